Source: an optimization exercise on an open RTL-to-GDS flow (aim: small area). Production flows keep margins and buffers that such runs may drop. Function was checked by simulation only, so behaviour that the tests miss may differ from the original. The runs stand in the order in which they began. Some may have run side by side, so a run need not build on the results above it, and the first need not be the original design. The series may have gaps, and a smaller design here may also do less where the tests do not look.

==> flow/design.v <==
package risc_v_core_pkg;
typedef enum logic [6:0] { 
    R_type        =   7'b0110011,
    load_type     =   7'b0000011,
    I_type        =   7'b0010011,
    jalr_type     =   7'b1100111,
    S_type        =   7'b0100011,
    B_type        =   7'b1100011,
    lui_type      =   7'b0110111,
    auipc_type    =   7'b0010111,
    J_type        =   7'b1101111,
    E_type        =   7'b1110011,
    Noop          =   7'b0000000,
    Atomic_type   =   7'b0101111
 }opcode_t ;    
typedef enum logic [1:0] {
    STATE0,
    STATE1,
    STATE2,
    STATE3
} fsm_state;
typedef enum logic [15:0] { 
    NOP,
    ADD,  SUB,  SLL,    SLT,  SLTU,
    XOR,  SRL,  SRA,    OR,   AND,
    ADDI, SLTI, SLTIU,  XORI, ORI,
    ANDI, SLLI, SRAI,   SRLI, 
    LB,   LH,   LW,     LBU,  LHU,
    JALR, 
    SB,   SH,   SW,     
    BEQ,  BNE,  BLT,    BGE,  BLTU,
    BGEU,
    LUI,  AUIPC,
    JAL,
    ECALL, EBREAK,
    MUL, MULH, MULHSU, MULHU, DIV, DIVU, REM, REMU,
    LR_W,   SC_W, AMOSWAP, AMOADD, AMOOR, AMOXOR, AMOAND, AMOMAX, AMOMINI,
    AMOMINU, AMOMAXU,
    INVALID
  } instr_name_t;
typedef logic [4:0] rs1_addr_t;
typedef logic [4:0] rs2_addr_t;
typedef logic [4:0] rd_addr_t;
typedef logic [2:0] funct3_t;
typedef logic [4:0] funct5_t;
typedef logic [6:0] funct7_t;
typedef logic [11:0]  imm_I_t;
typedef logic [11:0]  imm_S_t;
typedef logic [12:0]  imm_B_t;
typedef logic [31:0]  imm_U_t;
typedef logic [20:0]  imm_J_t;
typedef struct packed {
  instr_name_t  instr_name;
  opcode_t      opcode    ;
  funct3_t      funct3    ;
  funct5_t      funct5    ;
  rs1_addr_t    rs1_addr  ;
  rs2_addr_t    rs2_addr  ;
  rd_addr_t     rd_addr   ;
  funct7_t      funct7    ;
  imm_I_t       imm_I     ;
  imm_S_t       imm_S     ;
  imm_B_t       imm_B     ;
  imm_U_t       imm_U     ;
  imm_J_t       imm_J     ;
} instruction_t;
typedef logic         one_bit_t;
typedef logic [1:0]   two_bit_t;
typedef struct packed {
    one_bit_t amo_stall ;
    two_bit_t ALUSrcA   ;
    two_bit_t ALUSrcB   ;
    two_bit_t ALUOp     ;
    one_bit_t MemRead   ;
    one_bit_t MemWrite  ;
    one_bit_t regfile_rd_addr_sel   ;
    one_bit_t RegWrite  ;
    one_bit_t MemtoReg  ;
    one_bit_t dmem_wr_data_sel      ;
    two_bit_t is_sc_reg_wr         ;
}amo_controls_t;
endpackage
module adder (
  input   [31:0]  a,b,
  output  [31:0]  c
);
  assign  c = a + b;
endmodule
module m_PC_selector(
input	csr_new_pc_req,
input	exe_new_pc_req,
input	wfi_req,
input[31:0]	csr_new_pc,
input[31:0]	pc_plus_4,
input[31:0]	pc_ff,       
input[31:0]	exe_new_pc,
output reg[31:0] pc_next
);
always_comb begin
    pc_next = (pc_plus_4);
    case (1'b1)
        csr_new_pc_req : begin
            pc_next = csr_new_pc;
        end
        wfi_req        : begin
            pc_next = csr_new_pc;  
        end
        exe_new_pc_req : begin
            pc_next = exe_new_pc;  
        end
        default        : begin       end
    endcase
end	
endmodule
module register_en
#(
  parameter width       = 32,  
  parameter Default_val = 0
)(
  input       clk, 
  input       reset, 
  input       en,
  input       flush,
  input       [width-1:0] d,
  output reg  [width-1:0] q
);
  always@(posedge clk or posedge reset )
  begin
  	if(reset)
  		q <= Default_val;
  	else if(flush)
  	 	q <= Default_val;
  	else if(en)
  		q <= d;
  end
endmodule
module register
#(
  parameter width       = 32,  
  parameter Default_val = 0
)(
  input       clk, 
  input       reset, 
  input       flush,
  input       [width-1:0] d,
  output reg  [width-1:0] q
);
  always@(posedge clk or posedge reset )
  begin
  	if(reset)
  		q <= Default_val;
  	else if(flush)
  	 	q <= Default_val;
  	else
  		q <= d;
  end
endmodule
import risc_v_core_pkg::*;
module c_controller
(
  input             clk,
  input             reset, 
  input      [31:0] instruction_in,
  input      [31:0] PC_jump_addr, 
  input             PCSrc, 
  input             PCWrite,
  input  logic      atomic_,
  input  logic      amo_stall,
  output reg [31:0] instruction_out,
  output reg        pc_disable,
  output reg        compressed,
  output risc_v_core_pkg::fsm_state  comp_state
);
  reg  [15:0] inst_comp;
  wire [1 :0]  op, op1;
  wire [2 :0] funct3;
  reg  [31:0] instruction_reg;
  wire [2 :0] r_d;
  wire [4 :0] rd;
  wire [9 :0] nzuimm;
  wire [4 :0] x1;
  wire [4 :0] x2;
  wire [2 :0] r_s1;
  wire [4 :0] rs1;
  wire [6 :0] load_imm;
  wire [6 :0] store_imm;
  wire [5 :0] addi_imm;
  wire [4 :0] rs1_ci;
  wire [4 :0] rd_ci;
  wire [11:0] jal_imm;
  wire [9 :0] addi16sp_imm;
  wire [2 :0] r_s2;
  wire [4 :0] rs2;
  wire [8 :0] branch_imm;
  wire [7 :0] lwsp_imm;
  wire [4 :0] rs2_cr;
  wire [7 :0] swsp_imm;
  risc_v_core_pkg::fsm_state   p_state;
  risc_v_core_pkg::fsm_state   n_state;
  reg  [1 :0] register; 
  wire [31:0] nop;
  reg  [31:0] PC_jump_addr_reg;
  wire [31:0] jump_addr;
  reg         PCSrc_reg;
  logic       ato_stall;
  logic       ato_stall_reg;
  assign op1           = instruction_in[1:0];
  assign op            = inst_comp[1:0];
  assign funct3        = inst_comp[15:13];
  assign r_d           = inst_comp[4:2];
  assign rd            = r_d + 8;
  assign nzuimm        = {inst_comp[10:7],inst_comp[12:11],inst_comp[5],inst_comp[6],2'b0};
  assign x2            = 5'd2;
  assign x1            = 5'd1;
  assign r_s1          = inst_comp[9:7];
  assign rs1           = r_s1 + 8;
  assign r_s2          = inst_comp[4:2];
  assign rs2           = r_s2 + 8;
  assign load_imm      = {inst_comp[5],inst_comp[12:10],inst_comp[6],2'b0};
  assign store_imm     = {inst_comp[5],inst_comp[12:10],inst_comp[6],2'b0};
  assign addi_imm      = {inst_comp[12],inst_comp[6:2]};
  assign rs1_ci        = inst_comp[11:7];
  assign rd_ci         = inst_comp[11:7];
  assign jal_imm       = {inst_comp[12],inst_comp[8],inst_comp[10:9],inst_comp[6],inst_comp[7],inst_comp[2],inst_comp[11],inst_comp[5:3],1'b0};
  assign addi16sp_imm  = {inst_comp[12],inst_comp[4:3],inst_comp[5],inst_comp[2],inst_comp[6],4'b0};
  assign branch_imm    = {inst_comp[12],inst_comp[6:5],inst_comp[2],inst_comp[11:10],inst_comp[4:3],1'b0};
  assign lwsp_imm      = {inst_comp[3:2],inst_comp[12],inst_comp[6:4],2'b0};
  assign rs2_cr        = inst_comp[6:2];
  assign swsp_imm      = {inst_comp[8:7],inst_comp[12:9],2'b0};
  assign comp_state    = p_state; 
  assign nop           = {instruction_in[15:0],instruction_reg[31:16]};
  assign jump_addr     = {PC_jump_addr_reg[31:1],1'b0};
  always@(posedge clk or posedge reset)
  begin
      if(reset)
          instruction_reg <= 32'b0;
      else if(!pc_disable & PCWrite & !amo_stall)
          instruction_reg <= instruction_in;
  end
  always@(posedge clk or posedge reset)
  begin
      if(reset)begin
          PCSrc_reg         <= 1'b0;
          PC_jump_addr_reg  <= 32'd0;
      end
      else begin 
          PCSrc_reg         <=  PCSrc; 
          PC_jump_addr_reg  <= PC_jump_addr;
      end
  end
  always@(*)
  begin
    instruction_out = 32'b0;
    if(!compressed) begin
        if(register==2'd0)
              instruction_out = instruction_in;
        else if(register==2'd1)
              instruction_out = {instruction_in[15:0],instruction_reg[31:16]};
        else if(register==2'd2)
              instruction_out = instruction_reg;
        else if(register==2'd3)
              instruction_out = 32'd0;
    end
    else if (compressed)
        begin
        case(op)
        2'b00  : case(funct3)
                  3'b000     : instruction_out = {2'b0, nzuimm, x2, 3'b0, rd, 7'b0010011};
                  3'b010     : instruction_out = {5'b0, load_imm, rs1, 3'b010, rd, 7'b0000011};
                  3'b110     : instruction_out = {5'b0, store_imm[6:5], rs2, rs1, 3'b010, store_imm[4:0], 7'b0100011}; 
                  default    : instruction_out = 32'b0;
        endcase
        2'b01  : case(funct3)
                  3'b000     :  if(inst_comp[11:7]==5'b0)
                                      instruction_out = 32'b0;   
                                else  instruction_out = {{6{addi_imm[5]}}, addi_imm, rd_ci, 3'b000, rd_ci, 7'b0010011};   
                  3'b001     :  instruction_out = { jal_imm[11], jal_imm[10:1], jal_imm[11], {8{jal_imm[11]}}, x1, 7'b1101111}; 
                  3'b010     :  instruction_out = {{6{addi_imm[5]}}, addi_imm, 5'b0, 3'b000, rd_ci, 7'b0010011};  
                  3'b011     :  if(inst_comp[11:7]==5'd2)
                                      instruction_out = {{2{addi16sp_imm[9]}}, addi16sp_imm, x2, 3'b000, x2, 7'b0010011};   
                                else  instruction_out = {{14{addi_imm[5]}}, addi_imm, rd_ci, 7'b0110111};  					        
                  3'b100     :  if(inst_comp[11:10]==2'b00)
                                      instruction_out = {7'b0, addi_imm[4:0], rs1, 3'b101, rs1, 7'b0010011};  			  
                                else if(inst_comp[11:10]==2'b01)
                                       instruction_out = {7'b0100000, addi_imm[4:0], rs1, 3'b101, rs1, 7'b0010011};   
                                else if(inst_comp[11:10]==2'b10)
                                       instruction_out = {{6{addi_imm[5]}}, addi_imm, rs1, 3'b111, rs1, 7'b0010011};  
                                else if(inst_comp[11:10]==2'b11) begin
                                          if(inst_comp[12]==1'b0 && inst_comp[6:5]==2'b00)
                                              instruction_out = {7'b0100000, rs2, rs1, 3'b000, rs1, 7'b0110011}; 		  
                                          else if(inst_comp[12]==1'b0 && inst_comp[6:5]==2'b01)
                                              instruction_out = {7'b0000000, rs2, rs1, 3'b100, rs1, 7'b0110011};      
                                          else if(inst_comp[12]==1'b0 && inst_comp[6:5]==2'b10)
                                              instruction_out = {7'b0000000, rs2, rs1, 3'b110, rs1, 7'b0110011};      
                                          else if(inst_comp[12]==1'b0 && inst_comp[6:5]==2'b11)
                                              instruction_out = {7'b0000000, rs2, rs1, 3'b111, rs1, 7'b0110011};      
                                end
                  3'b101     :   instruction_out = { jal_imm[11], jal_imm[10:1], jal_imm[11], {8{jal_imm[11]}}, 5'b0, 7'b1101111}; 
                  3'b110     :   instruction_out = {{3{branch_imm[8]}}, branch_imm[8:5], 5'b0, rs1, 3'b000, branch_imm[4:1], branch_imm[8], 7'b1100011}; 
                  3'b111     :   instruction_out = {{3{branch_imm[8]}}, branch_imm[8:5], 5'b0, rs1, 3'b001, branch_imm[4:1], branch_imm[8], 7'b1100011}; 
                  default    :   instruction_out = 32'b0;
        endcase
        2'b10  : case(funct3)
                  3'b000     :  instruction_out = {7'b0, addi_imm[4:0], rd_ci, 3'b001, rd_ci, 7'b0010011};
                  3'b010     :  instruction_out = {4'b0, lwsp_imm, x2, 3'b010, rd_ci, 7'b0000011};				
                  3'b100     :  if(inst_comp[12]==1'b0) begin
                                        if(rs1_ci != 5'b0 && rs2_cr == 5'b0)
                                              instruction_out = {12'b0, rs1_ci, 3'b000, 5'b0, 7'b1100111};  			     
                                        else if(rs1_ci != 5'b0 && rs2_cr != 5'b0)
                                              instruction_out = {7'b0, rs2_cr, 5'b0, 3'b000, rs1_ci, 7'b0110011};      
                                        end
                                else  begin
                                        if(rs1_ci == 5'b0 && rs2_cr == 5'b0)
                                              instruction_out = {11'b0, 1'b1, 5'b0, 3'b0, 5'b0, 7'b1110011};          
                                        else if(rs1_ci != 5'b0 && rs2_cr == 5'b0)
                                              instruction_out = {12'b0, rs1_ci, 3'b000, x1, 7'b1100111};              
                                        else if(rs1_ci != 5'b0 && rs2_cr != 5'b0)
                                              instruction_out = {7'b0, rs2_cr, rs1_ci, 3'b000, rs1_ci, 7'b0110011};   
                                      end
                  3'b110     :  instruction_out = {4'b0, swsp_imm[7:5], rs2_cr, x2, 3'b010, swsp_imm[4:0], 7'b0100011}; 
                  default    :  instruction_out = 32'b0;
        endcase
        default:   instruction_out = 32'b0;
        endcase
        end
  end
  always @(*)
    begin
    n_state = p_state;
    case (p_state)
        STATE0  :   if (op1 == 2'b11 | instruction_in == 32'b0)begin
                        if(PCSrc_reg) begin
                            if(jump_addr % 4 ==0)
                                n_state = STATE0;
                            else 
                                n_state = STATE3;
                        end
                        else n_state    = STATE0;
                    end
                    else if (op1 == 2'b10| op1 == 2'b01| op1 == 2'b00 ) begin
                        if(PCSrc_reg) begin
                            if(jump_addr % 4 ==0)
                                n_state = STATE0;
                            else
                                n_state = STATE3;
                        end
                        else n_state    = STATE1;
                    end
        STATE1  :   if (instruction_reg[17:16] == 2'b11 | nop == 32'b0)begin
                        if(PCSrc_reg) begin
                            if(jump_addr % 4 ==0)
                                n_state = STATE0;
                            else 
                                n_state = STATE3;
                        end
                        else n_state    = STATE1;
                    end
                    else begin
                        if(PCSrc_reg) begin
                            if(jump_addr % 4 ==0)
                                n_state = STATE0;
                            else 
                                n_state = STATE3;
                        end
                        else n_state    = STATE2;
                    end
        STATE2  :   if (instruction_reg[1:0] == 2'b11 | instruction_reg == 32'b0)begin
                        if(PCSrc_reg) begin
                            if(jump_addr % 4 ==0)
                                n_state = STATE0;
                            else
                                n_state = STATE3;
                        end
                        else n_state    = STATE2;
                    end
                    else begin
                        if(PCSrc_reg) begin
                            if(jump_addr % 4 ==0)
                                n_state = STATE0;
                            else
                                n_state = STATE3;
                        end
                        else n_state    = STATE1;
                    end
        STATE3  :   if (instruction_in[17:16] == 2'b11 || instruction_in[31:16] == 16'b0) begin
                    n_state    = STATE1;
                    end
                    else begin
                    n_state    = STATE0;
                    end
        default :   begin n_state = STATE0; end
	  endcase
	end
  always @(*)
    begin
    pc_disable = 1'b0;
    compressed = 1'b0;
    register   = 2'd0;
    inst_comp  = 16'b0;
    case (p_state)
        STATE0  :   if (op1 == 2'b11 | instruction_in == 32'b0)begin
                    compressed = 1'b0;
                    register   = 2'd0;
                    end
                    else if (op1 == 2'b10| op1 == 2'b01| op1 == 2'b00 ) begin
                    compressed  = 1'b1;
                    register    = 2'd0;
                    inst_comp   = instruction_in[15:0];
                    end
        STATE1  :   if (instruction_reg[17:16] == 2'b11 | nop == 32'b0)begin
                    compressed = 1'b0;
                    register   = 2'd1;
                    end
                    else begin
                    compressed = 1'b1;
                    register   = 2'd0;
                    inst_comp  = instruction_reg[31:16];
                    end
        STATE2  :   if (instruction_reg[1:0] == 2'b11 | instruction_reg == 32'b0)begin
                    compressed  = 1'b0;
                    register    = 2'd2;
                    end
                    else begin
                    compressed = 1'b1;
                    register   = 2'd0;
                    inst_comp  = instruction_reg[15:0];
                    if (PCSrc | PCSrc_reg ) 
                      pc_disable = 1'b0;
                    else
                      pc_disable = 1'b1;
                    end
        STATE3  :   if (instruction_in[17:16] == 2'b11 || instruction_in[31:16] == 16'b0) begin
                    compressed = 1'b0;
                    register   = 2'd3;
                    end
                    else begin
                    compressed = 1'b1;
                    register   = 2'd0;
                    inst_comp  = instruction_in[31:16];
                    end
        default :   begin compressed = 1'b0; register = 2'd0; inst_comp = 16'b0; pc_disable = 1'b0; end
	  endcase
	end
  assign ato_stall = (PCSrc_reg)?1'b0:atomic_;
  always@(posedge clk or posedge reset)
  begin
      if(reset)
          p_state <= STATE0;
      else if(ato_stall)
          p_state <= p_state; 
      else if (PCWrite)
          p_state <= n_state;
  end
  always_ff @(posedge clk or posedge reset) begin
    if(reset) begin 
      ato_stall_reg <= 0;
    end
    else  
      begin 
        ato_stall_reg <= ato_stall;
      end
  end
endmodule
import risc_v_core_pkg::*;
module dummy_PC
(
  input             clk,
  input             reset,
  input             enable,
  input      [31:0] instruction,
  input             PCSrc,
  input             PCWrite,
  input      [31:0] PC_jump_addr,
  input   risc_v_core_pkg::fsm_state p_state,
  output reg [31:0] dummy_pc
);
  wire [31:0] nop;
  reg  [31:0] pc_next;
  reg  [31:0] instruction_dec;
  reg  [31:0] PC_jump_addr_reg;
  reg  PC_disable;
  reg  PCSrc_reg;
  always_ff @(posedge clk or posedge reset)
  begin
      if(reset)begin
          PCSrc_reg         <= 1'b0;
          PC_jump_addr_reg  <= 32'd0;
      end
      else begin
        if(enable) begin
          PCSrc_reg         <= PCSrc; 
          PC_jump_addr_reg  <= PC_jump_addr;
        end
        else begin 
          PCSrc_reg         <= PCSrc_reg;
          PC_jump_addr_reg  <= PC_jump_addr_reg;
        end
      end
  end
  always_ff @( posedge clk or posedge reset) 
  begin 
      if(reset)
          instruction_dec 	<= 32'd0; 
      else if(enable) begin 
        if(!PC_disable & PCWrite)
          instruction_dec   <= instruction;
        else 
          instruction_dec   <= instruction_dec;
      end
      else 
        instruction_dec   <= instruction_dec;
  end
  assign nop = {instruction[15:0],instruction_dec[31:16]};
  always@(*) begin
    pc_next = dummy_pc;
    PC_disable = 0;
    case (p_state)
        STATE0  :   if (PCSrc_reg) begin
                        pc_next = {PC_jump_addr_reg[31:1],1'b0};
                    end
                    else if (PCWrite == 1'b0) 
                        pc_next = pc_next;
                    else if (instruction[1:0] == 2'b11 | instruction == 32'b0)begin 
                        pc_next = dummy_pc + 4;
                    end
                    else if (instruction[1:0] == 2'b10| instruction[1:0] == 2'b01| instruction[1:0] == 2'b00 ) begin
                        pc_next = dummy_pc + 2;
                    end
        STATE1  :   if (PCSrc_reg) begin
                        pc_next = {PC_jump_addr_reg[31:1],1'b0};
                    end
                    else if (PCWrite == 1'b0) 
                        pc_next = pc_next;
                    else if (instruction_dec[17:16] == 2'b11  | nop == 32'b0) begin
                        pc_next = dummy_pc + 4; 
                    end
                    else begin
                        pc_next = dummy_pc + 2;
                    end
        STATE2  :   if (PCSrc_reg) begin
                        pc_next = {PC_jump_addr_reg[31:1],1'b0};
                    end
                    else if (PCWrite == 1'b0) 
                        pc_next = pc_next;
                    else if (instruction_dec[1:0] == 2'b11  | instruction_dec == 32'b0)begin
                        pc_next = dummy_pc + 4;
                    end
                    else begin
                        pc_next = dummy_pc + 2;
                        PC_disable = 1;
                    end
        STATE3  :   if (PCSrc_reg) begin
                        pc_next = {PC_jump_addr_reg[31:1],1'b0};
                    end
                    else if (PCWrite == 1'b0) 
                        pc_next = pc_next;
                    else if (instruction[17:16] == 2'b11 | instruction[31:16] == 16'b0)begin 
                        pc_next = pc_next;
                    end
                    else begin
                        pc_next = dummy_pc + 2;
                    end
        default :   begin pc_next = dummy_pc; PC_disable = 0; end
	  endcase
  end
  always_ff @( posedge clk or posedge reset)
  begin
      if(reset)
          dummy_pc <= 32'h80000000;
      else if(enable)
          dummy_pc <= pc_next;
      else 
        dummy_pc   <= dummy_pc;
  end
endmodule
module	m_exc_gen(
input 		clk,
input       rst, 
input			[31:0]instruction,   
input 		[31:0]pc,
input			csr_new_pc_req,  
input 		exe_new_pc_req,  
input 		wfi_req,         
input 		if_stall,		 
input 		i_page_fault,    
output 		   exc_req_o,
output  [3:0]  exc_code_o
);
logic		pc_misaligned;
logic		exc_req_ff , exc_req_next;
logic		[3:0]exc_code_ff , exc_code_next;
parameter EXC_CODE_NO_EXCEPTION    = 4'd14;
parameter EXC_CODE_INSTR_MISALIGN  = 4'd0 ;
parameter EXC_CODE_INST_PAGE_FAULT = 4'd12;
assign pc_misaligned = pc[1] | pc[0];  
always_ff @(posedge clk) begin	 
    if (rst) begin
        exc_req_ff  <= '0; 
        exc_code_ff <= EXC_CODE_NO_EXCEPTION;
    end else begin
        exc_req_ff  <= exc_req_next;
        exc_code_ff <= exc_code_next;
    end
end
always_comb begin
exc_req_next   = exc_req_ff;
exc_code_next  = exc_code_ff;
    if (csr_new_pc_req | exe_new_pc_req | wfi_req | (~if_stall & exc_req_ff)) begin    
        exc_req_next  = 1'b0;
        exc_code_next = EXC_CODE_NO_EXCEPTION;
    end else if (pc_misaligned) begin
        exc_req_next  = 1'b1;
        exc_code_next = EXC_CODE_INSTR_MISALIGN; 
    end else if (i_page_fault & ~exc_req_ff) begin
        exc_req_next   = 1'b1;
        exc_code_next  = EXC_CODE_INST_PAGE_FAULT; 
    end 
end
assign exc_req_o  = exc_req_next;
assign exc_code_o = exc_code_next;
endmodule
module m_hazard_detection_unit_v3(
	input logic clk,
	input logic rst,
	input [4:0] ID_EX_rd, 
	input [4:0] IF_ID_rs1, 
	input [4:0] IF_ID_rs2,
	input       ID_EX_memread,
	input [6:0] opcode,
	input		exe_pc_req_i,	 
	input		csr_pc_req_i,
	input 	wfi_req_i,
   input    irq_flush_i,
	input logic csr_rd_req_i,
	input logic lsu_req,
	input logic lsu_ack,
	output		exe_pc_req_o,
	output		csr_pc_req_o,
	output		wfi_req_o,
	output reg  	PCWrite, 	  
	output reg  	IF_Dwrite,   	 
	output logic 	ID_EXEwrite,	 
	output logic 	EXE_MEMwrite,	 
	output reg  	hazard_out,	  
	output logic  flush_IF_ID,
	output logic  flush_ID_EXE,
	output logic  flush_EXE_MEM,
	output logic  flush_MEM_WB,
	output logic  PC_changed,
	output logic  lsu_flush_o
);
  parameter Load = 7'b0000011;
  logic 	ld_use_hazard;
  logic  lsu_stall_ff, lsu_stall_next;
  logic	lsu_flush;
  logic  serve_exe_pc_req;
	assign lsu_flush = csr_pc_req_i | wfi_req_i;  
	assign ld_use_hazard = ( ID_EX_memread && ( ID_EX_rd==IF_ID_rs1 || (ID_EX_rd==IF_ID_rs2 && opcode!=Load)) ) & ~(lsu_req  );  
	assign serve_exe_pc_req = exe_pc_req_i & ~(ld_use_hazard | lsu_stall_next);  
	assign exe_pc_req_o = serve_exe_pc_req;
	assign csr_pc_req_o = csr_pc_req_i;
	assign wfi_req_o 	= wfi_req_i;
	assign PC_changed = serve_exe_pc_req | csr_pc_req_i;	 
		assign PCWrite      = ~(ld_use_hazard | lsu_stall_next);
		assign IF_Dwrite    = ~(ld_use_hazard | lsu_stall_next);
		assign ID_EXEwrite  = ~lsu_stall_next;
		assign EXE_MEMwrite = ~lsu_stall_next;  			    
		assign hazard_out   = ld_use_hazard;   
		assign flush_IF_ID   = serve_exe_pc_req | csr_pc_req_i | wfi_req_i;
		assign flush_ID_EXE  = serve_exe_pc_req | csr_pc_req_i | wfi_req_i;
		assign flush_EXE_MEM = lsu_flush;   
		assign flush_MEM_WB  =  irq_flush_i;   
	always_ff @(posedge clk)
	begin
		    if (rst | lsu_flush) begin
				  lsu_stall_ff <= '0;
			 end else begin
				  lsu_stall_ff <= lsu_stall_next;
			 end
	end
	always_comb 
	begin
			 lsu_stall_next = lsu_stall_ff; 
			 if (lsu_ack) begin
				  lsu_stall_next = 1'b0;
			 end else if (lsu_req) begin                         
				  lsu_stall_next = 1'b1; 
			 end   
	end
	assign lsu_flush_o= lsu_flush;
endmodule
module mux
#(
	parameter width = 32
)(
	input  [width-1:0] a,
	input  [width-1:0] b,
	input              s, 
	output [width-1:0] c
);
	assign c = (s) ? b : a ;
endmodule
module register_file
#(
	parameter DATA_WIDTH=32, 
	parameter ADDR_WIDTH=5
)(
	input                     we, 
	input                     clk,
	input                     rst,
	input [(DATA_WIDTH-1):0]  write_data,
	input [(ADDR_WIDTH-1):0]  rs1,
	input [(ADDR_WIDTH-1):0]  rs2,
	input [(ADDR_WIDTH-1):0]  rd,
	output [(DATA_WIDTH-1):0] read_data1, 
	output [(DATA_WIDTH-1):0] read_data2,
	output  [32:0]		  reg_x10,
	output  [32:0]		  reg_x11
);
	reg      [DATA_WIDTH-1:0] ram[2**ADDR_WIDTH-1:0];  
	integer  i;                                        
  assign read_data1 = (we && rd==rs1 && rd!=0) ? write_data: ram[rs1];
  assign read_data2 = (we && rd==rs2 && rd!=0) ? write_data: ram[rs2];
  always @ (posedge clk, posedge rst)
	begin
		if(rst) begin
		  for (i=0; i< 2**ADDR_WIDTH; i=i+1)
		    ram[i] <= 32'd0;
		end
		else if (we & rd!=0)
		  ram[rd] <= write_data;
	end
	assign reg_x10 = ram[10];
	assign reg_x11 = ram[11];
endmodule
module Imm_Gen 
(
  input      [31:0] Inst_In,
  output reg [31:0] Imm_Out
);
  wire [6:0]opcode;
  assign opcode = Inst_In[6:0];
  always@(*)
  begin
    case(opcode)
      7'b0100011 : Imm_Out = {{20{Inst_In[31]}},Inst_In[31:25],Inst_In[11:7]};
      7'b1100011 : Imm_Out = {{20{Inst_In[31]}}, Inst_In[7], Inst_In[30:25], Inst_In[11:8], 1'b0};
      7'b1101111 : Imm_Out = {{12{Inst_In[31]}}, Inst_In[19:12], Inst_In[20], Inst_In[30:21], 1'b0};
      7'b0010111 : Imm_Out = {Inst_In[31:12], 12'b0};
      7'b0110111 : Imm_Out = {Inst_In[31:12], 12'b0};
		7'b1110011 : Imm_Out = {27'b0,Inst_In[19:15]};
      default    : Imm_Out = {{20{Inst_In[31]}},Inst_In[31:20]};
    endcase
  end
endmodule
module m_control_unit_ZICSR(
  input       [6:0] Op,
  input       [2:0] funct3,
  input       [6:0] funct7,
  input 	  [4:0] funct5,
  input 	  [1:0] priv_mode,
  output reg  [1:0] ALUOp, 
  output reg  [1:0] ALUSrcA, 
  output reg  [1:0] ALUSrcB,
  output reg  [5:0] Branch,
  output reg        RegWrite, 
  output reg  [1:0] MemtoReg, 
  output reg        MemRead, 
  output reg        MemWrite, 
  output reg        jal,
  output reg        jalr, 
  output reg        valid,
  output logic      dmem_addr_sel,                
  input 	   			exc_req_if2id,				 
  input					exc_code_if_id,
  output reg [1:0]	csr_ops,
  output reg [2:0] 	sys_ops,
  output reg		 	exc_req,
  output reg [3:0]	exc_code
);
    parameter R_type  = 7'b0110011, I_type = 7'b0010011, Load_type = 7'b0000011;
    parameter St_type = 7'b0100011, B_type = 7'b1100011, J_type    = 7'b1101111;
    parameter lui_type = 7'b0110111, auipc = 7'b0010111, JALR_Type = 7'b1100111;
    parameter Noop = 7'b0000000;
	parameter system = 7'b1110011; 
	parameter csr_ops_none  = 2'b00;
	parameter csr_ops_write = 2'b01;
	parameter csr_ops_set	= 2'b10;
	parameter csr_ops_clear = 2'b11;
	parameter SYS_OPS_NONE = 3'b000;
	parameter SYS_OPS_SRET = 3'b001;
	parameter SYS_OPS_WFI =  3'b010;
	parameter SYS_OPS_MRET = 3'b011;
	parameter SYS_OPS_SFENCE_VMA = 3'b100;
	parameter  EXC_CODE_ECALL_UMODE = 4'd8;      
   parameter  EXC_CODE_ECALL_SMODE = 4'd9;      
   parameter  EXC_CODE_ECALL_MMODE = 4'd11;     
	parameter  EXC_CODE_BREAKPOINT  = 4'd3;      
	parameter  EXC_CODE_ILLEGAL_INSTR = 4'd2;      
	parameter PRIV_MODE_M = 2'b11;
   parameter PRIV_MODE_S = 2'b01;
   parameter PRIV_MODE_U = 2'b00;
	logic illegal_instr;	 
  always@(*)
  begin
    valid   = 1'b1;
    ALUSrcA = 2'b00;
    ALUSrcB = 2'b00;
    MemtoReg= 2'b00;
    RegWrite= 1'b0;
    MemRead = 1'b0;
    MemWrite= 1'b0;
    Branch  = 6'b000000;
    ALUOp   = 2'b00;
    jal     = 1'b0;
    jalr    = 1'b0;
    dmem_addr_sel = 1'b1;            
	csr_ops = 2'b00;
	sys_ops = '0;
	exc_req =  0;
	exc_code ='0;
	illegal_instr=0; 
    case(Op)
      R_type : begin
        ALUSrcA  = 2'b00;
        ALUSrcB  = 2'b00;
        MemtoReg = 2'b00;
        RegWrite = 1'b1;
        MemRead  = 1'b0;
        MemWrite = 1'b0;
        Branch   = 6'b000000;
        ALUOp    = 2'b10;
        jal      = 1'b0;
        jalr     = 1'b0;
      end
      I_type : begin
        ALUSrcA  = 2'b00;
        ALUSrcB  = 2'b01;
        MemtoReg = 2'b00;
        RegWrite = 1'b1;
        MemRead  = 1'b0;
        MemWrite = 1'b0;
        Branch   = 6'b000000;
        ALUOp    = 2'b10;
        jal      = 1'b0;
        jalr     = 1'b0;
      end
      Load_type : begin
        ALUSrcA  = 2'b00;
        ALUSrcB  = 2'b01;
        MemtoReg = 2'b01;
        RegWrite = 1'b1;
        MemRead  = 1'b1;
        MemWrite = 1'b0;
        Branch   = 6'b000000;
        ALUOp    = 2'b00;
        jal      = 1'b0;
        jalr     = 1'b0;
      end
      St_type : begin
        ALUSrcA  = 2'b00;
        ALUSrcB  = 2'b01; 
        MemtoReg = 2'b00;
        RegWrite = 1'b0;
        MemRead  = 1'b0;
        MemWrite = 1'b1;
        Branch   = 6'b000000;
        ALUOp    = 2'b00;
        jal      = 1'b0;
        jalr     = 1'b0;
      end         
      J_type : begin
        ALUSrcA   = 2'b01;
        ALUSrcB   = 2'b10;
        MemtoReg  = 2'b00;
        RegWrite  = 1'b1;
        MemRead   = 1'b0;
        MemWrite  = 1'b0;
        Branch    = 6'b000000;
        ALUOp     = 2'b00;
        jal       = 1'b1;
        jalr      = 1'b0;
      end
      JALR_Type : begin
        ALUSrcA   = 2'b01;
        ALUSrcB   = 2'b10;
        MemtoReg  = 2'b00;
        RegWrite  = 1'b1;
        MemRead   = 1'b0;
        MemWrite  = 1'b0;
        Branch    = 6'b000000;
        ALUOp     = 2'b00;
        jal       = 1'b0;
        jalr      = 1'b1;
      end
      lui_type : begin
        ALUSrcA   = 2'b10;
        ALUSrcB   = 2'b01;
        MemtoReg  = 2'b00;
        RegWrite  = 1'b1;
        MemRead   = 1'b0;
        MemWrite  = 1'b0;
        Branch    = 6'b000000;
        ALUOp     = 2'b00;
        jal       = 1'b0;
        jalr      = 1'b0;
      end
      auipc : begin
        ALUSrcA   = 2'b01;
        ALUSrcB   = 2'b01;
        MemtoReg  = 2'b00;
        RegWrite  = 1'b1;
        MemRead   = 1'b0;
        MemWrite  = 1'b0;
        Branch    = 6'b000000;
        ALUOp     = 2'b00;
        jal       = 1'b0;
        jalr      = 1'b0;
      end
      B_type : begin
              dmem_addr_sel = 1'b1;
        case(funct3)
          3'd0 : begin
            ALUSrcA   = 2'b00;
            ALUSrcB   = 2'b00;
            MemtoReg  = 2'b00;
            RegWrite  = 1'b0;
            MemRead   = 1'b0;
            MemWrite  = 1'b0;
            Branch    = 6'b000001;
            ALUOp     = 2'b01;
            jal       = 1'b0;
            jalr      = 1'b0;
          end
          3'd1 : begin
            ALUSrcA   = 2'b00;
            ALUSrcB   = 2'b00;
            MemtoReg  = 2'b00;
            RegWrite  = 1'b0;
            MemRead   = 1'b0;
            MemWrite  = 1'b0;
            Branch    = 6'b000010;
            ALUOp     = 2'b01;
            jal       = 1'b0;
            jalr      = 1'b0;
          end
          3'd4 : begin
            ALUSrcA   = 2'b00;
            ALUSrcB   = 2'b00;
            MemtoReg  = 2'b00;
            RegWrite  = 1'b0;
            MemRead   = 1'b0;
            MemWrite  = 1'b0;
            Branch    = 6'b000100;
            ALUOp     = 2'b01;
            jal       = 1'b0;
            jalr      = 1'b0;
          end
          3'd5 : begin
            ALUSrcA   = 2'b00;
            ALUSrcB   = 2'b00;
            MemtoReg  = 2'b00;
            RegWrite  = 1'b0;
            MemRead   = 1'b0;
            MemWrite  = 1'b0;
            Branch    = 6'b001000;
            ALUOp     = 2'b01;
            jal       = 1'b0;
            jalr      = 1'b0;
          end
          3'd6 : begin
            ALUSrcA   = 2'b00;
            ALUSrcB   = 2'b00;
            MemtoReg  = 2'b00;
            RegWrite  = 1'b0;
            MemRead   = 1'b0;
            MemWrite  = 1'b0;
            Branch    = 6'b010000;
            ALUOp     = 2'b01;
            jal       = 1'b0;
            jalr      = 1'b0;
          end
          3'd7 : begin
            ALUSrcA   = 2'b00;
            ALUSrcB   = 2'b00;
            MemtoReg  = 2'b00;
            RegWrite  = 1'b0;
            MemRead   = 1'b0;
            MemWrite  = 1'b0;
            Branch    = 6'b100000;
            ALUOp     = 2'b01;
            jal       = 1'b0;
            jalr      = 1'b0;
          end
			 default:begin 
			 end
        endcase
      end
      Noop : begin
        ALUSrcA   = 2'b00;
        ALUSrcB   = 2'b00;
        MemtoReg  = 2'b00;
        RegWrite  = 1'b0;
        MemRead   = 1'b0;
        MemWrite  = 1'b0;
        Branch    = 6'b000000;
        ALUOp     = 2'b00;
        jal       = 1'b0;
        jalr      = 1'b0;
      end
	  system: begin     
		case(funct3)
			3'b001 : begin               
				ALUSrcA   = 2'b00;  
				ALUSrcB   = 2'b11;  
				RegWrite  = 1'b1;
				ALUOp     = 2'b00;
				csr_ops	  = csr_ops_write;   
				MemtoReg  = 2'b10;  
            end
			3'b010 : begin               
				ALUSrcA   = 2'b00;  
				ALUSrcB   = 2'b11;  
				RegWrite  = 1'b1;
				ALUOp     = 2'b00;
				csr_ops	  = csr_ops_set;   
				MemtoReg  = 2'b10;  
			end
			3'b011 : begin              
				ALUSrcA   = 2'b00;  
				ALUSrcB   = 2'b11;  
				RegWrite  = 1'b1;
				ALUOp     = 2'b00;
				csr_ops	  = csr_ops_clear;   
				MemtoReg  = 2'b10;  
			end
			3'b101 : begin              
				ALUSrcA   = 2'b10;  
				ALUSrcB   = 2'b01;  
				RegWrite  = 1'b1;
				ALUOp     = 2'b00;
				csr_ops	  = csr_ops_write;   
				MemtoReg  = 2'b10;  
			end
			3'b110 : begin              
				ALUSrcA   = 2'b10;  
				ALUSrcB   = 2'b01;  
				RegWrite  = 1'b1;
				ALUOp     = 2'b00;
				csr_ops	  = csr_ops_set;   
				MemtoReg  = 2'b10;  
			end
			3'b111 : begin              
				ALUSrcA   = 2'b10;  
				ALUSrcB   = 2'b01;  
				RegWrite  = 1'b1;
				ALUOp     = 2'b00;
				csr_ops	  = csr_ops_clear;   
				MemtoReg  = 2'b10;  
			end	
			3'b000 : begin
				case(funct7)
					7'b0000000: begin
						case(funct5)
							5'b00000 : begin   
								exc_req  = 1'b1;
                                exc_code = EXC_CODE_ECALL_MMODE;
								 case (priv_mode)
												PRIV_MODE_M: exc_code = EXC_CODE_ECALL_MMODE;
                                    PRIV_MODE_S: exc_code = EXC_CODE_ECALL_SMODE;
                                    PRIV_MODE_U: exc_code = EXC_CODE_ECALL_UMODE;
												default: 	; 
                                  endcase
							end
							5'b00001 : begin   
                                exc_req  = 1'b1;
                                exc_code = EXC_CODE_BREAKPOINT;
                            end
                            default : illegal_instr  =  1'b1;
						endcase
					end
					7'b0001000: begin
						case (funct5)
                            5'b00010 : begin   
                                sys_ops    = SYS_OPS_SRET;
                            end
                            5'b00101 : begin   
                                sys_ops    = SYS_OPS_WFI;  
                            end
                            default : illegal_instr  =  1'b1; 
                        endcase  
					end
					7'b0011000: begin
						sys_ops    = SYS_OPS_MRET;   
					end
					7'b0001001: begin
						sys_ops    = SYS_OPS_SFENCE_VMA;  
					end
					default: illegal_instr = 1'b1;
				endcase  
			end
			default: illegal_instr = 1'b1;
		endcase  
	  end  
      default : begin
        ALUSrcA = 2'b00; MemtoReg = 1'b0; MemRead = 1'b0; Branch = 6'b000000;
        ALUSrcB = 2'b00; RegWrite = 1'b0; MemWrite= 1'b0; ALUOp  = 2'b00;
        jal = 1'b0;      jalr = 1'b0;     valid = 1'b1; dmem_addr_sel = 1'b1;
      end
      endcase
	   if(illegal_instr | exc_req_if2id)  begin
		ALUSrcA   = 2'b00;
        ALUSrcB   = 2'b00;
        MemtoReg  = 1'b0;
        RegWrite  = 1'b0;
        MemRead   = 1'b0;
        MemWrite  = 1'b0;
        Branch    = 6'b000000;
        ALUOp     = 2'b00;
        jal       = 1'b0;
        jalr      = 1'b0;
		exc_req     = 1'b1;
		 if (exc_req_if2id) begin 	 
			 exc_code = exc_code_if_id; 
		 end else begin
			 exc_code    = EXC_CODE_ILLEGAL_INSTR;
		 end
	   end
  end
endmodule
import risc_v_core_pkg::*;
module amo_control_unit(
		input	  clk,
		input	  reset,
    input   [31:0]  instruction,
    output logic lr_sc_w_inst,
    output logic is_atomic,
    output logic atomic_,
    output logic lr_w_inst_reg,
    output logic sc_w_inst_reg,
    output logic amo_stall,
    output logic [1:0] ALUSrcA,
    output logic [1:0] ALUSrcB,
    output logic [1:0] ALUOp,
    output logic MemRead,
    output logic MemWrite,
    output logic regfile_rd_addr_sel,
    output logic RegWrite,
    output logic MemtoReg,
    output logic dmem_wr_data_sel,
    output logic dmem_addr_sel,
    output logic [1:0] is_sc_reg_wr
		);
	logic   [1:0]	    state;
	logic   [1:0]	    next_state;
  logic             is_atomic_reg;
  logic             is_atomic_reg2;
  logic   [4:0]     amo_inst_for_state_3;
  logic             lr_w_inst;
  logic             sc_w_inst;
  logic   [31:0]    Instruction_reg; 
	parameter	idle_state	    =	2'b00;           
	parameter	lr_sc_state	    =	2'b01;           
	parameter	amo_ins_state	  =	2'b10;           
  parameter amo_ins_state_2 = 2'b11;           
  assign lr_w_inst  =   (instruction[6:0] == 7'b0101111 & instruction[14:12] == 3'd2 & instruction[31:27] == 5'd2) ? 1:0;
  assign sc_w_inst  =   (instruction[6:0] == 7'b0101111 & instruction[14:12] == 3'd2 & instruction[31:27] == 5'd3) ? 1:0;
  assign is_atomic  =   ((instruction[6:0] == 7'b0101111) & (instruction[14:12] == 3'd2) & (instruction[31:27] != 5'd2) & (instruction[31:27] != 5'd3)) ? 1:0;
  assign amo_inst   =   instruction[31:27];      
  assign amo_inst_for_state_3 = Instruction_reg[31:27];    
  assign atomic_ = ((Instruction_reg[6:0] == 7'b0101111) & (Instruction_reg[14:12] == 3'd2) & (Instruction_reg[31:27] != 5'd2) & (Instruction_reg[31:27] != 5'd3)) ? 1:0;
  assign lr_sc_w_inst = lr_w_inst | sc_w_inst;
  parameter amoswap =  5'd1;
  parameter amoor   =  5'd8;
  parameter amoxor  =  5'd4;
  parameter amoand  =  5'd12; 
  parameter amomax  =  5'd20;
  parameter amomini =  5'd16;
  parameter amoadd  =  5'd0;
  parameter amominu =  5'd24;
  parameter amomaxu =  5'd28;
    always_ff @(posedge clk or posedge reset) begin
      if(reset) begin 
        lr_w_inst_reg   <= 0;
        sc_w_inst_reg   <= 0;
        Instruction_reg <= 0;
      end
      else begin  
        lr_w_inst_reg   <=  lr_w_inst;
        sc_w_inst_reg   <=  sc_w_inst;
        Instruction_reg <=  instruction;
      end
    end
	always @ (*) begin 
    case (state)
    idle_state:         begin 
                        if(is_atomic)
                          next_state = amo_ins_state;           
                        else if(lr_w_inst | sc_w_inst)
                          next_state = lr_sc_state;             
                        else
                          next_state = idle_state;              
                        end
    amo_ins_state:      begin 
                        next_state = amo_ins_state_2;
                        end 
    amo_ins_state_2:    begin 
                        if(is_atomic)
                          next_state = amo_ins_state;         
                        else if(lr_w_inst | sc_w_inst)
                          next_state = lr_sc_state;           
                        else
                          next_state = idle_state;            
                        end 
    lr_sc_state:        begin 
                        if(is_atomic)
                          next_state = amo_ins_state;           
                        else if(lr_w_inst | sc_w_inst)
                          next_state = lr_sc_state;             
                        else
                          next_state = idle_state;              
                        end
    default:            begin 
                        next_state = idle_state;             
                        end     
    endcase
  end
		always @ (posedge clk or posedge reset) begin 
			if(reset) begin 
				state           <= idle_state;
        is_atomic_reg   <= 0;
        is_atomic_reg2  <= 0;
      end
			else begin  
				state           <= next_state;
        is_atomic_reg   <= is_atomic;
        is_atomic_reg2  <= is_atomic_reg;
      end
		end
    always @ (*)  begin 
      ALUSrcA  = 2'b00;            
      ALUSrcB = 2'd0;              
      ALUOp    = 2'b10;            
      MemRead  = 1'b0;             
      RegWrite = 1'b0;             
      MemtoReg = 1'b0;             
      is_sc_reg_wr = 2'd0;        
      regfile_rd_addr_sel = 1'b0;  
      dmem_wr_data_sel = 1'b0;     
      amo_stall = 1'b0;            
      MemWrite = 1'b0;             
      dmem_addr_sel = 0;           
    if(is_atomic  | atomic_ | lr_w_inst_reg | sc_w_inst_reg) begin 
      case (state)
        idle_state:       begin 
                          if(!lr_sc_w_inst)
                            amo_stall = 1;
                          else 
                            amo_stall = 0;
        end
        lr_sc_state:      begin 
                          dmem_addr_sel = 1;           
                          if(next_state == amo_ins_state)
                              amo_stall = 1;
                            else  
                              amo_stall = 0;
                          if(lr_w_inst_reg) begin
                            ALUSrcA = 2'b00;               
                            ALUSrcB = 2'd3;                
                            ALUOp = 2'b11;                 
                            MemRead = 1'b1;                
                            MemWrite  = 1'b0;              
                            regfile_rd_addr_sel = 1'b0;    
                            MemtoReg = 1'b1;               
                            RegWrite = 1'b1;               
                          end
                          else begin
                            ALUSrcA = 2'b00;               
                            ALUSrcB = 2'd3;                
                            ALUOp = 2'b11;                 
                            MemRead = 1'b0;                
                            regfile_rd_addr_sel = 1'b0;    
                            RegWrite = 1'b1;               
                            is_sc_reg_wr = 2'd1;       
                          end
        end
        amo_ins_state:    begin 
                          dmem_addr_sel = 1;           
                          case(amo_inst)
                            amoswap:      begin         
                                          ALUSrcA  = 2'b00;            
                                          ALUSrcB  = 2'd3;              
                                          ALUOp    = 2'b0;            
                                          MemRead  = 1'b1;             
                                          RegWrite = 1'b1;             
                                          MemtoReg = 1'b1;             
                                          is_sc_reg_wr = 2'd0;        
                                          end
                            amoadd:       begin
                                          ALUSrcA  = 2'b00;            
                                          ALUSrcB = 2'd3;              
                                          ALUOp    = 2'b0;            
                                          MemRead  = 1'b1;             
                                          MemtoReg = 1'b1;             
                                          is_sc_reg_wr = 2'd0;        
                                          RegWrite = 1'b1;             
                                          end
                            amoor:       begin
                                          ALUSrcA  = 2'b00;            
                                          ALUSrcB = 2'd3;              
                                          ALUOp    = 2'b0;            
                                          MemRead  = 1'b1;             
                                          MemtoReg = 1'b1;             
                                          is_sc_reg_wr = 2'd0;        
                                          RegWrite = 1'b1;             
                                          end
                            amoxor:       begin
                                          ALUSrcA  = 2'b00;            
                                          ALUSrcB = 2'd3;              
                                          ALUOp    = 2'b0;            
                                          MemRead  = 1'b1;             
                                          MemtoReg = 1'b1;             
                                          is_sc_reg_wr = 2'd0;        
                                          RegWrite = 1'b1;             
                                          end
                            amoand:       begin
                                          ALUSrcA  = 2'b00;            
                                          ALUSrcB = 2'd3;              
                                          ALUOp    = 2'b0;            
                                          MemRead  = 1'b1;             
                                          MemtoReg = 1'b1;             
                                          is_sc_reg_wr = 2'd0;        
                                          RegWrite = 1'b1;             
                                          end
                            amomax:       begin
                                          ALUSrcA  = 2'b00;            
                                          ALUSrcB = 2'd3;              
                                          ALUOp    = 2'b0;            
                                          MemRead  = 1'b1;             
                                          MemtoReg = 1'b1;             
                                          is_sc_reg_wr = 2'd0;        
                                          RegWrite = 1'b1;             
                                          end
                            amomini:       begin
                                          ALUSrcA  = 2'b00;            
                                          ALUSrcB = 2'd3;              
                                          ALUOp    = 2'b0;            
                                          MemRead  = 1'b1;             
                                          MemtoReg = 1'b1;             
                                          is_sc_reg_wr = 2'd0;        
                                          RegWrite = 1'b1;             
                                          end
                            amominu:      begin 
                                          ALUSrcA  = 2'b00;            
                                          ALUSrcB = 2'd3;              
                                          ALUOp    = 2'b0;            
                                          MemRead  = 1'b1;             
                                          MemtoReg = 1'b1;             
                                          is_sc_reg_wr = 2'd0;        
                                          RegWrite = 1'b1;             
                            end
                            amomaxu:      begin 
                                          ALUSrcA  = 2'b00;            
                                          ALUSrcB = 2'd3;              
                                          ALUOp    = 2'b0;            
                                          MemRead  = 1'b1;             
                                          MemtoReg = 1'b1;             
                                          is_sc_reg_wr = 2'd0;        
                                          RegWrite = 1'b1;             
                            end
                            default:      begin 
                                          ALUSrcA  = 2'b00;            
                                          ALUSrcB = 2'd0;              
                                          ALUOp    = 2'b0;            
                                          MemRead  = 1'b0;             
                                          RegWrite = 1'b0;             
                                          MemtoReg = 1'b0;             
                                          is_sc_reg_wr = 2'd0;        
                                          regfile_rd_addr_sel = 1'b0;  
                                          dmem_wr_data_sel = 1'b0;     
                                          dmem_addr_sel = 0;           
                            end
                          endcase
                          end
        amo_ins_state_2:    begin 
                            dmem_addr_sel = 0;           
                            if(next_state == amo_ins_state)
                              amo_stall = 1;
                            else  
                              amo_stall = 0;
                            case(amo_inst_for_state_3) 
                              amoswap:      begin
                                            ALUSrcA  = 2'd3;             
                                            ALUSrcB = 2'd3;              
                                            ALUOp    = 2'b11;            
                                            MemWrite = 1'b1;             
                                            dmem_wr_data_sel = 1'b0;     
                                            end
                              amoadd:       begin
                                            ALUSrcA  = 2'd3;             
                                            ALUSrcB  = 2'b00;            
                                            ALUOp    = 2'b11;            
                                            MemWrite = 1'b1;             
                                            dmem_wr_data_sel = 1'b1;     
                                            end
                              amoand:       begin
                                            ALUSrcA  = 2'd3;             
                                            ALUSrcB  = 2'b00;            
                                            ALUOp    = 2'b11;            
                                            MemWrite = 1'b1;             
                                            dmem_wr_data_sel = 1'b1;     
                                            end
                              amoor:       begin
                                            ALUSrcA  = 2'd3;             
                                            ALUSrcB  = 2'b00;            
                                            ALUOp    = 2'b11;            
                                            MemWrite = 1'b1;             
                                            dmem_wr_data_sel = 1'b1;     
                                            end
                              amoxor:       begin
                                            ALUSrcA  = 2'd3;             
                                            ALUSrcB  = 2'b00;            
                                            ALUOp    = 2'b11;            
                                            MemWrite = 1'b1;             
                                            dmem_wr_data_sel = 1'b1;     
                                            end
                              amomax:       begin
                                            ALUSrcA  = 2'd3;             
                                            ALUSrcB  = 2'b00;            
                                            ALUOp    = 2'b11;            
                                            MemWrite = 1'b1;             
                                            dmem_wr_data_sel = 1'b1;     
                                            end
                              amomini:       begin
                                            ALUSrcA  = 2'd3;             
                                            ALUSrcB  = 2'b00;            
                                            ALUOp    = 2'b11;            
                                            MemWrite = 1'b1;             
                                            dmem_wr_data_sel = 1'b1;     
                                            end
                              amominu:      begin 
                                            ALUSrcA  = 2'd3;             
                                            ALUSrcB  = 2'b00;            
                                            ALUOp    = 2'b11;            
                                            MemWrite = 1'b1;             
                                            dmem_wr_data_sel = 1'b1;     
                              end
                              amomaxu:      begin 
                                            ALUSrcA  = 2'd3;             
                                            ALUSrcB  = 2'b00;            
                                            ALUOp    = 2'b11;            
                                            MemWrite = 1'b1;             
                                            dmem_wr_data_sel = 1'b1;     
                              end
                              default:      begin 
                                            ALUSrcA  = 2'b00;            
                                            ALUSrcB = 2'd0;              
                                            ALUOp    = 2'b10;            
                                            MemRead  = 1'b0;             
                                            RegWrite = 1'b0;             
                                            MemtoReg = 1'b0;             
                                            is_sc_reg_wr = 2'd0;        
                                            regfile_rd_addr_sel = 1'b0;  
                                            dmem_wr_data_sel = 1'b0;     
                                            amo_stall = 1'b0;            
                                            MemWrite = 1'b0;             
                              end
                            endcase
                            end 
        default:    begin 
                    ALUSrcA  = 2'b00;            
                    ALUSrcB = 2'd0;              
                    ALUOp    = 2'b10;            
                    MemRead  = 1'b0;             
                    RegWrite = 1'b0;             
                    MemtoReg = 1'b0;             
                    is_sc_reg_wr = 2'd0;        
                    regfile_rd_addr_sel = 1'b0;  
                    dmem_wr_data_sel = 1'b0;     
                    amo_stall = 1'b0;            
                    MemWrite = 1'b0;             
                    dmem_addr_sel = 0;           
        end 
      endcase
    end
    end
endmodule 
module forwarding_unit(
  input      [4:0] rs1, 
  input      [4:0] rs2, 
  input      [4:0] EX_MEM_rd, 
  input      [4:0] MEM_WB_rd,
  input            EX_MEM_regwrite, 
  input            MEM_WB_regwrite,
  input            is_atomic,
  input            sc_w_inst_EX_MEM,
  input            sc_w_inst_MEM_WB,
  input            reserved,
  input		 [6:0]instruction_in,
  output reg [2:0] forward_A, 
  output reg [2:0] forward_B
);
	always@(*)
	begin
		forward_B = 3'b000;
    if(sc_w_inst_EX_MEM && EX_MEM_rd!=5'b0 && EX_MEM_rd==rs1)
      forward_A = 3'b011;      
		else if(EX_MEM_regwrite==1'b1 && EX_MEM_rd!=5'b0 && EX_MEM_rd==rs1 && !sc_w_inst_EX_MEM) 
			begin      
				if(instruction_in == 7'b1110011)
					forward_A = 3'b100;
				else
					forward_A = 3'b010;
			end
		else if(MEM_WB_regwrite==1'b1 && MEM_WB_rd!=5'b0 && MEM_WB_rd==rs1 )  
			forward_A = 3'b001;
		else 	forward_A = 3'b000;									                           
    if(sc_w_inst_EX_MEM && EX_MEM_rd!=5'b0 && EX_MEM_rd==rs2)
      forward_A = 3'b011;
    else if(EX_MEM_regwrite==1'b1 && EX_MEM_rd!=5'b0 && EX_MEM_rd==rs2 && !is_atomic && !sc_w_inst_EX_MEM) begin      
			if(instruction_in[6:0] == 7'b1110011)
				forward_A = 3'b100;
			else
				forward_B = 3'b010;
			end
		else if(MEM_WB_regwrite==1'b1 && MEM_WB_rd!=5'b0 && MEM_WB_rd==rs2 )  
			forward_B = 3'b001;
		else  forward_B = 3'b000;								                             
	end
endmodule
module mux_5x1
#(
  parameter width = 32
)(
  input      [width-1:0] a,
  input      [width-1:0] b,
  input      [width-1:0] c,
  input      [width-1:0] d,
  input      [width-1:0] e,
  input      [      2:0] s,
  output reg [width-1:0] q 
);
  always@(*)
  begin
  	case(s)
  	3'b000: q = a;
  	3'b001: q = b;
  	3'b010: q = c;
   3'b011: q = d;
   3'b100: q = e;
  	default: q = {width{1'b0}};
  	endcase
  end
endmodule
module mux_3x1
#(
  parameter width = 32
)(
  input      [width-1:0] a,
  input      [width-1:0] b,
  input      [width-1:0] c,
  input      [      1:0] s,
  output reg [width-1:0] q 
);
  always@(*)
  begin
  	case(s)
  	2'b00: q = a;
  	2'b01: q = b;
  	2'b10: q = c;
  	default: q = {width{1'b0}};
  	endcase
  end
endmodule
module mux_4x1
#(
  parameter width = 32
)(
  input      [width-1:0] a,
  input      [width-1:0] b,
  input      [width-1:0] c,
  input      [width-1:0] d,
  input      [      1:0] s,
  output reg [width-1:0] q 
);
  always@(*)
  begin
  	case(s)
  	2'b00: q = a;
  	2'b01: q = b;
  	2'b10: q = c;
    2'b11: q = d;
  	default: q = {width{1'b0}};
  	endcase
  end
endmodule
module ALUControl(
  input       [1:0] ALUOp,
  input       [2:0] funct3,
  input       [6:0] funct7,
  input       [4:0] funct5,
  input       [6:0] OP,
  output reg  [4:0] ALUCtl
);
  always@(*)
  begin
  ALUCtl = 5'b00000; 
  case(ALUOp)
  2'b00 : ALUCtl = 5'b00010;    
  2'b01 : ALUCtl = 5'b00110;    
  2'b10 : if (OP == 7'b0010011)
          begin
          case(funct3)
          3'b000 : ALUCtl = 5'b00010;    
          3'b010 : ALUCtl = 5'b01000;    
          3'b011 : ALUCtl = 5'b00111;    
          3'b100 : ALUCtl = 5'b01001;    
          3'b110 : ALUCtl = 5'b00001;    
          3'b111 : ALUCtl = 5'b00000;    
          3'b001 : ALUCtl = 5'b00011;    
          3'b101 : case(funct7)
                   7'b0000000 : ALUCtl = 5'b00100;    
                   7'b0100000 : ALUCtl = 5'b00101;    
                   default    : ALUCtl = 5'b00000;
                   endcase
          default : ALUCtl = 5'b00000;  
          endcase
          end
          else 
          begin
          case(funct7)
          7'b0000000 : case(funct3)
                       3'b000 : ALUCtl = 5'b00010;    
                       3'b001 : ALUCtl = 5'b00011;    
                       3'b010 : ALUCtl = 5'b01000;    
                       3'b011 : ALUCtl = 5'b00111;    
                       3'b100 : ALUCtl = 5'b01001;    
                       3'b101 : ALUCtl = 5'b00100;    
                       3'b110 : ALUCtl = 5'b00001;    
                       3'b111 : ALUCtl = 5'b00000;    
                       default : ALUCtl = 5'b00000;  
                       endcase
          7'b0100000 : case(funct3)
                       3'b000 : ALUCtl = 5'b00110;    
                       3'b101 : ALUCtl = 5'b00101;    
                       default : ALUCtl = 5'b00000;
                       endcase
          7'b0000001 : case(funct3)
                       3'b000 : ALUCtl = 5'd11;       
                       3'b001 : ALUCtl = 5'd12;       
                       3'b010 : ALUCtl = 5'd13;       
                       3'b011 : ALUCtl = 5'd14;       
                       3'b100 : ALUCtl = 5'd15;       
                       3'b101 : ALUCtl = 5'd16;       
                       3'b110 : ALUCtl = 5'd17;       
                       3'b111 : ALUCtl = 5'd18;       
                       default : ALUCtl = 5'b00000;  
                       endcase
          default    : ALUCtl = 5'b00000; 
          endcase
          end
  2'b11 : begin
          case(funct5)
            5'h00, 5'h01, 5'h03, 5'h02:     ALUCtl = 5'b00010;    
            5'h0c:                          ALUCtl = 5'b00000;    
            5'h08:                          ALUCtl = 5'b00001;     
            5'h04:                          ALUCtl = 5'b01001;     
            5'h14:                          ALUCtl = 5'd19;        
            5'h10:                          ALUCtl = 5'd20;        
            5'd28:                          ALUCtl = 5'd21;        
            5'd24:                          ALUCtl = 5'd22;        
            default:                        ALUCtl = 5'b00010;
          endcase
  end
  default : ALUCtl = 5'b00000; 
  endcase				
  end 
endmodule
module ALU (
  input      [4:0] ALUctl,
  input      [31:0] A,
  input      [31:0] B,
  output reg [31:0] ALUOut,
  output            Zero,
  output            n_zero,
  output            less_than,
  output            greater_than,
  output            less_than_u,
  output            greater_than_u
);
wire [4:0]shamt; 
  assign Zero           = (ALUOut==0);  
  assign n_zero         = (ALUOut!=0)  ? 1 : 0;  
  assign less_than      = ($signed(A) < $signed(B)) ? 1 : 0;  
  assign greater_than   = ($signed(A)>$signed(B) | $signed(A)==$signed(B)) ? 1 : 0;  
  assign less_than_u    = (A < B)      ? 1 : 0;  
  assign greater_than_u = (A>B | A==B) ? 1 : 0;  
  assign shamt = B[4:0]; 
  always @(*) 
  begin
    ALUOut = 32'd0; 
    case (ALUctl)
    0: ALUOut  = A & B;
    1: ALUOut  = A | B;
    2: ALUOut  = A + B;
    6: ALUOut  = A - B;
    7: ALUOut  = (A < B) ? 1 : 0;  
    10: ALUOut = ~(A | B);  
    9: ALUOut  = A ^ B;  
    3: ALUOut  = A << shamt;  
    4: ALUOut  = A >> shamt;  
    5: ALUOut  = $signed(A) >>> shamt;  
    8: ALUOut  = $signed(A) < $signed(B) ? 1 : 0;  
    19: ALUOut = ($signed(A) < $signed(B)) ? $signed(B): $signed(A);       
    20: ALUOut = ($signed(A) < $signed(B)) ? $signed(A): $signed(B);       
    21: ALUOut = (A < B) ? B: A;                                           
    22: ALUOut = (A < B) ? A: B;                                           
    default: ALUOut = 0;  
    endcase
  end
endmodule
module m_csr_RWChecker(
input		[31:0]instruction, 	 
input		[31:0]immediate, 		 
input		[1:0]csr_ops,
input       RegWrite_id2exe,
output reg	csr_rd_req,
output reg	csr_wr_req,
output reg	RegWrite 		 
);
parameter CSR_OPS_NONE  = 2'b00;
parameter CSR_OPS_WRITE = 2'b01;
parameter CSR_OPS_SET	= 2'b10;
parameter CSR_OPS_CLEAR = 2'b11;
logic	[4:0]rd_addr ;
logic	[4:0]rs1_addr;
assign  rd_addr  = instruction[11:7] ;
assign  rs1_addr = instruction[19:15];
always_comb begin
    case (csr_ops)
        CSR_OPS_WRITE  : begin
            csr_rd_req = |rd_addr;
            csr_wr_req = 1'b1;
        end
        CSR_OPS_SET,
        CSR_OPS_CLEAR  : begin
            csr_rd_req = |rd_addr;		
            csr_wr_req = 1'b1;
        end
        default : begin
            csr_rd_req = 1'b0;
            csr_wr_req = 1'b0;
        end
    endcase
end
assign RegWrite  = (|csr_ops) ? (|rd_addr) : RegWrite_id2exe;   
endmodule
module store_unit(
  input       [2:0] func3,
  input       [1:0] dmem_address,
  output reg  [3:0] byte_en
);
  always@(*)
  begin
    case(func3)
      3'd0 : begin
        case(dmem_address)
          2'd0    : byte_en = 4'b0001;
          2'd1    : byte_en = 4'b0010;
          2'd2    : byte_en = 4'b0100;
          2'd3    : byte_en = 4'b1000;
          default : byte_en = 4'b0001;
        endcase
      end
      3'd1 : begin
        case(dmem_address)
          2'd0    : byte_en = 4'b0011;
          2'd2    : byte_en = 4'b1100;
          default : byte_en = 4'b0011;
        endcase
      end
      3'd2 : byte_en = 4'b1111;
      default : byte_en = 4'b1111;
    endcase
  end
endmodule
module reservation_file
#(
	parameter DATA_WIDTH=6, 
	parameter ADDR_WIDTH=2
)(
	input                           clk,
	input                           rst,
  input   [31:0]                  instruction,   
  output  logic                   reserved          
);
	reg      [DATA_WIDTH-1:0] ram[2**ADDR_WIDTH-1:0];  
	integer  i;                                        
  logic         we;
  logic [4:0]   comp_addr;
  logic [5:0]   compare_data;
  logic [5:0]   write_data;
  assign we         =   (instruction[6:0] == 7'b0101111 & instruction[14:12] == 3'd2 & instruction[31:27] == 5'd2) ? 1:0;                
  assign read_en1   =   (instruction[6:0] == 7'b0101111 & instruction[14:12] == 3'd2 & instruction[31:27] == 5'd3) ? 1:0;          
  assign comp_addr  =   instruction[19:15];
  assign read_en2   =   (instruction[6:0] ==  7'b0100011) ? 1:0;  
  assign read_en    =   read_en1 | read_en2;
  assign compare_data = {1'b1,comp_addr};
  assign write_data   = {1'b1,comp_addr};                   
  always @ (*) begin 
    reserved = 0;
    if(read_en) begin 
      if(ram[0] == compare_data) begin 
        reserved  = 1;
      end
      else if(ram[1] == compare_data) begin
        reserved  = 1;
      end
      else if(ram[2] == compare_data) begin
        reserved  = 1;
      end
      else if(ram[3] == compare_data) begin
        reserved  = 1;
      end
      else 
        reserved = 0;
    end
  end
  always @ (posedge clk, posedge rst)
	begin
		if(rst) begin                       
		  for (i=0; i< 2**ADDR_WIDTH; i=i+1)
		    ram[i] <= 6'd0;
		end
    else if(read_en) begin               
      if(ram[0] == compare_data)
        ram[0] <= 6'd0;
      else if(ram[1] == compare_data)
        ram[1] <= 6'd0;
      else if(ram[2] == compare_data)
        ram[2] <= 6'd0;
      else if(ram[2] == compare_data)
        ram[3] <= 6'd0;
    end
		else if (we) begin 
      if(ram[0][DATA_WIDTH-1] == 0 )           
		    ram[0] <= write_data;
      else if (ram[1][DATA_WIDTH-1] == 0) 
        ram[1] <= write_data;
      else if (ram[2][DATA_WIDTH-1] == 0) 
        ram[2] <= write_data;
      else
        ram[3] <= write_data;       
    end
	end
endmodule
module m_lsu(
input logic[31:0] alu_result,
input logic[31:0] write_data,
input logic mem_rd,
input logic mem_wr,
input logic[3:0] byte_enable_in,
input logic [21:0] satp_ppn,
input logic	 en_vaddr,
input logic	 mxr,
input logic  tlb_flush,
input logic  en_ld_st_vaddr,
input logic  dcache_flush,
input logic	 sum,
input logic[1:0]  priv_mode,  
input logic[31:0] dbus_rdata,
input logic	dbus_ack,
input logic ld_page_fault,
input logic st_page_fault,
input logic[31:0] d_paddr,
input logic d_hit,
input logic  hzd2lsu_lsu_flush,
output logic[31:0] lsu2csr_dbus_addr,
output logic lsu2csr_ld_page_fault,
output logic lsu2csr_st_page_fault,
output logic lsu2csr_dcache_flush_or_ack,
output logic lsu_req,
output logic lsu_ack,
output logic[31:0] r_data,
output logic  		lsu2mmu_satp_ppn,
output logic  		lsu2mmu_en_vaddr,
output logic  		lsu2mmu_mxr,
output logic  		lsu2mmu_tlb_flush,
output logic  		lsu2mmu_lsu_flush,
output logic  		lsu2mmu_en_ld_st_vaddr,
output logic  		lsu2mmu_dcache_flush,
output logic  		lsu2mmu_sum,
output logic[1:0] lsu2mmu_priv_mode,  
output logic[31:0] lsu2mmu_d_vaddr,
output logic      lsu2mmu_d_req,
output logic      lsu2mmu_st_req,
output logic[31:0] dbus_addr,				 
output logic 		 lsu2dbus_ld_req,
output logic[3:0]	 lsu2dbus_byte_enable,
output logic 		 lsu2dbus_st_req,
output logic[31:0] lsu2dbus_W_data		 
);
logic dcache_flush_req;
assign lsu2csr_dbus_addr = alu_result;    
assign lsu2csr_ld_page_fault = ld_page_fault;	 
assign lsu2csr_st_page_fault = st_page_fault;	 
assign lsu2csr_dcache_flush_or_ack = dbus_ack;   
assign  lsu2mmu_satp_ppn		= satp_ppn;
assign  lsu2mmu_en_vaddr		= en_vaddr;
assign  lsu2mmu_mxr				= mxr;
assign  lsu2mmu_tlb_flush		= tlb_flush; 
assign  lsu2mmu_en_ld_st_vaddr=en_ld_st_vaddr; 
assign  lsu2mmu_dcache_flush 	= dcache_flush; 
assign  lsu2mmu_sum 				= sum;	    
assign  lsu2mmu_priv_mode		= priv_mode; 
assign  lsu2mmu_lsu_flush		= hzd2lsu_lsu_flush;	 
assign  lsu2mmu_d_vaddr 		= alu_result;  
assign  lsu2mmu_d_req         = mem_rd | mem_wr; 
assign  lsu2mmu_st_req        = mem_wr;	 
assign dcache_flush_req = dcache_flush;  
assign  lsu_req = mem_wr|mem_rd|dcache_flush_req;
assign  lsu_ack = dbus_ack;
assign lsu2dbus_W_data  = write_data; 		 
assign dbus_addr 			= d_paddr;			 
assign lsu2dbus_ld_req  = mem_rd & d_hit;  
assign lsu2dbus_st_req  = mem_wr & d_hit;  
assign lsu2dbus_byte_enable = byte_enable_in;
assign r_data = dbus_rdata;
endmodule
module load_unit
(
  input      [31:0] data_in_load,
  input      [ 2:0] func3,
  input      [ 1:0] addr,
  output reg [31:0] data_out_load
);
  always@(*)
  begin
    case(func3)
      3'd0    : begin
        case(addr)
          2'd0    : data_out_load <= {{24{data_in_load[7 ]}}, data_in_load[ 7: 0]};
          2'd1    : data_out_load <= {{24{data_in_load[15]}}, data_in_load[15: 8]};
          2'd2    : data_out_load <= {{24{data_in_load[23]}}, data_in_load[23:16]};
          2'd3    : data_out_load <= {{24{data_in_load[31]}}, data_in_load[31:24]};
          default : data_out_load <= {{24{data_in_load[7 ]}}, data_in_load[ 7: 0]};
        endcase
      end
      3'd1    : begin
        case(addr)
          2'd0    : data_out_load <= {{16{data_in_load[15]}}, data_in_load[15: 0]};
          2'd2    : data_out_load <= {{16{data_in_load[31]}}, data_in_load[31:16]};
          default : data_out_load <= {{16{data_in_load[15]}}, data_in_load[15: 0]};
        endcase
      end
      3'd2    : data_out_load <= data_in_load;
      3'd4    : begin
        case(addr)
          2'd0    : data_out_load <= {24'b0, data_in_load[ 7: 0]};
          2'd1    : data_out_load <= {24'b0, data_in_load[15: 8]};
          2'd2    : data_out_load <= {24'b0, data_in_load[23:16]};
          2'd3    : data_out_load <= {24'b0, data_in_load[31:24]};
          default : data_out_load <= {24'b0, data_in_load[ 7: 0]};
        endcase
      end
      3'd5    : begin
        case(addr)
          2'd0    : data_out_load <= {16'b0, data_in_load[15: 0]};
          2'd2    : data_out_load <= {16'b0, data_in_load[31:16]};
          default : data_out_load <= {16'b0, data_in_load[15: 0]};
        endcase
      end
      default : data_out_load <= data_in_load;
    endcase
  end
endmodule
import risc_v_core_pkg::*;
module m_RISCV32I_ZICSR
(
  input                clk_in                ,
  input                rst_in                ,
  output	logic			  i_kill						,			 
  output logic[31:0]	  i_vaddr					,
  output logic			  icache_flush				,
  input 	logic			  i_page_fault				,
  input  logic[31:0]   instruction_in					,
  input logic[31:0]    dbus_rdata_in			,
  input logic			  dbus_ack_in				,
  output logic[31:0]  dbus_addr_o				,				 
  output logic 		 dbus_ld_req_o				,
  output logic 		 dbus_st_req_o				,
  output logic[31:0]  dbus_W_data_o				,				 
  output logic[3:0]	 dbus_byte_en				,
  input logic 			  ld_page_fault_in		,
  input logic 			  st_page_fault_in		,
  input logic[31:0] 	  d_paddr_in				,
  input logic 			  d_hit_in					,
  	output logic  		 satp_ppn_o					,
	output logic  		 en_vaddr_o					,
	output logic  		 mxr_o						,
	output logic  		 tlb_flush_o				,
	output logic  		 lsu_flush_o				,
	output logic  		 en_ld_st_vaddr_o			,
	output logic  		 dcache_flush_o			,
	output logic  		 sum_o						,
	output logic[1:0]  priv_mode_o				, 				 
	output logic[31:0] d_vaddr_o					,
	output logic       d_req_o						,
	output logic       st_req_o,
	output logic [31:0]	reg_x10,
	output logic [31:0]	reg_x11,
	output logic [31:0]	reg_mcause,
	output logic [31:0]	reg_mepc,
	output logic [31:0]	reg_mtval
);
      wire [31:0] PCout_plus4;		
		wire [31:0] pc_selector_out;	
		wire 			exc_req_if2id;	
		wire [3:0]	exc_code_if2id;
      wire [31:0] PC_out; 
      wire [31:0] inst_mem_out;
      reg  [31:0] PC_out_reg;
		wire 			exc_req_out;
		wire [3:0]	exc_code_out;
		wire			exe_pc_req_fb2if;		 
		wire			csr_pc_reqid_fb2if;	 
		wire			wfi_req_fb2if;			 
		wire			lsu_req_lsu2hzd;		 
		wire			lsu_ack_lsu2hzd;		 
		wire 			irq_flush_lsu;			 
		assign irq_flush_lsu = 1'b0;	 
		wire        PCWrite; 
      wire        IF_Dwrite; 
		wire			ID_EXEwrite;			 
		wire			EXE_MEMwrite;			 
      wire        hazard_out;
		wire			flush_IF_ID;			 
		wire			flush_ID_EXE;			 
		wire			flush_EXE_MEM;			 
		wire			flush_MEM_WB;			 
		wire			PC_changed;				 
		wire			lsu_flush_hzd2lsu;	 
      reg         hazard_out_reg; 
      reg         IF_Dwrite_reg;
      reg         PCSrc_reg;
      wire [31:0] PC_out_IF_ID; 
      wire [31:0] inst_out_IF_ID;
      wire [31:0] rs1_out; 
      wire [31:0] rs2_out; 
      wire [31:0] rd_regfile;
      wire [31:0] inst_out_imm; 
      wire        RegWrite; 
      wire        MemtoReg; 
      wire        MemRead; 
      wire        MemWrite; 
      wire        jal; 
      wire        jalr;
      wire [1:0]  ALUOp; 
      wire [1:0]  ALUSrcA; 
      wire [1:0]  ALUSrcB;
      wire [5:0]  Branch;
      wire        valid;
		wire [1:0]	csr_ops;					 
		wire [2:0] 	sys_ops;					 
		wire			exc_req_out_cntrl;	 
		wire [3:0]	exc_code_out_cntrl;	 
      wire [33:0] cntrl_out; 				 
		wire [3:0]	exc_code_out_IF_ID;
		wire 			exc_req_out_IF_ID;
      wire [31:0] PC_out_ID_EX; 
      wire [31:0] inst_out_ID_EX;
      wire [31:0] imm_out_ID_EX;
      wire [33:0] cntrl_out_ID_EX;
      wire [31:0] rs1_out_ID_EX;
      wire [31:0] rs2_out_ID_EX;
      wire [31:0] mux_out_jump;
      wire [31:0] jump_addr;
      wire [2 :0] forwardA; 
      wire [2 :0] forwardB;
      wire [31:0] rs1_forwarded;
      wire [31:0] rs2_forwarded;
      wire [31:0] alu_input_A;
      wire [31:0] alu_input_B;
      wire [4 :0] alu_contrl;
      wire [31:0] alu_result;
      wire zero; 
      wire nzero; 
      wire less; 
      wire greater; 
      wire lessun; 
      wire greaterun;
      wire a_n_d_1, a_n_d_2, a_n_d_3, a_n_d_4, a_n_d_5, a_n_d_6;
      wire PCSrc; 
		wire	csr_rd_req;
		wire	csr_wr_req;
		wire	reg_write_exe;
      wire [3:0] byte_en;
      wire [31:0] data_mem_out;
      wire [33:0] cntrl_out_Ex_MEM;
      wire [31:0] alu_result_EX_MEM;
      wire [31:0] inst_out_EX_MEM;
		logic [31:0] PC_out_EX_MEM;
      wire [31:0] dmem_wr_data;
		logic       dmem_addr_sel;
		wire			csr_rd_req_EX_MEM;
		wire			csr_wr_req_EX_MEM;
			wire [31:0]	pc_new_csr2if_fb;
			wire [1:0]  priv_mode_csr2id_fb;
			wire [31:0] rdata_csr2wb;	
			wire 			wfi_req_csr2hzd;
			wire			csr_pc_req_csr2hzd;
			wire			csr_read_req_csr2hzd;
			wire			irq_flush_mem2wb_csr2hzd;
		   wire [21:0]	satp_ppn_csr2lsu;   
			wire        en_vaddr_csr2lsu;
			wire			en_ld_st_vaddr_csr2lsu;
			wire			mxr_csr2lsu; 
			wire			lsu_flush_csr2lsu;  
			wire			tlb_flush_csr2lsu;
			wire	      dcache_flush_csr2lsu;
			wire 			sum_csr2lsu;
			wire [1:0]  priv_mode_csr2lsu;   
			wire[31:0] dbus_addr_lsu2csr;
			wire ld_page_fault_lsu2csr;
			wire st_page_fault_lsu2csr;
			wire dcache_flush_or_ack_lsu2csr;
      wire [33:0] cntrl_out_MEM_WB;
      wire [31:0] dataout_MEM_WB;
      wire [31:0] alu_result_MEM_WB;
      wire [31:0] inst_out_MEM_WB; 
      wire [31:0] load_store_unit_out;
      wire  [31:0]  regfile_write_data; 
      logic [31:0]  regfile_wr_data_final;
    wire [31:0] inst_out_comp;
    wire        pc_disable;
	 risc_v_core_pkg::fsm_state   comp_state;
    wire [31:0] mux_jump_out;
    wire [31:0] dummypc;
    reg  [31:0] dummy_pc_ifid; 
    reg  [31:0] dummy_pc_idex; 
    reg  [31:0] dummy_pc_exmem; 
    reg  [31:0] dummy_pc_memwb;
    reg         compressed; 
    reg         compressed1; 
    reg         compressed2; 
    wire        regfile_rd_addr_sel;
    wire        dmem_wr_data_sel;
    logic       reserved;
    wire [31:0]   rs2_out_MEM_WB; 
    logic         amo_stall ;
    logic [1:0]   amo_ALUSrcA   ;
    logic [1:0]   amo_ALUSrcB   ;
    logic [1:0]   amo_ALUOp     ;
    logic         amo_MemRead   ;
    logic         amo_MemWrite  ;
    logic         amo_regfile_rd_addr_sel;
    logic         amo_RegWrite  ;
    logic         amo_MemtoReg  ;
    logic         amo_dmem_wr_data_sel;
    logic [1:0]   amo_is_sc_reg_wr;
    logic         is_atomic;
    logic [33:0]  cntrl_out_normal;
    logic         is_atomic_reg;
    logic         is_atomic_reg2;
    logic         is_atomic_reg3;
    logic         amo_stall_reg;
    logic         atomic_;
    logic         lr_w_inst_reg;
    logic         sc_w_inst_reg;
    logic         sc_w_inst_reg2;
    logic         lr_sc_w_inst_reg;
    logic         reserved_reg;
    logic         reserved_reg2;
    logic [31:0]  rs2_forwarded_reg;
    logic         amo_dmem_addr_sel;
    logic         dmem_addr_sel_reg;
    logic         sc_w_inst_EX_MEM;
    logic         sc_w_inst_MEM_WB;
    logic         atomic_stall;
    logic         PCSrc_reg2;
    logic         atomic_stall_2;
    adder pc_adder(
      .a(PC_out     ),
      .b(32'd4      ),
      .c(PCout_plus4)
    );
	 m_PC_selector selector(
	 	.csr_new_pc_req(csr_pc_reqid_fb2if),
		.exe_new_pc_req(exe_pc_req_fb2if),
		.wfi_req(wfi_req_fb2if),
		.csr_new_pc(pc_new_csr2if_fb),
		.pc_plus_4(PCout_plus4),
		.pc_ff(PC_out),      
		.exe_new_pc(jump_addr),
		.pc_next(pc_selector_out)
	 );
    register_en   
    #(
      .Default_val(32'h00000000)  
    )  PC (  
        .clk  (clk_in                ), 
        .reset(rst_in                ),
        .en   (PCWrite & ~pc_disable & !atomic_stall ),
        .flush(1'b0                  ),
        .d    (pc_selector_out),             
        .q    (PC_out                )
    );
	assign i_vaddr = PC_out;
	assign i_kill = csr_pc_reqid_fb2if | exe_pc_req_fb2if;
    always@(posedge clk_in or posedge rst_in)
    begin
      if (rst_in)
          PC_out_reg <= 32'b0;
      else PC_out_reg <= PC_out;        
    end
    c_controller		compr(					
      .clk            (clk_in         ),
      .reset          (rst_in         ),
      .instruction_in (instruction_in   ),					 
      .PCWrite        (PCWrite        ),
      .atomic_        (is_atomic        ),
      .amo_stall      (atomic_stall),
      .instruction_out(inst_out_comp  ),
      .pc_disable     (pc_disable     ),
      .compressed     (compressed     ),
      .PCSrc          (PC_changed          ),	 
      .PC_jump_addr   (jump_addr      ),			 
      .comp_state     (comp_state     )
	  );
    dummy_PC dummy_PC_inst(
      .clk          (clk_in           ),
      .reset        (rst_in           ),
      .enable       (!atomic_stall),       
      .instruction  (instruction_in     ), 			 
      .PCWrite      (PCWrite          ),
      .PCSrc        (PC_changed            ),
      .PC_jump_addr (jump_addr        ),			 
      .p_state      (comp_state       ),        
      .dummy_pc     (dummypc          )
	);
  assign atomic_stall = (PCSrc_reg) ? 0 : amo_stall;
    always@(posedge clk_in or posedge rst_in)
    begin
      if(rst_in)begin 
        dummy_pc_ifid  <= 32'd0;
        dummy_pc_idex  <= 32'd0;
        dummy_pc_exmem <= 32'd0;
        dummy_pc_memwb <= 32'd0;
        end
      else begin
        dummy_pc_ifid  <= dummypc;
        dummy_pc_idex  <= dummy_pc_ifid;
        dummy_pc_exmem <= dummy_pc_idex;
        dummy_pc_memwb <= dummy_pc_exmem;
        end
    end
    always@(posedge clk_in or posedge rst_in) 
    begin
      if(rst_in)
           PCSrc_reg <= 1'b0;
      else PCSrc_reg <= PC_changed;
    end
	 m_exc_gen exc_gen(
	.clk(clk_in),
	.rst(rst_in), 
	.instruction(instruction_in),
	.pc(PC_out_reg),																				 
	.csr_new_pc_req(csr_pc_reqid_fb2if),  
	.exe_new_pc_req(exe_pc_req_fb2if),  
	.wfi_req(wfi_req_fb2if),         
	.if_stall(IF_Dwrite),		 
	.i_page_fault(i_page_fault),    
	.exc_req_o(exc_req_out),
	.exc_code_o(exc_code_out)
	 );
	register_en #(1)	IF_ID_exc_req(					 
		.clk   (clk_in            ), 
      .reset (rst_in            ),
      .flush (flush_IF_ID|PC_changed | PCSrc_reg ),  
      .en    (IF_Dwrite_reg     ), 
      .d     (exc_req_out        ),
      .q     (exc_req_out_IF_ID  )
	);
		register_en #(4)	IF_ID_exc_code(					 
		.clk   (clk_in            ), 
      .reset (rst_in            ),
      .flush (flush_IF_ID| PC_changed | PCSrc_reg ),  
      .en    (IF_Dwrite_reg     ), 
      .d     (exc_code_out        ),
      .q     (exc_code_out_IF_ID  )
	);
    m_hazard_detection_unit_v3 hazard_unit(	
	 .clk(clk_in),
	 .rst(rst_in),
	.ID_EX_rd	(inst_out_IF_ID[11:7]), 
	.IF_ID_rs1	(inst_out_comp[19:15]), 
	.IF_ID_rs2	(inst_out_comp[24:20]),
	.ID_EX_memread(MemRead | (amo_MemRead && lr_w_inst_reg)),
	.opcode (inst_out_comp[6:0]  ),
	.exe_pc_req_i(PCSrc),	 
	.csr_pc_req_i(csr_pc_req_csr2hzd),
	.wfi_req_i(wfi_req_csr2hzd),
	.irq_flush_i(irq_flush_lsu),
	.csr_rd_req_i(csr_read_req_csr2hzd),
	.lsu_req(lsu_req_lsu2hzd),
	.lsu_ack(lsu_ack_lsu2hzd),
	.exe_pc_req_o(exe_pc_req_fb2if),
	.csr_pc_req_o(csr_pc_reqid_fb2if),
	.wfi_req_o(wfi_req_fb2if),
	.PCWrite(PCWrite), 	  
	.IF_Dwrite(IF_Dwrite),    
	.ID_EXEwrite(ID_EXEwrite),
	.EXE_MEMwrite(EXE_MEMwrite),
	.hazard_out(hazard_out),  
	.flush_IF_ID(flush_IF_ID),
	.flush_ID_EXE(flush_ID_EXE),
	.flush_EXE_MEM(flush_EXE_MEM),
	.flush_MEM_WB(flush_MEM_WB),
	.PC_changed(PC_changed),
	.lsu_flush_o(lsu_flush_hzd2lsu)
  );
    always@(posedge clk_in or posedge rst_in)
    begin
      if (rst_in) begin
          hazard_out_reg <= 1'b0;
          IF_Dwrite_reg  <= 1'b0;
          PCSrc_reg2     <= 0;
      end
      else begin
        hazard_out_reg <= hazard_out;
        IF_Dwrite_reg  <= IF_Dwrite;
        PCSrc_reg2     <= PCSrc_reg;
      end
    end
    register_en IF_ID_pcout(
      .clk   (clk_in            ), 
      .reset (rst_in            ),
      .flush ( flush_IF_ID | PC_changed | PCSrc_reg ),  
      .en    (IF_Dwrite_reg     ), 
      .d     (PC_out_reg        ),
      .q     (PC_out_IF_ID      )
    );
    register_en IF_ID_instout(
      .clk   (clk_in            ), 
      .reset (rst_in            ), 
      .flush ( flush_IF_ID | PC_changed | PCSrc_reg ),  
      .en    (IF_Dwrite_reg  & atomic_stall_2  ),  
      .d     (inst_out_comp     ),
      .q     (inst_out_IF_ID    )
    );
    assign atomic_stall_2 = (PCSrc_reg2) ? 1:!amo_stall_reg;
    mux mux_rd_regfile(
      .a(inst_out_MEM_WB[11:7]),     
      .b(inst_out_MEM_WB[24:20]),    
      .s(cntrl_out_MEM_WB[22]),     
      .c(rd_regfile)
    );
    register_file reg_file(
      .write_data (regfile_wr_data_final ), 
      .rs1        (inst_out_IF_ID[19:15] ),  
      .rs2        (inst_out_IF_ID[24:20] ),   
      .rd         (inst_out_MEM_WB[11:7] ),     
      .we         (cntrl_out_MEM_WB[1]   ),    
      .clk        (clk_in                ), 
      .rst        (rst_in                ),
      .read_data1 (rs1_out               ), 
      .read_data2 (rs2_out               ),
		.reg_x10		(reg_x10					  ),
		.reg_x11		(reg_x11					  )
  );
    Imm_Gen imm_gen(
      .Inst_In    (inst_out_IF_ID        ),      
      .Imm_Out    (inst_out_imm          )
  );
  m_control_unit_ZICSR control_unit2(
  .Op(inst_out_IF_ID[6:0]   ),
  .funct3(inst_out_IF_ID[14:12] ),
  .funct7(inst_out_IF_ID[31:25] ),
  .funct5(inst_out_IF_ID[31:25] ),		 
  .priv_mode(priv_mode_csr2id_fb),
  .ALUOp (ALUOp                 ), 
  .ALUSrcA (ALUSrcA               ), 
  .ALUSrcB(ALUSrcB               ),
  .Branch(Branch                ),
  .RegWrite(RegWrite              ), 
  .MemtoReg(MemtoReg              ), 
  .MemRead(MemRead               ), 
  .MemWrite(MemWrite              ), 
  .jal (jal                   ),
  .jalr(jalr                  ), 
  .valid(valid                 ),
  .dmem_addr_sel(dmem_addr_sel),                
  .exc_req_if2id(exc_req_out_IF_ID),				 
  .exc_code_if_id(exc_code_out_IF_ID),
  .csr_ops(csr_ops),
  .sys_ops(sys_ops),
  .exc_req(exc_req_out_cntrl),
  .exc_code(exc_code_out_cntrl)
);
    amo_control_unit amo_control_unit_inst(
        .clk(clk_in),
        .reset(rst_in),
        .instruction(inst_out_comp),   
        .lr_sc_w_inst(lr_sc_w_inst),
        .is_atomic(is_atomic),
        .atomic_(atomic_),
        .lr_w_inst_reg(lr_w_inst_reg),
        .sc_w_inst_reg(sc_w_inst_reg),
        .amo_stall(amo_stall),
        .ALUSrcA(amo_ALUSrcA),
        .ALUSrcB(amo_ALUSrcB),  
        .ALUOp(amo_ALUOp),   
        .MemRead(amo_MemRead),
        .MemWrite(amo_MemWrite),
        .regfile_rd_addr_sel(amo_regfile_rd_addr_sel),  
        .RegWrite(amo_RegWrite),
        .MemtoReg(amo_MemtoReg),
        .dmem_wr_data_sel(amo_dmem_wr_data_sel),  
        .dmem_addr_sel(amo_dmem_addr_sel),  
        .is_sc_reg_wr(amo_is_sc_reg_wr)
    );
    mux #(34) control_signals(						 
      .a({csr_ops[1:0],sys_ops[2:0],exc_req_out_cntrl,exc_code_out_cntrl[3:0],dmem_addr_sel,amo_regfile_rd_addr_sel,amo_stall,amo_is_sc_reg_wr[1:0],amo_dmem_wr_data_sel,ALUOp[1:0], ALUSrcA[1:0], ALUSrcB[1:0], jalr, Branch[5:0], jal, MemRead, MemWrite, RegWrite, MemtoReg }), 
      .b(34'd0), 
      .s(hazard_out_reg ), 	 
      .c(cntrl_out_normal)
  );
    always_ff @(posedge clk_in or posedge rst_in) begin
      if(rst_in) begin
        is_atomic_reg <= 0;
        lr_sc_w_inst_reg  <= 0;
        amo_stall_reg <= 0;
        dmem_addr_sel_reg <= 0;
        is_atomic_reg2    <= 0;
        is_atomic_reg3    <= 0;
      end
      else begin 
        is_atomic_reg <= is_atomic;
        amo_stall_reg <= amo_stall;
        lr_sc_w_inst_reg <= lr_sc_w_inst;
        dmem_addr_sel_reg <=  dmem_addr_sel;
        is_atomic_reg2  <= is_atomic_reg;
        is_atomic_reg3    <= is_atomic_reg2;
      end 
    end
    mux #(34) final_controls(
      .a(cntrl_out_normal),
      .b({csr_ops[1:0],sys_ops[2:0],exc_req_out_cntrl,exc_code_out_cntrl[3:0],amo_dmem_addr_sel,amo_regfile_rd_addr_sel,amo_stall,amo_is_sc_reg_wr[1:0],amo_dmem_wr_data_sel,amo_ALUOp[1:0], amo_ALUSrcA[1:0],amo_ALUSrcB[1:0],jalr,Branch[5:0],jal,amo_MemRead,amo_MemWrite,amo_RegWrite,amo_MemtoReg}),
      .s(is_atomic_reg | cntrl_out_ID_EX[21] | lr_sc_w_inst_reg),
      .c(cntrl_out)
    );
    register_en ID_EX_pcout(
      .clk   (clk_in                ), 
      .reset (rst_in                ),
      .flush (flush_ID_EXE ),    
		.en    (ID_EXEwrite),
      .d     (PC_out_IF_ID          ), 
      .q     (PC_out_ID_EX          )
    );
    register_en ID_EX_instout(
      .clk   (clk_in                ), 
      .reset (rst_in                ), 
      .flush (flush_ID_EXE ),         
		.en    (ID_EXEwrite),
      .d     (inst_out_IF_ID        ),   
      .q     (inst_out_ID_EX        )
    );
    register_en ID_EX_imm(
      .clk   (clk_in                ), 
      .reset (rst_in                ), 
      .flush (flush_ID_EXE          ), 
		.en    (ID_EXEwrite),
      .d     (inst_out_imm          ), 
      .q     (imm_out_ID_EX         )
    );
    register_en #(34) ID_EX_controls(
      .clk   (clk_in                ), 
      .reset (rst_in                ), 
      .flush (flush_ID_EXE                 ), 
		.en    (ID_EXEwrite),
      .d     (cntrl_out             ),
      .q     (cntrl_out_ID_EX       )
    );
    register_en ID_EX_rs1out(
      .clk   (clk_in                ), 
      .reset (rst_in                ), 
      .flush (flush_ID_EXE                 ), 
		.en    (ID_EXEwrite),
      .d     (rs1_out               ), 
      .q     (rs1_out_ID_EX         )
    );
    register_en ID_EX_rs2out(
      .clk   (clk_in                ), 
      .reset (rst_in                ), 
      .flush (flush_ID_EXE                 ), 
		.en    (ID_EXEwrite),
      .d     (rs2_out               ), 
      .q     (rs2_out_ID_EX         )
    );
    mux jump(
      .a     (dummy_pc_idex         ), 
      .b     (rs1_forwarded         ),   
      .s     (cntrl_out_ID_EX[11]   ),  
      .c     (mux_out_jump          )
    );
    adder ADDJump_imm(
      .a     (mux_out_jump          ),
      .b     (imm_out_ID_EX         ),
      .c     (jump_addr             )
    );
    forwarding_unit forwarding_unit(
      .rs1            (inst_out_ID_EX[19:15]), 
      .rs2            (inst_out_ID_EX[24:20]), 
      .EX_MEM_rd      (inst_out_EX_MEM[11:7]), 
      .MEM_WB_rd      (inst_out_MEM_WB[11:7]),
      .EX_MEM_regwrite(cntrl_out_Ex_MEM[1]  ),   
      .MEM_WB_regwrite(cntrl_out_MEM_WB[1]  ),   
      .is_atomic      (is_atomic_reg3       ),
      .sc_w_inst_EX_MEM(sc_w_inst_EX_MEM    ),
      .sc_w_inst_MEM_WB(sc_w_inst_MEM_WB    ),
      .reserved       (reserved             ),
		.instruction_in (inst_out_EX_MEM[6:0]	  ),	 
      .forward_A      (forwardA             ), 
      .forward_B      (forwardB             )
    );
    mux_5x1 mux_rs1(
      .a     (rs1_out_ID_EX         ),  
      .b     (regfile_write_data    ),  
      .c     (alu_result_EX_MEM     ),  
      .d     ((reserved_reg) ? 0:1  ),   
		.e		 (rdata_csr2wb				),
      .s     (forwardA              ), 
      .q     (rs1_forwarded         )
    );
    mux_5x1 mux_rs2(
      .a     (rs2_out_ID_EX         ),  
      .b     (regfile_write_data    ),  
      .c     (alu_result_EX_MEM     ),  
      .d     ((reserved_reg) ? 0:1  ),
		.e		 ( rdata_csr2wb			),
      .s     (forwardB              ),  
      .q     (rs2_forwarded         )
    );
	  always@(posedge clk_in or posedge rst_in)			
	  begin
      if(rst_in)begin 
          compressed1       <= 1'b0;
          compressed2       <= 1'b0;
          sc_w_inst_reg2    <= 0;  
          sc_w_inst_EX_MEM  <= 0;    
          sc_w_inst_MEM_WB  <= 0;
      end
      else begin
          compressed1       <= compressed;
          compressed2       <= compressed1;
          sc_w_inst_reg2    <= sc_w_inst_reg;       
          sc_w_inst_EX_MEM  <= sc_w_inst_reg2;    
          sc_w_inst_MEM_WB  <= sc_w_inst_EX_MEM;  
      end
	  end
	  mux comp_jump (
      .a	(32'd4          ),
      .b	(32'd2          ), 
      .s	(compressed2    ), 
      .c	(mux_jump_out   )
	  );
    mux_4x1 mux_ALU_A(
      .a     (rs1_forwarded         ), 
      .b     (dummy_pc_idex         ), 
      .c     (32'd0                 ),
      .d     (data_mem_out          ),   
      .s     (cntrl_out_ID_EX[15:14]),   
      .q     (alu_input_A           )
    );
    mux_4x1 mux_ALU_B(
      .a     (rs2_forwarded         ), 
      .b     (imm_out_ID_EX         ), 
      .c     (mux_jump_out          ),
      .d     (32'd0                 ),     
      .s     (cntrl_out_ID_EX[13:12]),   
      .q     (alu_input_B           )
    );
    ALUControl alu_control(
      .ALUOp          (cntrl_out_ID_EX[17:16]), 
      .funct3         (inst_out_ID_EX[14:12] ), 
      .funct7         (inst_out_ID_EX[31:25] ),
      .funct5         (inst_out_ID_EX[31:27] ),   
      .OP             (inst_out_ID_EX[6:0]   ),
      .ALUCtl         (alu_contrl            )
    );
    ALU alu (
      .ALUctl         (alu_contrl            ), 
      .A              (alu_input_A           ), 
      .B              (alu_input_B           ), 
      .ALUOut         (alu_result            ), 
      .Zero           (zero                  ),
      .n_zero         (nzero                 ),
      .less_than      (less                  ),
      .greater_than   (greater               ),
      .less_than_u    (lessun                ),
      .greater_than_u (greaterun             )
    );
	 m_csr_RWChecker csr_rw_checker(
		.instruction(inst_out_ID_EX), 	
		.immediate(imm_out_ID_EX), 		
		.csr_ops(cntrl_out_ID_EX[33:32]),
		.RegWrite_id2exe(cntrl_out_ID_EX[1]),
		.csr_rd_req(csr_rd_req),
		.csr_wr_req(csr_wr_req),
		.RegWrite(reg_write_exe) 		 
);
    assign a_n_d_1 = zero       & cntrl_out_ID_EX[5];  
    assign a_n_d_2 = nzero      & cntrl_out_ID_EX[6];  
    assign a_n_d_3 = less       & cntrl_out_ID_EX[7];  
    assign a_n_d_4 = greater    & cntrl_out_ID_EX[8];  
    assign a_n_d_5 = lessun     & cntrl_out_ID_EX[9];  
    assign a_n_d_6 = greaterun  & cntrl_out_ID_EX[10]; 
    assign PCSrc = a_n_d_1 | a_n_d_2 |a_n_d_3 |a_n_d_4 |a_n_d_5 |a_n_d_6 | cntrl_out_ID_EX[11] | cntrl_out_ID_EX[4];
    store_unit store_unit(
      .func3       (inst_out_ID_EX[14:12] ),
      .dmem_address(alu_result[1:0]       ), 
      .byte_en     (byte_en               )
    );
  always_ff @(posedge clk_in or posedge rst_in) begin
    if(rst_in)
      rs2_forwarded_reg <= 0;
    else  
      rs2_forwarded_reg <= rs2_forwarded;
  end
    mux dmem_wr_mux(
      .a(rs2_forwarded),  
      .b(alu_result),
      .s(cntrl_out_ID_EX[18]),   
      .c(dmem_wr_data)
    );
    reservation_file  reserve_file(
          .clk(clk_in),
          .rst(rst_in),
          .instruction(inst_out_ID_EX),
          .reserved(reserved)
    );
    register_en #(34) EX_MEM_controls(
      .clk   (clk_in               ), 
      .reset (rst_in               ), 
		.en	(EXE_MEMwrite),
		.flush(flush_EXE_MEM),
      .d     ({cntrl_out_ID_EX[33:2],reg_write_exe ,cntrl_out_ID_EX[0]} ),
      .q     (cntrl_out_Ex_MEM     )
    );
    register_en EX_MEM_ALU(
      .clk   (clk_in               ), 
      .reset (rst_in               ), 
		.en	(EXE_MEMwrite),
		.flush(flush_EXE_MEM),
      .d     (alu_result           ), 
      .q     (alu_result_EX_MEM    )
    );
    register_en EX_MEM_instout(
      .clk   (clk_in               ), 
      .reset (rst_in               ), 
				.en(EXE_MEMwrite),
		.flush(flush_EXE_MEM),
      .d     (inst_out_ID_EX       ), 
      .q     (inst_out_EX_MEM      )
    );
	 register_en #(1) EX_MEM_csr_rd_req(
      .clk   (clk_in               ), 
      .reset (rst_in               ), 
				.en(EXE_MEMwrite),
		.flush(flush_EXE_MEM),
      .d     (csr_rd_req      ), 
      .q     (csr_rd_req_EX_MEM      )
    );
	 register_en #(1) EX_MEM_csr_wr_req(
      .clk   (clk_in               ), 
      .reset (rst_in               ), 
				.en(EXE_MEMwrite),
		.flush(flush_EXE_MEM),
      .d     (csr_wr_req      ), 
      .q     (csr_wr_req_EX_MEM      )
    );
	  register_en EX_MEM_pcout(
      .clk   (clk_in                ), 
      .reset (rst_in                ),		
		.en(EXE_MEMwrite),
		.flush(flush_EXE_MEM),		
      .d     (PC_out_ID_EX          ), 
      .q     (PC_out_EX_MEM)
    );
	 m_lsu lsu(			
		.alu_result((cntrl_out_ID_EX[23]) ? alu_result : alu_result_EX_MEM),
		.write_data(dmem_wr_data),
		.mem_rd(cntrl_out_ID_EX[3]),
		.mem_wr(reserved | cntrl_out_ID_EX[2]),
		.byte_enable_in(byte_en),
		.satp_ppn(satp_ppn_csr2lsu),
		.en_vaddr(en_vaddr_csr2lsu),
		.mxr(mxr_csr2lsu),
		.tlb_flush(tlb_flush_csr2lsu),
		.en_ld_st_vaddr(en_ld_st_vaddr_csr2lsu),
		.dcache_flush(dcache_flush_csr2lsu),
		.sum(sum_csr2lsu),
		.priv_mode(priv_mode_csr2lsu),
		.dbus_rdata(dbus_rdata_in),
		.dbus_ack(dbus_ack_in),
		.ld_page_fault(ld_page_fault_in),
		.st_page_fault(st_page_fault_in),
		.d_paddr(d_paddr_in),
		.d_hit(d_hit_in),
		.hzd2lsu_lsu_flush(lsu_flush_hzd2lsu),    
		.lsu2csr_dbus_addr(dbus_addr_lsu2csr),
		.lsu2csr_ld_page_fault(ld_page_fault_lsu2csr),
		.lsu2csr_st_page_fault(st_page_fault_lsu2csr),
		.lsu2csr_dcache_flush_or_ack(dcache_flush_or_ack_lsu2csr),
		.lsu_req(lsu_req_lsu2hzd),					 
		.lsu_ack(lsu_ack_lsu2hzd),
		.r_data(data_mem_out),				 
		.lsu2mmu_satp_ppn(satp_ppn_o),	 
		.lsu2mmu_en_vaddr(en_vaddr_o),
		.lsu2mmu_mxr(mxr_o),
		.lsu2mmu_tlb_flush(tlb_flush_o),
		.lsu2mmu_lsu_flush(lsu_flush_o),
		.lsu2mmu_en_ld_st_vaddr(en_ld_st_vaddr_o),
		.lsu2mmu_dcache_flush(dcache_flush_o),
		.lsu2mmu_sum(sum_o),
		.lsu2mmu_priv_mode(priv_mode_o),
		.lsu2mmu_d_vaddr(d_vaddr_o),
		.lsu2mmu_d_req(d_req_o),
		.lsu2mmu_st_req(st_req_o),
		.dbus_addr(dbus_addr_o),						 
		.lsu2dbus_ld_req(dbus_ld_req_o),
		.lsu2dbus_byte_enable(dbus_byte_en),
		.lsu2dbus_st_req(dbus_st_req_o),
		.lsu2dbus_W_data(dbus_W_data_o)
	 );
	 m_csr_new csr(
		.rst(rst_in),
		.clk(clk_in),
		.csr_ops_in(cntrl_out_Ex_MEM[33:32]),			 
		.sys_ops_in(cntrl_out_Ex_MEM[31:29]),			 
		.exc_req_in(cntrl_out_Ex_MEM[28]),
		.irq_req_in('0),											 
		.csr_rd_req_in(csr_rd_req_EX_MEM),
		.csr_wr_req_in(csr_wr_req_EX_MEM),
		.fence_i_req_in('0),    					 
		.csr_addr_in(inst_out_EX_MEM[31:20]),		 
		.pc_in(PC_out_EX_MEM),
		.instr_in(inst_out_EX_MEM),
		.csr_wdata_in(alu_result_EX_MEM),      
		.exc_code_in(cntrl_out_Ex_MEM[27:24]),		 
		.instr_flushed_in('0),							 
		.pipe_stall_in('0),			 
		.timer_val_low_in('0), 
		.timer_val_high_in('0),  
		.csr_mhartid_in('0),                           
		.ext_irq_in('0),  
		.timer_irq_in('0),  
		.soft_irq_in('0),
		.uart_irq_in('0),   
		.dbus_addr_in(dbus_addr_lsu2csr),
		.ld_page_fault_in(ld_page_fault_lsu2csr),
		.st_page_fault_in(st_page_fault_lsu2csr),
		.pc_next_in('0),
		.dcache_flush_ack_in(dcache_flush_or_ack_lsu2csr),
		.csr_rdata_o(rdata_csr2wb),  
		.new_pc_req_o(csr_pc_req_csr2hzd), 
		.irq_flush_lsu_o(irq_flush_mem2wb_csr2hzd),
		.wfi_req_o(wfi_req_csr2hzd ),						 
		.csr_read_req_o(csr_read_req_csr2hzd),
		.priv_mode_o(priv_mode_csr2id_fb),
		.pc_new_o(pc_new_csr2if_fb),	
		.icache_flush_o(icache_flush),
		.satp_ppn(satp_ppn_csr2lsu),   
		.en_vaddr(en_vaddr_csr2lsu),
		.mxr(mxr_csr2lsu),
		.tlb_flush(tlb_flush_csr2lsu),
		.en_ld_st_vaddr(en_ld_st_vaddr_csr2lsu),
		.dcache_flush(dcache_flush_csr2lsu),
		.sum(sum_csr2lsu),
		.priv_mode_to_lsu(priv_mode_csr2lsu),
		.lsu_flush(),									 
		.mcause_o(reg_mcause),
		.mepc_o(reg_mepc),
		.mtval_o(reg_mtval)
	 );
	wire[31:0] csr_rdata_MEM_WB;
	wire csr_rd_req_MEM_WB;
	wire[31:0] regfile_write_data2;
	 register #(1)  MEM_WB_csr_rd_req(
      .clk   (clk_in               ), 
      .reset (rst_in               ), 
		.flush (flush_MEM_WB),
      .d     (csr_rd_req_EX_MEM       ), 
      .q     (csr_rd_req_MEM_WB      )
    );
    register #(34) MEM_WB_controls(
      .clk   (clk_in               ), 
      .reset (rst_in               ), 
		.flush(flush_MEM_WB),
      .d     (cntrl_out_Ex_MEM),
      .q     (cntrl_out_MEM_WB     )		 
    );
    register #(32) csr_rdata_reg(
      .clk   (clk_in               ), 
      .reset (rst_in               ), 
		.flush(flush_MEM_WB),
      .d     (rdata_csr2wb),
      .q     (csr_rdata_MEM_WB     )
    );
    register MEM_WB_datamem(
      .clk   (clk_in               ), 
      .reset (rst_in               ), 
		.flush (flush_MEM_WB         ),
      .d     (data_mem_out         ), 	 
      .q     (dataout_MEM_WB       )
    );
    register MEM_WB_ALU(
      .clk   (clk_in               ), 
      .reset (rst_in               ), 
		.flush (flush_MEM_WB			  ),
      .d     (alu_result_EX_MEM    ), 
      .q     (alu_result_MEM_WB    )
    );
    register MEM_WB_instout(
      .clk   (clk_in               ), 
      .reset (rst_in               ), 
		.flush(flush_MEM_WB),
      .d     (inst_out_EX_MEM      ), 
      .q     (inst_out_MEM_WB      )
    );
    load_unit load_unit(
      .data_in_load (dataout_MEM_WB        ), 
      .func3        (inst_out_MEM_WB[14:12]),  
      .addr         (alu_result_MEM_WB[1:0]),  
      .data_out_load(load_store_unit_out   )
    );
    mux write_back(
      .a     (alu_result_MEM_WB    ),  
      .b     (load_store_unit_out  ),  
      .s     (cntrl_out_MEM_WB[0]  ),  
      .c     (regfile_write_data   )
    );
	   mux write_back2(
      .a     (regfile_write_data    ),  
      .b     (csr_rdata_MEM_WB      ),  
      .s     (csr_rd_req_MEM_WB ),  
      .c     (regfile_write_data2   )
    );
    always_ff @(posedge clk_in or posedge rst_in) begin
      if(rst_in) begin 
        reserved_reg <= 0;
        reserved_reg2 <= 0;
        end
      else begin 
        reserved_reg <= reserved; 
        reserved_reg2 <= reserved_reg;
        end
      end
    mux_4x1 final_write_back(
      .a(regfile_write_data2),        
      .b((reserved_reg2) ? 32'd0: 32'd1),                     
      .c(32'd1),                     
      .d(rs2_out_MEM_WB),
      .s(cntrl_out_MEM_WB[20:19]),  
      .q(regfile_wr_data_final)                           
    );
  wire [31:0] rs1_out_EX_MEM; 
  wire [31:0] rs2_out_EX_MEM;  
  wire [31:0] rs1_out_MEM_WB; 
  wire [31:0] PC_out_MEM_WB;
  reg valid_ie;
  reg valid_dmem;
  reg valid_wback;
  register EX_MEM_rs1out(
    .clk  (clk_in        ), 
    .flush(1'b0          ),
    .reset(rst_in        ), 
    .d    (rs1_out_ID_EX ), 
    .q    (rs1_out_EX_MEM)
  );
  register EX_MEM_rs2out(
    .clk  (clk_in        ), 
    .flush(1'b0          ),
    .reset(rst_in        ), 
    .d    (rs2_out_ID_EX ), 
    .q    (rs2_out_EX_MEM)
  );
  register MEM_WB_rs1out(
    .clk  (clk_in        ), 
    .flush(1'b0          ),
    .reset(rst_in        ),  
    .d    (rs1_out_EX_MEM), 
    .q    (rs1_out_MEM_WB)
  );
  register MEM_WB_rs2out(
    .clk  (clk_in        ), 
    .flush(1'b0          ),
    .reset(rst_in        ),  
    .d    (rs2_out_EX_MEM),
    .q    (rs2_out_MEM_WB)			 
  );
  register MEM_WB_pcout(
    .clk  (clk_in        ), 
    .flush(1'b0          ),
    .reset(rst_in        ), 
    .d    (PC_out_EX_MEM ), 
    .q    (PC_out_MEM_WB )
  );
  always @ (posedge clk_in , posedge rst_in)
  begin
    if(rst_in)
    begin
      valid_ie<=0;
      valid_dmem<=0;
      valid_wback<=0;
    end
    else
    begin
      valid_ie<=valid;
      valid_dmem<=valid_ie;
      valid_wback<=valid_dmem;
    end
  end
endmodule
    parameter int unsigned EXC_CODE_WIDTH = 4;
    parameter logic [EXC_CODE_WIDTH-1:0] EXC_CODE_INSTR_MISALIGN        = 4'd0;   
    parameter logic [EXC_CODE_WIDTH-1:0] EXC_CODE_INSTR_ACCESS_FAULT    = 4'd1;   
    parameter logic [EXC_CODE_WIDTH-1:0] EXC_CODE_ILLEGAL_INSTR         = 4'd2;   
    parameter logic [EXC_CODE_WIDTH-1:0] EXC_CODE_BREAKPOINT            = 4'd3;   
    parameter logic [EXC_CODE_WIDTH-1:0] EXC_CODE_LD_ADDR_MISALIGN      = 4'd4;   
    parameter logic [EXC_CODE_WIDTH-1:0] EXC_CODE_LD_ACCESS_FAULT       = 4'd5;   
    parameter logic [EXC_CODE_WIDTH-1:0] EXC_CODE_ST_ADDR_MISALIGN      = 4'd6;   
    parameter logic [EXC_CODE_WIDTH-1:0] EXC_CODE_ST_ACCESS_FAULT       = 4'd7;   
    parameter logic [EXC_CODE_WIDTH-1:0] EXC_CODE_ECALL_UMODE           = 4'd8;   
    parameter logic [EXC_CODE_WIDTH-1:0] EXC_CODE_ECALL_SMODE           = 4'd9;   
    parameter logic [EXC_CODE_WIDTH-1:0] EXC_CODE_ECALL_MMODE           = 4'd11;  
    parameter logic [EXC_CODE_WIDTH-1:0] EXC_CODE_INST_PAGE_FAULT       = 4'd12;  
    parameter logic [EXC_CODE_WIDTH-1:0] EXC_CODE_LD_PAGE_FAULT         = 4'd13;  
    parameter logic [EXC_CODE_WIDTH-1:0] EXC_CODE_NO_EXCEPTION          = 4'd14;  
    parameter logic [EXC_CODE_WIDTH-1:0] EXC_CODE_ST_PAGE_FAULT         = 4'd15;  
localparam int unsigned IRQ_CODE_WIDTH = 4;
typedef enum logic [IRQ_CODE_WIDTH-1:0] {
    IRQ_CODE_NONE       = 4'd0,
    IRQ_CODE_S_SOFTWARE = 4'd1,      
    IRQ_CODE_M_SOFTWARE = 4'd3,      
    IRQ_CODE_S_TIMER    = 4'd5,      
    IRQ_CODE_M_TIMER    = 4'd7,      
    IRQ_CODE_S_EXTERNAL = 4'd9,      
    IRQ_CODE_M_EXTERNAL = 4'd11      
} type_irq_code_e;
    parameter logic [11:0] CSR_ADDR_MVENDORID    = 12'hF11;
    parameter logic [11:0] CSR_ADDR_MARCHID      = 12'hF12;
    parameter logic [11:0] CSR_ADDR_MIMPID       = 12'hF13;
    parameter logic [11:0] CSR_ADDR_MHARTID      = 12'hF14;
    parameter logic [11:0] CSR_ADDR_MSTATUS      = 12'h300;   
    parameter logic [11:0] CSR_ADDR_MISA         = 12'h301;   
    parameter logic [11:0] CSR_ADDR_MEDELEG      = 12'h302;   
    parameter logic [11:0] CSR_ADDR_MIDELEG      = 12'h303;   
    parameter logic [11:0] CSR_ADDR_MIE          = 12'h304;   
    parameter logic [11:0] CSR_ADDR_MTVEC        = 12'h305;   
    parameter logic [11:0] CSR_ADDR_MCOUNTEREN   = 12'h306;   
    parameter logic [11:0] CSR_ADDR_MSTATUSH     = 12'h310;   
    parameter logic [11:0] CSR_ADDR_MSCRATCH     = 12'h340;   
    parameter logic [11:0] CSR_ADDR_MEPC         = 12'h341;   
    parameter logic [11:0] CSR_ADDR_MCAUSE       = 12'h342;   
    parameter logic [11:0] CSR_ADDR_MTVAL        = 12'h343;   
    parameter logic [11:0] CSR_ADDR_MIP          = 12'h344;   
    parameter logic [11:0] CSR_ADDR_SSTATUS      = 12'h100;
    parameter logic [11:0] CSR_ADDR_SIE          = 12'h104;
    parameter logic [11:0] CSR_ADDR_STVEC        = 12'h105;
    parameter logic [11:0] CSR_ADDR_SCOUNTEREN   = 12'h106;
    parameter logic [11:0] CSR_ADDR_SSCRATCH     = 12'h140;
    parameter logic [11:0] CSR_ADDR_SEPC         = 12'h141;
    parameter logic [11:0] CSR_ADDR_SCAUSE       = 12'h142;
    parameter logic [11:0] CSR_ADDR_STVAL        = 12'h143;
    parameter logic [11:0] CSR_ADDR_SIP          = 12'h144;
    parameter logic [11:0] CSR_ADDR_SATP         = 12'h180;
    parameter logic [11:0] CSR_ADDR_PMPCFG0      = 12'h3A0;
    parameter logic [11:0] CSR_ADDR_PMPADDR0     = 12'h3B0;
    parameter logic [11:0] CSR_ADDR_PMPADDR1     = 12'h3B1;
    parameter logic [11:0] CSR_ADDR_PMPADDR2     = 12'h3B2;
    parameter logic [11:0] CSR_ADDR_PMPADDR3     = 12'h3B3;
    parameter logic [11:0] CSR_ADDR_MCYCLE       = 12'hB00;
    parameter logic [11:0] CSR_ADDR_MINSTRET     = 12'hB02;
    parameter logic [11:0] CSR_ADDR_MHPMCOUNTER3 = 12'hB03;
    parameter logic [11:0] CSR_ADDR_MINSTRETH    = 12'hB82;
    parameter logic [11:0] CSR_ADDR_MCYCLEH      = 12'hB80;
    parameter logic [11:0] CSR_ADDR_MHPMCOUNTER3H = 12'hB83;
    parameter logic [11:0] CSR_ADDR_MCOUNTINHIBIT = 12'h320;
    parameter logic [11:0] CSR_ADDR_CYCLE        = 12'hC00;
    parameter logic [11:0] CSR_ADDR_TIME         = 12'hC01;
    parameter logic [11:0] CSR_ADDR_INSTRET      = 12'hC02;
    parameter logic [11:0] CSR_ADDR_CYCLEH       = 12'hC80;
    parameter logic [11:0] CSR_ADDR_TIMEH        = 12'hC81;
    parameter logic [11:0] CSR_ADDR_INSTRETH     = 12'hC82;
parameter logic [1:0] PRIV_MODE_M = 2'b11;   
parameter logic [1:0] PRIV_MODE_S = 2'b01;   
parameter logic [1:0] PRIV_MODE_U = 2'b00;   
 typedef struct packed {
    logic              sd;      
    logic [7:0]        wpri3;   
    logic              tsr;     
    logic              tw;      
    logic              tvm;     
    logic              mxr;     
    logic              sum;     
    logic              mprv;    
    logic [1:0]        xs;      
    logic [1:0]        fs;      
    logic [1:0]   	  mpp;     
    logic [1:0]        vs;      
    logic              spp;     
    logic              mpie;    
    logic              ube;     
    logic              spie;    
    logic              wpri2;   
    logic              mie;     
    logic              wpri1;   
    logic              sie;     
    logic              wpri0;   
} type_status_reg_s;
localparam int unsigned CSR_MTVEC_BASE_ALIGN_VECTOR = 6;
localparam int unsigned CSR_MTVEC_BASE_ALIGN_DIRECT = 2;
localparam int unsigned MODE_BIT = 0;
localparam int unsigned CSR_STVEC_BASE_ALIGN_VECTOR = 6;
localparam int unsigned CSR_STVEC_BASE_ALIGN_DIRECT = 2;
localparam int unsigned S_SOFT_INT_IDX  = 1;
localparam int unsigned M_SOFT_INT_IDX  = 3;
localparam int unsigned S_TIMER_INT_IDX = 5;
localparam int unsigned M_TIMER_INT_IDX = 7;
localparam int unsigned S_EXT_INT_IDX   = 9;
localparam int unsigned M_EXT_INT_IDX   = 11;
localparam logic [32-1:0] MIE_SSIP = 1 << S_SOFT_INT_IDX;
localparam logic [32-1:0] MIE_MSIP = 1 << M_SOFT_INT_IDX;
localparam logic [32-1:0] MIE_STIP = 1 << S_TIMER_INT_IDX;
localparam logic [32-1:0] MIE_MTIP = 1 << M_TIMER_INT_IDX;
localparam logic [32-1:0] MIE_SEIP = 1 << S_EXT_INT_IDX;
localparam logic [32-1:0] MIE_MEIP = 1 << M_EXT_INT_IDX;
localparam logic [32-1:0] MIE_MASK = MIE_SSIP | MIE_STIP | MIE_SEIP | MIE_MSIP | MIE_MTIP | MIE_MEIP;
localparam logic [32-1:0] MIP_MASK = MIE_MASK;
localparam logic [32-1:0] SIE_MASK = MIE_SSIP | MIE_STIP | MIE_SEIP;
localparam logic [32-1:0] SIP_MASK = SIE_MASK;
localparam logic [32-1:0] SIE_SSIP = MIE_SSIP;
localparam logic [32-1:0] SIP_SSIP = SIE_SSIP;
localparam logic [32-1:0] STATUS_SIE  = 'h00000002;
localparam logic [32-1:0] STATUS_SPIE = 'h00000020;
localparam logic [32-1:0] STATUS_UBE  = 'h00000040;
localparam logic [32-1:0] STATUS_SPP  = 'h00000100;
localparam logic [32-1:0] STATUS_VS   = 'h00000600;
localparam logic [32-1:0] STATUS_FS   = 'h00006000;
localparam logic [32-1:0] STATUS_XS   = 'h00018000;
localparam logic [32-1:0] STATUS_SUM  = 'h00040000;
localparam logic [32-1:0] STATUS_MXR  = 'h00080000;
localparam logic [32-1:0] STATUS_SD   = 'h80000000;
localparam logic [32-1:0] SSTATUS_READ_MASK  = STATUS_SIE | STATUS_SPIE
                                                | STATUS_UBE | STATUS_SPP
                                                | STATUS_VS  | STATUS_FS
                                                | STATUS_XS  | STATUS_SUM
                                                | STATUS_MXR | STATUS_SD;
localparam logic [32-1:0] SSTATUS_WRITE_MASK = STATUS_SIE | STATUS_SPIE
                                                | STATUS_SPP | STATUS_FS
                                                | STATUS_SUM | STATUS_MXR;
localparam logic [32-1:0] SATP_ASID_MASK  = 'h803FFFFF;
localparam SATP_MODE_WIDTH = 1;
localparam SATP_ASID_WIDTH = 9;
localparam SATP_PPN_WIDTH  = 22;
localparam MODE_SV32       = 1;
typedef struct packed {
    logic [SATP_MODE_WIDTH-1:0] mode;
    logic [SATP_ASID_WIDTH-1:0] asid;
    logic [SATP_PPN_WIDTH-1:0]  ppn;
} type_satp_reg_s;
localparam TVEC_MODE_WIDTH = 2;
localparam TVEC_BASE_WIDTH = 30;
typedef struct packed {
    logic [TVEC_BASE_WIDTH-1:0] base;
    logic [TVEC_MODE_WIDTH-1:0] mode;
} type_tvec_reg_s;
typedef struct packed {
    logic [14:0]                warl7;    
    logic                       uart;
    logic [3:0]                 warl6;
    logic                       meie;     
    logic                       warl5;
    logic                       seie;     
    logic                       warl4;
    logic                       mtie;     
    logic                       warl3;
    logic                       stie;     
    logic                       warl2;
    logic                       msie;     
    logic                       warl1;
    logic                       ssie;     
    logic                       warl0;
} type_mie_reg_s;
typedef struct packed {
    logic [14:0]                warl7;    
    logic                       uart;
    logic [3:0]                 warl6;
    logic                       meip;     
    logic                       warl5;
    logic                       seip;     
    logic                       warl4;
    logic                       mtip;     
    logic                       warl3;
    logic                       stip;     
    logic                       warl2;
    logic                       msip;     
    logic                       warl1;
    logic                       ssip;     
    logic                       warl0;
} type_mip_reg_s;
typedef struct packed {
    logic [14:0]                warl10;    
    logic                       uart;
    logic [3:0]                 warl9;
    logic                       warl8;   
    logic                       warl7;
    logic                       seie;     
    logic                       warl6;
    logic                       warl5;    
    logic                       warl4;
    logic                       stie;     
    logic                       warl3;
    logic                       warl2;    
    logic                       warl1;
    logic                       ssie;     
    logic                       warl0;
} type_sie_reg_s;
typedef struct packed {
    logic [14:0]                warl10;    
    logic                       uart;
    logic [3:0]                 warl9;
    logic                       warl8;   
    logic                       warl7;
    logic                       seip;     
    logic                       warl6;
    logic                       warl5;    
    logic                       warl4;
    logic                       stip;     
    logic                       warl3;
    logic                       warl2;    
    logic                       warl1;
    logic                       ssip;     
    logic                       warl0;
} type_sip_reg_s;
typedef struct packed {
    logic [27:0]               warl1;
    logic                       hpm3;
    logic                       ir;
    logic                       warl0;
    logic                       cy;
} type_mcountinhibit_reg_s;
    parameter logic [2:0] SYS_OPS_NONE       = 3'b000;   
    parameter logic [2:0] SYS_OPS_SFENCE_VMA = 3'b001;   
    parameter logic [2:0] SYS_OPS_SRET       = 3'b010;   
    parameter logic [2:0] SYS_OPS_MRET       = 3'b011;   
    parameter logic [2:0] SYS_OPS_WFI        = 3'b100;   
    parameter logic [1:0] CSR_OPS_NONE  = 2'b00;   
    parameter logic [1:0] CSR_OPS_WRITE = 2'b01;   
    parameter logic [1:0] CSR_OPS_SET   = 2'b10;   
    parameter logic [1:0] CSR_OPS_CLEAR = 2'b11;   
typedef enum logic {
    CSR_OPR_REG = '0,        
    CSR_OPR_IMM              
} type_csr_opr_sel_e;
typedef enum logic [2:0] {
    LD_OPS_NONE = '0,
    LD_OPS_LB,
    LD_OPS_LBU,
    LD_OPS_LH,
    LD_OPS_LHU,
    LD_OPS_LW
} type_ld_ops_e;
typedef enum logic [1:0] {
    ST_OPS_NONE = '0,
    ST_OPS_SB,
    ST_OPS_SH,
    ST_OPS_SW
} type_st_ops_e;
typedef struct packed {
type_ld_ops_e                    ld_ops;
type_st_ops_e                    st_ops;
logic                            ld_page_fault;
logic                            st_page_fault;
logic                            dcache_flush_ack; 
}type_LSU_to_CSR_ctrl;
typedef struct packed {   
logic [32-1:0]                dbus_addr;
logic [32-1:0]                pc_next; 
}type_LSU_to_CSR_data;
typedef struct packed {                            
logic [32-1:0]           satp_ppn;  
logic                            en_vaddr;
logic                            en_ld_st_vaddr;
logic                            mxr; 
logic                            lsu_flush;  
logic                            tlb_flush;
logic                            dcache_flush;
} type_CSR_to_LSU_data;
module m_csr_new (
input logic rst,
input logic clk,
input [1:0]							csr_ops_in,			 
input [2:0]							sys_ops_in,			 
input									exc_req_in,
input									irq_req_in,
input                         csr_rd_req_in,
input                         csr_wr_req_in,
input                         fence_i_req_in,
input [11:0]						csr_addr_in,		 
input [31:0] 						pc_in,
input [31:0]						instr_in,
input [31:0]						csr_wdata_in,
input [3:0]							exc_code_in,		 
input								   instr_flushed_in,
input									 pipe_stall_in,
input [31:0]                timer_val_low_in, 
input [31:0]                timer_val_high_in,  
input [31:0]                	 csr_mhartid_in,                           
input [1:0]                      ext_irq_in,  
input                            timer_irq_in,  
input                            soft_irq_in,
input                            uart_irq_in,   
input [31:0]							dbus_addr_in,
input logic								ld_page_fault_in,
input logic								st_page_fault_in,
input logic[31:0]						pc_next_in,		 
input logic 							dcache_flush_ack_in,
output reg [32-1:0]                	csr_rdata_o,  
output logic                          new_pc_req_o, 
output logic                          irq_flush_lsu_o,
output logic                          wfi_req_o,
output                                csr_read_req_o,
output logic[1:0]						priv_mode_o,
output logic [31:0]                pc_new_o,
output logic							  icache_flush_o,
output logic  			satp_ppn,
output logic		   en_vaddr,
output logic			mxr,
output logic  			tlb_flush,
output logic  			en_ld_st_vaddr,
output logic  			dcache_flush,
output logic	 		sum,
output logic[1:0]  	priv_mode_to_lsu,  
output logic 			lsu_flush,		 
output logic [32 -1 : 0]						mcause_o,
output logic [32 -1 : 0]						mepc_o,
output logic [32 -1 : 0]						mtval_o
);
		logic [32-1:0]                csr_rdata; 		 
		logic                            csr_rd_exc_req;  
		logic[1:0]                 priv_mode_ff, priv_mode_next;  
		logic[1:0]                 trap_priv_mode;  
		logic [32-1:0]                csr_mcycle_ff,  csr_mcycle_next;
		logic [32-1:0]                csr_mcycleh_ff,  csr_mcycleh_next;
		logic [32-1:0]                csr_minstret_ff,  csr_minstret_next;
		logic [32-1:0]                csr_minstreth_ff,  csr_minstreth_next;
		logic [32-1:0]                csr_mcounteren_ff,  csr_mcounteren_next;
		type_mcountinhibit_reg_s         csr_mcountinhibit_ff,  csr_mcountinhibit_next; 
		type_status_reg_s                csr_mstatus_ff,  csr_mstatus_next;
		logic [32-1:0]                csr_medeleg_ff,  csr_medeleg_next;
		logic [32-1:0]                csr_mideleg_ff,  csr_mideleg_next;
		type_mie_reg_s                   csr_mie_ff,      csr_mie_next;
		type_tvec_reg_s                  csr_mtvec_ff,    csr_mtvec_next;
		logic [32-1:0]                csr_mscratch_ff, csr_mscratch_next;
		logic [32-1:0]                csr_mepc_ff,     csr_mepc_next;
		logic [32-1:0]                csr_mcause_ff,   csr_mcause_next;
		logic [32-1:0]                csr_mtval_ff,    csr_mtval_next;
		type_mip_reg_s                   csr_mip_ff,      csr_mip_next;
		type_tvec_reg_s                  csr_stvec_ff,    csr_stvec_next; 
		logic [32-1:0]                csr_sscratch_ff, csr_sscratch_next;
		logic [32-1:0]                csr_sepc_ff,     csr_sepc_next;
		logic [32-1:0]                csr_scause_ff,   csr_scause_next;
		logic [32-1:0]                csr_stval_ff,    csr_stval_next;
		type_satp_reg_s                  csr_satp_ff,     csr_satp_next;
		logic [32-1:0]                csr_scounteren_ff,  csr_scounteren_next;
		type_irq_code_e             irq_code;   
		logic 		is_m_irq_req;				 
		logic		meip_irq_req,	mtip_irq_req ,msip_irq_req;  
		logic 		m_mode_global_ie; 	 
		logic 		irq_req_sync;			 
		logic 		irq_delegated_req;	 
		logic			serve_m_irq_req;   	 
		logic 		is_s_irq_req;				 
		logic 		seip_irq_req,	stip_irq_req ,ssip_irq_req; 
		logic			s_mode_global_ie;
		logic 	   serve_s_irq_req;
		logic		   ext_irq0_ff;
		logic		   ext_irq1_ff;
		logic			timer_irq_ff;
		logic[3:0] 					exc_code;			
		logic 						ld_pf_exc_req;
		logic							st_pf_exc_req;
		logic						i_pf_exc_req ;
		logic						csr_exc_req;
		logic  					csr_wr_exc_req;
		logic						csr_satp_exc_req;
		logic						ld_misalign_exc_req;		 
		logic						st_misalign_exc_req;		 
		logic						exc_req;
		logic						serve_m_exc_req;
		logic						serve_s_exc_req;
		logic						exc_delegated_req;
		logic 		sret_req;
		logic 		mret_req;
		logic			wfi_req;
		logic			sfence_vma_req;
		logic 		fence_i_req;		 
		logic			serve_mret_pc_req;   
		logic 		serve_sret_pc_req;  
		logic [32-1:0]  		m_mode_new_pc;			 
		logic [32-1:0] 		s_mode_new_pc;
		logic       serve_m_mode_pc_req;	 
		logic       serve_s_mode_pc_req;
		logic			icache_flush_req;  
		logic 		csr_vaddr_iflush_req; 
		logic       wfi_ff , wfi_next;	 
		logic [32-1:0]     csr_wdata; 		 
		logic                            csr_mcycle_wr_flag;
		logic                            csr_mcycleh_wr_flag;
		logic                            csr_minstret_wr_flag;
		logic                            csr_minstreth_wr_flag;
		logic                            csr_mcounteren_wr_flag;
		logic                            csr_mcountinhibit_wr_flag;
		logic                            csr_mstatus_wr_flag;
		logic                            csr_medeleg_wr_flag;
		logic                            csr_mideleg_wr_flag;
		logic                            csr_mie_wr_flag;
		logic                            csr_mtvec_wr_flag;
		logic                            csr_mscratch_wr_flag;
		logic                            csr_mepc_wr_flag;
		logic                            csr_mcause_wr_flag;
		logic                            csr_mtval_wr_flag;
		logic                            csr_mip_wr_flag;
		logic                            csr_sstatus_wr_flag;
		logic                            csr_sscratch_wr_flag;
		logic                            csr_sie_wr_flag;
		logic                            csr_stvec_wr_flag;
		logic                            csr_sepc_wr_flag;
		logic                            csr_scause_wr_flag;
		logic                            csr_stval_wr_flag;
		logic                            csr_sip_wr_flag;
		logic                            csr_satp_wr_flag;
		logic                            csr_scounteren_wr_flag;	
		logic is_not_ecall;
		logic is_not_ebreak;
		logic csr_minstret_inc;
		logic pipe_stall_flush;   
		logic en_ld_st_vaddr_ff , en_ld_st_vaddr_next;  
		logic[31:0]							ld_st_addr;
		logic [6:0] 						opcode;
		assign ld_st_addr = dbus_addr_in;
	always_comb begin
		  ld_misalign_exc_req = 1'b0;
		  st_misalign_exc_req = 1'b0;
		  opcode = instr_in[6:0];    
		  case (opcode)
			 7'b0000011: begin   
				case (instr_in[14:12])   
				  3'b000: ;  
				  3'b001: begin  
					 if (ld_st_addr[0] != 1'b0)
						ld_misalign_exc_req = 1'b1;
				  end
				  3'b010: begin  
					 if (ld_st_addr[1:0] != 2'b00)
						ld_misalign_exc_req = 1'b1;
				  end
				  3'b100: ;  
				  3'b101: begin  
					 if (ld_st_addr[0] != 1'b0)
						ld_misalign_exc_req = 1'b1;
				  end
				  default: ;
				endcase
			 end
			 7'b0100011: begin   
				case (instr_in[14:12])   
				  3'b000: ;  
				  3'b001: begin  
					 if (ld_st_addr[0] != 1'b0)
						st_misalign_exc_req = 1'b1;
				  end
				  3'b010: begin  
					 if (ld_st_addr[1:0] != 2'b00)
						st_misalign_exc_req = 1'b1;
				  end
				  default: ;
				endcase
			 end
			 default: ;
  endcase
end
	assign icache_flush_req    =  fence_i_req & dcache_flush_ack_in;	 
	assign csr_vaddr_iflush_req =  csr_satp_wr_flag | icache_flush_req;  
	assign icache_flush_o = icache_flush_req;
always_comb begin
	csr_rdata = {32{1'b1}};
	csr_rd_exc_req = 1'b0;
	if(csr_rd_req_in  | csr_wr_req_in  ) begin  
		case(csr_addr_in)
			CSR_ADDR_MVENDORID: begin
				if(priv_mode_ff !== PRIV_MODE_M)
					begin
						csr_rd_exc_req  = 1'b1; 
					end
				else	
					begin
						csr_rdata =	32'b1111_0000_1111_0000_1111_0000_1111_0000;;
					end
										end
			CSR_ADDR_MARCHID:	  begin
				if(priv_mode_ff !== PRIV_MODE_M)
						begin
							csr_rd_exc_req  = 1'b1; 
						end
					else	
						begin
							csr_rdata =	32'b0000_0000_0000_0000_0000_0000_0000_0000;;
						end
									  end
			CSR_ADDR_MHARTID:	  begin
				if(priv_mode_ff !== PRIV_MODE_M)
						begin
							csr_rd_exc_req  = 1'b1; 
						end
					else	
						begin
							csr_rdata =	'0;
						end
										end
			 CSR_ADDR_MSTATUS:	  begin
				if(priv_mode_ff !== PRIV_MODE_M)
						begin
							csr_rd_exc_req  = 1'b1; 
						end
					else	
						begin
							csr_rdata =	csr_mstatus_ff;
						end
										end
			 CSR_ADDR_MISA:	     begin
				if(priv_mode_ff !== PRIV_MODE_M)
						begin
							csr_rd_exc_req  = 1'b1; 
						end
					else	
						begin
							csr_rdata =	32'b0000_0000_0000_0000_0000_0000_0000_0000;;
						end
										end
			 CSR_ADDR_MEDELEG:	  begin
				if(priv_mode_ff !== PRIV_MODE_M)
						begin
							csr_rd_exc_req  = 1'b1; 
						end
					else	
						begin
							csr_rdata =	csr_medeleg_ff;
						end
										end
			 CSR_ADDR_MIDELEG:	  begin
				if(priv_mode_ff !== PRIV_MODE_M)
						begin
							csr_rd_exc_req  = 1'b1; 
						end
					else	
						begin
							csr_rdata =	csr_mideleg_ff;
						end
										end
			 CSR_ADDR_MIE:	  		  begin
				if(priv_mode_ff !== PRIV_MODE_M)
						begin
							csr_rd_exc_req  = 1'b1; 
						end
					else	
						begin
							csr_rdata =	csr_mie_ff;
						end
										end
			 CSR_ADDR_MTVEC:	 	  begin
				if(priv_mode_ff !== PRIV_MODE_M)
						begin
							csr_rd_exc_req  = 1'b1; 
						end
					else	
						begin
							csr_rdata =	csr_mtvec_ff;
						end
										end
			 CSR_ADDR_MSCRATCH:	  begin
				if(priv_mode_ff !== PRIV_MODE_M)
						begin
							csr_rd_exc_req  = 1'b1; 
						end
					else	
						begin
							csr_rdata =	csr_mscratch_ff;
						end
										end
		    CSR_ADDR_MEPC:	  	  begin
				if(priv_mode_ff !== PRIV_MODE_M)
						begin
							csr_rd_exc_req  = 1'b1; 
						end
					else	
						begin
							csr_rdata =	csr_mepc_ff;
						end
										end
			 CSR_ADDR_MCAUSE:	  	  begin
				if(priv_mode_ff !== PRIV_MODE_M)
						begin
							csr_rd_exc_req  = 1'b1; 
						end
					else	
						begin
							csr_rdata =	csr_mcause_ff;
						end
										end
			 CSR_ADDR_MTVAL:	     begin
				if(priv_mode_ff !== PRIV_MODE_M)
						begin
							csr_rd_exc_req  = 1'b1; 
						end
					else	
						begin
							csr_rdata =	csr_mtval_ff;
						end
										end
			 CSR_ADDR_MIP:	  		  begin
				if(priv_mode_ff !== PRIV_MODE_M)
						begin
							csr_rd_exc_req  = 1'b1; 
						end
					else	
						begin
							csr_rdata =	csr_mip_ff;
						end
										end
			  CSR_ADDR_SSTATUS:	  begin
				if(priv_mode_ff !== PRIV_MODE_M && priv_mode_ff !== PRIV_MODE_S )
						begin
							csr_rd_exc_req  = 1'b1; 
						end
					else	
						begin
							csr_rdata =	(csr_mstatus_ff & SSTATUS_READ_MASK);
						end
										end
			  CSR_ADDR_SIE:	  	  begin
				if(priv_mode_ff !== PRIV_MODE_M && priv_mode_ff !== PRIV_MODE_S )
						begin
							csr_rd_exc_req  = 1'b1; 
						end
					else	
						begin
							csr_rdata =	csr_mie_ff & SIE_MASK;
						end
										end
			  CSR_ADDR_SSCRATCH:	  begin
				if(priv_mode_ff !== PRIV_MODE_M && priv_mode_ff !== PRIV_MODE_S )
						begin
							csr_rd_exc_req  = 1'b1; 
						end
					else	
						begin
							csr_rdata =	csr_sscratch_ff;
						end
										end
			  CSR_ADDR_STVEC:	  	  begin
				if(priv_mode_ff !== PRIV_MODE_M && priv_mode_ff !== PRIV_MODE_S )
						begin
							csr_rd_exc_req  = 1'b1; 
						end
					else	
						begin
							csr_rdata =	csr_stvec_ff;
						end
										end
			  CSR_ADDR_SCAUSE:	  begin
				if(priv_mode_ff !== PRIV_MODE_M && priv_mode_ff !== PRIV_MODE_S )
						begin
							csr_rd_exc_req  = 1'b1; 
						end
					else	
						begin
							csr_rdata =	csr_scause_ff;
						end
										end
		     CSR_ADDR_STVAL:	  	  begin
				if(priv_mode_ff !== PRIV_MODE_M && priv_mode_ff !== PRIV_MODE_S )
						begin
							csr_rd_exc_req  = 1'b1; 
						end
					else	
						begin
							csr_rdata =	csr_stval_ff;
						end
										end
			  CSR_ADDR_SEPC:	  	  begin
				if(priv_mode_ff !== PRIV_MODE_M && priv_mode_ff !== PRIV_MODE_S )
						begin
							csr_rd_exc_req  = 1'b1; 
						end
					else	
						begin
							csr_rdata =	csr_sepc_ff;
						end
										end
			  CSR_ADDR_SIP:	  	  begin
				if(priv_mode_ff !== PRIV_MODE_M && priv_mode_ff !== PRIV_MODE_S )
						begin
							csr_rd_exc_req  = 1'b1; 
						end
					else	
						begin
							csr_rdata =csr_mip_ff & SIP_MASK;
						end
										end
			  CSR_ADDR_SCOUNTEREN: begin
				if(priv_mode_ff !== PRIV_MODE_M && priv_mode_ff !== PRIV_MODE_S )
						begin
							csr_rd_exc_req  = 1'b1; 
						end
					else	
						begin
							csr_rdata =csr_scounteren_ff;
						end
										end
			  CSR_ADDR_SATP:	  	  begin
				if( ( (priv_mode_ff == PRIV_MODE_S) && csr_mstatus_ff.tvm ) || (priv_mode_ff == PRIV_MODE_U) )
						begin
							csr_rd_exc_req  = 1'b1; 
						end
					else	
						begin
							csr_rdata =csr_satp_ff;
						end
										end
			  default :				  
			  begin
			   csr_rd_exc_req  = 1'b1; 
				csr_rdata = '0;
				end
		endcase
	end  
end
always_ff @(posedge rst, posedge clk) begin
    if (rst) begin
        ext_irq0_ff  <= 1'b0;
        ext_irq1_ff  <= 1'b0; 
        timer_irq_ff <= 1'b0; 
    end else begin
        ext_irq0_ff  <= ext_irq_in[0];
        ext_irq1_ff  <= ext_irq_in[1];
        timer_irq_ff <= timer_irq_in;
    end
end
assign meip_irq_req  = csr_mie_ff.meie && csr_mip_next.meip; 		
assign mtip_irq_req  = csr_mip_next.mtip & csr_mie_ff.mtie;
assign msip_irq_req  = csr_mip_next.msip & csr_mie_ff.msie;
assign seip_irq_req = csr_mip_ff.seip & csr_mie_ff.seie;
assign stip_irq_req = csr_mip_ff.stip & csr_mie_ff.stie;
assign ssip_irq_req = csr_mip_ff.ssip & csr_mie_ff.ssie; 
always_comb begin
    irq_code = type_irq_code_e'(IRQ_CODE_NONE);
    case (1'b1)
        meip_irq_req: irq_code = type_irq_code_e'(IRQ_CODE_M_EXTERNAL);
        msip_irq_req: irq_code = type_irq_code_e'(IRQ_CODE_M_SOFTWARE);
        mtip_irq_req: irq_code = type_irq_code_e'(IRQ_CODE_M_TIMER);
        seip_irq_req: irq_code = type_irq_code_e'(IRQ_CODE_S_EXTERNAL);
        ssip_irq_req: irq_code = type_irq_code_e'(IRQ_CODE_S_SOFTWARE);
        stip_irq_req: irq_code = type_irq_code_e'(IRQ_CODE_S_TIMER);
    endcase
end
assign is_m_irq_req = meip_irq_req | mtip_irq_req | msip_irq_req;
assign is_s_irq_req = seip_irq_req | stip_irq_req | ssip_irq_req;
assign m_mode_global_ie = ((priv_mode_ff == PRIV_MODE_M) & csr_mstatus_ff.mie) | (priv_mode_ff != PRIV_MODE_M);
assign irq_delegated_req = csr_mideleg_ff[irq_code]; 
assign serve_m_irq_req = (is_m_irq_req | is_s_irq_req)  & m_mode_global_ie & ~irq_delegated_req;
assign s_mode_global_ie = ((priv_mode_ff == PRIV_MODE_S) & csr_mstatus_ff.sie) | (priv_mode_ff == PRIV_MODE_U);
assign serve_s_irq_req   =  is_s_irq_req & s_mode_global_ie & irq_delegated_req;
assign irq_flush_lsu_o = serve_m_irq_req | serve_s_irq_req;
assign csr_exc_req     = csr_rd_exc_req | csr_wr_exc_req | csr_satp_exc_req;  
assign ld_pf_exc_req   = ld_page_fault_in;
assign st_pf_exc_req   = st_page_fault_in;  
assign i_pf_exc_req    = exc_req_in & (exc_code_in == EXC_CODE_INST_PAGE_FAULT);  
assign exc_req         = exc_req_in | csr_exc_req | ld_pf_exc_req | st_pf_exc_req | ld_misalign_exc_req  | st_misalign_exc_req;
always_comb begin
    exc_code = EXC_CODE_NO_EXCEPTION;
    case (1'b1)
        exc_req_in 					  : exc_code = exc_code_in;
        csr_exc_req          		  : exc_code = EXC_CODE_ILLEGAL_INSTR;
        ld_pf_exc_req        		  : exc_code = EXC_CODE_LD_PAGE_FAULT;
        st_pf_exc_req        		  : exc_code = EXC_CODE_ST_PAGE_FAULT;
        ld_misalign_exc_req        : exc_code = EXC_CODE_LD_ADDR_MISALIGN;
        st_misalign_exc_req        : exc_code = EXC_CODE_ST_ADDR_MISALIGN;
    endcase
end
assign exc_delegated_req =  csr_medeleg_ff[exc_code];
assign serve_m_exc_req   = (exc_req && ~exc_delegated_req) || (exc_req && exc_delegated_req && (priv_mode_ff == PRIV_MODE_M));
assign serve_s_exc_req   = (exc_req & exc_delegated_req) && (priv_mode_ff != PRIV_MODE_M);  
always_comb
	begin
		trap_priv_mode = PRIV_MODE_M;
		if( (irq_delegated_req && ~serve_m_irq_req) || (exc_delegated_req && ~serve_m_exc_req) )
			begin
				trap_priv_mode = (priv_mode_ff == PRIV_MODE_M) ? PRIV_MODE_M : PRIV_MODE_S;
			end
	end
always_comb begin
		sret_req       = 1'b0;
		mret_req       = 1'b0;
		wfi_req        = 1'b0;
		sfence_vma_req = 1'b0;
		case(sys_ops_in)
		SYS_OPS_SRET       : sret_req       = 1'b1;
        SYS_OPS_MRET       : mret_req       = 1'b1;
        SYS_OPS_WFI        : wfi_req        = 1'b1;
        SYS_OPS_SFENCE_VMA : sfence_vma_req = 1'b1;
        default            : begin  end 
		endcase
	end
assign serve_mret_pc_req = mret_req & ~serve_m_exc_req & ~serve_m_irq_req;
assign serve_m_mode_pc_req = serve_mret_pc_req || serve_m_exc_req || serve_m_irq_req;
always_comb begin
	if(serve_mret_pc_req)
		begin
			m_mode_new_pc = csr_mepc_ff;	 
		end
	else
		begin
			if(csr_mtvec_ff.mode[0])
				begin
					case(1'b1)
						serve_m_exc_req:	m_mode_new_pc = {csr_mtvec_ff.base , 2'd0};
						serve_m_irq_req:	m_mode_new_pc = {csr_mtvec_ff.base[(TVEC_BASE_WIDTH-1):IRQ_CODE_WIDTH],irq_code,2'd0};
						default			:	m_mode_new_pc = {csr_mtvec_ff.base , 2'd0};
					endcase
				end
			else
				begin
					m_mode_new_pc =  {csr_mtvec_ff.base , 2'd0};
				end
		end
	end
assign serve_sret_pc_req = sret_req & ~serve_s_exc_req & ~serve_s_irq_req;
assign serve_s_mode_pc_req = serve_sret_pc_req || serve_s_exc_req || serve_s_irq_req;
always_comb begin
	if(serve_sret_pc_req)
		begin
			s_mode_new_pc = csr_sepc_ff;	 
		end
	else
		begin
			if(csr_stvec_ff.mode[0])
				begin
					case(1'b1)
						serve_s_exc_req:	s_mode_new_pc = {csr_stvec_ff.base , 2'd0};
						serve_s_irq_req:	s_mode_new_pc = {csr_stvec_ff.base[(TVEC_BASE_WIDTH-1):IRQ_CODE_WIDTH],irq_code,2'd0};
						default			:	s_mode_new_pc = {csr_stvec_ff.base , 2'd0};
					endcase
				end
			else
				begin
					s_mode_new_pc =  {csr_stvec_ff.base , 2'd0};
				end
		end
	end
always_ff @ (posedge rst , posedge clk)
	begin
		if(rst)begin
			wfi_ff<= 1'b0;
		end
		else begin
			wfi_ff<= wfi_next;	
		end
	end
always_comb 
	begin
		wfi_next = wfi_ff;
		if(serve_m_irq_req || serve_s_irq_req)
			begin
				wfi_next = 1'b0;
			end
		else if(wfi_req)
			begin
				wfi_next = 1'b1;
			end
	end
always_comb 
	begin
		 csr_wr_exc_req             = 1'b0;
						 csr_mcycle_wr_flag         = 1'b0;
						 csr_mcycleh_wr_flag        = 1'b0;
						 csr_minstret_wr_flag       = 1'b0;
						 csr_minstreth_wr_flag      = 1'b0;
						 csr_mcounteren_wr_flag     = 1'b0;
						 csr_mcountinhibit_wr_flag  = 1'b0;
						 csr_mstatus_wr_flag        = 1'b0;
						 csr_medeleg_wr_flag        = 1'b0;
						 csr_mideleg_wr_flag        = 1'b0; 
						 csr_mie_wr_flag            = 1'b0;
						 csr_mtvec_wr_flag          = 1'b0;
						 csr_mscratch_wr_flag       = 1'b0;
						 csr_mepc_wr_flag           = 1'b0;
						 csr_mcause_wr_flag         = 1'b0;
						 csr_mtval_wr_flag          = 1'b0;
						 csr_mip_wr_flag            = 1'b0;
						 csr_sscratch_wr_flag       = 1'b0;
						 csr_sstatus_wr_flag        = 1'b0;
						 csr_sie_wr_flag            = 1'b0;
						 csr_stvec_wr_flag          = 1'b0;
						 csr_sepc_wr_flag           = 1'b0;
						 csr_scause_wr_flag         = 1'b0;
						 csr_stval_wr_flag          = 1'b0;
						 csr_sip_wr_flag            = 1'b0;
						 csr_satp_wr_flag           = 1'b0;
						 csr_scounteren_wr_flag     = 1'b0;
		if(csr_wr_req_in)	 
			begin
				case(csr_addr_in)
						CSR_ADDR_MCYCLE         : csr_mcycle_wr_flag         = 1'b1;
						CSR_ADDR_MCYCLEH        : csr_mcycleh_wr_flag        = 1'b1;
						CSR_ADDR_MINSTRET       : csr_minstret_wr_flag       = 1'b1;
						CSR_ADDR_MINSTRETH      : csr_minstreth_wr_flag      = 1'b1;
						CSR_ADDR_MCOUNTEREN     : csr_mcounteren_wr_flag     = 1'b1;
						CSR_ADDR_MCOUNTINHIBIT  : csr_mcountinhibit_wr_flag  = 1'b1;
						CSR_ADDR_MSTATUS        : csr_mstatus_wr_flag  = 1'b1;
						CSR_ADDR_MEDELEG        : csr_medeleg_wr_flag  = 1'b1;
						CSR_ADDR_MIDELEG        : csr_mideleg_wr_flag  = 1'b1; 
						CSR_ADDR_MIE            : csr_mie_wr_flag      = 1'b1;
						CSR_ADDR_MTVEC          : csr_mtvec_wr_flag    = 1'b1;
						CSR_ADDR_MSCRATCH       : csr_mscratch_wr_flag = 1'b1;
						CSR_ADDR_MEPC           : csr_mepc_wr_flag     = 1'b1;
						CSR_ADDR_MCAUSE         : csr_mcause_wr_flag   = 1'b1;
						CSR_ADDR_MTVAL          : csr_mtval_wr_flag    = 1'b1;
						CSR_ADDR_MIP            : csr_mip_wr_flag      = 1'b1;  	
						CSR_ADDR_SSTATUS        : csr_sstatus_wr_flag    = 1'b1;
						CSR_ADDR_SSCRATCH       : csr_sscratch_wr_flag   = 1'b1;
						CSR_ADDR_SIE            : csr_sie_wr_flag        = 1'b1;
						CSR_ADDR_STVEC          : csr_stvec_wr_flag      = 1'b1; 
						CSR_ADDR_SEPC           : csr_sepc_wr_flag       = 1'b1;
						CSR_ADDR_STVAL          : csr_stval_wr_flag      = 1'b1;
						CSR_ADDR_SIP            : csr_sip_wr_flag        = 1'b1;
						CSR_ADDR_SATP           : csr_satp_wr_flag       = 1'b1; 
						CSR_ADDR_SCOUNTEREN     : csr_scounteren_wr_flag = 1'b1;
						default:
							begin
								csr_wr_exc_req  = 1'b1;  
							end
				endcase
			end
	end
always_comb begin
    case (csr_ops_in)
        CSR_OPS_WRITE  : csr_wdata =  csr_wdata_in;
        CSR_OPS_SET    : csr_wdata =  csr_wdata_in | csr_rdata;
        CSR_OPS_CLEAR  : csr_wdata = ~csr_wdata_in & csr_rdata;
        default        : csr_wdata = '0;
    endcase
end
			always_ff @(posedge rst, posedge clk) 
				begin
					if (rst) 
						begin
						  csr_mstatus_ff <= {32{1'b0}}; 
						  priv_mode_ff   <= PRIV_MODE_M;
						end 
					else 
						begin
						  csr_mstatus_ff <= csr_mstatus_next;
						  priv_mode_ff   <= priv_mode_next;
						end
				end
			always_comb
				begin
					csr_mstatus_next = csr_mstatus_ff;
					priv_mode_next   = priv_mode_ff;
					case(1'b1)
						serve_m_exc_req, serve_m_irq_req :
							begin
								csr_mstatus_next.mie  = 1'b0;     				  
								csr_mstatus_next.mpie = csr_mstatus_ff.mie;    
								csr_mstatus_next.mpp  = priv_mode_ff;          
								priv_mode_next        = trap_priv_mode;
							end
						serve_s_exc_req, serve_s_irq_req :
							begin
								csr_mstatus_next.sie  = 1'b0;     				  
								csr_mstatus_next.spie = csr_mstatus_ff.sie;    
								csr_mstatus_next.spp  = priv_mode_ff[0];          
								priv_mode_next        = trap_priv_mode;
							end
						mret_req:
							begin
								csr_mstatus_next.mie  = csr_mstatus_ff.mpie;  
								priv_mode_next        = csr_mstatus_ff.mpp;   
								csr_mstatus_next.mpie = 1'b0;                 
								csr_mstatus_next.mpp  = PRIV_MODE_U;			
							end
						sret_req:
							begin
								csr_mstatus_next.sie  = csr_mstatus_ff.spie;  
								priv_mode_next        = {1'b0, csr_mstatus_ff.spp};   
								csr_mstatus_next.spie = 1'b0;                 
								csr_mstatus_next.spp  = 1'b0;			
							end
						csr_mstatus_wr_flag:
							begin
								 csr_mstatus_next = csr_wdata;
							end
						csr_sstatus_wr_flag:
							begin
								csr_mstatus_next = (csr_mstatus_ff & ~{SSTATUS_WRITE_MASK}) | {(csr_wdata & SSTATUS_WRITE_MASK)};
							end
					endcase
				end
			always_ff @(posedge rst, posedge clk) 
				begin
					 if (rst) begin
						  csr_medeleg_ff <= '0;
					 end else begin
						  csr_medeleg_ff <= csr_medeleg_next;
					 end
				end
			always_comb
				begin
					csr_medeleg_next = csr_medeleg_ff;
					if (csr_medeleg_wr_flag) 
						begin
							csr_medeleg_next = csr_wdata; 
						end  
				end
			always_ff @(posedge rst, posedge clk) 
				begin
					 if (rst) begin
						  csr_mideleg_ff <= '0;
					 end else begin
						  csr_mideleg_ff <= csr_mideleg_next;
					 end
				end
			always_comb 
				begin 
					csr_mideleg_next = csr_mideleg_ff;
					if (csr_mideleg_wr_flag) 
						begin
							csr_mideleg_next = csr_wdata; 
						end        
				end
			always_ff @(posedge rst, posedge clk) 
				begin
					 if (rst) begin
						  csr_mie_ff <= '0;
					 end else begin
						  csr_mie_ff <= csr_mie_next;
					 end
				end
			always_comb  
				begin   
					 csr_mie_next = csr_mie_ff;
					 if (csr_mie_wr_flag) begin
						  csr_mie_next = (csr_wdata & MIE_MASK);   
					 end else if (csr_sie_wr_flag) begin
						  csr_mie_next = (csr_wdata & csr_mideleg_ff) | (csr_mie_ff & ~csr_mideleg_ff);  
					 end 
				end
			always_ff @(posedge rst, posedge clk) 
				begin
					if (rst)
						begin
					  csr_mtvec_ff <= '0;
						end 
					else 
						begin
						  csr_mtvec_ff <= csr_mtvec_next;
						end
				end
			 always_comb
				begin
					csr_mtvec_next = csr_mtvec_ff;
					if(csr_mtvec_wr_flag)
						begin
							if(csr_wdata[MODE_BIT]) 
								begin
									csr_mtvec_next = {csr_wdata[(32-1):CSR_MTVEC_BASE_ALIGN_VECTOR],
															{(CSR_MTVEC_BASE_ALIGN_VECTOR-1){1'b0}},
															csr_wdata[MODE_BIT]};
								end
							else
								begin
									csr_mtvec_next = {csr_wdata[(32-1):CSR_MTVEC_BASE_ALIGN_DIRECT], 
															{(CSR_MTVEC_BASE_ALIGN_DIRECT-1){1'b0}}, 
															 csr_wdata[MODE_BIT]}; 
								end
						end
				end
			always_ff @(posedge rst, posedge clk) 
				begin
					if (rst)
						begin
					  csr_mcause_ff <= {32{1'b0}};
						end 
					else 
						begin
						  csr_mcause_ff <= csr_mcause_next;
						end
				end
				always_comb
					begin
						csr_mcause_next = csr_mcause_ff;
						case(1'b1)
							serve_m_exc_req:
								begin
									csr_mcause_next = {1'b0 ,{32 - EXC_CODE_WIDTH-1{1'b0}} ,exc_code};
								end
							serve_m_irq_req:
								begin
									csr_mcause_next = {1'b1 ,{32 - EXC_CODE_WIDTH-1{1'b0}} ,irq_code};
								end
							csr_mcause_wr_flag:
								begin
									csr_mcause_next = {csr_wdata[32-1], {32-EXC_CODE_WIDTH-1{1'b0}}, csr_wdata[EXC_CODE_WIDTH-1:0]};  
								end
							default:
								begin
								end
						endcase
					end
			always_ff @(posedge rst, posedge clk) 
				begin
					if (rst)
						begin
					  csr_mepc_ff <= {32{1'b0}};
						end 
					else 
						begin
						  csr_mepc_ff <= csr_mepc_next;
						end
				end		
			always_comb
				begin
					csr_mepc_next = csr_mepc_ff;
					case(1'b1)
						serve_m_irq_req:
							begin
								csr_mepc_next = pc_in;  
							end
						serve_m_exc_req:
							begin
								csr_mepc_next = pc_in;	 
							end
						csr_mepc_wr_flag:
							begin						
								csr_mepc_next = {csr_wdata[32-1:2], 2'b00};
							end
						default:
							begin
							end
					endcase
				end
		logic[32-1:0]   sip_mask;
			always_ff @(posedge rst, posedge clk) 
				begin
					if (rst)
						begin
					  csr_mip_ff <= {32{1'b0}};
						end 
					else 
						begin
						  csr_mip_ff <= csr_mip_next;
						end
				end	
			always_comb
				begin
					csr_mip_next = csr_mip_ff;
					sip_mask     = '0;
					csr_mip_next.meip = ext_irq0_ff;
					csr_mip_next.seip = ext_irq1_ff;
					csr_mip_next.mtip = timer_irq_ff;
					csr_mip_next.msip = '0;  
					if(csr_mip_wr_flag)
						begin
							csr_mip_next = (csr_wdata & MIP_MASK) | (csr_mip_ff & ~MIP_MASK);  
						end
					else if(csr_sip_wr_flag)
						begin
							sip_mask     = SIP_MASK & csr_mideleg_ff;   
							csr_mip_next = (csr_wdata & SIP_MASK) | (csr_mip_ff & ~SIP_MASK);
						end
				end
			always_ff @(posedge rst, posedge clk)   
				begin
					if (rst)
						begin
					  csr_mscratch_ff <= {32{1'b0}};
						end 
					else 
						begin
						  csr_mscratch_ff <= csr_mscratch_next;
						end
				end	
			always_comb
				begin
				if (csr_mscratch_wr_flag) 
					begin
						csr_mscratch_next = csr_wdata;
					end 
				else 
					begin
						csr_mscratch_next = csr_mscratch_ff;
					end
				end
			always_ff @(posedge rst, posedge clk) 
					begin
						if (rst)
							begin
						  csr_mtval_ff <= {32{1'b0}};
							end 
						else 
							begin
							  csr_mtval_ff <= csr_mtval_next;
							end
					end	
		always_comb				 
				begin
					case(1'b1)
						(serve_m_exc_req & (ld_misalign_exc_req | st_misalign_exc_req)):  
							begin
								csr_mtval_next = dbus_addr_in;  
							end
						(serve_m_exc_req & csr_exc_req):		 
							begin
								csr_mtval_next = instr_in;  
							end
						(serve_m_exc_req & (ld_pf_exc_req | st_pf_exc_req)):	 
							begin
								csr_mtval_next = dbus_addr_in;  
							end
						(serve_m_exc_req & i_pf_exc_req):	 
							begin
								csr_mtval_next = pc_in;	 
							end
						(serve_m_irq_req):						 
							begin
								csr_mtval_next = '0;
							end
						(csr_mtval_wr_flag):						 
							begin
								csr_mtval_next = csr_wdata;
							end
						default:										 
							begin
								csr_mtval_next = csr_mtval_ff;
							end
					endcase
				end
			always_ff @(posedge rst, posedge clk) 
					begin
						if (rst)
							begin
								csr_mcycle_ff <= {32{1'b0}};
							end 
						else 
							begin
							   csr_mcycle_ff <= csr_mcycle_next;
							end
					end
			always_comb
					begin
					if(csr_mcycle_wr_flag)
						begin
							csr_mcycle_next = csr_wdata; 
						end
					else if(~csr_mcountinhibit_ff.cy)
						begin
							csr_mcycle_next = csr_mcycle_ff + 1'b1;
						end
					else
						begin
							csr_mcycle_next = csr_mcycle_ff;
						end
					end
			always_ff @(posedge rst, posedge clk) 
				begin
					if (rst)
						begin
							csr_mcycleh_ff <= {32{1'b0}};
						end 
					else 
						begin
							csr_mcycleh_ff <= csr_mcycleh_next;
						end
				end
			always_comb
				begin
					if(csr_mcycleh_wr_flag)
						begin
							csr_mcycleh_next = csr_wdata; 
						end
					else if((&csr_mcycle_ff) & (~csr_mcountinhibit_ff.cy))
						begin
						   csr_mcycleh_next = csr_mcycleh_ff + 1'b1;  						
						end
					else
						begin
							 csr_mcycleh_next = csr_mcycleh_ff;
						end
				end
			assign pipe_stall_flush = instr_flushed_in | pipe_stall_in;	 
			always_ff @(posedge rst, posedge clk) 
				begin
					if (rst)
						begin
							csr_minstret_ff <= {32{1'b0}};
						end 
					else 
						begin
							csr_minstret_ff <= csr_minstret_next;
						end
				end
			always_comb
				begin
					is_not_ecall  =  ~(exc_code_in[3] & ~exc_code_in[2]);  
					is_not_ebreak = (exc_code_in != EXC_CODE_BREAKPOINT);
					csr_minstret_inc = (~csr_mcountinhibit_ff.ir) & (~(pipe_stall_flush | (exc_req & is_not_ecall & is_not_ebreak)));
					 if (csr_minstret_wr_flag) 
						 begin
							csr_minstret_next = csr_wdata; 
						 end
					 else if(csr_minstret_inc)
						 begin
							csr_minstret_next = csr_minstret_ff + 1'b1; 
						 end
					 else
						 begin
							csr_minstret_next = csr_minstret_ff;
						 end
				end
				always_ff @(posedge rst, posedge clk) 
					begin
						if (rst)
							begin
								csr_minstreth_ff <= {32{1'b0}};
							end 
						else 
							begin
								csr_minstreth_ff <= csr_minstreth_next;
							end
					end
				always_comb
					begin
						if (csr_minstreth_wr_flag) 
							begin
								csr_minstreth_next = csr_wdata; 
						   end
						else if((&csr_minstret_ff) & csr_minstret_inc)
							begin
								csr_minstreth_next = csr_minstreth_ff + 1'b1;  
							end
						else
							begin
								csr_minstreth_next = csr_minstreth_ff;
							end
					end
				always_ff @(posedge rst, posedge clk) 
					begin
						 if (rst) 
							begin
							  csr_mcounteren_ff <= '0;
							end 
						 else 
							begin
							  csr_mcounteren_ff <= csr_mcounteren_next;
							end
					end
				always_comb 
					begin 
					 csr_mcounteren_next = csr_mcounteren_ff; 
					 if (csr_mcounteren_wr_flag) 
						begin
						  csr_mcounteren_next = csr_wdata; 
						end      
					end
					always_ff @(posedge rst, posedge clk) 
						begin
							 if (rst) 
								begin
								  csr_mcountinhibit_ff <= '0;
								end 
							 else 
								begin
								  csr_mcountinhibit_ff <= csr_mcountinhibit_next;
							 end
						end
					always_comb 
						begin 
							 csr_mcountinhibit_next = csr_mcountinhibit_ff; 
							 if (csr_mcountinhibit_wr_flag) 
								begin
								  csr_mcountinhibit_next = csr_wdata; 
								end      
						end
assign pc_new_o = serve_m_mode_pc_req ? m_mode_new_pc:
												serve_s_mode_pc_req ? s_mode_new_pc:
												csr_vaddr_iflush_req? pc_next_in:
												32'hFFFFFFFF;
assign priv_mode_o = priv_mode_ff;	
assign new_pc_req_o = serve_m_mode_pc_req || serve_s_mode_pc_req || csr_vaddr_iflush_req; 
assign wfi_req_o 	= wfi_next ;  
assign csr_read_req_o = csr_rd_req_in;
assign satp_ppn = csr_satp_next.ppn;
assign en_vaddr = ((csr_satp_next.mode == MODE_SV32) && (priv_mode_next != PRIV_MODE_M))? 1'b1 : 1'b0;  
assign mxr = csr_mstatus_ff.mxr;
assign tlb_flush = sfence_vma_req;
assign en_ld_st_vaddr = en_ld_st_vaddr_next;
assign dcache_flush   = fence_i_req;
assign lsu_flush= new_pc_req_o | wfi_req_o;		 
assign sum = csr_mstatus_ff.sum;
assign priv_mode_to_lsu = priv_mode_ff;
assign csr_rdata_o = csr_rd_req_in? csr_rdata : '0;
assign mcause_o = csr_mcause_ff;
assign mtval_o = csr_mtval_ff;
assign mepc_o = csr_mepc_ff;
assign csr_stvec_ff        = '0;
assign csr_sscratch_ff     = '0;
assign csr_sepc_ff         = '0;
assign csr_scause_ff       = '0;
assign csr_stval_ff        = '0;
assign csr_satp_ff         = '0;
assign csr_satp_next       = '0;
assign csr_scounteren_ff   = '0;
assign csr_satp_exc_req    = 1'b0;
assign fence_i_req         = 1'b0;
assign en_ld_st_vaddr_next = 1'b0;
endmodule
==> flow/run.sh <==
#!/bin/bash
# synth_recipe.tcl (not shown) runs the flow's synth.tcl, then flattens the netlist and writes it again
# the make line also repeats each setting of config.mk as NAME=value (left out here)
make -C /OpenROAD-flow-scripts/flow DESIGN_CONFIG=/design/flow/config.mk WORK_HOME=/design/flow/orfs CLKGATE_MAP_FILE= SYNTH_SCRIPT=/design/flow/synth_recipe.tcl finish
==> flow/config.mk <==
export PLATFORM = sky130hd
export DESIGN_NAME = m_RISCV32I_ZICSR
export DESIGN_NICKNAME = m_RISCV32I_ZICSR
export VERILOG_FILES = /design/flow/design.v
export SDC_FILE = /design/flow/constraint.sdc
export NUM_CORES = 4
export LEC_CHECK = 0
export CAP_MARGIN = 20
export CORE_MARGIN = 2
export CORE_UTILIZATION = 25
export PLACE_DENSITY = 0.45
export SLEW_MARGIN = 20
==> flow/constraint.sdc <==
create_clock -name core_clock -period 25.0 [get_ports {clk_in}]
set_input_delay 5.0000 -clock core_clock [delete_from_list [all_inputs] [get_ports {clk_in}]]
set_output_delay 5.0000 -clock core_clock [all_outputs]
set_load 0.01 [all_outputs]
==> key figures, run 1 <==
Cells and area
  • Layout Nets: 13866
  • Share of cells above drive strength 1: 10.8%
  • Area growth syn-to-layout: 16.8%
  • Register name with the most flops: reg_file.ram
  • Largest register FFs: 1024
  • FILL cells: 50684

Synthesis
  • Main synth FF type: dfrtp_1
  • Syn Area/Cell: 8.67 sq um
  • Cell with the most instances after synthesis: nand2_1
  • Top cells by area, synth: dfrtp_1 (44%), o21ai_0 (7.6%), nand2_1 (6.9%)
  • Gate Count Post-Synth: 13739
  • Synthesized area: 119000 sq um
  • Yosys top cell area share: 43.6%
  • Sequential area share after synthesis: 43.8%
  • List of most frequent post-synthesis cells: nand2_1 (2184), dfrtp_1 (2078), o21ai_0 (1817), clkbuf_1 (980), nor2_1 (849)
  • Cell variety after synth: 123
  • Synthesis Warnings: 50
  • Cell accounting for the most synthesized area: dfrtp_1
  • Post-synth ARST share: 99.9%
  • Register bit total from synthesis: 2084
  • Number of flops mapped to enable cells by yosys: 0

Floorplan
  • Ports: 411
  • Die area: 482000 sq um
  • Die width: 694 um
  • Core area: 475000 sq um
  • # rows: 253
  • Starting Density: 25.1%
  • Die H: 694 um

CTS
  • Clk sinks: 2084
  • Clk slew on worst S/H paths: 0.06 ns
  • H-tree depth: 5
  • Hold Buf Count CTS: 0
  • # resized after CTS: 0
  • CTS buffer count: 263
  • Root buffer cell: clkbuf_16
  • CTS tree: done
  • Max clock buf depth: 4
  • Postcts setup bufs: 0
  • Worst-skew pair later-pin latency: 0.99 ns

Timing
  • Hold slack: 0.330 ns
  • # setup viols final: 0
  • Final count of pins violating max slew: 0
  • Fin Clk Skew: 0.0608 ns
  • Final hold violations: 0
  • Period utilization: 82.1%
  • RSZ-0062 raised after global routing: no
  • Crit path time final: 20.53 ns
  • Slew Limit Headroom: 12.5%
  • Worst-Margin Slew: 1.30 ns
  • Setup_tns: 0 ns
  • Fmax: 48.7 MHz

Critical path
  • Slowest-stage cell, CP: or3_1
  • Worst-path fanout max: 13
  • Crit start category: primary input
  • CP Capture Type: primary output
  • Largest stage delay, worst path: 0.74 ns
  • Critical path data arrival time: 15.53 ns
  • Worst path most repeated cell: clkdlybuf4s50_1
  • Worst path bufs/invs: 3
  • Worst endpoint required time: 20.00 ns
  • CP Class: in2out
  • Crit path max-delay family: simple AND/OR/NAND/NOR gates

Global route
  • First-pass GRT wire length: 1060000 um
  • Antenna violations before repair: 88
  • Vias in the first global route: 114769
  • Largest net degree at the start of global routing: 160
  • Grt total ovfl: 0
  • Global router's overall resource usage: 31.6%

Detailed routing
  • Pre-Repair DR Iteration Count: 13
  • DRT iter0 DRCs: 19634
  • Via count of the routed design: 124098
  • Total wire length: 793000 um
  • Wire length per cell: 39.4 um
  • Routed vias/inst: 6.17
  • Drc violations: 0
  • Post-DRT Antenna Nets: 0

Place
  • Buffers on Ports: 314
  • Post-DP HPWL: 548000 um
  • Placer Congestion: 1.07

Flow run
  • Maxcap violations: 0

Status
  • Outcome: complete, no violations

Worst hold path
  • HP Class: reg2reg
==> cell families (layout without fill, tap and decap cells) <==
logic type | Yosys count | after routing | share of synthesized area [%]
fa+ha+maj | 156 | 156 | 1.66
simple gates | 4355 | 4355 | 16.4
other cells | 1 | 87 | 0.00315
compound gates | 5143 | 5143 | 29.0
flops | 2084 | 2084 | 43.8
buf+inv | 1535 | 1565 | 5.30
xor+xnor | 140 | 140 | 1.03
mux | 325 | 325 | 2.91
==> per-stage QoR <==
stage          setup WS, ns  cell area (sq um)  std cells  util [%]
2_1_floorplan        -15.46             119000      13770         -
3_3_place_gp           4.96             130000      19583      27.4
3_5_place_dp           4.99             130000      19583      27.4
4_1_cts                4.93             139000      20041      29.3
5_1_grt                4.43             139000      20052      29.3
6_report               4.47             139000      20102      29.3
==> final timing paths <==
path                                                from                          endpoint  slack (ns)  depth (start not counted)
max in group asynchronous                         rst_in  reg_file.ram[19][10]$_DFFE_PP0P_       15.15                          8
setup reg to reg           MEM_WB_instout.q[7]$_DFF_PP0_     ID_EX_rs2out.q[9]$_DFFE_PP0P_       10.15                         35
hold reg to reg              dummy_pc_ifid[26]$_DFF_PP0_       dummy_pc_idex[26]$_DFF_PP0_        0.33                          0
hold / removal               dummy_pc_ifid[26]$_DFF_PP0_       dummy_pc_idex[26]$_DFF_PP0_        0.33                          0
setup / recovery                       dbus_rdata_in[10]                            i_kill        4.47                         25
min in group asynchronous                         rst_in          PC_out_reg[12]$_DFF_PP0_        5.09                          2
==> metal layers <==
layer	up-vias	part of all wire, %	global-route usage [%]
met1	62948	41	41.7
met2	8335	41	44.6
li1	50598	-	-
met3	2151	11	9.12
met4	66	8.0	20.6
met5	-	0.087	0.0800
==> layout by cell type (no fill, tap or decap), drive strengths merged, types with 47 or more instances in the layout <==
master,Yosys,final
dfrtp,2078,2078
clkdlybuf4s50,0,314
nor2b,52,52
nor4,87,87
o31ai,68,68
a221oi,398,398
or2,75,75
xnor2,70,70
nor2,852,852
nand2,2186,2186
clkinv,3,65
a211oi,180,180
nand3,301,301
o221ai,75,75
nand2b,96,96
o211ai,90,90
a31oi,117,117
a22oi,424,424
buf,306,545
and3,63,63
nor3,183,183
mux2i,180,180
a22o,493,493
mux2,142,142
and2,61,61
o32a,66,66
clkbuf,983,366
nand4,198,198
a21oi,683,683
a222oi,61,61
a21o,47,47
o21ai,1841,1841
ha,153,153
xor2,70,70
diode,0,55
o22ai,91,91
inv,243,253
==> layout make-up <==
cell class | instances | area, sq um | area share [%]
inverter | 246 | 935 | 0.672
clock buffer | 365 | 7580 | 5.45
tap | 6247 | 7820 | 5.62
sequential | 2084 | 52200 | 37.5
clock inverter | 93 | 1040 | 0.751
antenna | 55 | 138 | 0.0989
multi-input combinational | 10151 | 62200 | 44.7
timing repair buffer | 861 | 7330 | 5.27
Power of run 1 is not shown: the default activity estimate is doubtful for this run.
==> inputs of run 2 (changes only) <==
--- a/flow/design.v
+++ b/flow/design.v
@@ -85,5 +85,51 @@
   output  [31:0]  c
 );
-  assign  c = a + b;
+  rca #(32) u_rca (.a(a), .b(b), .cin(1'b0), .s(c), .cout());
+endmodule
+module rca #(parameter W = 32) (
+  input  [W-1:0] a,
+  input  [W-1:0] b,
+  input          cin,
+  output [W-1:0] s,
+  output         cout
+);
+  wire [W:0] c;
+  assign c[0] = cin;
+  genvar i;
+  generate for (i = 0; i < W; i = i + 1) begin : B
+    wire p = a[i] ^ b[i];
+    assign s[i]   = p ^ c[i];
+    assign c[i+1] = (a[i] & b[i]) | (p & c[i]);
+  end endgenerate
+  assign cout = c[W];
+endmodule
+module bka #(parameter W = 32) (
+  input  [W-1:0] a,
+  input  [W-1:0] b,
+  input          cin,
+  output [W-1:0] s,
+  output         cout
+);
+  reg [W-1:0] G, P, p;
+  integer l, i;
+  always @(*) begin
+    p = a ^ b;
+    G = a & b;
+    G[0] = G[0] | (p[0] & cin);
+    P = p;
+    for (l = 0; (1 << (l + 1)) <= W; l = l + 1)
+      for (i = (1 << (l + 1)) - 1; i < W; i = i + (1 << (l + 1))) begin
+        G[i] = G[i] | (P[i] & G[i - (1 << l)]);
+        P[i] = P[i] & P[i - (1 << l)];
+      end
+    for (l = 15; l >= 0; l = l - 1)
+      if ((1 << (l + 1)) < W)
+        for (i = 3 * (1 << l) - 1; i < W; i = i + (1 << (l + 1))) begin
+          G[i] = G[i] | (P[i] & G[i - (1 << l)]);
+          P[i] = P[i] & P[i - (1 << l)];
+        end
+  end
+  assign s    = p ^ {G[W-2:0], cin};
+  assign cout = G[W-1];
 endmodule
 module m_PC_selector(
@@ -116,5 +162,6 @@
 #(
   parameter width       = 32,  
-  parameter Default_val = 0
+  parameter Default_val = 0,
+  parameter SYNC_RST    = 0
 )(
   input       clk, 
@@ -125,18 +172,29 @@
   output reg  [width-1:0] q
 );
-  always@(posedge clk or posedge reset )
-  begin
-  	if(reset)
-  		q <= Default_val;
-  	else if(flush)
-  	 	q <= Default_val;
-  	else if(en)
-  		q <= d;
-  end
+  generate if (SYNC_RST) begin : G_SYNC
+    always@(posedge clk)
+    begin
+      if(reset | flush)
+        q <= Default_val;
+      else if(en)
+        q <= d;
+    end
+  end else begin : G_ASYNC
+    always@(posedge clk or posedge reset )
+    begin
+    	if(reset)
+    		q <= Default_val;
+    	else if(flush)
+    	 	q <= Default_val;
+    	else if(en)
+    		q <= d;
+    end
+  end endgenerate
 endmodule
 module register
 #(
   parameter width       = 32,  
-  parameter Default_val = 0
+  parameter Default_val = 0,
+  parameter NO_RST      = 0
 )(
   input       clk, 
@@ -146,13 +204,23 @@
   output reg  [width-1:0] q
 );
-  always@(posedge clk or posedge reset )
-  begin
-  	if(reset)
-  		q <= Default_val;
-  	else if(flush)
-  	 	q <= Default_val;
-  	else
-  		q <= d;
-  end
+  generate if (NO_RST) begin : G_NORST
+    always@(posedge clk)
+    begin
+      if(flush)
+        q <= Default_val;
+      else
+        q <= d;
+    end
+  end else begin : G_RST
+    always@(posedge clk or posedge reset )
+    begin
+    	if(reset)
+    		q <= Default_val;
+    	else if(flush)
+    	 	q <= Default_val;
+    	else
+    		q <= d;
+    end
+  end endgenerate
 endmodule
 import risc_v_core_pkg::*;
@@ -231,5 +299,5 @@
   assign nop           = {instruction_in[15:0],instruction_reg[31:16]};
   assign jump_addr     = {PC_jump_addr_reg[31:1],1'b0};
-  always@(posedge clk or posedge reset)
+  always@(posedge clk)
   begin
       if(reset)
@@ -443,5 +511,5 @@
 	end
   assign ato_stall = (PCSrc_reg)?1'b0:atomic_;
-  always@(posedge clk or posedge reset)
+  always@(posedge clk)
   begin
       if(reset)
@@ -481,5 +549,5 @@
   reg  PC_disable;
   reg  PCSrc_reg;
-  always_ff @(posedge clk or posedge reset)
+  always_ff @(posedge clk)
   begin
       if(reset)begin
@@ -498,5 +566,5 @@
       end
   end
-  always_ff @( posedge clk or posedge reset) 
+  always_ff @(posedge clk) 
   begin 
       if(reset)
@@ -512,55 +580,27 @@
   end
   assign nop = {instruction[15:0],instruction_dec[31:16]};
-  always@(*) begin
-    pc_next = dummy_pc;
-    PC_disable = 0;
+  wire four_0 = (instruction[1:0] == 2'b11) | (instruction == 32'b0);
+  wire four_1 = (instruction_dec[17:16] == 2'b11) | (nop == 32'b0);
+  wire four_2 = (instruction_dec[1:0] == 2'b11) | (instruction_dec == 32'b0);
+  wire hold_3 = (instruction[17:16] == 2'b11) | (instruction[31:16] == 16'b0);
+  reg  four, hold;
+  always @(*) begin
     case (p_state)
-        STATE0  :   if (PCSrc_reg) begin
-                        pc_next = {PC_jump_addr_reg[31:1],1'b0};
-                    end
-                    else if (PCWrite == 1'b0) 
-                        pc_next = pc_next;
-                    else if (instruction[1:0] == 2'b11 | instruction == 32'b0)begin 
-                        pc_next = dummy_pc + 4;
-                    end
-                    else if (instruction[1:0] == 2'b10| instruction[1:0] == 2'b01| instruction[1:0] == 2'b00 ) begin
-                        pc_next = dummy_pc + 2;
-                    end
-        STATE1  :   if (PCSrc_reg) begin
-                        pc_next = {PC_jump_addr_reg[31:1],1'b0};
-                    end
-                    else if (PCWrite == 1'b0) 
-                        pc_next = pc_next;
-                    else if (instruction_dec[17:16] == 2'b11  | nop == 32'b0) begin
-                        pc_next = dummy_pc + 4; 
-                    end
-                    else begin
-                        pc_next = dummy_pc + 2;
-                    end
-        STATE2  :   if (PCSrc_reg) begin
-                        pc_next = {PC_jump_addr_reg[31:1],1'b0};
-                    end
-                    else if (PCWrite == 1'b0) 
-                        pc_next = pc_next;
-                    else if (instruction_dec[1:0] == 2'b11  | instruction_dec == 32'b0)begin
-                        pc_next = dummy_pc + 4;
-                    end
-                    else begin
-                        pc_next = dummy_pc + 2;
-                        PC_disable = 1;
-                    end
-        STATE3  :   if (PCSrc_reg) begin
-                        pc_next = {PC_jump_addr_reg[31:1],1'b0};
-                    end
-                    else if (PCWrite == 1'b0) 
-                        pc_next = pc_next;
-                    else if (instruction[17:16] == 2'b11 | instruction[31:16] == 16'b0)begin 
-                        pc_next = pc_next;
-                    end
-                    else begin
-                        pc_next = dummy_pc + 2;
-                    end
-        default :   begin pc_next = dummy_pc; PC_disable = 0; end
-	  endcase
+      STATE0  : begin four = four_0; hold = 1'b0;   end
+      STATE1  : begin four = four_1; hold = 1'b0;   end
+      STATE2  : begin four = four_2; hold = 1'b0;   end
+      default : begin four = 1'b0;   hold = hold_3; end
+    endcase
+  end
+  wire [30:0] pc_inc;
+  rca #(31) u_inc (.a(dummy_pc[31:1]), .b({29'b0, four, ~four}), .cin(1'b0), .s(pc_inc), .cout());
+  always @(*) begin
+    if (PCSrc_reg)
+      pc_next = {PC_jump_addr_reg[31:1], 1'b0};
+    else if (!PCWrite | hold)
+      pc_next = dummy_pc;
+    else
+      pc_next = {pc_inc, dummy_pc[0]};
+    PC_disable = (p_state == STATE2) & !PCSrc_reg & PCWrite & !four_2;
   end
   always_ff @( posedge clk or posedge reset)
@@ -715,22 +755,38 @@
 	output [(DATA_WIDTH-1):0] read_data1, 
 	output [(DATA_WIDTH-1):0] read_data2,
-	output  [32:0]		  reg_x10,
-	output  [32:0]		  reg_x11
+	output [31:0]             reg_x10,
+	output [31:0]             reg_x11
 );
-	reg      [DATA_WIDTH-1:0] ram[2**ADDR_WIDTH-1:0];  
-	integer  i;                                        
-  assign read_data1 = (we && rd==rs1 && rd!=0) ? write_data: ram[rs1];
-  assign read_data2 = (we && rd==rs2 && rd!=0) ? write_data: ram[rs2];
-  always @ (posedge clk, posedge rst)
-	begin
-		if(rst) begin
-		  for (i=0; i< 2**ADDR_WIDTH; i=i+1)
-		    ram[i] <= 32'd0;
+	reg [31:0] ram [1:31];
+	reg [31:1] valid;
+	wire [31:0] sel1, sel2, wsel;
+	genvar g;
+	generate for (g = 1; g < 32; g = g + 1) begin : R
+		assign sel1[g] = (rs1 == g) & valid[g];
+		assign sel2[g] = (rs2 == g) & valid[g];
+		assign wsel[g] = we & (rd == g);
+		always @(posedge clk)
+			if (wsel[g]) ram[g] <= write_data;
+	end endgenerate
+	assign sel1[0] = 1'b0;
+	assign sel2[0] = 1'b0;
+	assign wsel[0] = 1'b0;
+	always @(posedge clk, posedge rst)
+		if (rst) valid <= 31'd0;
+		else     valid <= valid | wsel[31:1];
+	reg [31:0] r1, r2;
+	integer k;
+	always @(*) begin
+		r1 = 32'd0;
+		r2 = 32'd0;
+		for (k = 1; k < 32; k = k + 1) begin
+			r1 = r1 | ({32{sel1[k]}} & ram[k]);
+			r2 = r2 | ({32{sel2[k]}} & ram[k]);
 		end
-		else if (we & rd!=0)
-		  ram[rd] <= write_data;
 	end
-	assign reg_x10 = ram[10];
-	assign reg_x11 = ram[11];
+	assign read_data1 = (we && rd==rs1 && rd!=0) ? write_data : r1;
+	assign read_data2 = (we && rd==rs2 && rd!=0) ? write_data : r2;
+	assign reg_x10 = valid[10] ? ram[10] : 32'd0;
+	assign reg_x11 = valid[11] ? ram[11] : 32'd0;
 endmodule
 module Imm_Gen 
@@ -1689,32 +1745,42 @@
   output            greater_than_u
 );
-wire [4:0]shamt; 
-  assign Zero           = (ALUOut==0);  
-  assign n_zero         = (ALUOut!=0)  ? 1 : 0;  
-  assign less_than      = ($signed(A) < $signed(B)) ? 1 : 0;  
-  assign greater_than   = ($signed(A)>$signed(B) | $signed(A)==$signed(B)) ? 1 : 0;  
-  assign less_than_u    = (A < B)      ? 1 : 0;  
-  assign greater_than_u = (A>B | A==B) ? 1 : 0;  
-  assign shamt = B[4:0]; 
-  always @(*) 
-  begin
-    ALUOut = 32'd0; 
+  wire [32:0] diff;
+  bka #(32) u_sub (.a(A), .b(~B), .cin(1'b1), .s(diff[31:0]), .cout(diff[32]));
+  wire        ltu  = ~diff[32];
+  wire        lts  = (A[31] ^ B[31]) ? A[31] : diff[31];
+  wire [31:0] sum;
+  bka #(32) u_add (.a(A), .b(B), .cin(1'b0), .s(sum), .cout());
+  wire        left = (ALUctl == 5'd3);
+  reg  [31:0] A_rev, sh_rev;
+  integer     i;
+  always @(*) for (i = 0; i < 32; i = i + 1) A_rev[i] = A[31-i];
+  wire [31:0] sh_in  = left ? A_rev : A;
+  wire        fill   = (ALUctl == 5'd5) & A[31];
+  wire [31:0] sh_out = $signed({fill, sh_in}) >>> B[4:0];
+  always @(*) for (i = 0; i < 32; i = i + 1) sh_rev[i] = sh_out[31-i];
+  assign Zero           = (ALUOut == 32'd0);
+  assign n_zero         = ~Zero;
+  assign less_than      = lts;
+  assign greater_than   = ~lts;
+  assign less_than_u    = ltu;
+  assign greater_than_u = ~ltu;
+  always @(*) begin
     case (ALUctl)
-    0: ALUOut  = A & B;
-    1: ALUOut  = A | B;
-    2: ALUOut  = A + B;
-    6: ALUOut  = A - B;
-    7: ALUOut  = (A < B) ? 1 : 0;  
-    10: ALUOut = ~(A | B);  
-    9: ALUOut  = A ^ B;  
-    3: ALUOut  = A << shamt;  
-    4: ALUOut  = A >> shamt;  
-    5: ALUOut  = $signed(A) >>> shamt;  
-    8: ALUOut  = $signed(A) < $signed(B) ? 1 : 0;  
-    19: ALUOut = ($signed(A) < $signed(B)) ? $signed(B): $signed(A);       
-    20: ALUOut = ($signed(A) < $signed(B)) ? $signed(A): $signed(B);       
-    21: ALUOut = (A < B) ? B: A;                                           
-    22: ALUOut = (A < B) ? A: B;                                           
-    default: ALUOut = 0;  
+    5'd0:  ALUOut = A & B;
+    5'd1:  ALUOut = A | B;
+    5'd2:  ALUOut = sum;
+    5'd3:  ALUOut = sh_rev;
+    5'd4:  ALUOut = sh_out;
+    5'd5:  ALUOut = sh_out;
+    5'd6:  ALUOut = diff[31:0];
+    5'd7:  ALUOut = {31'd0, ltu};
+    5'd8:  ALUOut = {31'd0, lts};
+    5'd9:  ALUOut = A ^ B;
+    5'd10: ALUOut = ~(A | B);
+    5'd19: ALUOut = lts ? B : A;
+    5'd20: ALUOut = lts ? A : B;
+    5'd21: ALUOut = ltu ? B : A;
+    5'd22: ALUOut = ltu ? A : B;
+    default: ALUOut = 32'd0;
     endcase
   end
@@ -1827,5 +1893,5 @@
     end
   end
-  always @ (posedge clk, posedge rst)
+  always @ (posedge clk)
 	begin
 		if(rst) begin                       
@@ -2137,5 +2203,8 @@
     wire [31:0] mux_jump_out;
     wire [31:0] dummypc;
-    reg  [31:0] dummy_pc_ifid; 
+    wire [31:0] dummy_pc_ifid; 
+    reg         dummy_pc_ifid_31;
+    reg  [30:0] dummy_pc_ifid_lo;
+    assign      dummy_pc_ifid = {dummy_pc_ifid_31, dummy_pc_ifid_lo};
     reg  [31:0] dummy_pc_idex; 
     reg  [31:0] dummy_pc_exmem; 
@@ -2208,9 +2277,7 @@
 	assign i_vaddr = PC_out;
 	assign i_kill = csr_pc_reqid_fb2if | exe_pc_req_fb2if;
-    always@(posedge clk_in or posedge rst_in)
+    always@(posedge clk_in)
     begin
-      if (rst_in)
-          PC_out_reg <= 32'b0;
-      else PC_out_reg <= PC_out;        
+      PC_out_reg <= PC_out;        
     end
     c_controller		compr(					
@@ -2242,16 +2309,13 @@
     always@(posedge clk_in or posedge rst_in)
     begin
-      if(rst_in)begin 
-        dummy_pc_ifid  <= 32'd0;
-        dummy_pc_idex  <= 32'd0;
-        dummy_pc_exmem <= 32'd0;
-        dummy_pc_memwb <= 32'd0;
-        end
-      else begin
-        dummy_pc_ifid  <= dummypc;
+      if(rst_in)
+        dummy_pc_ifid_31 <= 1'b0;
+      else
+        dummy_pc_ifid_31 <= dummypc[31];
+    end
+    always@(posedge clk_in)
+    begin
+        dummy_pc_ifid_lo <= dummypc[30:0];
         dummy_pc_idex  <= dummy_pc_ifid;
-        dummy_pc_exmem <= dummy_pc_idex;
-        dummy_pc_memwb <= dummy_pc_exmem;
-        end
     end
     always@(posedge clk_in or posedge rst_in) 
@@ -2274,5 +2338,5 @@
 	.exc_code_o(exc_code_out)
 	 );
-	register_en #(1)	IF_ID_exc_req(					 
+	register_en #(.width(1), .SYNC_RST(1))	IF_ID_exc_req(					 
 		.clk   (clk_in            ), 
       .reset (rst_in            ),
@@ -2282,5 +2346,5 @@
       .q     (exc_req_out_IF_ID  )
 	);
-		register_en #(4)	IF_ID_exc_code(					 
+		register_en #(.width(4), .SYNC_RST(1))	IF_ID_exc_code(					 
 		.clk   (clk_in            ), 
       .reset (rst_in            ),
@@ -2333,5 +2397,5 @@
       end
     end
-    register_en IF_ID_pcout(
+    register_en #(.SYNC_RST(1)) IF_ID_pcout(
       .clk   (clk_in            ), 
       .reset (rst_in            ),
@@ -2341,5 +2405,5 @@
       .q     (PC_out_IF_ID      )
     );
-    register_en IF_ID_instout(
+    register_en #(.SYNC_RST(1)) IF_ID_instout(
       .clk   (clk_in            ), 
       .reset (rst_in            ), 
@@ -2369,8 +2433,4 @@
 		.reg_x11		(reg_x11					  )
   );
-    Imm_Gen imm_gen(
-      .Inst_In    (inst_out_IF_ID        ),      
-      .Imm_Out    (inst_out_imm          )
-  );
   m_control_unit_ZICSR control_unit2(
   .Op(inst_out_IF_ID[6:0]   ),
@@ -2450,5 +2510,5 @@
       .c(cntrl_out)
     );
-    register_en ID_EX_pcout(
+    register_en #(.SYNC_RST(1)) ID_EX_pcout(
       .clk   (clk_in                ), 
       .reset (rst_in                ),
@@ -2458,5 +2518,5 @@
       .q     (PC_out_ID_EX          )
     );
-    register_en ID_EX_instout(
+    register_en #(.SYNC_RST(1)) ID_EX_instout(
       .clk   (clk_in                ), 
       .reset (rst_in                ), 
@@ -2466,13 +2526,9 @@
       .q     (inst_out_ID_EX        )
     );
-    register_en ID_EX_imm(
-      .clk   (clk_in                ), 
-      .reset (rst_in                ), 
-      .flush (flush_ID_EXE          ), 
-		.en    (ID_EXEwrite),
-      .d     (inst_out_imm          ), 
-      .q     (imm_out_ID_EX         )
-    );
-    register_en #(34) ID_EX_controls(
+    Imm_Gen imm_gen(
+      .Inst_In    (inst_out_ID_EX        ),      
+      .Imm_Out    (imm_out_ID_EX         )
+  );
+    register_en #(.width(34), .SYNC_RST(1)) ID_EX_controls(
       .clk   (clk_in                ), 
       .reset (rst_in                ), 
@@ -2482,5 +2538,5 @@
       .q     (cntrl_out_ID_EX       )
     );
-    register_en ID_EX_rs1out(
+    register_en #(.SYNC_RST(1)) ID_EX_rs1out(
       .clk   (clk_in                ), 
       .reset (rst_in                ), 
@@ -2490,5 +2546,5 @@
       .q     (rs1_out_ID_EX         )
     );
-    register_en ID_EX_rs2out(
+    register_en #(.SYNC_RST(1)) ID_EX_rs2out(
       .clk   (clk_in                ), 
       .reset (rst_in                ), 
@@ -2640,5 +2696,5 @@
           .reserved(reserved)
     );
-    register_en #(34) EX_MEM_controls(
+    register_en #(.width(34), .SYNC_RST(1)) EX_MEM_controls(
       .clk   (clk_in               ), 
       .reset (rst_in               ), 
@@ -2648,5 +2704,5 @@
       .q     (cntrl_out_Ex_MEM     )
     );
-    register_en EX_MEM_ALU(
+    register_en #(.SYNC_RST(1)) EX_MEM_ALU(
       .clk   (clk_in               ), 
       .reset (rst_in               ), 
@@ -2656,5 +2712,5 @@
       .q     (alu_result_EX_MEM    )
     );
-    register_en EX_MEM_instout(
+    register_en #(.SYNC_RST(1)) EX_MEM_instout(
       .clk   (clk_in               ), 
       .reset (rst_in               ), 
@@ -2664,5 +2720,5 @@
       .q     (inst_out_EX_MEM      )
     );
-	 register_en #(1) EX_MEM_csr_rd_req(
+	 register_en #(.width(1), .SYNC_RST(1)) EX_MEM_csr_rd_req(
       .clk   (clk_in               ), 
       .reset (rst_in               ), 
@@ -2672,5 +2728,5 @@
       .q     (csr_rd_req_EX_MEM      )
     );
-	 register_en #(1) EX_MEM_csr_wr_req(
+	 register_en #(.width(1), .SYNC_RST(1)) EX_MEM_csr_wr_req(
       .clk   (clk_in               ), 
       .reset (rst_in               ), 
@@ -2680,5 +2736,5 @@
       .q     (csr_wr_req_EX_MEM      )
     );
-	  register_en EX_MEM_pcout(
+	  register_en #(.SYNC_RST(1)) EX_MEM_pcout(
       .clk   (clk_in                ), 
       .reset (rst_in                ),		
@@ -2787,5 +2843,5 @@
 	wire csr_rd_req_MEM_WB;
 	wire[31:0] regfile_write_data2;
-	 register #(1)  MEM_WB_csr_rd_req(
+	 register #(.width(1), .NO_RST(1))  MEM_WB_csr_rd_req(
       .clk   (clk_in               ), 
       .reset (rst_in               ), 
@@ -2794,5 +2850,5 @@
       .q     (csr_rd_req_MEM_WB      )
     );
-    register #(34) MEM_WB_controls(
+    register #(.width(34), .NO_RST(1)) MEM_WB_controls(
       .clk   (clk_in               ), 
       .reset (rst_in               ), 
@@ -2801,5 +2857,5 @@
       .q     (cntrl_out_MEM_WB     )		 
     );
-    register #(32) csr_rdata_reg(
+    register #(.width(32), .NO_RST(1)) csr_rdata_reg(
       .clk   (clk_in               ), 
       .reset (rst_in               ), 
@@ -2808,5 +2864,5 @@
       .q     (csr_rdata_MEM_WB     )
     );
-    register MEM_WB_datamem(
+    register #(.NO_RST(1)) MEM_WB_datamem(
       .clk   (clk_in               ), 
       .reset (rst_in               ), 
@@ -2815,5 +2871,5 @@
       .q     (dataout_MEM_WB       )
     );
-    register MEM_WB_ALU(
+    register #(.NO_RST(1)) MEM_WB_ALU(
       .clk   (clk_in               ), 
       .reset (rst_in               ), 
@@ -2822,5 +2878,5 @@
       .q     (alu_result_MEM_WB    )
     );
-    register MEM_WB_instout(
+    register #(.NO_RST(1)) MEM_WB_instout(
       .clk   (clk_in               ), 
       .reset (rst_in               ), 
@@ -3649,5 +3705,5 @@
 	end  
 end
-always_ff @(posedge rst, posedge clk) begin
+always_ff @(posedge clk) begin
     if (rst) begin
         ext_irq0_ff  <= 1'b0;
@@ -3771,5 +3827,5 @@
 		end
 	end
-always_ff @ (posedge rst , posedge clk)
+always_ff @(posedge clk)
 	begin
 		if(rst)begin
@@ -3864,5 +3920,5 @@
     endcase
 end
-			always_ff @(posedge rst, posedge clk) 
+			always_ff @(posedge clk) 
 				begin
 					if (rst) 
@@ -3920,5 +3976,5 @@
 					endcase
 				end
-			always_ff @(posedge rst, posedge clk) 
+			always_ff @(posedge clk) 
 				begin
 					 if (rst) begin
@@ -3936,5 +3992,5 @@
 						end  
 				end
-			always_ff @(posedge rst, posedge clk) 
+			always_ff @(posedge clk) 
 				begin
 					 if (rst) begin
@@ -3952,5 +4008,5 @@
 						end        
 				end
-			always_ff @(posedge rst, posedge clk) 
+			always_ff @(posedge clk) 
 				begin
 					 if (rst) begin
@@ -3969,5 +4025,5 @@
 					 end 
 				end
-			always_ff @(posedge rst, posedge clk) 
+			always_ff @(posedge clk) 
 				begin
 					if (rst)
@@ -3999,5 +4055,5 @@
 						end
 				end
-			always_ff @(posedge rst, posedge clk) 
+			always_ff @(posedge clk) 
 				begin
 					if (rst)
@@ -4031,5 +4087,5 @@
 						endcase
 					end
-			always_ff @(posedge rst, posedge clk) 
+			always_ff @(posedge clk) 
 				begin
 					if (rst)
@@ -4064,5 +4120,5 @@
 				end
 		logic[32-1:0]   sip_mask;
-			always_ff @(posedge rst, posedge clk) 
+			always_ff @(posedge clk) 
 				begin
 					if (rst)
@@ -4093,5 +4149,5 @@
 						end
 				end
-			always_ff @(posedge rst, posedge clk)   
+			always_ff @(posedge clk)   
 				begin
 					if (rst)
@@ -4115,5 +4171,5 @@
 					end
 				end
-			always_ff @(posedge rst, posedge clk) 
+			always_ff @(posedge clk) 
 					begin
 						if (rst)
@@ -4159,5 +4215,5 @@
 					endcase
 				end
-			always_ff @(posedge rst, posedge clk) 
+			always_ff @(posedge clk) 
 					begin
 						if (rst)
@@ -4185,5 +4241,5 @@
 						end
 					end
-			always_ff @(posedge rst, posedge clk) 
+			always_ff @(posedge clk) 
 				begin
 					if (rst)
@@ -4212,5 +4268,5 @@
 				end
 			assign pipe_stall_flush = instr_flushed_in | pipe_stall_in;	 
-			always_ff @(posedge rst, posedge clk) 
+			always_ff @(posedge clk) 
 				begin
 					if (rst)
@@ -4241,5 +4297,5 @@
 						 end
 				end
-				always_ff @(posedge rst, posedge clk) 
+				always_ff @(posedge clk) 
 					begin
 						if (rst)
@@ -4267,5 +4323,5 @@
 							end
 					end
-				always_ff @(posedge rst, posedge clk) 
+				always_ff @(posedge clk) 
 					begin
 						 if (rst) 
@@ -4286,5 +4342,5 @@
 						end      
 					end
-					always_ff @(posedge rst, posedge clk) 
+					always_ff @(posedge clk) 
 						begin
 							 if (rst) 
--- a/flow/config.mk
+++ b/flow/config.mk
@@ -8,5 +8,7 @@
 export CAP_MARGIN = 20
 export CORE_MARGIN = 2
-export CORE_UTILIZATION = 25
+export CORE_UTILIZATION = 30
+export CTS_CLUSTER_DIAMETER = 60
+export CTS_CLUSTER_SIZE = 18
 export PLACE_DENSITY = 0.45
 export SLEW_MARGIN = 20
==> run 2 against run 1 <==
Clock skew is 0.11 ns higher. Final cell count decreased by 21%. Sequential cell count down 19. Critical path depth up 10. Fmax fell by 4.3%. Die area is 25% lower. Cell area down 10%. Synthesized cell count down 20%. Critical path type unchanged. Area after synthesis down 9.6%. Setup slack got worse by 0.92 ns. Worst hold slack got worse by 0.0033 ns. Critical endpoint is now lsu_flush_o.
==> key figures, run 2 <==
Synthesis
  • Number of flops mapped to enable cells by yosys: 992 (+992)
  • Register bit total from synthesis: 2065 (-0.91%)
  • Gate Count Post-Synth: 10923 (-20%)
  • Synthesis Warnings: 50 (unchanged)
  • Top cells by area, synth: edfxtp_1 (28%), dfxtp_1 (18%), nor2_1 (3.8%)
  • Syn Area/Cell: 9.86 sq um (+14%)
  • List of most frequent post-synthesis cells: nor2_1 (1100), edfxtp_1 (992), dfxtp_1 (943), nand2_1 (918), a21oi_1 (763)
  • Cell with the most instances after synthesis: nor2_1
  • Synthesized area: 108000 sq um (-9.6%)
  • Main synth FF type: edfxtp_1
  • Cell accounting for the most synthesized area: edfxtp_1
  • Yosys top cell area share: 27.6% (-16 points)
  • Sequential area share after synthesis: 48.2% (+4.4 points)
  • Cell variety after synth: 146 (+19%)
  • Post-synth ARST share: 6.30% (-94 points)

Global route
  • Vias in the first global route: 97374 (-15%)
  • Global router's overall resource usage: 36.2% (+4.6 points)
  • Antenna violations before repair: 42 (-52%)
  • Largest net degree at the start of global routing: 136 (-15%)
  • First-pass GRT wire length: 904000 um (-15%)
  • Grt total ovfl: 0 (unchanged)

CTS
  • CTS tree: done
  • Worst-skew pair later-pin latency: 1.06 ns (+0.07 ns)
  • Clk sinks: 2065 (-0.91%)
  • Postcts setup bufs: 0 (unchanged)
  • Root buffer cell: clkbuf_16
  • Hold Buf Count CTS: 0 (unchanged)
  • Clk slew on worst S/H paths: 0.08 ns (+0.02 ns)
  • Max clock buf depth: 4 (unchanged)
  • CTS buffer count: 213 (-19%)
  • H-tree depth: 4 (-1)
  • # resized after CTS: 0 (unchanged)

Flow run
  • Maxcap violations: 0 (unchanged)

Floorplan
  • # rows: 220 (-13%)
  • Core area: 358000 sq um (-25%)
  • Ports: 411 (unchanged)
  • Die area: 364000 sq um (-25%)
  • Die width: 603 um (-13%)
  • Starting Density: 30.1% (+5.0 points)
  • Die H: 603 um (-13%)

Place
  • Placer Congestion: 1.02 (-4.3%)
  • Post-DP HPWL: 479000 um (-13%)
  • Placement-stage cell area: 117000 sq um (-10%)
  • Buffers on Ports: 314 (unchanged)

Cells and area
  • Area growth syn-to-layout: 15.8%
  • Largest register FFs: 992 (-3.1%)
  • Layout Nets: 11306 (-18%)
  • Commonest non-fill, non-tap cell in the layout: nor2_1
  • Register name with the most flops: reg_file.ram
  • Share of cells above drive strength 1: 12.5% (+1.7 points)
  • Most frequent cells in the layout: nor2_1 (1024), edfxtp_1 (992), dfxtp_1 (931)
  • Final Instance Area: 125000 sq um (-10%)

Critical path
  • Worst path most repeated cell: inv_1
  • Worst-path fanout max: 11 (-2)
  • Crit start category: primary input
  • Largest stage delay, worst path: 0.80 ns (+0.06 ns)
  • Critical path data arrival time: 16.45 ns (+0.92 ns)
  • CP Class: in2out
  • CP Capture Type: primary output
  • Slowest-stage cell, CP: nor3_1
  • Worst endpoint required time: 20.00 ns (about the same)

Timing
  • Period utilization: 85.8% (+3.7 points)
  • Crit path time final: 21.45 ns (+0.925 ns)
  • Final count of pins violating max slew: 0 (unchanged)
  • Setup_tns: 0 ns (unchanged)
  • Slew Limit Headroom: 10.7% (-1.9 points)
  • Worst-Margin Slew: 1.34 ns (+0.0391 ns)
  • Fin Clk Skew: 0.173 ns (+0.113 ns)
  • RSZ-0062 raised after global routing: no
  • Final hold violations: 0 (unchanged)
  • Fmax: 46.6 MHz (-4.3%)
  • # setup viols final: 0 (unchanged)

Detailed routing
  • DRT iter0 DRCs: 20720 (+5.5%)
  • Post-DRT Antenna Nets: 0 (unchanged)
  • Wire length per cell: 43.1 um (+9.4%)
  • Total wire length: 687000 um (-13%)
  • Pre-Repair DR Iteration Count: 12 (-1)
  • Via count of the routed design: 105493 (-15%)
  • Drc violations: 0 (unchanged)
  • Routed vias/inst: 6.62 (+7.2%)

Status
  • Outcome: complete, no violations

Worst hold path
  • HP Class: reg2reg
## run 2: stage by stage
step | cells | hold WS (ns) | setup slack [ns] | util (%)
2_1_floorplan | 10954 | 0.310 | 7.89 | -
3_3_place_gp | 15519 | 0.316 | 3.93 | 32.6
3_5_place_dp | 15524 | 0.312 | 3.80 | 32.7
4_1_cts | 15917 | 0.329 | 3.77 | 34.8
5_1_grt | 15922 | 0.336 | 3.34 | 34.8
6_report | 15935 | 0.327 | 3.55 | 34.8
## run 2: area by class of cell
cell class / count / area, sq um
Tap cell: 4773 / 5970
Inverter: 210 / 798
Sequential cell: 2065 / 51900
Antenna cell: 16 / 40.0
Clock inverter: 154 / 1950
Fill cell: 36086 / 234000
Multi-Input combinational cell: 7677 / 51600
Timing Repair Buffer: 801 / 6850
Clock buffer: 239 / 5580
## run 2: worst max-delay path: cells and delay by family
kind	cells	cell delay, ns
multiplexers	1	0.32
AND/OR/NAND/NOR	10	3.38
buffers and inverters	7	2.12
adder cells (fa/ha/maj)	3	1.22
AO/OA/AOI/OAI	14	4.34
## run 2: logic make-up after synthesis
family	Yosys count	share of synthesized area (%)
flops	2065	48.2
xor+xnor	78	0.641
buf+inv	1212	5.05
mux	362	3.52
simple gates	3416	15.2
compound gates	3554	24.2
other cells	1	0.00348
fa+ha+maj	235	3.17
## run 2: final timing paths
path	start	end	slack, ns	cells after the start
min	dummy_pc_ifid_lo[9]$_DFF_P_	dummy_pc_idex[9]$_DFF_P_	0.33	0
min in group asynchronous	rst_in	PC.q[28]$_DFFE_PP0P_	4.27	2
max in group asynchronous	rst_in	reg_file.valid[11]$_DFF_PP0_	18.55	4
min reg2reg	dummy_pc_ifid_lo[9]$_DFF_P_	dummy_pc_idex[9]$_DFF_P_	0.33	0
max reg2reg	EX_MEM_instout.q[20]$_SDFFE_PP0N_	PC.q[31]$_DFFE_PP0P_	6.92	45
max	dbus_rdata_in[10]	lsu_flush_o	3.55	35
## run 2: layer usage
| layer | track usage (%) | share of wire (%) |
|---|---|---|
| met5 | 0 | 0.018 |
| met4 | 22.6 | 7.8 |
| met3 | 8.45 | 11 |
| met2 | 54.3 | 42 |
| met1 | 46.9 | 39 |
Power of run 2 is not shown: the default activity estimate is doubtful for this run.

## static timing again, ports no longer ideal
In the flow no input, the clock included, has a driving cell. The finished layouts below were timed again as built, in two steps.
Step 1, drivers: a clkbuf_16 drives clk_in and a buf_2 each remaining input, both assumed.
Step 2 also shifts input and output timing later by t, the mid clock arrival at the registers, as if the neighbouring blocks saw the same clock.
Slacks: no drivers / after step 1 / after step 2; pairs: no drivers / after step 1.
run | t (ns) | slack for setup (ns) | worst slew at a driven data input, ns
run 1 | 1.066 | 4.472 / 4.449 / 4.449 | 0.10
run 2 | 1.087 | 3.547 / 3.524 / 3.524 | 0.14
After both steps every run listed still meets setup and hold.
